This is an optimization exercise on Yosys and OpenROAD, whose aim is small area, not a production implementation.
In this exercise RTL edits were held to simulation tests only and were not proved equivalent to the original.
The runs stand in the order in which they began. Some may have run side by side, so a run need not build on the results above it, and the first need not be the original design.
Not every run is shown, and edits may drop behaviour that the tests do not exercise.
No activity file was given, so power comes from the tool's default toggle rates.

[design.v]
module Simple_Fixed_1 (
    clock,
    reset,
    op_code,
    instr_format,
    dest_reg_addr,
    src_reg_a,
    src_reg_b,
    store_reg,
    imm_value,
    enable_reg_write,
    wb_data,
    wb_reg_addr,
    wb_enable_reg_write,
    branch_is_taken,
    delayed_rt_addr,
    delayed_enable_reg_write
);
  input clock, reset;
  input [0:10] op_code;
  input [2:0] instr_format;
  input [0:6] dest_reg_addr;
  input [0:127] src_reg_a, src_reg_b, store_reg;
  input [0:17] imm_value;
  input enable_reg_write;
  input branch_is_taken;
  output logic [0:127] wb_data;
  output logic [0:6] wb_reg_addr;
  output logic wb_enable_reg_write;
  logic [3:0][0:127] delayed_rt_data;
  output logic [1:0][0:6] delayed_rt_addr;
  output logic [1:0] delayed_enable_reg_write;
  logic [6:0] i;
  localparam logic signed [31:0] max_value_32 = 32'h7FFFFFFF;
  localparam logic signed [31:0] min_value_32 = 32'h80000000;
  localparam logic signed [15:0] max_value_16 = 16'h7FFF;
  localparam logic signed [15:0] min_value_16 = 16'h8000;
  logic [0:128] temporary_variable;
  always_comb begin
    wb_data = delayed_rt_data[0];
    wb_reg_addr = delayed_rt_addr[0];
    wb_enable_reg_write = delayed_enable_reg_write[0];
  end
  always_ff @(posedge clock) begin
    if (reset == 1) begin
      delayed_rt_data[1] <= 0;
      delayed_rt_addr[1] <= 0;
      delayed_enable_reg_write[1] <= 0;
      delayed_rt_data[0] <= 0;
      delayed_rt_addr[0] <= 0;
      delayed_enable_reg_write[0] <= 0;
      temporary_variable = 0;
    end else begin
      delayed_rt_data[1] <= delayed_rt_data[0];
      delayed_rt_addr[1] <= delayed_rt_addr[0];
      delayed_enable_reg_write[1] <= delayed_enable_reg_write[0];
      if (instr_format == 0 && op_code == 0) begin
        delayed_rt_data[0] <= 0;
        delayed_rt_addr[0] <= 0;
        delayed_enable_reg_write[0] <= 0;
      end else begin
        delayed_rt_addr[0] <= dest_reg_addr;
        delayed_enable_reg_write[0] <= enable_reg_write;
        if (branch_is_taken) begin
          delayed_rt_data[0] <= 0;
          delayed_rt_addr[0] <= 0;
          delayed_enable_reg_write[0] <= 0;
        end else if (instr_format == 0) begin
          case (op_code)
            11'b00011000010: begin
              for (int i = 0; i < 16; i = i + 4) begin
                bit [31:0] a_segment;
                bit [31:0] b_segment;
                bit [32:0] sum;
                a_segment = src_reg_a[(i*32)+:32];
                b_segment = src_reg_b[(i*32)+:32];
                sum = {1'b0, a_segment} + {1'b0, b_segment};
                delayed_rt_data[0][(i*32)+:32] <= sum[31:0];
                delayed_rt_data[0][((i+1)*32)] <= (b_segment >= a_segment) ? 1'b1 : 1'b0;
              end
            end
            11'b00001000010: begin
              for (int i = 0; i < 16; i = i + 4) begin
                bit [31:0] a_segment;
                bit [31:0] b_segment;
                bit [32:0] difference;
                a_segment = src_reg_a[(i*32)+:32];
                b_segment = src_reg_b[(i*32)+:32];
                difference = {1'b0, a_segment} - {1'b0, b_segment};
                delayed_rt_data[0][(i*32)+:32] <= difference[31:0];
                delayed_rt_data[0][((i+1)*32)] <= (b_segment > a_segment) ? 1'b1 : 1'b0;
              end
            end
            11'b00011001000: begin
              for (int i = 0; i < 16; i = i + 1) begin
                int sum;
                sum = $signed(src_reg_a[(i*16)+:16]) + $signed(src_reg_b[(i*16)+:16]);
                if (sum >= max_value_16) delayed_rt_data[0][(i*16)+:16] <= max_value_16;
                else if (sum <= min_value_16) delayed_rt_data[0][(i*16)+:16] <= min_value_16;
                else delayed_rt_data[0][(i*16)+:16] <= sum;
              end
            end
            11'b00011000000: begin
              for (int i = 0; i < 32; i = i + 1) begin
                int sum;
                sum = $signed(src_reg_a[(i*32)+:32]) + $signed(src_reg_b[(i*32)+:32]);
                if (sum >= max_value_32) delayed_rt_data[0][(i*32)+:32] <= max_value_32;
                else if (sum <= min_value_32) delayed_rt_data[0][(i*32)+:32] <= min_value_32;
                else delayed_rt_data[0][(i*32)+:32] <= sum;
              end
            end
            11'b00001001000: begin
              for (int i = 0; i < 16; i = i + 1) begin
                int difference;
                difference = $signed(src_reg_b[(i*16)+:16]) - $signed(src_reg_a[(i*16)+:16]);
                if (difference >= max_value_16) delayed_rt_data[0][(i*16)+:16] <= max_value_16;
                else if (difference <= min_value_16) delayed_rt_data[0][(i*16)+:16] <= min_value_16;
                else delayed_rt_data[0][(i*16)+:16] <= difference;
              end
            end
            11'b00001000000: begin
              for (int i = 0; i < 32; i = i + 1) begin
                int difference;
                difference = $signed(src_reg_b[(i*32)+:32]) - $signed(src_reg_a[(i*32)+:32]);
                if (difference >= max_value_32) delayed_rt_data[0][(i*32)+:32] <= max_value_32;
                else if (difference <= min_value_32) delayed_rt_data[0][(i*32)+:32] <= min_value_32;
                else delayed_rt_data[0][(i*32)+:32] <= difference;
              end
            end
            11'b00011000001: begin
              delayed_rt_data[0] <= src_reg_a & src_reg_b;
            end
            11'b00001000001: begin
              delayed_rt_data[0] <= src_reg_a | src_reg_b;
            end
            11'b01001000001: begin
              delayed_rt_data[0] <= src_reg_a ^ src_reg_b;
            end
            11'b00011001001: begin
              delayed_rt_data[0] <= ~(src_reg_a & src_reg_b);
            end
            11'b01111001000: begin
              for (int i = 0; i < 16; i = i + 2) begin
                if (src_reg_a[(i*8)+:16] == src_reg_b[(i*8)+:16]) begin
                  delayed_rt_data[0][(i*8)+:16] <= 16'hFFFF;
                end else begin
                  delayed_rt_data[0][(i*8)+:16] <= 16'h0000;
                end
              end
            end
            11'b01111000000: begin
              for (int i = 0; i < 16; i = i + 4) begin
                if (src_reg_a[(i*8)+:32] == src_reg_b[(i*8)+:32]) begin
                  delayed_rt_data[0][(i*8)+:32] <= 32'hFFFFFFFF;
                end else begin
                  delayed_rt_data[0][(i*8)+:32] <= 32'h00000000;
                end
              end
            end
            11'b01001001000: begin
              for (int i = 0; i < 16; i = i + 2) begin
                if ($signed(src_reg_a[(i*8)+:16]) > $signed(src_reg_b[(i*8)+:16])) begin
                  delayed_rt_data[0][(i*8)+:16] <= 16'hFFFF;
                end else begin
                  delayed_rt_data[0][(i*8)+:16] <= 16'h0000;
                end
              end
            end
            11'b01001000000: begin
              for (int i = 0; i < 16; i = i + 4) begin
                if ($signed(src_reg_a[(i*8)+:32]) > $signed(src_reg_b[(i*8)+:32])) begin
                  delayed_rt_data[0][(i*8)+:32] <= 32'hFFFFFFFF;
                end else begin
                  delayed_rt_data[0][(i*8)+:32] <= 32'h00000000;
                end
              end
            end
            11'b01011010000: begin
              for (int i = 0; i < 16; i = i + 1) begin
                if (src_reg_a[(i*8)+:8] > src_reg_b[(i*8)+:8]) begin
                  delayed_rt_data[0][(i*8)+:8] <= 8'hFF;
                end else begin
                  delayed_rt_data[0][(i*8)+:8] <= 8'h00;
                end
              end
            end
            11'b01011001000: begin
              for (int i = 0; i < 16; i = i + 2) begin
                if (src_reg_a[(i*8)+:16] > src_reg_b[(i*8)+:16]) begin
                  delayed_rt_data[0][(i*8)+:16] <= 16'hFFFF;
                end else begin
                  delayed_rt_data[0][(i*8)+:16] <= 16'h0000;
                end
              end
            end
            11'b01011000000: begin
              for (int i = 0; i < 16; i = i + 4) begin
                if (src_reg_a[(i*8)+:32] > src_reg_b[(i*8)+:32]) begin
                  delayed_rt_data[0][(i*8)+:32] <= 32'hFFFFFFFF;
                end else begin
                  delayed_rt_data[0][(i*8)+:32] <= 32'h00000000;
                end
              end
            end
            default begin
              delayed_rt_data[0] <= 0;
              delayed_rt_addr[0] <= 0;
              delayed_enable_reg_write[0] <= 0;
            end
          endcase
        end else if (instr_format == 4) begin   
          case (op_code)
            8'b00011101: begin
              for (int i = 0; i < 16; i = i + 1) begin
                int sum;
                sum = $signed(src_reg_a[(i*16)+:16]) + $signed(imm_value[8:17]);
                if (sum >= max_value_16) begin
                  delayed_rt_data[0][(i*16)+:16] <= max_value_16;
                end else if (sum <= min_value_16) begin
                  delayed_rt_data[0][(i*16)+:16] <= min_value_16;
                end else begin
                  delayed_rt_data[0][(i*16)+:16] <= sum;
                end
              end
            end
            8'b00011100: begin
              for (int i = 0; i < 4; i = i + 1) begin
                int sum;
                sum = $signed(src_reg_a[(i*32)+:32]) + $signed(imm_value[8:17]);
                if (sum >= max_value_32) begin
                  delayed_rt_data[0][(i*32)+:32] <= max_value_32;
                end else if (sum <= min_value_32) begin
                  delayed_rt_data[0][(i*32)+:32] <= min_value_32;
                end else begin
                  delayed_rt_data[0][(i*32)+:32] <= sum;
                end
              end
            end
            8'b00001101: begin
              for (int i = 0; i < 16; i = i + 1) begin
                int difference;
                difference = $signed(imm_value[8:17]) - $signed(src_reg_a[(i*16)+:16]);
                if (difference >= max_value_16) begin
                  delayed_rt_data[0][(i*16)+:16] <= max_value_16;
                end else if (difference <= min_value_16) begin
                  delayed_rt_data[0][(i*16)+:16] <= min_value_16;
                end else begin
                  delayed_rt_data[0][(i*16)+:16] <= difference;
                end
              end
            end
            8'b00001100: begin
              for (int i = 0; i < 32; i = i + 1) begin
                int difference;
                difference = $signed(imm_value[8:17]) - $signed(src_reg_a[(i*32)+:32]);
                if (difference >= max_value_32) begin
                  delayed_rt_data[0][(i*32)+:32] <= max_value_32;
                end else if (difference <= min_value_32) begin
                  delayed_rt_data[0][(i*32)+:32] <= min_value_32;
                end else begin
                  delayed_rt_data[0][(i*32)+:32] <= difference;
                end
              end
            end
            8'b01111101: begin
              int imm_halfword;
              imm_halfword = {imm_value[8], imm_value[8:17]};
              for (int i = 0; i < 16; i = i + 2) begin
                if (src_reg_a[(i*8)+:16] == imm_halfword) begin
                  delayed_rt_data[0][(i*8)+:16] <= 16'hFFFF;
                end else begin
                  delayed_rt_data[0][(i*8)+:16] <= 16'h0000;
                end
              end
            end
            8'b01111100: begin
              int imm_word;
              imm_word = {imm_value[8], imm_value[8:17]};
              for (int i = 0; i < 16; i = i + 4) begin
                if (src_reg_a[(i*8)+:32] == imm_word) begin
                  delayed_rt_data[0][(i*8)+:32] <= 32'hFFFFFFFF;
                end else begin
                  delayed_rt_data[0][(i*8)+:32] <= 32'h00000000;
                end
              end
            end
            8'b01001101: begin
              int imm_halfword;
              imm_halfword = {imm_value[8], imm_value[8:17]};
              for (int i = 0; i < 16; i = i + 2) begin
                if ($signed(src_reg_a[(i*8)+:16]) > $signed(imm_halfword)) begin
                  delayed_rt_data[0][(i*8)+:16] <= 16'hFFFF;
                end else begin
                  delayed_rt_data[0][(i*8)+:16] <= 16'h0000;
                end
              end
            end
            8'b01001100: begin
              int imm_word;
              imm_word = {imm_value[8], imm_value[8:17]};
              for (int i = 0; i < 16; i = i + 4) begin
                if ($signed(src_reg_a[(i*8)+:32]) > $signed(imm_word)) begin
                  delayed_rt_data[0][(i*8)+:32] <= 32'hFFFFFFFF;
                end else begin
                  delayed_rt_data[0][(i*8)+:32] <= 32'h00000000;
                end
              end
            end
            8'b01011110: begin
              int imm_byte;
              imm_byte = imm_value[10:17];
              for (int i = 0; i < 16; i = i + 1) begin
                if ($unsigned(src_reg_a[(i*8)+:8]) > $unsigned(imm_byte)) begin
                  delayed_rt_data[0][(i*8)+:8] <= 8'hFF;
                end else begin
                  delayed_rt_data[0][(i*8)+:8] <= 8'h00;
                end
              end
            end
            8'b01011101: begin
              shortint imm_halfword;
              imm_halfword = {imm_value[8], imm_value[8:17]};
              for (int i = 0; i < 16; i = i + 2) begin
                if ($unsigned(src_reg_a[(i*8)+:16]) > $unsigned(imm_halfword)) begin
                  delayed_rt_data[0][(i*8)+:16] <= 16'hFFFF;
                end else begin
                  delayed_rt_data[0][(i*8)+:16] <= 16'h0000;
                end
              end
            end
            8'b01011100: begin
              bit [31:0] imm_word;
              imm_word = imm_value[8:17];
              for (int i = 0; i < 16; i = i + 4) begin
                if ($unsigned(src_reg_a[(i*8)+:32]) > $unsigned(imm_word)) begin
                  delayed_rt_data[0][(i*8)+:32] <= 32'hFFFFFFFF;
                end else begin
                  delayed_rt_data[0][(i*8)+:32] <= 32'h00000000;
                end
              end
            end
            default begin
              delayed_rt_data[0] <= 0;
              delayed_rt_addr[0] <= 0;
              delayed_enable_reg_write[0] <= 0;
              temporary_variable = 0;
            end
          endcase
        end else if (instr_format == 5) begin
          case (op_code)
            9'b010000011: begin
              bit [15:0] imm_halfword;
              imm_halfword = imm_value[2:17];
              for (int i = 0; i < 16; i = i + 2) begin
                delayed_rt_data[0][(i*8)+:16] <= imm_halfword;
              end
            end
            9'b010000010: begin
              bit [15:0] imm_halfword_upper;
              imm_halfword_upper = imm_value[2:17];
              for (int i = 0; i < 16; i = i + 4) begin
                delayed_rt_data[0][(i*8)+:32] <= {imm_halfword_upper, 16'h0000};
              end
            end
            9'b010000001: begin
              bit [15:0] imm_word;
              imm_word = imm_value[2:17];
              for (int i = 0; i < 4; i = i + 1) begin
                delayed_rt_data[0][(i*32)+:32] <= $signed(imm_word);
              end
            end
            9'b011000001: begin
              bit [15:0] imm_halfword;
              imm_halfword = imm_value[2:17];
              for (int i = 0; i < 16; i = i + 4) begin
                delayed_rt_data[0][(i*8)+:16] <= store_reg[(i*8)+:16] | imm_halfword;
                delayed_rt_data[0][((i+2)*8)+:16] <= store_reg[((i+2)*8)+:16];
              end
            end
            default begin
              delayed_rt_data[0] <= 0;
              delayed_rt_addr[0] <= 0;
              delayed_enable_reg_write[0] <= 0;
              temporary_variable = 0;
            end
          endcase
        end else if (instr_format == 6) begin
          case (op_code)
            7'b0100001: begin
              bit [17:0] imm_address;
              imm_address = imm_value[0:17];
              for (int i = 0; i < 16; i = i + 4) begin
                delayed_rt_data[0][(i*8)+:18] <= imm_address;
                delayed_rt_data[0][((i+2)*8)+:14] <= store_reg[((i+2)*8)+:14];
              end
            end
            11'b01101000000: begin
              for (int i = 0; i < 4; i = i + 1) begin
                bit signed_sum;
                signed_sum = $signed(src_reg_a[(i*32)+:32]) + $signed(src_reg_b[(i*32)+:32]) +
                    $signed(store_reg[(i*32)+:32]);
                if (signed_sum >= max_value_32) begin
                  delayed_rt_data[0][(i*32)+:32] <= max_value_32;
                end else if (signed_sum <= min_value_32) begin
                  delayed_rt_data[0][(i*32)+:32] <= min_value_32;
                end else begin
                  delayed_rt_data[0][(i*32)+:32] <= signed_sum;
                end
              end
            end
            11'b01101000001: begin
              for (int i = 0; i < 4; i = i + 1) begin
                bit signed_diff;
                signed_diff = $signed(store_reg[(i*32)+:32]) - $signed(src_reg_b[(i*32)+:32]) -
                    $signed(src_reg_a[(i*32)+:32]);
                if (signed_diff >= max_value_32) begin
                  delayed_rt_data[0][(i*32)+:32] <= max_value_32;
                end else if (signed_diff <= min_value_32) begin
                  delayed_rt_data[0][(i*32)+:32] <= min_value_32;
                end else begin
                  delayed_rt_data[0][(i*32)+:32] <= signed_diff;
                end
              end
            end
            default begin
              delayed_rt_data[0] <= 0;
              delayed_rt_addr[0] <= 0;
              delayed_enable_reg_write[0] <= 0;
              temporary_variable = 0;
            end
          endcase
        end
      end
    end
  end
endmodule
[run.sh]
#!/bin/bash
# synth_recipe.tcl (not shown) runs the flow's synth.tcl, then flattens the netlist and writes it again
# the make line also repeats each setting of config.mk as NAME=value (left out here)
make -C /OpenROAD-flow-scripts/flow DESIGN_CONFIG=/design/flow/config.mk WORK_HOME=/design/flow/orfs CLKGATE_MAP_FILE= SYNTH_SCRIPT=/design/flow/synth_recipe.tcl finish
[config.mk]
export PLATFORM = sky130hd
export DESIGN_NAME = Simple_Fixed_1
export DESIGN_NICKNAME = Simple_Fixed_1
export VERILOG_FILES = /design/flow/design.v
export SDC_FILE = /design/flow/constraint.sdc
export NUM_CORES = 4
export LEC_CHECK = 0
export CAP_MARGIN = 20
export CORE_MARGIN = 2
export CORE_UTILIZATION = 40
export SLEW_MARGIN = 20
[constraint.sdc]
create_clock -name core_clock -period 8.0 [get_ports {clock}]
set_input_delay 1.6000 -clock core_clock [delete_from_list [all_inputs] [get_ports {clock}]]
set_output_delay 1.6000 -clock core_clock [all_outputs]
set_load 0.01 [all_outputs]
==> results of run 1 <==
[worst max-delay path by stage]
| stage | startpoint | slack (ns) | end |
|---|---|---|---|
| after floorplan | imm_value[17] | 2.76 | delayed_rt_data[90] |
| after global placement | src_reg_a[121] | -0.13 | delayed_rt_data[14] |
| after detailed placement | src_reg_a[64] | 0.05 | delayed_rt_data[59] |
| after CTS | src_reg_a[64] | 0.65 | delayed_rt_data[59] |
| after global routing | src_reg_a[16] | 0.42 | delayed_rt_data[121] |
| final | src_reg_a[16] | 0.37 | delayed_rt_data[121] |
[critical path, cell delays in order]
cell	delay (ns)
clkdlybuf4s50_1	0.80
inv_1	0.26
ha_1	0.58
or4_1	0.61
nor4_2	0.62
and4_1	0.48
nand2_1	0.26
and3_1	0.34
o311a_1	0.20
nor3_2	0.42
o211ai_1	0.42
a2111oi_0	0.89
a21oi_1	0.31
a211o_1	0.29
[layer usage]
metal	global-route usage [%]	up-vias	wire length [um]
met4	49.9	38	61100
met3	18.1	2482	70300
met2	73.7	8894	203000
met5	0.442	-	278
met1	62.1	48600	186000
li1	-	42500	-
[cells in the mapped netlist (all sizes together), types with 109 or more instances]
| cell | n | area share (%) |
|---|---|---|
| a21oi | 1069 | 7.3 |
| ha | 1006 | 17 |
| nor2 | 909 | 4.6 |
| o21ai | 884 | 6.0 |
| nand2 | 808 | 4.1 |
| inv | 622 | 3.2 |
| clkbuf | 458 | 2.3 |
| nor3 | 346 | 2.4 |
| xnor2 | 318 | 3.8 |
| nand3 | 246 | 1.7 |
| a211oi | 222 | 2.3 |
| nor4 | 221 | 2.0 |
| a31oi | 196 | 1.7 |
| a21o | 195 | 2.0 |
| o211ai | 195 | 2.0 |
| buf | 192 | 1.3 |
| nor2b | 180 | 1.5 |
| nand4 | 164 | 1.4 |
| o31ai | 164 | 1.7 |
| nand2b | 146 | 1.2 |
| dfxtp | 144 | 3.9 |
| o221ai | 132 | 1.6 |
| o21a | 131 | 1.3 |
| or3 | 129 | 1.1 |
| or2 | 124 | 1.1 |
| o21bai | 111 | 1.1 |
| a2111oi | 109 | 1.4 |
[kinds of logic after synthesis]
group	Yosys count
flip-flops	144
buffers and inverters	1291
AND/OR/NAND/NOR	3748
XOR/XNOR	373
adder cells (fa/ha/maj)	1051
AO/OA/AOI/OAI	4346
multiplexers	54
[registers in the layout (all words and copies together), names as in the netlist]
| signal | count |
|---|---|
| delayed_rt_data | 128 |
| delayed_rt_addr | 14 |
| delayed_enable_reg_write | 2 |
[layout make-up]
class	instances	area (um^2)	area share (%)
tap	2464	3080	3.66
inverter	641	2410	2.86
clock inverter	13	133	0.157
antenna	70	175	0.208
multi-input combinational	9572	65900	78.3
sequential	144	2880	3.42
timing repair buffer	1013	9200	10.9
clock buffer	19	433	0.514
[where the power goes]
part	internal (mW)	switching (mW)	leakage, nW	total, mW
sequential	0.737	0.0389	1.17	0.776
combinational	2.06	4.29	32.4	6.35
clock	0.435	0.512	0.275	0.947
total	3.23	4.84	33.8	8.07
[metrics by stage]
stage	power [mW]	util [%]	cell area (um^2)	hold WS [ns]
after floorplan	4.45	-	73500	0.490
after global placement	6.74	45.6	83400	0.464
after detailed placement	6.75	45.6	83500	0.471
after CTS	7.70	45.9	84000	0.482
after global routing	8.31	46.0	84100	0.491
final	8.07	46.1	84300	0.481
==> notes.md, run 1 <==
CTS H-Tree Depth=4; Layout fillers=around 19000; # hold bufs at CTS=0; WHS Path Cells=1; worst slew pin tran=approximately 1.4 ns; full die area=between 150000 and 200000 um^2; Ports=just under 600; GPL Wtd Cong=between 1 and 1.5; status=no timing/DRC/antenna violations; vias after detailed routing=around 100k; wirelength, routed=521000 um; CTS buffer count=17; Post-route DRC=0; area grow syn2layout=14.6%; Seq/Total Area, Yosys=under 10%; Synth Area in Compound Gates=between 30 and 40%; Min-Delay Endpoint=delayed_enable_reg_write[1]; Total Routing Usage GR=52.7%; adder-cell share of the synthesized area=18.2%; nets=12900; max frequency=about 130 MHz; XOR/XNOR share of the synthesized area=under 10%; Worst Setup End Kind=flip-flop; Startpoint Class=input pin; row cnt=between 150 and 200; pre-CTS setup slack=between 0.05 and 0.06 ns; number of distinct library cells after synthesis=between 100 and 150; number of synthesized flops with an enable pin=0; Final ANT Viol Nets=0; CTS clk-pin slew, worst paths=around 0.09 ns; final worst path period need=between 7 and 8 ns; reg2reg start=delayed_rt_data[8]; Reg2Reg Capture Point=delayed_rt_data[41]; starting density of the core=40.2%; per-cell routed wire length=~37 um; Leak=approximately 34 nW; Synth Area in Simple Gates=roughly 26%; drt via density=between 7 and 8; setup TNS=0 ns; CTS tree=built; Avg Cell Area, Syn=~6.7 um^2; commonest non-fill, non-tap cell in the layout=a21oi_1; Clock Tree Root=clkbuf_16; die width=between 400 and 500 um; Synth Register Bits=between 100 and 150; Detail Placement HPWL=about 410000 um; Pwr Density=roughly 96 nW/um^2; ys flop type=dfxtp_1; RSZ-0062 raised after global routing=no; Port Buffer Count=a little under 600; fin. max-slew vios=0; Max FO, Critical Path=17; post-route setup slack=0.372 ns; core area=183000 um^2; WP data required=8.50 ns; multiplexer share of the synthesized area=0.752%; largest family of logic cells by synthesized area=compound AO/OA/AOI/OAI gates; First DRT Iteration DRCs=approximately 18000; headroom to the max-slew limit=a little under a tenth; Arrival @ worst endpoint=a little over 8 ns; Layout Cells excl Fill=roughly 14000; final hold violation count=0; global route overflow=0; synthesized area=roughly 74000 um^2; clock latency (worst-skew pair)=slightly above 0.6 ns; commonest non-fill, non-tap cells in the layout=a21oi_1, ha_1, nor2_1, o21ai_0, nand2_1; R2R depth=5; Resize count post-CTS=0; Die Ht=about 430 um; Setup Buffers After CTS=0; Finish-stage setup viols=0; clock tree buffer depth=2; initial antenna violation count=between 70 and 80; Clock Sinks=approximately 140; ys async rst share=0%; first-pass GRT wire length=slightly above 700000 um; number of global-route vias before repair=between 90000 and 100k; Max Cap Violations=0; DRT Pass-1 Iters=14; Worst IR Drop VDD=between 0.0002 and 0.00025 V; Synth Instances=between 10000 and 15000; layout cells sized above 1=under 10%; largest net degree at the start of global routing=about 110; Hold Crit Start=delayed_enable_reg_write[0]; clock skew=about 0.024 ns; reg-to-reg slack, setup=just under 6 ns; placed cells=13800; worst min path class=reg -> reg; critical path class=in -> reg; Synthesis Warnings=about 920; ratio of final minimum period to clock period=a little over nine tenths
==> run 2, diff against run 1 <==
==> design.v (replaced) <==
module Simple_Fixed_1 (
    clock,
    reset,
    op_code,
    instr_format,
    dest_reg_addr,
    src_reg_a,
    src_reg_b,
    store_reg,
    imm_value,
    enable_reg_write,
    wb_data,
    wb_reg_addr,
    wb_enable_reg_write,
    branch_is_taken,
    delayed_rt_addr,
    delayed_enable_reg_write
);
  input clock, reset;
  input [0:10] op_code;
  input [2:0] instr_format;
  input [0:6] dest_reg_addr;
  input [0:127] src_reg_a, src_reg_b, store_reg;
  input [0:17] imm_value;
  input enable_reg_write;
  input branch_is_taken;
  output logic [0:127] wb_data;
  output logic [0:6] wb_reg_addr;
  output logic wb_enable_reg_write;
  output logic [1:0][0:6] delayed_rt_addr;
  output logic [1:0] delayed_enable_reg_write;
  wire f0 = instr_format == 3'd0;
  wire f4 = instr_format == 3'd4;
  wire f5 = instr_format == 3'd5;
  wire f6 = instr_format == 3'd6;
  wire fo = instr_format == 3'd1 || instr_format == 3'd2 || instr_format == 3'd3 ||
            instr_format == 3'd7;
  wire [10:0] o = op_code;
  wire d_cg    = f0 && o == 11'b00011000010;
  wire d_bg    = f0 && o == 11'b00001000010;
  wire d_ah    = f0 && o == 11'b00011001000;
  wire d_a     = f0 && o == 11'b00011000000;
  wire d_sfh   = f0 && o == 11'b00001001000;
  wire d_sf    = f0 && o == 11'b00001000000;
  wire d_and   = f0 && o == 11'b00011000001;
  wire d_or    = f0 && o == 11'b00001000001;
  wire d_xor   = f0 && o == 11'b01001000001;
  wire d_nand  = f0 && o == 11'b00011001001;
  wire d_ceqh  = f0 && o == 11'b01111001000;
  wire d_ceq   = f0 && o == 11'b01111000000;
  wire d_cgth  = f0 && o == 11'b01001001000;
  wire d_cgt   = f0 && o == 11'b01001000000;
  wire d_clgtb = f0 && o == 11'b01011010000;
  wire d_clgth = f0 && o == 11'b01011001000;
  wire d_clgt  = f0 && o == 11'b01011000000;
  wire d_ahi    = f4 && o == 11'b00000011101;
  wire d_ai     = f4 && o == 11'b00000011100;
  wire d_sfhi   = f4 && o == 11'b00000001101;
  wire d_sfi    = f4 && o == 11'b00000001100;
  wire d_ceqhi  = f4 && o == 11'b00001111101;
  wire d_ceqi   = f4 && o == 11'b00001111100;
  wire d_cgthi  = f4 && o == 11'b00001001101;
  wire d_cgti   = f4 && o == 11'b00001001100;
  wire d_clgtbi = f4 && o == 11'b00001011110;
  wire d_clgthi = f4 && o == 11'b00001011101;
  wire d_clgti  = f4 && o == 11'b00001011100;
  wire d_ilh  = f5 && o == 11'b00010000011;
  wire d_ilhu = f5 && o == 11'b00010000010;
  wire d_il   = f5 && o == 11'b00010000001;
  wire d_iohl = f5 && o == 11'b00011000001;
  wire d_ila  = f6 && o == 11'b00000100001;
  wire d_x    = f6 && (o == 11'b01101000000 || o == 11'b01101000001);
  wire go = !reset && !branch_is_taken;
  wire c_any = d_ceqh | d_ceq | d_cgth | d_cgt | d_clgtb | d_clgth | d_clgt |
               d_ceqhi | d_ceqi | d_cgthi | d_cgti | d_clgtbi | d_clgthi | d_clgti;
  wire a_hsat = d_ah | d_sfh | d_ahi | d_sfhi;
  wire a_word = d_a | d_sf | d_ai | d_sfi;
  wire lop = d_and | d_or | d_xor | d_nand;
  wire kop = d_ilh | d_ilhu | d_il | d_iohl | d_ila | d_x;
  wire listed = c_any | a_hsat | a_word | lop | kop | d_cg | d_bg;
  wire wr = go && listed;           
  wire keep_all = go && fo;         
  wire s_hsat = go & a_hsat;
  wire s_word = go & a_word;
  wire s_w0   = go & (a_word | d_cg | d_bg);
  wire s_cmp  = go & c_any;
  wire s_and  = go & d_and;
  wire s_or   = go & d_or;
  wire s_xor  = go & d_xor;
  wire s_nand = go & d_nand;
  wire s_cg   = go & d_cg;
  wire s_bg   = go & d_bg;
  wire s_ila  = go & d_ila;
  wire imm_form = instr_format[2];
  wire [0:10] op = op_code;
  wire inv_a  = imm_form ? (op[4] | ~op[6]) : (~op[10] & (op[1] | (~op[3] & ~op[9])));
  wire cin    = imm_form ? (op[4] | ~op[6]) : (op[1] | ~op[3]);
  wire inv_b0 = ~op[3] & op[9];                      
  wire seg8   = imm_form ? op[9] : op[6];
  wire seg16  = imm_form ? (op[9] | op[10]) : (op[6] | op[7]);
  wire k_eq   = imm_form ? op[5] : op[2];
  wire k_ugt  = imm_form ? (op[6] & ~op[5]) : (op[3] & ~op[2]);
  wire [9:0] i10 = imm_value[8:17];
  wire [10:0] u11 = {imm_value[8], i10};
  wire [15:0] i16 = imm_value[2:17];
  wire [7:0] i8 = imm_value[10:17];
  wire f4cmp = op[4];
  logic [31:0] yimm;
  always_comb begin
    if (!f4cmp) yimm = seg16 ? {2{{6{i10[9]}}, i10}} : {{22{i10[9]}}, i10};
    else if (seg8) yimm = {4{i8}};
    else if (seg16) yimm = {2{5'b0, u11}};
    else if (k_ugt) yimm = {22'b0, i10};
    else yimm = {21'b0, u11};
  end
  logic [31:0] kimm, kc;
  always_comb begin
    kimm = 32'h0;
    kc = 32'h0;
    if (d_ilh) kimm = {2{i16}};
    if (d_ilhu) kimm = {i16, 16'h0};
    if (d_il) kimm = {{16{i16[15]}}, i16};
    if (d_iohl) begin
      kimm = {i16, 16'h0};
      kc = 32'hFFFFFFFF;
    end
    if (d_ila) begin
      kimm = {imm_value[0:15], 16'h0};
      kc = 32'h0000FFFC;
    end
    if (d_x) kimm = 32'h80000000;
    if (!go) begin
      kimm = 32'h0;
      kc = 32'h0;
    end
  end
  logic [0:127] rnext;
  wire cg_ge = src_reg_b[0:31] >= src_reg_a[0:31];
  wire bg_gt;
  genvar k, j;
  generate
    for (k = 0; k < 4; k++) begin : g_word
      wire [31:0] a = src_reg_a[32*k +: 32];
      wire [31:0] b = src_reg_b[32*k +: 32];
      wire [31:0] c = store_reg[32*k +: 32];
      wire [31:0] r = wb_data[32*k +: 32];
      wire [31:0] x = a ^ {32{inv_a}};
      wire [31:0] bb = (k == 0) ? (b ^ {32{inv_b0}}) : b;
      wire [31:0] y = imm_form ? yimm : bb;
      wire [31:0] s;
      wire [3:0] co;
      wire [31:0] p, g;
      fx_add32 u_add (.x(x), .y(y), .cin(cin), .seg8(seg8), .seg16(seg16), .s(s), .co(co),
                      .p(p), .g(g));
      wire [3:0] eqb;
      for (j = 0; j < 4; j++) begin : g_eq
        assign eqb[j] = &p[8*j +: 8];
      end
      wire [1:0] eqh = {eqb[3] & eqb[2], eqb[1] & eqb[0]};
      wire eqw = &eqb;
      wire [1:0] ugth = {~co[3], ~co[1]};
      wire ugtw = ~co[3];
      wire [1:0] sgth = {ugth[1] ^ a[31] ^ y[31], ugth[0] ^ a[15] ^ y[15]};
      wire sgtw = ugtw ^ a[31] ^ y[31];
      logic [3:0] m;
      always_comb begin
        for (int q = 0; q < 4; q++) begin
          if (seg8) m[q] = ~co[q];
          else if (seg16) m[q] = k_eq ? eqh[q/2] : k_ugt ? ugth[q/2] : sgth[q/2];
          else m[q] = k_eq ? eqw : k_ugt ? ugtw : sgtw;
        end
      end
      wire [1:0] ovf;
      assign ovf[0] = (x[15] == y[15]) & (s[15] != x[15]);
      assign ovf[1] = (x[31] == y[31]) & (s[31] != x[31]);
      wire [3:0] ovs, ovv, ovm;
      for (j = 0; j < 4; j++) begin : g_ov
        assign ovs[j] = s_cmp | (s_hsat & ovf[j/2]);
        assign ovv[j] = s_cmp ? m[j] : s[16*(j/2)+15];
        assign ovm[j] = s_cmp ? m[j] : ~s[16*(j/2)+15];
      end
      wire sw = (k == 0) ? s_w0 : s_word;
      wire s_en = sw | s_hsat | s_cmp;
      wire [31:0] t;
      for (j = 0; j < 32; j++) begin : g_t
        if (j % 16 == 15) begin : msb
          assign t[j] = ovs[j/8] ? ovm[j/8] : s[j];
        end else begin : oth
          assign t[j] = ovs[j/8] ? ovv[j/8] : s[j];
        end
      end
      wire l_g = s_and | s_or;
      wire l_p = s_or | s_xor | s_nand;
      wire [31:0] lg = (g & {32{l_g}}) | (p & {32{l_p}}) | (~p & ~g & {32{s_nand}});
      wire [31:0] res = ({32{s_en}} & t) | lg | kimm | (kc & c);
      wire [31:0] kp;
      if (k == 0) begin : g_kp0
        assign kp = {{30{keep_all}}, {2{keep_all | s_ila}}};
        assign bg_gt = ~co[3];
      end else begin : g_kpn
        wire kw = keep_all | s_cg | s_bg;
        assign kp = {(k == 1) ? keep_all : kw, {29{kw}}, {2{kw | s_ila}}};
      end
      wire [31:0] nx;
      if (k == 1) begin : g_r32
        assign nx = {res[31] | (s_cg & cg_ge) | (s_bg & bg_gt), res[30:0]};
      end else begin : g_rn
        assign nx = res;
      end
      assign rnext[32*k +: 32] = (kp & r) | nx;
    end
  endgenerate
  always_ff @(posedge clock) begin
    wb_data <= rnext;
    if (reset) begin
      delayed_rt_addr[1] <= 0;
      delayed_enable_reg_write[1] <= 0;
    end else begin
      delayed_rt_addr[1] <= wb_reg_addr;
      delayed_enable_reg_write[1] <= wb_enable_reg_write;
    end
    wb_reg_addr <= (wr | keep_all) ? dest_reg_addr : 7'd0;
    wb_enable_reg_write <= (wr | keep_all) & enable_reg_write;
  end
  assign delayed_rt_addr[0] = wb_reg_addr;
  assign delayed_enable_reg_write[0] = wb_enable_reg_write;
endmodule
module fx_add32 (input [31:0] x, input [31:0] y, input cin, input seg8, input seg16,
                 output [31:0] s, output [3:0] co, output [31:0] p, output [31:0] g);
  assign p = x ^ y;
  assign g = x & y;
  wire [8:0] cg;    
  wire [7:0] G, P;
  wire [31:0] c;
  assign cg[0] = cin;
  genvar q, i;
  for (q = 0; q < 8; q++) begin : grp
    wire [3:0] pp = p[4*q +: 4];
    wire [3:0] gg = g[4*q +: 4];
    assign G[q] = gg[3] | pp[3] & (gg[2] | pp[2] & (gg[1] | pp[1] & gg[0]));
    assign P[q] = &pp;
    wire ci = (q == 2 || q == 6) ? (seg8 ? cin : cg[q]) : (q == 4) ? (seg16 ? cin : cg[q]) : cg[q];
    assign c[4*q] = ci;
    assign c[4*q+1] = gg[0] | pp[0] & ci;
    assign c[4*q+2] = gg[1] | pp[1] & c[4*q+1];
    assign c[4*q+3] = gg[2] | pp[2] & c[4*q+2];
    assign cg[q+1] = G[q] | P[q] & ci;
  end
  assign s = p ^ c;
  assign co = {cg[8], cg[6], cg[4], cg[2]};
endmodule
--- a/config.mk
+++ b/config.mk
@@ -7,5 +7,5 @@
 export LEC_CHECK = 0
 export CAP_MARGIN = 20
 export CORE_MARGIN = 2
-export CORE_UTILIZATION = 40
+export CORE_UTILIZATION = 50
 export SLEW_MARGIN = 20
==> notes.md, run 2 <==
ys async rst share=0% (unchanged); Worst IR Drop VDD=0.000135 V (was 0.000232 V); number of distinct library cells after synthesis=101 (was 115); DRT Pass-1 Iters=9 (was 14); Final ANT Viol Nets=0 (unchanged); nets=4319 (was 12900); CTS clk-pin slew, worst paths=0.08 ns (was 0.09 ns); starting density of the core=50.7% (was 40.2%); first-pass GRT wire length=162000 um (was 711000 um); number of global-route vias before repair=26400 (was 92200); CTS H-Tree Depth=4 (unchanged); crit-path cells=clkdlybuf4s50_1 > buf_4 > nor3_1 > a21oi_2 > a21o_1 > nor2_2 > buf_4 > nor2_1 > ha_1 > and4_1 > nand2_1 > a311oi_1 > o31ai_1 > a21o_1 > nand3_1 > a31oi_1 > fa_1 > fa_1 > fa_1 > xnor2_1 > nor3_1 > nor2_1 > and2_1 > o21ai_0 (was clkdlybuf4s50_1 > inv_1 > ha_1 > or4_1 > nor4_2 > and4_1 > nand2_1 > and3_1 > o311a_1 > nor3_2 > o211ai_1 > a2111oi_0 > a21oi_1 > a211o_1); clock tree buffer depth=2 (unchanged); area grow syn2layout=35.1% (was 14.6%); Largest Register=wb_data (was delayed_rt_data); largest net degree at the start of global routing=93 (was 108); Port Buffer Count=578 (unchanged); Leak=13.7 nW (was 33.8 nW); row cnt=77 (was 157); Synthesis Warnings=3 (was 921); clock latency (worst-skew pair)=0.52 ns (was 0.61 ns); Max FO, Critical Path=15 (was 17); commonest non-fill, non-tap cells in the layout=clkdlybuf4s50_1, inv_1, ha_1, nand2_1, nor2_1 (was a21oi_1, ha_1, nor2_1, o21ai_0, nand2_1); headroom to the max-slew limit=15.8% (was 9.35%); wirelength, routed=111000 um (was 521000 um); Worst Setup EP=wb_data[74] (was delayed_rt_data[121]); Max Cap Violations=0 (unchanged); Flop pwr share=19.4% (was 9.6%); max frequency=131 MHz (about the same); slowest CP cell=nor2_1 (was a2111oi_0); Finish-stage setup viols=0 (unchanged); Top Registers=wb_data x128, delayed_rt_addr x7, wb_reg_addr x7 (was delayed_rt_data x128, delayed_rt_addr x14, delayed_enable_reg_write x2); core area=44200 um^2 (was 183000 um^2); Layout Cells excl Fill=4124 (was 13900); CTS tree=built (unchanged); top cell type by total area after synthesis=ha_1 (unchanged); Synth Register Bits=144 (unchanged); WP data required=8.37 ns (was 8.50 ns); max reg flops=128 (unchanged); full die area=46600 um^2 (was 187000 um^2); Detail Placement HPWL=86000 um (was 413000 um); die width=216 um (was 433 um); top-count cell post-synth=inv_1 (was a21oi_1); WP buf/inv=3 (was 2); Worst Setup End Kind=flip-flop (unchanged); RSZ-0062 raised after global routing=no (unchanged); Avg Cell Area, Syn=7.74 um^2 (was 6.68 um^2); post-synth top area share=16.1% (was 17.1%); Total Routing Usage GR=46.1% (was 52.7%); Clk pwr share=23.7% (was 11.7%); status=no timing/DRC/antenna violations (unchanged); per-cell routed wire length=26.9 um (was 37.4 um); ratio of final minimum period to clock period=95.5% (was 95.3%); worst slew pin tran=1.26 ns (was 1.35 ns); ys flop type=dfxtp_1 (unchanged); final worst path period need=7.64 ns (was 7.63 ns); commonest non-fill, non-tap cell in the layout=clkdlybuf4s50_1 (was a21oi_1); setup TNS=0 ns (unchanged); vias after detailed routing=27000 (was 103000); top cells by count, synth=inv_1, ha_1, nand2_1, nor2_1, o21ai_0 (was a21oi_1, ha_1, nor2_1, o21ai_0, nand2_1); final hold violation count=0 (unchanged); Arrival @ worst endpoint=8.00 ns (was 8.13 ns); Ports=579 (unchanged); Clock Tree Root=clkbuf_16 (unchanged); initial antenna violation count=14 (was 78); Crit path depth=24 (was 14); Seq/Total Area, Yosys=12.9% (was 3.92%); synthesized area=22400 um^2 (was 73500 um^2); CTS buffer count=17 (unchanged); Synth Instances=2899 (was 11000); reg2reg start=wb_data[32] (was delayed_rt_data[8]); Reg2Reg Capture Point=wb_data[32] (was delayed_rt_data[41]); Startpoint Class=input pin (unchanged); worst min path class=reg -> reg (unchanged); R2R depth=6 (was 5); top post-synthesis cells by area=ha_1, dfxtp_1, fa_1 (was ha_1, a21oi_1, o21ai_0); drt via density=6.55 (was 7.36); layout cells sized above 1=7.61% (was 7.39%); CP peak stage delay=0.75 ns (was 0.89 ns); reg-to-reg slack, setup=6.38 ns (was 5.96 ns); fin. max-slew vios=0 (unchanged); Clock Sinks=144 (unchanged); GPL Wtd Cong=1.07 (was 1.14); critical path class=in -> reg (unchanged); Die Ht=216 um (was 433 um); placed cells=4080 (was 13800); CP Launch Point=op_code[6] (was src_reg_a[16]); First DRT Iteration DRCs=3839 (was 17800); Combinational Power Share=56.9% (was 78.7%); Post-route DRC=0 (unchanged); family with the most delay on the worst path=simple AND/OR/NAND/NOR gates (unchanged); cell-internal power=2.09 mW (was 3.23 mW); number of synthesized flops with an enable pin=0 (unchanged); global route overflow=0 (unchanged); clock skew=0.00116 ns (was 0.0238 ns); switch share=43.6% (was 59.9%); Most common cell on crit path=fa_1; Psw=1.62 mW (was 4.84 mW); Pwr Density=122 nW/um^2 (was 95.8 nW/um^2); # hold bufs at CTS=0 (unchanged)
==> run 2: what timing repair did <==
item                       4_1_cts  5_1_grt
setup endpoints to repair        0       30
resized for setup                0        2
buffers inserted                 0        0
==> run 2: per-layer routing <==
| metal | vias to the layer above | track usage (%) | wire, um |
|---|---|---|---|
| li1 | 11600 | - | - |
| met1 | 12800 | 57.2 | 40500 |
| met2 | 2232 | 71.6 | 48500 |
| met3 | 446 | 11.6 | 14600 |
| met4 | 6 | 28.4 | 7500 |
| met5 | - | 0 | 45 |
==> run 2: area by class of cell <==
cell class	instances	area (um^2)
antenna	11	27.5
clock buffer	18	439
clock inverter	14	140
fill	3675	13900
inverter	324	1220
multi-input combinational	2265	17700
sequential	144	2880
tap	592	741
timing repair buffer	756	7200
==> run 2: power by group through the flow <==
| stage | sequential [mW] | clock (mW) | combinational, mW |
|---|---|---|---|
| 6_report | 0.720 | 0.880 | 2.11 |
| 5_1_grt | 0.720 | 0.897 | 2.29 |
| 4_1_cts | 0.720 | 0.877 | 2.05 |
| 3_5_place_dp | 0.737 | 0 | 2.04 |
| 3_3_place_gp | 0.737 | 0 | 1.97 |
| 2_1_floorplan | 0.737 | 0 | 1.24 |
==> run 2: worst reg2reg max path, delay by kind of cell (launching register included) <==
| family | cells | cell delay, ns |
|---|---|---|
| AO/OA/AOI/OAI | 5 | 1.11 |
| flip-flops | 1 | 0.33 |
| AND/OR/NAND/NOR | 1 | 0.07 |
==> run 2: how the worst min path moves through the flow <==
stage                        startpoint                     endpoint  slack (ns)  cells past startpoint
global route        wb_enable_reg_write  delayed_enable_reg_write[1]        0.51                      1
finish                   wb_reg_addr[0]          delayed_rt_addr[13]        0.49                      1
detailed placement       wb_reg_addr[0]          delayed_rt_addr[13]        0.48                      1
floorplan           wb_enable_reg_write  delayed_enable_reg_write[1]        0.50                      1
CTS                      wb_reg_addr[0]          delayed_rt_addr[13]        0.50                      1
global placement         wb_reg_addr[0]          delayed_rt_addr[13]        0.47                      1
==> run 2: cells by family after synthesis <==
logic type	after synthesis	share of synthesized area, %
DFF	144	12.9
muxes	11	0.530
AOI/OAI and AO/OA	841	27.3
buffers and inverters	490	8.74
xor gates and xnor gates	202	7.89
adders and majority gates	384	24.6
and+or+nand+nor	827	18.1
==> run 2: stage by stage <==
step / worst slack (ns) / hold WS [ns] / util, % / instance area [um^2] / power, mW
after floorplan: 0.520 / 0.500 / - / 22400 / 1.97
after global placement: -0.0353 / 0.469 / 67.1 / 29700 / 2.70
after detailed placement: -0.184 / 0.482 / 67.1 / 29700 / 2.77
after CTS: 0.325 / 0.496 / 68.4 / 30300 / 3.65
after global routing: 0.0255 / 0.510 / 68.5 / 30300 / 3.91
final: 0.364 / 0.493 / 68.5 / 30300 / 3.71
==> run 3, diff against run 2 <==
==> flow/run.sh (new file) <==
#!/bin/bash
# Standard layout, except that the port buffers are the smallest buffer cell
# (sky130_fd_sc_hd__buf_1) instead of the cell buffer_ports picks by default.
set -euo pipefail
export BUFFER_PORTS_ARGS="-buffer_cell sky130_fd_sc_hd__buf_1"
bash standard.sh > standard.log 2>&1
==> standard.sh (new file) <==
#!/bin/bash
# synth_recipe.tcl (not shown) runs the flow's synth.tcl, then flattens the netlist and writes it again
# the make line also repeats each setting of config.mk as NAME=value (left out here)
make -C /OpenROAD-flow-scripts/flow DESIGN_CONFIG=/design/flow/config.mk WORK_HOME=/design/flow/orfs CLKGATE_MAP_FILE= SYNTH_SCRIPT=/design/flow/synth_recipe.tcl "${@:-finish}"
--- a/config.mk
+++ b/config.mk
@@ -7,5 +7,5 @@
 export LEC_CHECK = 0
 export CAP_MARGIN = 20
 export CORE_MARGIN = 2
-export CORE_UTILIZATION = 50
+export CORE_UTILIZATION = 55
 export SLEW_MARGIN = 20
removed: run.sh
==> notes.md, run 3 <==
DP Area=25300 um^2 (was 29700 um^2); final hold violation count=0 (unchanged); Total Routing Usage GR=46.9% (was 46.1%); Post-route DRC=0 (unchanged); status=no timing/DRC/antenna violations (unchanged); Finish-stage setup viols=0 (unchanged); CTS clk-pin slew, worst paths=0.08 ns (about the same); Worst Setup End Kind=flip-flop (unchanged); R2R depth=6 (unchanged); pre-CTS setup slack=0.339 ns (was -0.184 ns); worst min path class=reg -> reg (unchanged); Final ANT Viol Nets=0 (unchanged); DRT Pass-1 Iters=6 (was 9); slowest CP cell=inv_1 (was nor2_1); Pwr Density=133 nW/um^2 (was 122 nW/um^2); Detail Placement HPWL=79600 um (was 86000 um); clock tree buffer depth=2 (unchanged); synthesized area=22400 um^2 (unchanged); Port Buffer Count=578 (unchanged); RSZ-0062 raised after global routing=no (unchanged); global route overflow=0 (unchanged); initial antenna violation count=17 (was 14); CTS buffer count=17 (unchanged); ys flop type=dfxtp_1 (unchanged); post-synth top area share=16.1% (unchanged); Min-Delay Endpoint=delayed_rt_addr[10] (was delayed_rt_addr[13]); number of distinct library cells after synthesis=101 (unchanged); Layout fillers=3579 (was 3675); critical path class=in -> reg (unchanged); Ports=579 (unchanged); CP peak stage delay=0.60 ns (was 0.75 ns); commonest non-fill, non-tap cells in the layout=buf_1, inv_1, ha_1, nand2_1, nor2_1 (was clkdlybuf4s50_1, inv_1, ha_1, nand2_1, nor2_1); max frequency=137 MHz (was 131 MHz); post-layout util=65.0% (was 68.5%); First DRT Iteration DRCs=3236 (was 3839); Avg Cell Area, Syn=7.74 um^2 (unchanged); WP buf/inv=4 (was 3); post-route setup slack=0.711 ns (was 0.364 ns); Worst IR Drop VDD=0.000166 V (was 0.000135 V); Largest Register=wb_data (unchanged); WHS Path Cells=1 (unchanged); CTS H-Tree Depth=4 (unchanged); layout cells sized above 1=5.49% (was 7.61%); row cnt=73 (was 77); wirelength, routed=103000 um (was 111000 um); top cell type by total area after synthesis=ha_1 (unchanged); GPL Wtd Cong=1.05 (was 1.07); worst slew pin tran=1.19 ns (was 1.26 ns); reg-to-reg slack, setup=6.36 ns (was 6.38 ns); Startpoint Class=input pin (unchanged); Arrival @ worst endpoint=7.72 ns (was 8.00 ns); Synthesis Warnings=3 (unchanged); largest net degree at the start of global routing=75 (was 93); area of the multi-input gates=17700 um^2 (about the same); ys async rst share=0% (unchanged); per-cell routed wire length=25.8 um (was 26.9 um); number of synthesized flops with an enable pin=0 (unchanged); register area=2880 um^2 (unchanged); Max FO, Critical Path=64 (was 15); final worst path period need=7.29 ns (was 7.64 ns); full die area=42400 um^2 (was 46600 um^2); family with the most delay on the worst path=adder cells (was simple AND/OR/NAND/NOR gates); Hold Crit Start=wb_reg_addr[3] (was wb_reg_addr[0]); hold_ws=0.488 ns (was 0.493 ns); area grow syn2layout=15.9% (was 35.1%); WP data required=8.43 ns (was 8.37 ns); ratio of final minimum period to clock period=91.1% (was 95.5%); first-pass GRT wire length=149000 um (was 162000 um); Synth Instances=2899 (unchanged); top-count cell post-synth=inv_1 (unchanged); fin. max-slew vios=0 (unchanged); Clock Sinks=144 (unchanged); Setup Buffers After CTS=0 (unchanged); # hold bufs at CTS=0 (unchanged); commonest non-fill, non-tap cell in the layout=buf_1 (was clkdlybuf4s50_1); Reg2Reg Capture Point=wb_data[32] (unchanged); Clock Tree Root=clkbuf_16 (unchanged); reg2reg start=wb_data[32] (unchanged); clock skew=0.00678 ns (was 0.00116 ns); core area=40000 um^2 (was 44200 um^2); Seq/Total Area, Yosys=12.9% (unchanged); nets=4241 (was 4319); top post-synthesis cells by area=ha_1, dfxtp_1, fa_1 (unchanged); drt via density=6.59 (was 6.55); Top Registers=wb_data x128, delayed_rt_addr x7, wb_reg_addr x7 (unchanged); clock latency (worst-skew pair)=0.52 ns (about the same); final non-filler cell area=26000 um^2 (was 30300 um^2); Leak=11.8 nW (was 13.7 nW); Die Ht=206 um (was 216 um); headroom to the max-slew limit=20.1% (was 15.8%); Most common cell on crit path=fa_1 (unchanged); setup TNS=0 ns (unchanged); vias after detailed routing=26300 (was 27000); starting density of the core=56.1% (was 50.7%); top cells by count, synth=inv_1, ha_1, nand2_1, nor2_1, o21ai_0 (unchanged); CTS tree=built (unchanged); die width=206 um (was 216 um); Synth Register Bits=144 (unchanged); crit-path cells=clkbuf_4 > buf_12 > inv_1 > a21boi_0 > ha_1 > nand4_1 > or3_1 > a311oi_1 > o31ai_1 > a21o_1 > nand3_1 > a31oi_1 > fa_1 > fa_1 > fa_1 > xnor2_1 > nor3_1 > nor2_1 > buf_4 > and2_1 > o21ai_0 (was clkdlybuf4s50_1 > buf_4 > nor3_1 > a21oi_2 > a21o_1 > nor2_2 > buf_4 > nor2_1 > ha_1 > and4_1 > nand2_1 > a311oi_1 > o31ai_1 > a21o_1 > nand3_1 > a31oi_1 > fa_1 > fa_1 > fa_1 > xnor2_1 > nor3_1 > nor2_1 > and2_1 > o21ai_0); Resize count post-CTS=0 (unchanged); Max Cap Violations=0 (unchanged); number of global-route vias before repair=25000 (was 26400); max reg flops=128 (unchanged)
[run 3: stage by stage]
step           total power [mW]  std cells
6_report                   3.46       3988
5_1_grt                    3.66       3978
4_1_cts                    3.41       3968
3_5_place_dp               2.54       3936
3_3_place_gp               2.49       3936
2_1_floorplan              1.97       2899
[run 3: worst max-delay path by stage]
stage	from	end	slack [ns]	cells past startpoint
floorplan	instr_format[2]	wb_data[104]	0.52	24
global placement	instr_format[2]	wb_data[65]	0.35	21
detailed placement	instr_format[2]	wb_data[72]	0.34	21
CTS	instr_format[2]	wb_data[72]	0.84	21
global route	instr_format[2]	wb_data[72]	0.35	21
finish	instr_format[2]	wb_data[72]	0.71	21
[run 3: power breakdown]
part	internal (mW)	switching [mW]	total (mW)	leakage, nW
Combinational	0.727	1.14	1.86	10.4
Clock	0.420	0.458	0.878	0.288
Sequential	0.718	0.00139	0.720	1.16
[run 3: cell families (layout without fill, tap and decap cells)]
group	Yosys count	in the layout	synth area share (%)
XOR/XNOR	202	202	7.89
buffers and inverters	490	1034	8.74
adder cells (fa/ha/maj)	384	384	24.6
other	0	20	0
multiplexers	11	11	0.530
AO/OA/AOI/OAI	841	841	27.3
flip-flops	144	144	12.9
AND/OR/NAND/NOR	827	827	18.1
[run 3: metal layers]
metal	GRT usage [%]	up-vias	share of wire, %
li1	-	11400	-
met1	57.6	12300	36
met2	70.8	2059	43
met3	14.5	470	14
met4	30.7	6	7.3
met5	0	-	0.035
[run 3: final cells by class]
| type | count | area share (%) |
|---|---|---|
| inverters | 324 | 4.68 |
| multi-input cells | 2265 | 67.9 |
| repair buffers | 678 | 11.3 |
| clock inverters | 15 | 0.606 |
| diodes | 20 | 0.193 |
| clock buffers | 17 | 1.64 |
| well taps | 525 | 2.53 |
| flip-flops and latches | 144 | 11.1 |
==> run 4, diff against run 3 <==
--- a/design.v
+++ b/design.v
@@ -81,9 +81,9 @@
   wire wr = go && listed;           
   wire keep_all = go && fo;         
   wire s_hsat = go & a_hsat;
-  wire s_word = go & a_word;
-  wire s_w0   = go & (a_word | d_cg | d_bg);
   wire s_cmp  = go & c_any;
+  wire s_en0  = go & (a_hsat | a_word | c_any | d_cg | d_bg);
+  wire s_en   = go & (a_hsat | a_word | c_any);
   wire s_and  = go & d_and;
   wire s_or   = go & d_or;
   wire s_xor  = go & d_xor;
@@ -91,6 +91,9 @@
   wire s_cg   = go & d_cg;
   wire s_bg   = go & d_bg;
   wire s_ila  = go & d_ila;
+  wire l_g = s_and | s_or;                     
+  wire l_t = s_or | s_xor | s_nand;            
+  wire l_n = s_nand;                           
   wire imm_form = instr_format[2];
   wire [0:10] op = op_code;
   wire inv_a  = imm_form ? (op[4] | ~op[6]) : (~op[10] & (op[1] | (~op[3] & ~op[9])));
@@ -134,80 +137,34 @@
       kc = 32'h0;
     end
   end
+  wire kw = keep_all | s_cg | s_bg;            
+  wire [31:0] kp0 = {{30{keep_all}}, {2{keep_all | s_ila}}};
+  wire [31:0] kpn = {{30{kw}}, {2{kw | s_ila}}};
+  wire [31:0] kp1 = {keep_all, {29{kw}}, {2{kw | s_ila}}};
   logic [0:127] rnext;
-  wire cg_ge = src_reg_b[0:31] >= src_reg_a[0:31];
-  wire bg_gt;
-  genvar k, j;
+  wire cg_ge, bg_gt, r32;
+  fx_ge32 u_ge (.a(src_reg_a[0:31]), .b(src_reg_b[0:31]), .ge(cg_ge));
+  genvar k;
   generate
     for (k = 0; k < 4; k++) begin : g_word
-      wire [31:0] a = src_reg_a[32*k +: 32];
-      wire [31:0] b = src_reg_b[32*k +: 32];
-      wire [31:0] c = store_reg[32*k +: 32];
-      wire [31:0] r = wb_data[32*k +: 32];
-      wire [31:0] x = a ^ {32{inv_a}};
-      wire [31:0] bb = (k == 0) ? (b ^ {32{inv_b0}}) : b;
-      wire [31:0] y = imm_form ? yimm : bb;
-      wire [31:0] s;
       wire [3:0] co;
-      wire [31:0] p, g;
-      fx_add32 u_add (.x(x), .y(y), .cin(cin), .seg8(seg8), .seg16(seg16), .s(s), .co(co),
-                      .p(p), .g(g));
-      wire [3:0] eqb;
-      for (j = 0; j < 4; j++) begin : g_eq
-        assign eqb[j] = &p[8*j +: 8];
+      wire [31:0] d;
+      fx_word #(.W0(k == 0)) u_w (
+          .a(src_reg_a[32*k +: 32]), .b(src_reg_b[32*k +: 32]), .c(store_reg[32*k +: 32]),
+          .r(wb_data[32*k +: 32]), .inv_a(inv_a), .inv_b(inv_b0), .ub(~imm_form),
+          .yi(imm_form ? yimm : 32'h0), .cin(cin), .seg8(seg8), .seg16(seg16), .k_eq(k_eq), .k_ugt(k_ugt),
+          .s_hsat(s_hsat), .s_cmp(s_cmp), .s_en((k == 0) ? s_en0 : s_en), .l_g(l_g),
+          .l_t(l_t), .l_n(l_n), .kimm(kimm), .kc(kc),
+          .kp((k == 0) ? kp0 : (k == 1) ? kp1 : kpn), .co(co), .d(d));
+      if (k == 1) begin : g_r32
+        assign rnext[32] = d[31] | (s_cg & cg_ge) | (s_bg & bg_gt);
+        assign rnext[33:63] = d[30:0];
+      end else begin : g_rn
+        assign rnext[32*k +: 32] = d;
       end
-      wire [1:0] eqh = {eqb[3] & eqb[2], eqb[1] & eqb[0]};
-      wire eqw = &eqb;
-      wire [1:0] ugth = {~co[3], ~co[1]};
-      wire ugtw = ~co[3];
-      wire [1:0] sgth = {ugth[1] ^ a[31] ^ y[31], ugth[0] ^ a[15] ^ y[15]};
-      wire sgtw = ugtw ^ a[31] ^ y[31];
-      logic [3:0] m;
-      always_comb begin
-        for (int q = 0; q < 4; q++) begin
-          if (seg8) m[q] = ~co[q];
-          else if (seg16) m[q] = k_eq ? eqh[q/2] : k_ugt ? ugth[q/2] : sgth[q/2];
-          else m[q] = k_eq ? eqw : k_ugt ? ugtw : sgtw;
-        end
+      if (k == 0) begin : g_bg
+        assign bg_gt = ~co[3];
       end
-      wire [1:0] ovf;
-      assign ovf[0] = (x[15] == y[15]) & (s[15] != x[15]);
-      assign ovf[1] = (x[31] == y[31]) & (s[31] != x[31]);
-      wire [3:0] ovs, ovv, ovm;
-      for (j = 0; j < 4; j++) begin : g_ov
-        assign ovs[j] = s_cmp | (s_hsat & ovf[j/2]);
-        assign ovv[j] = s_cmp ? m[j] : s[16*(j/2)+15];
-        assign ovm[j] = s_cmp ? m[j] : ~s[16*(j/2)+15];
-      end
-      wire sw = (k == 0) ? s_w0 : s_word;
-      wire s_en = sw | s_hsat | s_cmp;
-      wire [31:0] t;
-      for (j = 0; j < 32; j++) begin : g_t
-        if (j % 16 == 15) begin : msb
-          assign t[j] = ovs[j/8] ? ovm[j/8] : s[j];
-        end else begin : oth
-          assign t[j] = ovs[j/8] ? ovv[j/8] : s[j];
-        end
-      end
-      wire l_g = s_and | s_or;
-      wire l_p = s_or | s_xor | s_nand;
-      wire [31:0] lg = (g & {32{l_g}}) | (p & {32{l_p}}) | (~p & ~g & {32{s_nand}});
-      wire [31:0] res = ({32{s_en}} & t) | lg | kimm | (kc & c);
-      wire [31:0] kp;
-      if (k == 0) begin : g_kp0
-        assign kp = {{30{keep_all}}, {2{keep_all | s_ila}}};
-        assign bg_gt = ~co[3];
-      end else begin : g_kpn
-        wire kw = keep_all | s_cg | s_bg;
-        assign kp = {(k == 1) ? keep_all : kw, {29{kw}}, {2{kw | s_ila}}};
-      end
-      wire [31:0] nx;
-      if (k == 1) begin : g_r32
-        assign nx = {res[31] | (s_cg & cg_ge) | (s_bg & bg_gt), res[30:0]};
-      end else begin : g_rn
-        assign nx = res;
-      end
-      assign rnext[32*k +: 32] = (kp & r) | nx;
     end
   endgenerate
   always_ff @(posedge clock) begin
@@ -225,27 +182,128 @@
   assign delayed_rt_addr[0] = wb_reg_addr;
   assign delayed_enable_reg_write[0] = wb_enable_reg_write;
 endmodule
-module fx_add32 (input [31:0] x, input [31:0] y, input cin, input seg8, input seg16,
-                 output [31:0] s, output [3:0] co, output [31:0] p, output [31:0] g);
-  assign p = x ^ y;
-  assign g = x & y;
-  wire [8:0] cg;    
-  wire [7:0] G, P;
-  wire [31:0] c;
-  assign cg[0] = cin;
-  genvar q, i;
-  for (q = 0; q < 8; q++) begin : grp
-    wire [3:0] pp = p[4*q +: 4];
-    wire [3:0] gg = g[4*q +: 4];
-    assign G[q] = gg[3] | pp[3] & (gg[2] | pp[2] & (gg[1] | pp[1] & gg[0]));
-    assign P[q] = &pp;
-    wire ci = (q == 2 || q == 6) ? (seg8 ? cin : cg[q]) : (q == 4) ? (seg16 ? cin : cg[q]) : cg[q];
-    assign c[4*q] = ci;
-    assign c[4*q+1] = gg[0] | pp[0] & ci;
-    assign c[4*q+2] = gg[1] | pp[1] & c[4*q+1];
-    assign c[4*q+3] = gg[2] | pp[2] & c[4*q+2];
-    assign cg[q+1] = G[q] | P[q] & ci;
-  end
-  assign s = p ^ c;
-  assign co = {cg[8], cg[6], cg[4], cg[2]};
-endmodule
+module fx_word #(
+    parameter bit W0 = 0
+) (
+    input [31:0] a, b, c, r,
+    input inv_a, inv_b, ub,
+    input [31:0] yi,
+    input cin, seg8, seg16, k_eq, k_ugt,
+    input s_hsat, s_cmp, s_en, l_g, l_t, l_n,
+    input [31:0] kimm, kc, kp,
+    output [3:0] co,
+    output [31:0] d
+);
+  genvar i, q;
+  wire [31:0] x, y, bb;
+  for (i = 0; i < 32; i++) begin : g_xy
+    c_xor2 u_x (.a(a[i]), .b(inv_a), .y(x[i]));
+    if (W0) begin : w0
+      c_xor2 u_b (.a(b[i]), .b(inv_b), .y(bb[i]));
+    end else begin : wn
+      assign bb[i] = b[i];
+    end
+    c_a21o u_y (.a1(bb[i]), .a2(ub), .b1(yi[i]), .x(y[i]));
+  end
+  wire [31:0] s, p, g;
+  wire [8:0] cb;       
+  wire [7:0] bp;       
+  assign cb[0] = cin;
+  wire nseg8 = ~seg8, nseg16 = ~seg16;
+  wire cs8 = seg8 & cin, cs16 = seg16 & cin;
+  for (q = 0; q < 8; q++) begin : g_blk
+    wire ci;
+    if (q == 2 || q == 6) begin : s8
+      c_a21o u_ci (.a1(cb[q]), .a2(nseg8), .b1(cs8), .x(ci));
+    end else if (q == 4) begin : s16
+      c_a21o u_ci (.a1(cb[q]), .a2(nseg16), .b1(cs16), .x(ci));
+    end else begin : ns
+      assign ci = cb[q];
+    end
+    fx_blk4 u_b (.x(x[4*q +: 4]), .y(y[4*q +: 4]), .ci(ci), .s(s[4*q +: 4]), .p(p[4*q +: 4]),
+                 .g(g[4*q +: 4]), .bp(bp[q]), .co(cb[q+1]));
+  end
+  assign co = {cb[8], cb[6], cb[4], cb[2]};
+  wire [3:0] eqb = {bp[7] & bp[6], bp[5] & bp[4], bp[3] & bp[2], bp[1] & bp[0]};
+  wire [1:0] eqh = {eqb[3] & eqb[2], eqb[1] & eqb[0]};
+  wire eqw = &eqb;
+  wire [1:0] ugth = {~co[3], ~co[1]};
+  wire ugtw = ~co[3];
+  wire [1:0] sgth = {ugth[1] ^ a[31] ^ y[31], ugth[0] ^ a[15] ^ y[15]};
+  wire sgtw = ugtw ^ a[31] ^ y[31];
+  logic [3:0] m;
+  always_comb begin
+    for (int j = 0; j < 4; j++) begin
+      if (seg8) m[j] = ~co[j];
+      else if (seg16) m[j] = k_eq ? eqh[j/2] : k_ugt ? ugth[j/2] : sgth[j/2];
+      else m[j] = k_eq ? eqw : k_ugt ? ugtw : sgtw;
+    end
+  end
+  wire [1:0] ovf;
+  assign ovf[0] = (x[15] == y[15]) & (s[15] != x[15]);
+  assign ovf[1] = (x[31] == y[31]) & (s[31] != x[31]);
+  wire [3:0] fq, fp, fpm;
+  for (q = 0; q < 4; q++) begin : g_ov
+    wire sat = s_hsat & ovf[q/2];
+    assign fq[q] = s_en & ~s_cmp & ~sat;
+    assign fp[q] = (s_cmp & m[q]) | (sat & s[16*(q/2)+15]);
+    assign fpm[q] = (s_cmp & m[q]) | (sat & ~s[16*(q/2)+15]);
+  end
+  for (i = 0; i < 32; i++) begin : g_o
+    fx_out u_o (.s(s[i]), .p(p[i]), .g(g[i]), .c(c[i]), .r(r[i]), .fq(fq[i/8]),
+                .fp((i % 16 == 15) ? fpm[i/8] : fp[i/8]), .l_g(l_g), .l_t(l_t), .l_n(l_n),
+                .kimm(kimm[i]), .kc(kc[i]), .kp(kp[i]), .d(d[i]));
+  end
+endmodule
+module fx_blk4 (input [3:0] x, y, input ci, output [3:0] s, p, g, output bp, co);
+  wire c1, c2, c3, g1, g2, g3;
+  genvar j;
+  for (j = 0; j < 4; j++) begin : g_h
+    c_ha u_h (.a(x[j]), .b(y[j]), .s(p[j]), .co(g[j]));
+  end
+  c_a21o u_c1 (.a1(p[0]), .a2(ci), .b1(g[0]), .x(c1));
+  c_a21o u_c2 (.a1(p[1]), .a2(c1), .b1(g[1]), .x(c2));
+  c_a21o u_c3 (.a1(p[2]), .a2(c2), .b1(g[2]), .x(c3));
+  c_a21o u_g1 (.a1(p[1]), .a2(g[0]), .b1(g[1]), .x(g1));
+  c_a21o u_g2 (.a1(p[2]), .a2(g1), .b1(g[2]), .x(g2));
+  c_a21o u_g3 (.a1(p[3]), .a2(g2), .b1(g[3]), .x(g3));
+  c_and4 u_p (.a(p[0]), .b(p[1]), .c(p[2]), .d(p[3]), .x(bp));
+  c_a21o u_co (.a1(bp), .a2(ci), .b1(g3), .x(co));
+  c_xor2 u_s0 (.a(p[0]), .b(ci), .y(s[0]));
+  c_xor2 u_s1 (.a(p[1]), .b(c1), .y(s[1]));
+  c_xor2 u_s2 (.a(p[2]), .b(c2), .y(s[2]));
+  c_xor2 u_s3 (.a(p[3]), .b(c3), .y(s[3]));
+endmodule
+module fx_out (input s, p, g, c, r, fq, fp, l_g, l_t, l_n, kimm, kc, kp, output d);
+  wire n1, n2, n3, z;
+  c_a222oi u_1 (.a1(fq), .a2(s), .b1(kc), .b2(c), .c1(kp), .c2(r), .y(n1));
+  c_nor2 u_z (.a(p), .b(g), .y(z));
+  c_a222oi u_2 (.a1(g), .a2(l_g), .b1(p), .b2(l_t), .c1(z), .c2(l_n), .y(n2));
+  c_nor2 u_3 (.a(fp), .b(kimm), .y(n3));
+  c_nand3 u_d (.a(n1), .b(n2), .c(n3), .y(d));
+endmodule
+module fx_ge32 (input [31:0] a, b, output ge);
+  assign ge = b >= a;
+endmodule
+module c_xor2 (input a, b, output y);
+  assign y = a ^ b;
+endmodule
+module c_a21o (input a1, a2, b1, output x);
+  assign x = (a1 & a2) | b1;
+endmodule
+module c_ha (input a, b, output s, co);
+  assign s = a ^ b;
+  assign co = a & b;
+endmodule
+module c_and4 (input a, b, c, d, output x);
+  assign x = a & b & c & d;
+endmodule
+module c_nor2 (input a, b, output y);
+  assign y = ~(a | b);
+endmodule
+module c_nand3 (input a, b, c, output y);
+  assign y = ~(a & b & c);
+endmodule
+module c_a222oi (input a1, a2, b1, b2, c1, c2, output y);
+  assign y = ~((a1 & a2) | (b1 & b2) | (c1 & c2));
+endmodule
--- a/config.mk
+++ b/config.mk
@@ -9,3 +9,4 @@
 export CORE_MARGIN = 2
 export CORE_UTILIZATION = 55
 export SLEW_MARGIN = 20
+export SYNTH_HIERARCHICAL = 1
==> notes.md, run 4 <==
full die area=33800 um^2 (was 42400 um^2); number of distinct library cells after synthesis=71 (was 101); Total Routing Usage GR=47.2% (was 46.9%); nets=3374 (was 4241); Clock Sinks=144 (unchanged); max frequency=128 MHz (was 137 MHz); Die Ht=184 um (was 206 um); number of synthesized flops with an enable pin=0 (unchanged); RSZ-0062 raised after global routing=yes (was no); max reg flops=128 (unchanged); fin. max-slew vios=0 (unchanged); ys flop type=dfxtp_1 (unchanged); post-layout util=68.0% (was 65.0%); final non-filler cell area=21600 um^2 (was 26000 um^2); per-cell routed wire length=26.0 um (was 25.8 um); clock latency (worst-skew pair)=0.44 ns (was 0.52 ns); Max FO, Critical Path=16 (was 64); Ports=579 (unchanged); Leak=10.8 nW (was 11.8 nW); Largest Register=wb_data (unchanged); CTS clk-pin slew, worst paths=0.07 ns (was 0.08 ns); Combinational Power Share=51.3% (was 53.8%); Synth Instances=2160 (was 2899); CTS tree=built (unchanged); Avg Cell Area, Syn=8.24 um^2 (was 7.74 um^2); WP data required=8.37 ns (was 8.43 ns); headroom to the max-slew limit=19.7% (was 20.1%); layout cells sized above 1=5.14% (was 5.49%); First DRT Iteration DRCs=4354 (was 3236); core area=31700 um^2 (was 40000 um^2); commonest non-fill, non-tap cells in the layout=buf_1, a21o_1, nor2_1, xor2_1, a222oi_1 (was buf_1, inv_1, ha_1, nand2_1, nor2_1); vias after detailed routing=22600 (was 26300); Psw=1.38 mW (was 1.59 mW); Seq/Total Area, Yosys=16.2% (was 12.9%); post-synth top area share=16.2% (was 16.1%); top-count cell post-synth=a21o_1 (was inv_1); Clk pwr share=26.4% (was 25.4%); Clock Tree Root=clkbuf_16 (unchanged); pre-CTS setup slack=-0.193 ns (was 0.339 ns); hold_ws=0.484 ns (was 0.488 ns); drt via density=7.05 (was 6.59); final worst path period need=7.82 ns (was 7.29 ns); final hold violation count=0 (unchanged); Pwr Density=150 nW/um^2 (was 133 nW/um^2); switch share=42.6% (was 46.1%); synthesized area=17800 um^2 (was 22400 um^2); cell-internal power=1.86 mW (was 1.87 mW); largest net degree at the start of global routing=77 (was 75); initial antenna violation count=6 (was 17); Flop pwr share=22.3% (was 20.8%); Top Registers=wb_data x128, delayed_rt_addr x7, wb_reg_addr x7 (unchanged); clock tree buffer depth=2 (unchanged); first-pass GRT wire length=122000 um (was 149000 um); global route overflow=0 (unchanged); top cells by count, synth=a21o_1, nor2_1, xor2_1, a222oi_1, ha_1 (was inv_1, ha_1, nand2_1, nor2_1, o21ai_0); post-route setup slack=0.176 ns (was 0.711 ns); Arrival @ worst endpoint=8.19 ns (was 7.72 ns); Worst IR Drop VDD=0.000158 V (was 0.000166 V); die width=184 um (was 206 um); CTS buffer count=17 (unchanged); worst min path class=reg -> reg (unchanged); Synth Register Bits=144 (unchanged); commonest non-fill, non-tap cell in the layout=buf_1 (unchanged); area grow syn2layout=21.3% (was 15.9%); Final ANT Viol Nets=0 (unchanged); wirelength, routed=83500 um (was 103000 um); row cnt=65 (was 73); DP Area=20900 um^2 (was 25300 um^2); Synthesis Warnings=11 (was 3); top cell type by total area after synthesis=dfxtp_1 (was ha_1); Post-route DRC=0 (unchanged); top post-synthesis cells by area=dfxtp_1, a21o_1, a222oi_1 (was ha_1, dfxtp_1, fa_1); Startpoint Class=input pin (unchanged); Layout fillers=2836 (was 3579); GPL Wtd Cong=1.03 (was 1.05); ys async rst share=0% (unchanged); Detail Placement HPWL=62300 um (was 79600 um); ratio of final minimum period to clock period=97.8% (was 91.1%); Max Cap Violations=0 (unchanged); CTS H-Tree Depth=4 (unchanged); clock skew=0.00192 ns (was 0.00678 ns); Worst Setup End Kind=flip-flop (unchanged); critical path class=in -> reg (unchanged); worst slew pin tran=1.20 ns (was 1.19 ns); Port Buffer Count=578 (unchanged); starting density of the core=56.1% (about the same); Finish-stage setup viols=0 (unchanged); number of global-route vias before repair=20900 (was 25000); status=no timing/DRC/antenna violations (unchanged); DRT Pass-1 Iters=15 (was 6)
==> run 4: cell count changes in the layout (fill, tap and decap cells not counted), moves of 128 or more <==
cell / change
a21o_1: +307
inv_1: -275
a222oi_1: +249
xor2_1: +192
nand2_1: -186
o21ai_0: -148
ha_1: -128
==> run 4: routing by layer <==
metal | up-vias | part of all wire, % | track usage, %
met5 | - | 0.026 | 0
met4 | 4 | 8.5 | 35.3
met3 | 426 | 13 | 11.6
met2 | 1908 | 43 | 73.0
met1 | 10400 | 35 | 56.7
li1 | 9879 | - | -
==> run 4: path summary, 6_finish.rpt <==
| kind | start | endpoint | slack, ns | cells past startpoint |
|---|---|---|---|---|
| worst max-delay path | op_code[1] | wb_data[64] | 0.18 | 26 |
| worst min register to register | wb_reg_addr[2] | delayed_rt_addr[11] | 0.48 | 1 |
| worst max register to register | wb_data[32] | wb_data[32] | 6.95 | 3 |
| worst min-delay path | wb_reg_addr[2] | delayed_rt_addr[11] | 0.48 | 1 |
==> run 4: modules after synthesis (local to each module, per instance), excerpt <==
module / flip-flops and latches / cells
c_nor2: 0 / 1
c_nand3: 0 / 1
c_xor2: 0 / 1
Simple_Fixed_1: 144 / 405
c_and4: 0 / 1
fx_ge32: 0 / 111
c_a21o: 0 / 1
c_a222oi: 0 / 1
c_ha: 0 / 1
==> run 4: metrics by stage <==
stage	setup TNS, ns	power [mW]	instances
6_report	0	3.23	3209
2_1_floorplan	-165.65	1.90	2160
3_5_place_dp	-3.94	2.32	3168
3_3_place_gp	0	2.29	3167
5_1_grt	-0.0631	3.38	3206
4_1_cts	0	3.17	3200
==> run 4: critical path, stage by stage <==
cell      delay, ns
buf_1          0.26
o21bai_1       0.19
a21oi_2        0.09
a31oi_4        0.35
buf_4          0.35
xor2_1         0.20
ha_1           0.30
and4_1         0.24
a21o_1         0.25
a21o_1         0.22
a21o_1         0.23
a21o_1         0.22
a21o_1         0.23
a21o_1         0.27
a21o_1         0.22
a21o_1         0.21
a21o_1         0.24
a21o_1         0.21
a21o_1         0.19
a21o_1         0.18
a21o_1         0.19
xor2_2         0.25
o21ai_1        0.12
a21oi_2        0.88
a222oi_1       0.30
nand3_1        0.19
==> run 4: area by class of cell <==
class                           count  area, um^2  share of cell area, %
Multi-Input combinational cell   1937       14800                   68.4
Sequential cell                   144        2880                   13.4
Timing Repair Buffer              637        2650                   12.3
Tap cell                          402         503                   2.33
Clock buffer                       20         457                   2.12
Inverter                           50         190                  0.881
Clock inverter                     12         134                  0.620
Antenna cell                        7        17.5                 0.0812
==> run 4: cell families after synthesis <==
group,synth area share (%)
flops,16.2
mux,0.183
compound gates,36.4
buf+inv,2.04
fa+ha+maj,11.2
xor+xnor,14.8
simple gates,19.2
==> run 4: power by group through the flow <==
| stage | Sequential (mW) | Combinational [mW] | Clock, mW |
|---|---|---|---|
| detailed placement | 0.737 | 1.59 | 0 |
| CTS | 0.721 | 1.60 | 0.848 |
| floorplan | 0.738 | 1.16 | 0 |
| global route | 0.721 | 1.78 | 0.879 |
| finish | 0.721 | 1.66 | 0.853 |
| global placement | 0.737 | 1.56 | 0 |
==> run 4: repair_timing <==
action                     in CTS  in global routing
resized for setup               0                  2
setup endpoints to repair       0                 36
hold buffers                    0                  0
buffers inserted                0                  2
==> run 5, diff against run 4 <==
--- a/design.v
+++ b/design.v
@@ -143,19 +143,20 @@
   wire [31:0] kp1 = {keep_all, {29{kw}}, {2{kw | s_ila}}};
   logic [0:127] rnext;
   wire cg_ge, bg_gt, r32;
-  fx_ge32 u_ge (.a(src_reg_a[0:31]), .b(src_reg_b[0:31]), .ge(cg_ge));
+  wire [31:0] p0;
+  fx_ge32 u_ge (.p(p0), .a(src_reg_a[0:31]), .b(src_reg_b[0:31]), .ge(cg_ge));
   genvar k;
   generate
     for (k = 0; k < 4; k++) begin : g_word
       wire [3:0] co;
-      wire [31:0] d;
+      wire [31:0] d, pw;
       fx_word #(.W0(k == 0)) u_w (
           .a(src_reg_a[32*k +: 32]), .b(src_reg_b[32*k +: 32]), .c(store_reg[32*k +: 32]),
           .r(wb_data[32*k +: 32]), .inv_a(inv_a), .inv_b(inv_b0), .ub(~imm_form),
           .yi(imm_form ? yimm : 32'h0), .cin(cin), .seg8(seg8), .seg16(seg16), .k_eq(k_eq), .k_ugt(k_ugt),
           .s_hsat(s_hsat), .s_cmp(s_cmp), .s_en((k == 0) ? s_en0 : s_en), .l_g(l_g),
-          .l_t(l_t), .l_n(l_n), .kimm(kimm), .kc(kc),
-          .kp((k == 0) ? kp0 : (k == 1) ? kp1 : kpn), .co(co), .d(d));
+          .l_t(l_t), .l_n(l_n), .nkimm(~kimm), .kc(kc),
+          .kp((k == 0) ? kp0 : (k == 1) ? kp1 : kpn), .co(co), .d(d), .p(pw));
       if (k == 1) begin : g_r32
         assign rnext[32] = d[31] | (s_cg & cg_ge) | (s_bg & bg_gt);
         assign rnext[33:63] = d[30:0];
@@ -164,6 +165,7 @@
       end
       if (k == 0) begin : g_bg
         assign bg_gt = ~co[3];
+        assign p0 = pw;
       end
     end
   endgenerate
@@ -190,9 +192,10 @@
     input [31:0] yi,
     input cin, seg8, seg16, k_eq, k_ugt,
     input s_hsat, s_cmp, s_en, l_g, l_t, l_n,
-    input [31:0] kimm, kc, kp,
+    input [31:0] nkimm, kc, kp,
     output [3:0] co,
-    output [31:0] d
+    output [31:0] d,
+    output [31:0] p
 );
   genvar i, q;
   wire [31:0] x, y, bb;
@@ -205,7 +208,7 @@
     end
     c_a21o u_y (.a1(bb[i]), .a2(ub), .b1(yi[i]), .x(y[i]));
   end
-  wire [31:0] s, p, g;
+  wire [31:0] s, g;
   wire [8:0] cb;       
   wire [7:0] bp;       
   assign cb[0] = cin;
@@ -251,8 +254,8 @@
   end
   for (i = 0; i < 32; i++) begin : g_o
     fx_out u_o (.s(s[i]), .p(p[i]), .g(g[i]), .c(c[i]), .r(r[i]), .fq(fq[i/8]),
-                .fp((i % 16 == 15) ? fpm[i/8] : fp[i/8]), .l_g(l_g), .l_t(l_t), .l_n(l_n),
-                .kimm(kimm[i]), .kc(kc[i]), .kp(kp[i]), .d(d[i]));
+                .nfp((i % 16 == 15) ? ~fpm[i/8] : ~fp[i/8]), .l_g(l_g), .l_t(l_t), .l_n(l_n),
+                .nkimm(nkimm[i]), .kc(kc[i]), .kp(kp[i]), .d(d[i]));
   end
 endmodule
 module fx_blk4 (input [3:0] x, y, input ci, output [3:0] s, p, g, output bp, co);
@@ -274,16 +277,37 @@
   c_xor2 u_s2 (.a(p[2]), .b(c2), .y(s[2]));
   c_xor2 u_s3 (.a(p[3]), .b(c3), .y(s[3]));
 endmodule
-module fx_out (input s, p, g, c, r, fq, fp, l_g, l_t, l_n, kimm, kc, kp, output d);
-  wire n1, n2, n3, z;
+module fx_out (input s, p, g, c, r, fq, nfp, l_g, l_t, l_n, nkimm, kc, kp, output d);
+  wire n1, n2, z;
   c_a222oi u_1 (.a1(fq), .a2(s), .b1(kc), .b2(c), .c1(kp), .c2(r), .y(n1));
   c_nor2 u_z (.a(p), .b(g), .y(z));
   c_a222oi u_2 (.a1(g), .a2(l_g), .b1(p), .b2(l_t), .c1(z), .c2(l_n), .y(n2));
-  c_nor2 u_3 (.a(fp), .b(kimm), .y(n3));
-  c_nand3 u_d (.a(n1), .b(n2), .c(n3), .y(d));
+  c_nand4 u_d (.a(n1), .b(n2), .c(nfp), .d(nkimm), .y(d));
 endmodule
-module fx_ge32 (input [31:0] a, b, output ge);
-  assign ge = b >= a;
+module fx_ge32 (input [31:0] p, a, b, output ge);
+  wire [3:0] gg, ee;
+  genvar q, j;
+  for (q = 0; q < 4; q++) begin : g_grp
+    wire [8:1] c;    
+    wire e0, e1;
+    c_nand2 u_c1 (.a(p[8*q]), .b(b[8*q]), .y(c[1]));
+    for (j = 1; j < 8; j++) begin : g_m
+      if (j % 2 == 1) begin : od
+        c_mux2i u_m (.s(p[8*q+j]), .a1(a[8*q+j]), .a0(c[j]), .y(c[j+1]));
+      end else begin : ev
+        c_mux2i u_m (.s(p[8*q+j]), .a1(b[8*q+j]), .a0(c[j]), .y(c[j+1]));
+      end
+    end
+    assign gg[q] = c[8];
+    c_nor4 u_e0 (.a(p[8*q]), .b(p[8*q+1]), .c(p[8*q+2]), .d(p[8*q+3]), .y(e0));
+    c_nor4 u_e1 (.a(p[8*q+4]), .b(p[8*q+5]), .c(p[8*q+6]), .d(p[8*q+7]), .y(e1));
+    c_and2 u_e (.a(e0), .b(e1), .x(ee[q]));
+  end
+  wire t0, t1, t2;
+  c_or2 u_t0 (.a(gg[0]), .b(ee[0]), .x(t0));
+  c_a21o u_t1 (.a1(ee[1]), .a2(t0), .b1(gg[1]), .x(t1));
+  c_a21o u_t2 (.a1(ee[2]), .a2(t1), .b1(gg[2]), .x(t2));
+  c_a21o u_t3 (.a1(ee[3]), .a2(t2), .b1(gg[3]), .x(ge));
 endmodule
 module c_xor2 (input a, b, output y);
   assign y = a ^ b;
@@ -307,3 +331,24 @@
 module c_a222oi (input a1, a2, b1, b2, c1, c2, output y);
   assign y = ~((a1 & a2) | (b1 & b2) | (c1 & c2));
 endmodule
+module c_and2 (input a, b, output x);
+  assign x = a & b;
+endmodule
+module c_or2 (input a, b, output x);
+  assign x = a | b;
+endmodule
+module c_mux2 (input s, a1, a0, output x);
+  assign x = s ? a1 : a0;
+endmodule
+module c_nor4 (input a, b, c, d, output y);
+  assign y = ~(a | b | c | d);
+endmodule
+module c_nand4 (input a, b, c, d, output y);
+  assign y = ~(a & b & c & d);
+endmodule
+module c_nand2 (input a, b, output y);
+  assign y = ~(a & b);
+endmodule
+module c_mux2i (input s, a1, a0, output y);
+  assign y = ~(s ? a1 : a0);
+endmodule
==> notes.md, run 5 <==
status=no timing/DRC/antenna violations (unchanged); Port Buffer Count=578 (unchanged); full die area=32400 um^2 (was 33800 um^2); Die Ht=180 um (was 184 um); ys flop type=dfxtp_1 (unchanged); CTS H-Tree Depth=4 (unchanged); number of global-route vias before repair=20500 (was 20900); core area=30600 um^2 (was 31700 um^2); final hold violation count=0 (unchanged); first-pass GRT wire length=121000 um (was 122000 um); initial antenna violation count=10 (was 6); Layout Cells excl Fill=3031 (was 3209); Synth Register Bits=144 (unchanged); wirelength, routed=82600 um (was 83500 um); max reg flops=128 (unchanged); Pwr Density=156 nW/um^2 (was 150 nW/um^2); met3 Resource Use GR=12.6% (was 11.6%); Layout fillers=2700 (was 2836); largest net degree at the start of global routing=73 (was 77); area grow syn2layout=22.2% (was 21.3%); Finish-stage setup viols=0 (unchanged); CTS clk-pin slew, worst paths=0.06 ns (was 0.07 ns); DP Area=20300 um^2 (was 20900 um^2); clock latency (worst-skew pair)=0.45 ns (was 0.44 ns); final non-filler cell area=20800 um^2 (was 21600 um^2); headroom to the max-slew limit=26.8% (was 19.7%); Max FO, Critical Path=21 (was 16); ratio of final minimum period to clock period=94.9% (was 97.8%); top cells by count, synth=a21o_1, xor2_1, a222oi_1, nor2_1, dfxtp_1 (was a21o_1, nor2_1, xor2_1, a222oi_1, ha_1); WP buf/inv=4 (was 2); Detail Placement HPWL=60700 um (was 62300 um); hold_ws=0.479 ns (was 0.484 ns); number of synthesized flops with an enable pin=0 (unchanged); critical path class=in -> reg (unchanged); Avg Cell Area, Syn=8.64 um^2 (was 8.24 um^2); Power, Total=3.25 mW (was 3.23 mW); Resize count post-CTS=0 (unchanged); max frequency=132 MHz (was 128 MHz); reg-to-reg slack, setup=6.94 ns (was 6.95 ns); number of distinct library cells after synthesis=65 (was 71); DRT Pass-1 Iters=13 (was 15); Synthesis Warnings=11 (unchanged); Top Registers=wb_data x128, delayed_rt_addr x7, wb_reg_addr x7 (unchanged); Worst IR Drop VDD=0.000160 V (was 0.000158 V); CTS tree=built (unchanged); Startpoint Class=input pin (unchanged); clock tree buffer depth=2 (unchanged); # hold bufs at CTS=0 (unchanged); Total Routing Usage GR=47.6% (was 47.2%); top post-synthesis cells by area=dfxtp_1, a21o_1, xor2_1 (was dfxtp_1, a21o_1, a222oi_1); Arrival @ worst endpoint=7.88 ns (was 8.19 ns); per-cell routed wire length=27.2 um (was 26.0 um); Leak=10.3 nW (was 10.8 nW); worst slew pin tran=1.09 ns (was 1.20 ns); Post-route DRC=0 (unchanged); Ports=579 (unchanged); placed cells=2987 (was 3168); pre-CTS setup slack=-0.00986 ns (was -0.193 ns); commonest non-fill, non-tap cell in the layout=buf_1 (unchanged); post-route setup slack=0.410 ns (was 0.176 ns); synthesized area=17100 um^2 (was 17800 um^2); row cnt=64 (was 65); top-count cell post-synth=a21o_1 (unchanged); post-synth top area share=16.9% (was 16.2%); Worst Setup End Kind=flip-flop (unchanged); Synth Instances=1975 (was 2160); vias after detailed routing=22100 (was 22600); starting density of the core=55.8% (was 56.1%); Most common cell on crit path=a21o_1 (unchanged); layout cells sized above 1=6.29% (was 5.14%); clock skew=0.00205 ns (was 0.00192 ns); RSZ-0062 raised after global routing=no (was yes); fin. max-slew vios=0 (unchanged); Seq/Total Area, Yosys=16.9% (was 16.2%); nets=3165 (was 3374); area of the multi-input gates=14100 um^2 (was 14800 um^2); register area=2880 um^2 (unchanged); final worst path period need=7.59 ns (was 7.82 ns); GR peak layer=met2 (unchanged); CTS buffer count=17 (unchanged); drt via density=7.29 (was 7.05); Max Cap Violations=0 (unchanged); top cell type by total area after synthesis=dfxtp_1 (unchanged); GRT met2 Usage=73.2% (was 73.0%); First DRT Iteration DRCs=4112 (was 4354); worst min path class=reg -> reg (unchanged); ys async rst share=0% (unchanged); CP peak stage delay=0.43 ns (was 0.88 ns); GR Util met1=58.7% (was 56.7%); Clock Tree Root=clkbuf_16 (unchanged); die width=180 um (was 184 um); Setup Buffers After CTS=0 (unchanged); commonest non-fill, non-tap cells in the layout=buf_1, a21o_1, xor2_1, a222oi_1, nor2_1 (was buf_1, a21o_1, nor2_1, xor2_1, a222oi_1); Final ANT Viol Nets=0 (unchanged); Largest Register=wb_data (unchanged); global route overflow=0 (unchanged); GPL Wtd Cong=1.01 (was 1.03); slowest CP cell=o21a_4 (was a21oi_2); WP data required=8.29 ns (was 8.37 ns); Clock Sinks=144 (unchanged); family with the most delay on the worst path=compound AO/OA/AOI/OAI gates (unchanged)
==> run 5: changes by cell type in the layout (fill, tap and decap cells not counted), moves of 12 or more <==
| cell | change |
|---|---|
| mux2i_1 | +30 |
| ha_1 | -33 |
| o21ai_1 | -12 |
| nand2_1 | +14 |
| nand3_1 | -136 |
| nor2_1 | -130 |
| a221oi_1 | -14 |
| inv_1 | -24 |
| nand4_1 | +130 |
| a21oi_1 | -16 |
| a31oi_1 | +12 |
| buf_4 | +14 |
==> run 5: power by group <==
group / internal (mW) / switching, mW / leakage [nW]
logic: 0.692 / 1.04 / 8.86
clock network: 0.432 / 0.366 / 0.258
registers: 0.719 / 0.00162 / 1.16
==> run 5: per-layer routing <==
layer  part of all wire, %  vias to the layer above
met3                    14                      404
li1                      -                     9476
met4                   7.0                        2
met2                    43                     2034
met1                    36                    10200
met5                 0.013                        -
==> run 5: path summary, 6_finish.rpt <==
| check | from | end | cells after the start |
|---|---|---|---|
| max reg2reg | wb_data[32] | wb_data[32] | 3 |
| min | wb_reg_addr[5] | delayed_rt_addr[8] | 1 |
| min reg2reg | wb_reg_addr[5] | delayed_rt_addr[8] | 1 |
| max | op_code[1] | wb_data[41] | 29 |
==> run 5: area by class of cell <==
class	instances	area share, %
Multi-Input combinational cell	1771	67.6
Sequential cell	144	13.8
Timing Repair Buffer	650	13.1
Clock buffer	24	2.22
Antenna cell	13	0.156
Clock inverter	7	0.300
Inverter	26	0.480
Tap cell	396	2.38
==> run 5: cells by family (layout without fill, tap and decap cells) <==
kind of cell    after synthesis  count (layout)  synth area share, %
compound gates              763             763                 37.0
xor+xnor                    301             301                 15.5
fa+ha+maj                   128             128                 9.39
buf+inv                      60             707                 1.66
flops                       144             144                 16.9
mux                          34              34                 2.02
other cells                   0              13                    0
simple gates                545             545                 17.6
==> run 5: worst register-to-register path: cells and delay by family (launching register included) <==
kind               cells  cell delay [ns]
DFF                    1             0.33
and+or+nand+nor        1             0.15
AOI/OAI and AO/OA      2             0.48
==> run 5: per-module statistics from Yosys (local to each module, per instance), a selection <==
module          copies in the design  flip-flops and latches  cells
c_a21o                           367                       0      1
c_and2                             4                       0      1
c_nand4                          128                       0      1
c_mux2i                           28                       0      1
c_a222oi                         256                       0      1
Simple_Fixed_1                     1                     144    403
c_nor4                             8                       0      1
c_or2                              1                       0      1
c_nand2                            4                       0      1
c_ha                             128                       0      1
c_xor2                           288                       0      1
c_and4                            32                       0      1
c_nor2                           128                       0      1
==> run 5: stage by stage <==
step / setup TNS (ns) / util [%]
4_1_cts: 0 / 68.0
6_report: 0 / 68.1
5_1_grt: 0 / 68.1
3_3_place_gp: 0 / 66.3
3_5_place_dp: -0.0106 / 66.3
2_1_floorplan: -1.18 / -
==> run 6, diff against run 5 <==
==> flow/run.sh (replaced) <==
#!/bin/bash
# Standard layout with two changes to how it is made:
#  - the port buffers are the smallest buffer cell (sky130_fd_sc_hd__buf_1) instead of the
#    cell buffer_ports picks by default;
#  - clock tree synthesis uses clkbuf_8 buffers and inserts no dummy loads.
# make's output goes to standard.log; each tool's full log is under orfs/logs/.
set -euo pipefail
export BUFFER_PORTS_ARGS="-buffer_cell sky130_fd_sc_hd__buf_1"
export CTS_ARGS="-sink_clustering_enable -repair_clock_nets -buf_list sky130_fd_sc_hd__clkbuf_8 -dont_use_dummy_load"
bash standard.sh > standard.log 2>&1
==> notes.md, run 6 <==
status=no timing/DRC/antenna violations (unchanged); post-route setup slack=0.439 ns (was 0.410 ns); Detail Placement HPWL=60700 um (unchanged); switch share=45.8% (was 43.3%); first-pass GRT wire length=120000 um (was 121000 um); CTS clk-pin slew, worst paths=0.08 ns (was 0.06 ns); First DRT Iteration DRCs=4235 (was 4112); top cell type by total area after synthesis=dfxtp_1 (unchanged); fin. max-slew vios=0 (unchanged); CTS tree=built (unchanged); Largest Register=wb_data (unchanged); Top Registers=wb_data x128, delayed_rt_addr x7, wb_reg_addr x7 (unchanged); starting density of the core=55.8% (unchanged); ys async rst share=0% (unchanged); number of global-route vias before repair=20500 (about the same); multiplexer share of the synthesized area=2.02% (unchanged); # hold bufs at CTS=0 (unchanged); Clock Sinks=144 (unchanged); core area=30600 um^2 (unchanged); CP peak stage delay=0.43 ns (about the same); placed cells=2987 (unchanged); critical path class=in -> reg (unchanged); top cells by count, synth=a21o_1, xor2_1, a222oi_1, nor2_1, dfxtp_1 (unchanged); Clock Tree Root=clkbuf_8 (was clkbuf_16); DP Area=20300 um^2 (unchanged); Avg Cell Area, Syn=8.64 um^2 (unchanged); CTS buffer count=17 (unchanged); Worst Setup End Kind=flip-flop (unchanged); reg2reg start=wb_data[32] (unchanged); commonest non-fill, non-tap cells in the layout=buf_1, a21o_1, xor2_1, a222oi_1, nor2_1 (unchanged); Synth Register Bits=144 (unchanged); Total Routing Usage GR=47.5% (was 47.6%); Most common cell on crit path=a21o_1 (unchanged); Synthesis Warnings=11 (unchanged); Combinational Power Share=58.8% (was 53.3%); Post-route DRC=0 (unchanged); Flop pwr share=24.4% (was 22.2%); family with the most delay on the worst path=compound AO/OA/AOI/OAI gates (unchanged); Layout Cells excl Fill=3018 (was 3031); Ports=579 (unchanged); Final ANT Viol Nets=0 (unchanged); Synth Area in Simple Gates=17.6% (unchanged); area grow syn2layout=20.5% (was 22.2%); Setup Buffers After CTS=0 (unchanged); GPL Wtd Cong=1.01 (unchanged); post-layout util=67.2% (was 68.1%); WHS Path Cells=1 (unchanged); Pwr Density=143 nW/um^2 (was 156 nW/um^2); ratio of final minimum period to clock period=94.5% (was 94.9%); Max Cap Violations=0 (unchanged); CTS H-Tree Depth=4 (unchanged); worst slew pin tran=1.13 ns (was 1.09 ns); WP data required=8.33 ns (was 8.29 ns); Worst IR Drop VDD=0.0000979 V (was 0.000160 V); die width=180 um (unchanged); setup TNS=0 ns (unchanged); Synth Area in Compound Gates=37.0% (unchanged); Power, Total=2.95 mW (was 3.25 mW); full die area=32400 um^2 (unchanged); hold_ws=0.482 ns (was 0.479 ns); Leak=10.1 nW (was 10.3 nW); slowest CP cell=o21a_4 (unchanged); worst min path class=reg -> reg (unchanged); Seq/Total Area, Yosys=16.9% (unchanged); Clk pwr share=16.8% (was 24.5%); synthesized area=17100 um^2 (unchanged); Resize count post-CTS=0 (unchanged); drt via density=7.32 (was 7.29); Min-Delay Endpoint=delayed_rt_addr[12] (was delayed_rt_addr[8]); Psw=1.35 mW (was 1.41 mW); final worst path period need=7.56 ns (was 7.59 ns); max frequency=132 MHz (about the same); clock tree buffer depth=2 (unchanged); reg-to-reg slack, setup=6.94 ns (about the same); adder-cell share of the synthesized area=9.39% (unchanged); ys flop type=dfxtp_1 (unchanged); DRT Pass-1 Iters=14 (was 13); R2R depth=3 (unchanged); post-synth top area share=16.9% (unchanged); top post-synthesis cells by area=dfxtp_1, a21o_1, xor2_1 (unchanged); vias after detailed routing=22100 (about the same); Max FO, Critical Path=21 (unchanged); Finish-stage setup viols=0 (unchanged); Startpoint Class=input pin (unchanged); RSZ-0062 raised after global routing=no (unchanged); XOR/XNOR share of the synthesized area=15.5% (unchanged); pre-CTS setup slack=-0.00986 ns (unchanged); max reg flops=128 (unchanged); Reg2Reg Capture Point=wb_data[32] (unchanged); headroom to the max-slew limit=23.9% (was 26.8%); Layout fillers=2744 (was 2700); clock latency (worst-skew pair)=0.49 ns (was 0.45 ns); layout cells sized above 1=6.02% (was 6.29%); commonest non-fill, non-tap cell in the layout=buf_1 (unchanged); Synth Instances=1975 (unchanged); largest net degree at the start of global routing=73 (unchanged); nets=3165 (unchanged); Hold Crit Start=wb_reg_addr[1] (was wb_reg_addr[5]); wirelength, routed=82400 um (was 82600 um); Arrival @ worst endpoint=7.89 ns (was 7.88 ns); Port Buffer Count=578 (unchanged); number of synthesized flops with an enable pin=0 (unchanged); WP buf/inv=4 (unchanged); global route overflow=0 (unchanged); final hold violation count=0 (unchanged); per-cell routed wire length=27.3 um (was 27.2 um); initial antenna violation count=8 (was 10); cell-internal power=1.60 mW (was 1.84 mW); largest family of logic cells by synthesized area=compound AO/OA/AOI/OAI gates (unchanged); clock skew=0.00178 ns (was 0.00205 ns); Die Ht=180 um (unchanged); top-count cell post-synth=a21o_1 (unchanged); row cnt=64 (unchanged); final non-filler cell area=20500 um^2 (was 20800 um^2); number of distinct library cells after synthesis=65 (unchanged)
run 6: cell counts after synthesis:
No cell type changed its count.
run 6: how the worst max path moves through the flow:
stage	startpoint	endpoint	slack [ns]	cells after the start
after detailed placement	op_code[1]	wb_data[77]	-0.01	27
after floorplan	op_code[3]	wb_data[32]	-0.09	30
after global routing	op_code[1]	wb_data[41]	0.15	29
final	op_code[1]	wb_data[41]	0.44	29
after CTS	op_code[1]	wb_data[77]	0.46	27
after global placement	op_code[1]	wb_data[78]	0.15	27
run 6: kinds of logic after synthesis:
logic type / after synthesis
AO/OA/AOI/OAI: 763
XOR/XNOR: 301
adder cells (fa/ha/maj): 128
buffers and inverters: 60
flip-flops: 144
multiplexers: 34
AND/OR/NAND/NOR: 545
run 6: per-layer routing:
layer	routed length (um)	track usage [%]	vias up	part of all wire (%)
met3	11200	12.0	390	14
met1	29900	58.7	10300	36
li1	-	-	9454	-
met4	5730	30.9	2	7.0
met5	14	0	-	0.017
met2	35600	73.3	1948	43
run 6: power groups by stage:
stage / logic, mW / registers, mW / clock network [mW]
after global placement: 1.63 / 0.737 / 0
final: 1.73 / 0.720 / 0.495
after floorplan: 1.22 / 0.738 / 0
after detailed placement: 1.66 / 0.737 / 0
after global routing: 1.85 / 0.721 / 0.515
after CTS: 1.67 / 0.720 / 0.495
run 6: area by class of cell:
type                    instances  area (um^2)  area share, %
diodes                         14         35.0          0.170
well taps                     396          495           2.41
repair buffers                650         2720           13.2
flip-flops and latches        144         2880           14.0
clock buffers                  17          234           1.14
inverters                      26          100          0.487
multi-input cells            1771        14100           68.5
run 6: per-module statistics from Yosys, one instance, submodules excluded, a selection:
module / cell area [um^2] / flops+latches / copies in the design
c_nor4: 12.5 / 0 / 8
c_ha: 12.5 / 0 / 128
c_and2: 6.26 / 0 / 4
Simple_Fixed_1: 4440 / 144 / 1
c_a21o: 7.51 / 0 / 367
c_nor2: 3.75 / 0 / 128
c_a222oi: 10.0 / 0 / 256
c_nand2: 3.75 / 0 / 4
c_or2: 6.26 / 0 / 1
c_xor2: 8.76 / 0 / 288
c_nand4: 6.26 / 0 / 128
c_mux2i: 10.0 / 0 / 28
c_and4: 8.76 / 0 / 32
==> run 7, diff against run 6 <==
--- a/design.v
+++ b/design.v
@@ -103,6 +103,13 @@
   wire seg16  = imm_form ? (op[9] | op[10]) : (op[6] | op[7]);
   wire k_eq   = imm_form ? op[5] : op[2];
   wire k_ugt  = imm_form ? (op[6] & ~op[5]) : (op[3] & ~op[2]);
+  wire c_b  = s_cmp & seg8;
+  wire c_h  = s_cmp & ~seg8 & seg16;
+  wire c_w  = s_cmp & ~seg16;
+  wire c_he = c_h & k_eq, c_hu = c_h & ~k_eq & k_ugt, c_hs = c_h & ~k_eq & ~k_ugt;
+  wire c_we = c_w & k_eq, c_wu = c_w & ~k_eq & k_ugt, c_ws = c_w & ~k_eq & ~k_ugt;
+  wire fq0 = s_en & ~s_cmp;
+  wire fq00 = s_en0 & ~s_cmp;
   wire [9:0] i10 = imm_value[8:17];
   wire [10:0] u11 = {imm_value[8], i10};
   wire [15:0] i16 = imm_value[2:17];
@@ -153,8 +160,9 @@
       fx_word #(.W0(k == 0)) u_w (
           .a(src_reg_a[32*k +: 32]), .b(src_reg_b[32*k +: 32]), .c(store_reg[32*k +: 32]),
           .r(wb_data[32*k +: 32]), .inv_a(inv_a), .inv_b(inv_b0), .ub(~imm_form),
-          .yi(imm_form ? yimm : 32'h0), .cin(cin), .seg8(seg8), .seg16(seg16), .k_eq(k_eq), .k_ugt(k_ugt),
-          .s_hsat(s_hsat), .s_cmp(s_cmp), .s_en((k == 0) ? s_en0 : s_en), .l_g(l_g),
+          .yi(imm_form ? yimm : 32'h0), .cin(cin), .seg8(seg8), .seg16(seg16), .nc_b(~c_b),
+          .c_he(c_he), .c_hu(c_hu), .c_hs(c_hs), .c_we(c_we), .c_wu(c_wu), .c_ws(c_ws),
+          .s_hsat(s_hsat), .fq0((k == 0) ? fq00 : fq0), .l_g(l_g),
           .l_t(l_t), .l_n(l_n), .nkimm(~kimm), .kc(kc),
           .kp((k == 0) ? kp0 : (k == 1) ? kp1 : kpn), .co(co), .d(d), .p(pw));
       if (k == 1) begin : g_r32
@@ -190,8 +198,9 @@
     input [31:0] a, b, c, r,
     input inv_a, inv_b, ub,
     input [31:0] yi,
-    input cin, seg8, seg16, k_eq, k_ugt,
-    input s_hsat, s_cmp, s_en, l_g, l_t, l_n,
+    input cin, seg8, seg16,
+    input nc_b, c_he, c_hu, c_hs, c_we, c_wu, c_ws,
+    input s_hsat, fq0, l_g, l_t, l_n,
     input [31:0] nkimm, kc, kp,
     output [3:0] co,
     output [31:0] d,
@@ -227,34 +236,42 @@
                  .g(g[4*q +: 4]), .bp(bp[q]), .co(cb[q+1]));
   end
   assign co = {cb[8], cb[6], cb[4], cb[2]};
-  wire [3:0] eqb = {bp[7] & bp[6], bp[5] & bp[4], bp[3] & bp[2], bp[1] & bp[0]};
-  wire [1:0] eqh = {eqb[3] & eqb[2], eqb[1] & eqb[0]};
-  wire eqw = &eqb;
-  wire [1:0] ugth = {~co[3], ~co[1]};
-  wire ugtw = ~co[3];
-  wire [1:0] sgth = {ugth[1] ^ a[31] ^ y[31], ugth[0] ^ a[15] ^ y[15]};
-  wire sgtw = ugtw ^ a[31] ^ y[31];
-  logic [3:0] m;
-  always_comb begin
-    for (int j = 0; j < 4; j++) begin
-      if (seg8) m[j] = ~co[j];
-      else if (seg16) m[j] = k_eq ? eqh[j/2] : k_ugt ? ugth[j/2] : sgth[j/2];
-      else m[j] = k_eq ? eqw : k_ugt ? ugtw : sgtw;
-    end
+  wire [1:0] eqh, sgt, nsat, t, ns;
+  wire eqw;
+  wire [3:0] nco;
+  wire [1:0] nh;
+  wire nw;
+  for (q = 0; q < 4; q++) begin : g_nco
+    c_inv u_n (.a(co[q]), .y(nco[q]));
+  end
+  for (q = 0; q < 2; q++) begin : g_h
+    c_and4 u_eq (.a(bp[4*q]), .b(bp[4*q+1]), .c(bp[4*q+2]), .d(bp[4*q+3]), .x(eqh[q]));
+    c_xor2 u_sg (.a(co[2*q+1]), .b(p[16*q+15]), .y(sgt[q]));
+    c_a222oi u_h (.a1(c_he), .a2(eqh[q]), .b1(c_hs), .b2(sgt[q]), .c1(c_hu), .c2(nco[2*q+1]),
+                  .y(nh[q]));
+    c_xor2 u_t (.a(s[16*q+15]), .b(x[16*q+15]), .y(t[q]));
+    c_nand3b u_sat (.a_n(p[16*q+15]), .b(t[q]), .c(s_hsat), .y(nsat[q]));
+    c_and2 u_fq (.a(nsat[q]), .b(fq0), .x(fq[2*q]));
+    assign fq[2*q+1] = fq[2*q];
+    c_inv u_ns (.a(s[16*q+15]), .y(ns[q]));
   end
-  wire [1:0] ovf;
-  assign ovf[0] = (x[15] == y[15]) & (s[15] != x[15]);
-  assign ovf[1] = (x[31] == y[31]) & (s[31] != x[31]);
-  wire [3:0] fq, fp, fpm;
-  for (q = 0; q < 4; q++) begin : g_ov
-    wire sat = s_hsat & ovf[q/2];
-    assign fq[q] = s_en & ~s_cmp & ~sat;
-    assign fp[q] = (s_cmp & m[q]) | (sat & s[16*(q/2)+15]);
-    assign fpm[q] = (s_cmp & m[q]) | (sat & ~s[16*(q/2)+15]);
+  c_and2 u_eqw (.a(eqh[0]), .b(eqh[1]), .x(eqw));
+  c_a222oi u_w (.a1(c_we), .a2(eqw), .b1(c_ws), .b2(sgt[1]), .c1(c_wu), .c2(nco[3]), .y(nw));
+  wire [3:0] fq, nfp, nfpm;
+  for (q = 0; q < 4; q++) begin : g_f
+    wire u, um;
+    c_o22a u_u (.a1(nc_b), .a2(co[q]), .b1(nsat[q/2]), .b2(ns[q/2]), .x(u));
+    c_and3 u_f (.a(u), .b(nh[q/2]), .c(nw), .x(nfp[q]));
+    if (q % 2 == 1) begin : m
+      c_o22a u_um (.a1(nc_b), .a2(co[q]), .b1(nsat[q/2]), .b2(s[16*(q/2)+15]), .x(um));
+      c_and3 u_fm (.a(um), .b(nh[q/2]), .c(nw), .x(nfpm[q]));
+    end else begin : nm
+      assign nfpm[q] = nfp[q];
+    end
   end
   for (i = 0; i < 32; i++) begin : g_o
     fx_out u_o (.s(s[i]), .p(p[i]), .g(g[i]), .c(c[i]), .r(r[i]), .fq(fq[i/8]),
-                .nfp((i % 16 == 15) ? ~fpm[i/8] : ~fp[i/8]), .l_g(l_g), .l_t(l_t), .l_n(l_n),
+                .nfp((i % 16 == 15) ? nfpm[i/8] : nfp[i/8]), .l_g(l_g), .l_t(l_t), .l_n(l_n),
                 .nkimm(nkimm[i]), .kc(kc[i]), .kp(kp[i]), .d(d[i]));
   end
 endmodule
@@ -299,9 +316,9 @@
       end
     end
     assign gg[q] = c[8];
-    c_nor4 u_e0 (.a(p[8*q]), .b(p[8*q+1]), .c(p[8*q+2]), .d(p[8*q+3]), .y(e0));
-    c_nor4 u_e1 (.a(p[8*q+4]), .b(p[8*q+5]), .c(p[8*q+6]), .d(p[8*q+7]), .y(e1));
-    c_and2 u_e (.a(e0), .b(e1), .x(ee[q]));
+    c_or4 u_e0 (.a(p[8*q]), .b(p[8*q+1]), .c(p[8*q+2]), .d(p[8*q+3]), .x(e0));
+    c_or4 u_e1 (.a(p[8*q+4]), .b(p[8*q+5]), .c(p[8*q+6]), .d(p[8*q+7]), .x(e1));
+    c_nor2 u_e (.a(e0), .b(e1), .y(ee[q]));
   end
   wire t0, t1, t2;
   c_or2 u_t0 (.a(gg[0]), .b(ee[0]), .x(t0));
@@ -352,3 +369,27 @@
 module c_mux2i (input s, a1, a0, output y);
   assign y = ~(s ? a1 : a0);
 endmodule
+module c_inv (input a, output y);
+  assign y = ~a;
+endmodule
+module c_and3 (input a, b, c, output x);
+  assign x = a & b & c;
+endmodule
+module c_and3b (input a_n, b, c, output x);
+  assign x = ~a_n & b & c;
+endmodule
+module c_nor2b (input a, b_n, output y);
+  assign y = ~(a | ~b_n);
+endmodule
+module c_a22oi (input a1, a2, b1, b2, output y);
+  assign y = ~((a1 & a2) | (b1 & b2));
+endmodule
+module c_nand3b (input a_n, b, c, output y);
+  assign y = ~(~a_n & b & c);
+endmodule
+module c_o22a (input a1, a2, b1, b2, output x);
+  assign x = (a1 | a2) & (b1 | b2);
+endmodule
+module c_or4 (input a, b, c, d, output x);
+  assign x = a | b | c | d;
+endmodule
==> flow/run.sh (replaced) <==
#!/bin/bash
# Standard layout, except that the port buffers are the smallest buffer cell
# (sky130_fd_sc_hd__buf_1) instead of the cell buffer_ports picks by default.
set -euo pipefail
export BUFFER_PORTS_ARGS="-buffer_cell sky130_fd_sc_hd__buf_1"
bash standard.sh > standard.log 2>&1
==> notes.md, run 7 <==
Total Routing Usage GR=47.2% (was 47.5%); synthesized area=16900 um^2 (was 17100 um^2); die width=179 um (was 180 um); largest family of logic cells by synthesized area=compound AO/OA/AOI/OAI gates (unchanged); Max FO, Critical Path=28 (was 21); ys flop type=dfxtp_1 (unchanged); Worst IR Drop VDD=0.000159 V (was 0.0000979 V); Layout fillers=2754 (was 2744); Ports=579 (unchanged); Seq/Total Area, Yosys=17.1% (was 16.9%); Port Buffer Count=578 (unchanged); Flop pwr share=21.9% (was 24.4%); CP Launch Point=op_code[4] (was op_code[1]); first-pass GRT wire length=115000 um (was 120000 um); XOR/XNOR share of the synthesized area=15.8% (was 15.5%); top post-synthesis cells by area=dfxtp_1, a21o_1, a222oi_1 (was dfxtp_1, a21o_1, xor2_1); Pwr Density=160 nW/um^2 (was 143 nW/um^2); vias after detailed routing=21600 (was 22100); CTS H-Tree Depth=4 (unchanged); Power, Total=3.29 mW (was 2.95 mW); worst slew pin tran=1.27 ns (was 1.13 ns); R2R depth=3 (unchanged); CTS tree=built (unchanged); status=no timing/DRC/antenna violations (unchanged); max reg flops=128 (unchanged); clock skew=0.00243 ns (was 0.00178 ns); GRT met2 Usage=75.8% (was 73.3%); global route overflow=0 (unchanged); GR Util met1=55.5% (was 58.7%); Combinational Power Share=51.5% (was 58.8%); final hold violation count=0 (unchanged); cell-internal power=1.92 mW (was 1.60 mW); max frequency=132 MHz (about the same); critical path class=in -> reg (unchanged); Synth Instances=1911 (was 1975); multiplexer share of the synthesized area=1.85% (was 2.02%); Synth Area in Compound Gates=37.1% (was 37.0%); met3 Resource Use GR=12.4% (was 12.0%); GPL Wtd Cong=1.02 (was 1.01); per-cell routed wire length=27.3 um (about the same); core area=30400 um^2 (was 30600 um^2); Top Registers=wb_data x128, delayed_rt_addr x7, wb_reg_addr x7 (unchanged); reg2reg start=wb_data[32] (unchanged); Max Cap Violations=0 (unchanged); full die area=32100 um^2 (was 32400 um^2); Largest Register=wb_data (unchanged); Psw=1.37 mW (was 1.35 mW); post-synth top area share=17.1% (was 16.9%); drt via density=7.28 (was 7.32); CTS buffer count=17 (unchanged); Detail Placement HPWL=58800 um (was 60700 um); Arrival @ worst endpoint=7.89 ns (about the same); Worst Setup EP=wb_data[78] (was wb_data[41]); Finish-stage setup viols=0 (unchanged); DRT Pass-1 Iters=15 (was 14); Setup Buffers After CTS=0 (unchanged); clock latency (worst-skew pair)=0.44 ns (was 0.49 ns); hold_ws=0.482 ns (about the same); top cells by count, synth=a21o_1, xor2_1, a222oi_1, nor2_1, dfxtp_1 (unchanged); top cell type by total area after synthesis=dfxtp_1 (unchanged); nets=3100 (was 3165); wirelength, routed=80800 um (was 82400 um); setup TNS=0 ns (unchanged); Resize count post-CTS=0 (unchanged); row cnt=64 (unchanged); ratio of final minimum period to clock period=95.0% (was 94.5%); Startpoint Class=input pin (unchanged); First DRT Iteration DRCs=4256 (was 4235); Synthesis Warnings=9 (was 11); largest net degree at the start of global routing=90 (was 73); Clk pwr share=26.6% (was 16.8%); Clock Sinks=144 (unchanged); number of distinct library cells after synthesis=67 (was 65); Clock Tree Root=clkbuf_16 (was clkbuf_8); GR peak layer=met2 (unchanged); commonest non-fill, non-tap cell in the layout=buf_1 (unchanged); clock tree buffer depth=2 (unchanged); # hold bufs at CTS=0 (unchanged); fin. max-slew vios=0 (unchanged); commonest non-fill, non-tap cells in the layout=buf_1, a21o_1, xor2_1, a222oi_1, nor2_1 (unchanged); number of global-route vias before repair=19800 (was 20500); headroom to the max-slew limit=14.9% (was 23.9%); Worst Setup End Kind=flip-flop (unchanged); CTS clk-pin slew, worst paths=0.07 ns (was 0.08 ns); Die Ht=179 um (was 180 um); Final ANT Viol Nets=0 (unchanged); RSZ-0062 raised after global routing=no (unchanged); Synth Register Bits=144 (unchanged); worst min path class=reg -> reg (unchanged); Synth Area in Simple Gates=16.7% (was 17.6%); adder-cell share of the synthesized area=9.54% (was 9.39%); final worst path period need=7.60 ns (was 7.56 ns); area grow syn2layout=22.2% (was 20.5%); post-layout util=67.8% (was 67.2%); WP data required=8.29 ns (was 8.33 ns); Post-route DRC=0 (unchanged); initial antenna violation count=5 (was 8); Reg2Reg Capture Point=wb_data[32] (unchanged); Avg Cell Area, Syn=8.84 um^2 (was 8.64 um^2); Leak=10.3 nW (was 10.1 nW); number of synthesized flops with an enable pin=0 (unchanged); layout cells sized above 1=5.83% (was 6.02%); top-count cell post-synth=a21o_1 (unchanged); post-route setup slack=0.397 ns (was 0.439 ns); switch share=41.7% (was 45.8%); ys async rst share=0% (unchanged); reg-to-reg slack, setup=6.92 ns (was 6.94 ns); pre-CTS setup slack=0.124 ns (was -0.00986 ns); starting density of the core=55.5% (was 55.8%); WHS Path Cells=1 (unchanged)
## run 7: routing by layer
metal	part of all wire (%)	wire length, um
met5	0.035	28
met4	7.3	5900
met3	14	11100
met2	45	36100
met1	34	27700
## run 7: how the worst min path moves through the flow
| stage | startpoint | to |
|---|---|---|
| 3_3_place_gp | wb_reg_addr[0] | delayed_rt_addr[13] |
| 2_1_floorplan | wb_enable_reg_write | delayed_enable_reg_write[1] |
| 4_1_cts | wb_reg_addr[3] | delayed_rt_addr[10] |
| 5_1_grt | wb_reg_addr[3] | delayed_rt_addr[10] |
| 6_report | wb_reg_addr[3] | delayed_rt_addr[10] |
| 3_5_place_dp | wb_reg_addr[3] | delayed_rt_addr[10] |
## run 7: Yosys stat by module, one instance, submodules excluded, a selection
| module | times used | cell area, um^2 |
|---|---|---|
| c_xor2 | 304 | 8.76 |
| c_a21o | 367 | 7.51 |
| c_mux2i | 28 | 10.0 |
| c_a222oi | 268 | 10.0 |
| c_and3 | 24 | 6.26 |
| c_o22a | 24 | 8.76 |
## run 7: power by group through the flow
| stage | clock network (mW) | logic [mW] | registers (mW) |
|---|---|---|---|
| finish | 0.875 | 1.70 | 0.721 |
| global route | 0.903 | 1.82 | 0.721 |
| CTS | 0.872 | 1.64 | 0.721 |
| detailed placement | 0 | 1.62 | 0.737 |
| global placement | 0 | 1.60 | 0.737 |
| floorplan | 0 | 1.19 | 0.738 |
## run 7: final cells by class
class	count	area, um^2	area share (%)
sequential	144	2880	14.0
clock inverter	10	135	0.655
tap	396	495	2.40
antenna	7	17.5	0.0849
inverter	39	149	0.722
clock buffer	21	470	2.28
multi-input combinational	1701	13800	66.9
timing repair buffer	642	2680	13.0
## run 7: critical path: stages
cell and delay [ns]:
buf_1 0.35, inv_1 0.16, a31oi_4 0.23, buf_12 0.27
xor2_1 0.18, ha_1 0.31, a21o_1 0.21, a21o_1 0.15
a21o_1 0.15, a21o_1 0.21, a21o_1 0.20, a21o_1 0.24
a21o_1 0.21, a21o_1 0.27, a21o_1 0.26, a21o_1 0.21
a21o_1 0.22, a21o_1 0.26, a21o_1 0.21, a21o_1 0.19
a21o_1 0.18, a21o_1 0.19, xor2_2 0.28, xor2_1 0.18
nand3b_1 0.16, and2_4 0.28, a222oi_1 0.36, nand4_1 0.14
## run 7: cells by family (layout without fill, tap and decap cells)
| logic type | count (synthesis) | in the layout |
|---|---|---|
| compound gates | 733 | 733 |
| xor+xnor | 304 | 304 |
| fa+ha+maj | 129 | 129 |
| buf+inv | 66 | 712 |
| flops | 144 | 144 |
| mux | 31 | 31 |
| other cells | 0 | 7 |
| simple gates | 504 | 504 |
## run 7: stage by stage
step | cells | area, um^2
6_report | 2960 | 20600
4_1_cts | 2953 | 20600
3_5_place_dp | 2922 | 20000
3_3_place_gp | 2922 | 20000
5_1_grt | 2955 | 20600
2_1_floorplan | 1911 | 17000
==> run 8, diff against run 7 <==
==> flow/run.sh (replaced) <==
#!/bin/bash
# Standard layout with three changes to how it is made:
#  - the port buffers are the smallest buffer cell (sky130_fd_sc_hd__buf_1) instead of the
#    cell buffer_ports picks by default;
#  - clock tree synthesis uses clkbuf_8 buffers and inserts no dummy loads;
#  - floorplan removes synthesis buffers instead of sizing for timing before placement
#    (REMOVE_ABC_BUFFERS); timing is repaired after placement and clock tree synthesis.
# make's output goes to standard.log; each tool's full log is under orfs/logs/.
set -euo pipefail
export BUFFER_PORTS_ARGS="-buffer_cell sky130_fd_sc_hd__buf_1"
export CTS_ARGS="-sink_clustering_enable -repair_clock_nets -buf_list sky130_fd_sc_hd__clkbuf_8 -dont_use_dummy_load"
export REMOVE_ABC_BUFFERS=1
bash standard.sh > standard.log 2>&1
==> notes.md, run 8 <==
First DRT Iteration DRCs=4325 (was 4256); GR peak layer=met2 (unchanged); starting density of the core=55.5% (unchanged); max frequency=128 MHz (was 132 MHz); clock tree buffer depth=2 (unchanged); post-synth top area share=17.1% (unchanged); final non-filler cell area=20400 um^2 (was 20600 um^2); clock skew=0.00815 ns (was 0.00243 ns); commonest non-fill, non-tap cell in the layout=buf_1 (unchanged); Seq/Total Area, Yosys=17.1% (unchanged); post-layout util=66.9% (was 67.8%); pre-CTS setup slack=-0.0977 ns (was 0.124 ns); post-route setup slack=0.173 ns (was 0.397 ns); DP Area=20100 um^2 (was 20000 um^2); placed cells=2943 (was 2922); fin. max-slew vios=0 (unchanged); # hold bufs at CTS=0 (unchanged); Largest Register=wb_data (unchanged); Clock Tree Root=clkbuf_8 (was clkbuf_16); status=no timing/DRC/antenna violations (unchanged); top-count cell post-synth=a21o_1 (unchanged); per-cell routed wire length=27.6 um (was 27.3 um); CTS H-Tree Depth=4 (unchanged); row cnt=64 (unchanged); area grow syn2layout=20.6% (was 22.2%); CP Launch Point=op_code[1] (was op_code[4]); DRT Pass-1 Iters=13 (was 15); GR Util met1=56.3% (was 55.5%); layout cells sized above 1=5.89% (was 5.83%); Layout Cells excl Fill=2961 (was 2960); Reg2Reg Capture Point=wb_data[32] (unchanged); Detail Placement HPWL=60000 um (was 58800 um); Post-route DRC=0 (unchanged); Power, Total=2.96 mW (was 3.29 mW); GRT met2 Usage=75.8% (about the same); Worst Setup End Kind=flip-flop (unchanged); full die area=32100 um^2 (unchanged); reg-to-reg slack, setup=7.00 ns (was 6.92 ns); final worst path period need=7.83 ns (was 7.60 ns); Startpoint Class=input pin (unchanged); clock latency (worst-skew pair)=0.49 ns (was 0.44 ns); drt via density=7.32 (was 7.28); Final ANT Viol Nets=0 (unchanged); max reg flops=128 (unchanged); initial antenna violation count=3 (was 5); met3 Resource Use GR=15.2% (was 12.4%); Max Cap Violations=0 (unchanged); global route overflow=0 (unchanged); Synthesis Warnings=9 (unchanged); Flop pwr share=24.4% (was 21.9%); wirelength, routed=81800 um (was 80800 um); top cell type by total area after synthesis=dfxtp_1 (unchanged); Max FO, Critical Path=27 (was 28); switch share=45.1% (was 41.7%); RSZ-0062 raised after global routing=no (unchanged); Port Buffer Count=578 (unchanged); ratio of final minimum period to clock period=97.8% (was 95.0%); Synth Register Bits=144 (unchanged); number of global-route vias before repair=19800 (about the same); GPL Wtd Cong=1.06 (was 1.02); Finish-stage setup viols=0 (unchanged); critical path class=in -> reg (unchanged); commonest non-fill, non-tap cells in the layout=buf_1, a21o_1, xor2_1, a222oi_1, nor2_1 (unchanged); WP data required=8.35 ns (was 8.29 ns); CTS tree=built (unchanged); Clock Sinks=144 (unchanged); synthesized area=16900 um^2 (unchanged); Leak=10.2 nW (was 10.3 nW); largest net degree at the start of global routing=90 (unchanged); worst min path class=reg -> reg (unchanged); final hold violation count=0 (unchanged); R2R depth=3 (unchanged); ys async rst share=0% (unchanged); number of distinct library cells after synthesis=67 (unchanged); top cells by count, synth=a21o_1, xor2_1, a222oi_1, nor2_1, dfxtp_1 (unchanged); Total Routing Usage GR=48.2% (was 47.2%); CTS buffer count=17 (unchanged); Top Registers=wb_data x128, delayed_rt_addr x7, wb_reg_addr x7 (unchanged); core area=30400 um^2 (unchanged); Psw=1.33 mW (was 1.37 mW); vias after detailed routing=21700 (was 21600); headroom to the max-slew limit=24.7% (was 14.9%); cell-internal power=1.62 mW (was 1.92 mW); Worst Setup EP=wb_data[101] (was wb_data[78]); top post-synthesis cells by area=dfxtp_1, a21o_1, a222oi_1 (unchanged); CTS clk-pin slew, worst paths=0.09 ns (was 0.07 ns); Clk pwr share=16.4% (was 26.6%); Ports=579 (unchanged); Die Ht=179 um (unchanged); reg2reg start=wb_data[32] (unchanged); Resize count post-CTS=0 (unchanged); Arrival @ worst endpoint=8.18 ns (was 7.89 ns); Combinational Power Share=59.2% (was 51.5%); Avg Cell Area, Syn=8.84 um^2 (unchanged); Synth Instances=1911 (unchanged); Pwr Density=145 nW/um^2 (was 160 nW/um^2); die width=179 um (unchanged); ys flop type=dfxtp_1 (unchanged); Worst IR Drop VDD=0.000109 V (was 0.000159 V); nets=3121 (was 3100); worst slew pin tran=1.13 ns (was 1.27 ns); Setup Buffers After CTS=0 (unchanged); first-pass GRT wire length=117000 um (was 115000 um); number of synthesized flops with an enable pin=0 (unchanged)
==> run 8: cell counts after synthesis <==
No cell type changed its count.
==> run 8: layer usage <==
| layer | vias up | wire length, um |
|---|---|---|
| met5 | - | 38 |
| met4 | 4 | 6200 |
| met3 | 416 | 11500 |
| met2 | 1923 | 36400 |
| met1 | 10100 | 27800 |
| li1 | 9260 | - |
==> run 8: power by group through the flow <==
stage	clock [mW]	sequential, mW	combinational (mW)
after floorplan	0	0.738	1.17
after global placement	0	0.737	1.64
after detailed placement	0	0.737	1.67
after CTS	0.483	0.721	1.68
after global routing	0.502	0.721	1.87
final	0.485	0.721	1.75
==> run 8: per-module statistics from Yosys, one instance, submodules excluded, a selection <==
module	copies in the design	flip-flops and latches
Simple_Fixed_1	1	144
c_a21o	367	0
c_a222oi	268	0
c_and2	12	0
c_and4	40	0
c_ha	128	0
c_inv	16	0
c_mux2i	28	0
c_nand2	4	0
c_nand4	128	0
c_nor2	132	0
c_o22a	24	0
c_or2	1	0
c_xor2	304	0
==> run 8: per-stage QoR <==
step	hold slack, ns	TNS [ns]
3_3_place_gp	0.477	0
4_1_cts	0.504	0
5_1_grt	0.518	0
6_report	0.508	0
3_5_place_dp	0.486	-1.22
2_1_floorplan	0.542	-1018.62
==> run 8: worst max-delay path, cell delays in order <==
cell	delay (ns)
buf_1	0.23
o21bai_1	0.16
a21oi_1	0.12
a31oi_4	0.20
buf_12	0.24
buf_4	0.22
buf_4	0.45
xor2_1	0.14
ha_1	0.33
a21o_1	0.20
a21o_1	0.15
a21o_1	0.15
a21o_1	0.19
a21o_1	0.19
a21o_1	0.27
a21o_1	0.22
a21o_1	0.23
a21o_1	0.26
a21o_1	0.22
a21o_1	0.19
a21o_1	0.18
a21o_1	0.17
xor2_1	0.25
xor2_1	0.21
nand3b_1	0.18
and2_1	0.55
a222oi_1	0.48
nand4_1	0.15
==> run 8: cells by family after synthesis <==
group                      share of synthesized area, %
adders and majority gates                          9.54
AOI/OAI and AO/OA                                  37.1
and+or+nand+nor                                    16.7
DFF                                                17.1
buffers and inverters                              1.98
xor gates and xnor gates                           15.8
muxes                                              1.85
==> run 8: worst min-delay path by stage <==
stage,startpoint,to,slack [ns],cells past startpoint
global route,wb_reg_addr[5],delayed_rt_addr[8],0.52,1
detailed placement,wb_reg_addr[4],delayed_rt_addr[9],0.49,1
finish,wb_reg_addr[4],delayed_rt_addr[9],0.51,1
global placement,wb_reg_addr[1],delayed_rt_addr[12],0.48,1
floorplan,wb_enable_reg_write,delayed_enable_reg_write[1],0.54,1
CTS,wb_reg_addr[4],delayed_rt_addr[9],0.50,1
==> run 8: cell type report <==
class                   instances  area (um^2)
flip-flops and latches        144         2880
repair buffers                663         2830
diodes                          1         2.50
well taps                     396          495
inverters                      39          149
multi-input cells            1701        13800
clock buffers                  17          234
fillers                      2700        10100
==> run 9, diff against run 8 <==
--- a/design.v
+++ b/design.v
@@ -115,35 +115,58 @@
   wire [15:0] i16 = imm_value[2:17];
   wire [7:0] i8 = imm_value[10:17];
   wire f4cmp = op[4];
-  logic [31:0] yimm;
-  always_comb begin
-    if (!f4cmp) yimm = seg16 ? {2{{6{i10[9]}}, i10}} : {{22{i10[9]}}, i10};
-    else if (seg8) yimm = {4{i8}};
-    else if (seg16) yimm = {2{5'b0, u11}};
-    else if (k_ugt) yimm = {22'b0, i10};
-    else yimm = {21'b0, u11};
-  end
-  logic [31:0] kimm, kc;
-  always_comb begin
-    kimm = 32'h0;
-    kc = 32'h0;
-    if (d_ilh) kimm = {2{i16}};
-    if (d_ilhu) kimm = {i16, 16'h0};
-    if (d_il) kimm = {{16{i16[15]}}, i16};
-    if (d_iohl) begin
-      kimm = {i16, 16'h0};
-      kc = 32'hFFFFFFFF;
-    end
-    if (d_ila) begin
-      kimm = {imm_value[0:15], 16'h0};
-      kc = 32'h0000FFFC;
-    end
-    if (d_x) kimm = 32'h80000000;
-    if (!go) begin
-      kimm = 32'h0;
-      kc = 32'h0;
-    end
-  end
+  wire sg = i10[9];
+  wire im_a  = imm_form & ~f4cmp;                     
+  wire im_ah = im_a & seg16, im_aw = im_a & ~seg16;
+  wire im_cb = imm_form & f4cmp & seg8;                
+  wire im_ch = imm_form & f4cmp & seg16 & ~seg8;       
+  wire im_co = imm_form & f4cmp & ~seg16 & ~k_ugt;     
+  wire im_nb = imm_form & ~im_cb;
+  wire as_ = im_a & sg;                                
+  wire aws = im_aw & sg;
+  wire s10 = im_a | im_ch | im_co;                     
+  wire s26 = im_a | im_ch;
+  wire hb = im_ah | im_cb | im_ch;
+  wire ahc = im_ah | im_ch;
+  wire [31:0] yi;
+  genvar n;
+  for (n = 0; n < 8; n++) begin : g_y0
+    c_and2 u (.a(imm_form), .b(i10[n]), .x(yi[n]));
+  end
+  for (n = 8; n < 10; n++) begin : g_y8
+    c_a22o u (.a1(im_cb), .a2(i10[n-8]), .b1(im_nb), .b2(i10[n]), .x(yi[n]));
+  end
+  c_a22o u_y10 (.a1(im_cb), .a2(i10[2]), .b1(s10), .b2(sg), .x(yi[10]));
+  for (n = 11; n < 16; n++) begin : g_y11
+    c_a21o u (.a1(im_cb), .a2(i10[n-8]), .b1(as_), .x(yi[n]));
+  end
+  for (n = 16; n < 24; n++) begin : g_y16
+    c_a21o u (.a1(hb), .a2(i10[n-16]), .b1(aws), .x(yi[n]));
+  end
+  for (n = 24; n < 26; n++) begin : g_y24
+    c_a221o u (.a1(im_cb), .a2(i10[n-24]), .b1(ahc), .b2(i10[n-16]), .c1(aws), .x(yi[n]));
+  end
+  c_a22o u_y26 (.a1(im_cb), .a2(i10[2]), .b1(s26), .b2(sg), .x(yi[26]));
+  for (n = 27; n < 32; n++) begin : g_y27
+    c_a21o u (.a1(im_cb), .a2(i10[n-24]), .b1(as_), .x(yi[n]));
+  end
+  wire k_lo = go & (d_ilh | d_il);
+  wire k_hi = go & (d_ilh | d_ilhu | d_iohl);
+  wire k_la = go & d_ila;
+  wire k_x  = go & d_x;
+  wire [31:0] nkimm;
+  for (n = 0; n < 16; n++) begin : g_k0
+    c_nand2 u (.a(k_lo), .b(i16[n]), .y(nkimm[n]));
+  end
+  wire k_il = go & d_il;
+  for (n = 16; n < 31; n++) begin : g_k16
+    c_a222oi u (.a1(k_hi), .a2(i16[n-16]), .b1(k_la), .b2(imm_value[31-n]), .c1(k_il),
+                .c2(i16[15]), .y(nkimm[n]));
+  end
+  wire k_hs = k_hi | k_il;
+  c_a222oi u_k31 (.a1(k_hs), .a2(i16[15]), .b1(k_la), .b2(imm_value[0]), .c1(d_x), .c2(go),
+                  .y(nkimm[31]));
+  wire [31:0] kc = {{16{go & d_iohl}}, {14{go & (d_iohl | d_ila)}}, {2{go & d_iohl}}};
   wire kw = keep_all | s_cg | s_bg;            
   wire [31:0] kp0 = {{30{keep_all}}, {2{keep_all | s_ila}}};
   wire [31:0] kpn = {{30{kw}}, {2{kw | s_ila}}};
@@ -160,10 +183,10 @@
       fx_word #(.W0(k == 0)) u_w (
           .a(src_reg_a[32*k +: 32]), .b(src_reg_b[32*k +: 32]), .c(store_reg[32*k +: 32]),
           .r(wb_data[32*k +: 32]), .inv_a(inv_a), .inv_b(inv_b0), .ub(~imm_form),
-          .yi(imm_form ? yimm : 32'h0), .cin(cin), .seg8(seg8), .seg16(seg16), .nc_b(~c_b),
+          .yi(yi), .cin(cin), .seg8(seg8), .seg16(seg16), .nc_b(~c_b),
           .c_he(c_he), .c_hu(c_hu), .c_hs(c_hs), .c_we(c_we), .c_wu(c_wu), .c_ws(c_ws),
           .s_hsat(s_hsat), .fq0((k == 0) ? fq00 : fq0), .l_g(l_g),
-          .l_t(l_t), .l_n(l_n), .nkimm(~kimm), .kc(kc),
+          .l_t(l_t), .l_n(l_n), .nkimm(nkimm), .kc(kc),
           .kp((k == 0) ? kp0 : (k == 1) ? kp1 : kpn), .co(co), .d(d), .p(pw));
       if (k == 1) begin : g_r32
         assign rnext[32] = d[31] | (s_cg & cg_ge) | (s_bg & bg_gt);
@@ -393,3 +416,12 @@
 module c_or4 (input a, b, c, d, output x);
   assign x = a | b | c | d;
 endmodule
+module c_a22o (input a1, a2, b1, b2, output x);
+  assign x = (a1 & a2) | (b1 & b2);
+endmodule
+module c_a221o (input a1, a2, b1, b2, c1, output x);
+  assign x = (a1 & a2) | (b1 & b2) | c1;
+endmodule
+module c_a221oi (input a1, a2, b1, b2, c1, output y);
+  assign y = ~((a1 & a2) | (b1 & b2) | c1);
+endmodule
==> flow/run.sh (replaced) <==
#!/bin/bash
# Standard layout with two changes to how it is made:
#  - the port buffers are the smallest buffer cell (sky130_fd_sc_hd__buf_1) instead of the
#    cell buffer_ports picks by default;
#  - clock tree synthesis uses clkbuf_8 buffers and inserts no dummy loads.
# make's output goes to standard.log; each tool's full log is under orfs/logs/.
set -euo pipefail
export BUFFER_PORTS_ARGS="-buffer_cell sky130_fd_sc_hd__buf_1"
export CTS_ARGS="-sink_clustering_enable -repair_clock_nets -buf_list sky130_fd_sc_hd__clkbuf_8 -dont_use_dummy_load"
bash standard.sh > standard.log 2>&1
==> notes.md, run 9 <==
area grow syn2layout=20.6% (about the same); Seq/Total Area, Yosys=17.1% (about the same); critical path class=in -> reg (unchanged); Setup Buffers After CTS=0 (unchanged); Finish-stage setup viols=0 (unchanged); slowest CP cell=a222oi_1 (was and2_1); nets=3098 (was 3121); Avg Cell Area, Syn=8.92 um^2 (was 8.84 um^2); clock latency (worst-skew pair)=0.49 ns (about the same); commonest non-fill, non-tap cell in the layout=buf_1 (unchanged); post-synth top area share=17.2% (was 17.1%); core area=30400 um^2 (unchanged); Combinational Power Share=59.3% (was 59.2%); max frequency=129 MHz (was 128 MHz); Max Cap Violations=0 (unchanged); worst min path class=reg -> reg (unchanged); switch share=45.9% (was 45.1%); status=no timing/DRC/antenna violations (unchanged); DRT Pass-1 Iters=17 (was 13); Worst Setup End Kind=flip-flop (unchanged); top cell type by total area after synthesis=a21o_1 (was dfxtp_1); Clk pwr share=16.5% (was 16.4%); per-cell routed wire length=28.0 um (was 27.6 um); Startpoint Class=input pin (unchanged); Worst IR Drop VDD=0.0000921 V (was 0.000109 V); GPL Wtd Cong=1.03 (was 1.06); vias after detailed routing=21700 (about the same); Max FO, Critical Path=19 (was 27); Post-route DRC=0 (unchanged); First DRT Iteration DRCs=4442 (was 4325); Resize count post-CTS=0 (unchanged); cell-internal power=1.61 mW (was 1.62 mW); global route overflow=0 (unchanged); initial antenna violation count=4 (was 3); Top Registers=wb_data x128, delayed_rt_addr x7, wb_reg_addr x7 (unchanged); Synthesis Warnings=9 (unchanged); Pwr Density=146 nW/um^2 (was 145 nW/um^2); Final ANT Viol Nets=0 (unchanged); full die area=32100 um^2 (about the same); uppermost layer routed=met4 (was met5); commonest non-fill, non-tap cells in the layout=buf_1, a21o_1, xor2_1, a222oi_1, nor2_1 (unchanged); Layout fillers=2716 (was 2700); placed cells=2918 (was 2943); Leak=10.3 nW (was 10.2 nW); worst slew pin tran=1.27 ns (was 1.13 ns); Synth Instances=1893 (was 1911); WP data required=8.37 ns (was 8.35 ns); wirelength, routed=82400 um (was 81800 um); ratio of final minimum period to clock period=96.5% (was 97.8%); RSZ-0062 raised after global routing=no (unchanged); CTS H-Tree Depth=4 (unchanged); Die Ht=179 um (about the same); met2 wire len=35500 um (was 36400 um); Psw=1.37 mW (was 1.33 mW); row cnt=64 (unchanged); clock tree buffer depth=2 (unchanged); starting density of the core=55.5% (about the same); ys async rst share=0% (unchanged); Arrival @ worst endpoint=8.09 ns (was 8.18 ns); Layout Cells excl Fill=2940 (was 2961); CTS buffer count=17 (unchanged); max reg flops=128 (unchanged); met3 wire length=11100 um (was 11500 um); number of global-route vias before repair=19700 (was 19800); CP peak stage delay=0.37 ns (was 0.55 ns); final worst path period need=7.72 ns (was 7.83 ns); Detail Placement HPWL=61800 um (was 60000 um); headroom to the max-slew limit=15.1% (was 24.7%); Most common cell on crit path=a21o_1 (unchanged); top-count cell post-synth=a21o_1 (unchanged); CTS tree=built (unchanged); fin. max-slew vios=0 (unchanged); Largest Register=wb_data (unchanged); setup TNS=0 ns (unchanged); register area=2880 um^2 (unchanged); number of distinct library cells after synthesis=60 (was 67); # hold bufs at CTS=0 (unchanged); Ports=579 (unchanged); layout cells sized above 1=5.67% (was 5.89%); top cells by count, synth=a21o_1, xor2_1, a222oi_1, nor2_1, dfxtp_1 (unchanged); first-pass GRT wire length=118000 um (was 117000 um); clock skew=0.0213 ns (was 0.00815 ns); number of synthesized flops with an enable pin=0 (unchanged); synthesized area=16900 um^2 (about the same); die width=179 um (about the same); Flop pwr share=24.2% (was 24.4%); top post-synthesis cells by area=a21o_1, dfxtp_1, a222oi_1 (was dfxtp_1, a21o_1, a222oi_1); Metal-1 WL=28100 um (was 27800 um); final hold violation count=0 (unchanged); largest net degree at the start of global routing=83 (was 90); Clock Sinks=144 (unchanged); drt via density=7.37 (was 7.32); CTS clk-pin slew, worst paths=0.11 ns (was 0.09 ns); Port Buffer Count=578 (unchanged); post-layout util=66.9% (unchanged); Clock Tree Root=clkbuf_8 (unchanged); Total Routing Usage GR=48.5% (was 48.2%); Synth Register Bits=144 (unchanged); area of the multi-input gates=13900 um^2 (was 13800 um^2); ys flop type=dfxtp_1 (unchanged)
## run 9: metrics by stage
| stage | worst slack (ns) | hold WS, ns | power, mW | cell area [um^2] |
|---|---|---|---|---|
| finish | 0.278 | 0.465 | 2.98 | 20400 |
| global route | 0.112 | 0.474 | 3.11 | 20400 |
| CTS | 0.494 | 0.470 | 2.91 | 20300 |
| detailed placement | -0.0127 | 0.471 | 2.43 | 20100 |
| global placement | 0.219 | 0.462 | 2.40 | 20100 |
| floorplan | -2.00 | 0.500 | 1.95 | 17000 |
## run 9: cell families after synthesis
| kind of cell | count (synthesis) | synth area share (%) |
|---|---|---|
| AOI/OAI and AO/OA | 730 | 37.0 |
| and+or+nand+nor | 505 | 17.3 |
| muxes | 31 | 1.84 |
| xor gates and xnor gates | 304 | 15.8 |
| buffers and inverters | 51 | 1.63 |
| DFF | 144 | 17.1 |
| adders and majority gates | 128 | 9.48 |
## run 9: metal layers
layer,GRT usage (%),up-vias
li1,-,9238
met1,56.9,9969
met2,74.1,2000
met3,13.0,464
met4,39.1,0
met5,0,-
## run 9: power by group through the flow
stage	combinational, mW	clock, mW	sequential [mW]
3_3_place_gp	1.66	0	0.737
5_1_grt	1.88	0.512	0.720
4_1_cts	1.70	0.485	0.720
6_report	1.77	0.492	0.720
2_1_floorplan	1.21	0	0.738
3_5_place_dp	1.69	0	0.737
## run 9: final cells by class
cell class                 count  area share [%]
timing repair buffer         651            13.5
antenna                        3          0.0369
clock buffer                  17            1.15
tap                          396            2.43
sequential                   144            14.2
multi-input combinational   1698            68.2
inverter                      31           0.584
## run 9: path summary, 6_finish.rpt
| check | startpoint | to | slack [ns] | depth (start not counted) |
|---|---|---|---|---|
| hold reg to reg | wb_enable_reg_write | delayed_enable_reg_write[1] | 0.46 | 1 |
| setup reg to reg | wb_data[32] | wb_data[32] | 6.88 | 3 |
| setup / recovery | op_code[9] | wb_data[32] | 0.28 | 32 |
| hold / removal | wb_enable_reg_write | delayed_enable_reg_write[1] | 0.46 | 1 |
## run 9: critical path, delay by kind of cell
family / cells / cell delay [ns]
compound gates: 18 / 3.87
simple gates: 7 / 1.18
xor+xnor: 3 / 0.63
buf+inv: 3 / 0.52
fa+ha+maj: 1 / 0.26
## run 9: modules after synthesis, one instance, submodules excluded, excerpt
module   cell area [um^2]  flops+latches
c_and4               8.76              0
c_ha                 12.5              0
c_o22a               8.76              0
c_mux2i              10.0              0
c_or4                7.51              0
c_and2               6.26              0
c_nand2              3.75              0
c_nor2               3.75              0
==> run 10, diff against run 9 <==
--- a/design.v
+++ b/design.v
@@ -243,6 +243,7 @@
   wire [31:0] s, g;
   wire [8:0] cb;       
   wire [7:0] bp;       
+  wire [7:0] c3b;      
   assign cb[0] = cin;
   wire nseg8 = ~seg8, nseg16 = ~seg16;
   wire cs8 = seg8 & cin, cs16 = seg16 & cin;
@@ -255,8 +256,9 @@
     end else begin : ns
       assign ci = cb[q];
     end
-    fx_blk4 u_b (.x(x[4*q +: 4]), .y(y[4*q +: 4]), .ci(ci), .s(s[4*q +: 4]), .p(p[4*q +: 4]),
-                 .g(g[4*q +: 4]), .bp(bp[q]), .co(cb[q+1]));
+    fx_blk4 #(.RIP(q == 0 || q == 7)) u_b (.x(x[4*q +: 4]), .y(y[4*q +: 4]), .ci(ci), .s(s[4*q +: 4]),
+                                 .p(p[4*q +: 4]), .g(g[4*q +: 4]), .bp(bp[q]), .co(cb[q+1]),
+                                 .c3(c3b[q]));
   end
   assign co = {cb[8], cb[6], cb[4], cb[2]};
   wire [1:0] eqh, sgt, nsat, t, ns;
@@ -272,11 +274,11 @@
     c_xor2 u_sg (.a(co[2*q+1]), .b(p[16*q+15]), .y(sgt[q]));
     c_a222oi u_h (.a1(c_he), .a2(eqh[q]), .b1(c_hs), .b2(sgt[q]), .c1(c_hu), .c2(nco[2*q+1]),
                   .y(nh[q]));
-    c_xor2 u_t (.a(s[16*q+15]), .b(x[16*q+15]), .y(t[q]));
+    c_xor2 u_t (.a(c3b[4*q+3]), .b(x[16*q+15]), .y(t[q]));
     c_nand3b u_sat (.a_n(p[16*q+15]), .b(t[q]), .c(s_hsat), .y(nsat[q]));
     c_and2 u_fq (.a(nsat[q]), .b(fq0), .x(fq[2*q]));
     assign fq[2*q+1] = fq[2*q];
-    c_inv u_ns (.a(s[16*q+15]), .y(ns[q]));
+    c_inv u_ns (.a(c3b[4*q+3]), .y(ns[q]));
   end
   c_and2 u_eqw (.a(eqh[0]), .b(eqh[1]), .x(eqw));
   c_a222oi u_w (.a1(c_we), .a2(eqw), .b1(c_ws), .b2(sgt[1]), .c1(c_wu), .c2(nco[3]), .y(nw));
@@ -286,7 +288,7 @@
     c_o22a u_u (.a1(nc_b), .a2(co[q]), .b1(nsat[q/2]), .b2(ns[q/2]), .x(u));
     c_and3 u_f (.a(u), .b(nh[q/2]), .c(nw), .x(nfp[q]));
     if (q % 2 == 1) begin : m
-      c_o22a u_um (.a1(nc_b), .a2(co[q]), .b1(nsat[q/2]), .b2(s[16*(q/2)+15]), .x(um));
+      c_o22a u_um (.a1(nc_b), .a2(co[q]), .b1(nsat[q/2]), .b2(c3b[4*(q/2)+3]), .x(um));
       c_and3 u_fm (.a(um), .b(nh[q/2]), .c(nw), .x(nfpm[q]));
     end else begin : nm
       assign nfpm[q] = nfp[q];
@@ -298,8 +300,10 @@
                 .nkimm(nkimm[i]), .kc(kc[i]), .kp(kp[i]), .d(d[i]));
   end
 endmodule
-module fx_blk4 (input [3:0] x, y, input ci, output [3:0] s, p, g, output bp, co);
-  wire c1, c2, c3, g1, g2, g3;
+module fx_blk4 #(
+    parameter bit RIP = 0
+) (input [3:0] x, y, input ci, output [3:0] s, p, g, output bp, co, c3);
+  wire c1, c2, g1, g2, g3;
   genvar j;
   for (j = 0; j < 4; j++) begin : g_h
     c_ha u_h (.a(x[j]), .b(y[j]), .s(p[j]), .co(g[j]));
@@ -307,11 +311,15 @@
   c_a21o u_c1 (.a1(p[0]), .a2(ci), .b1(g[0]), .x(c1));
   c_a21o u_c2 (.a1(p[1]), .a2(c1), .b1(g[1]), .x(c2));
   c_a21o u_c3 (.a1(p[2]), .a2(c2), .b1(g[2]), .x(c3));
-  c_a21o u_g1 (.a1(p[1]), .a2(g[0]), .b1(g[1]), .x(g1));
-  c_a21o u_g2 (.a1(p[2]), .a2(g1), .b1(g[2]), .x(g2));
-  c_a21o u_g3 (.a1(p[3]), .a2(g2), .b1(g[3]), .x(g3));
   c_and4 u_p (.a(p[0]), .b(p[1]), .c(p[2]), .d(p[3]), .x(bp));
-  c_a21o u_co (.a1(bp), .a2(ci), .b1(g3), .x(co));
+  if (RIP) begin : rip
+    c_a21o u_co (.a1(p[3]), .a2(c3), .b1(g[3]), .x(co));
+  end else begin : la
+    c_a21o u_g1 (.a1(p[1]), .a2(g[0]), .b1(g[1]), .x(g1));
+    c_a21o u_g2 (.a1(p[2]), .a2(g1), .b1(g[2]), .x(g2));
+    c_a21o u_g3 (.a1(p[3]), .a2(g2), .b1(g[3]), .x(g3));
+    c_a21o u_co (.a1(bp), .a2(ci), .b1(g3), .x(co));
+  end
   c_xor2 u_s0 (.a(p[0]), .b(ci), .y(s[0]));
   c_xor2 u_s1 (.a(p[1]), .b(c1), .y(s[1]));
   c_xor2 u_s2 (.a(p[2]), .b(c2), .y(s[2]));
==> notes.md, run 10 <==
nets=3082 (was 3098); area of the multi-input gates=13700 um^2 (was 13900 um^2); reg-to-reg slack, setup=6.97 ns (was 6.88 ns); Synth Instances=1869 (was 1893); per-cell routed wire length=28.7 um (was 28.0 um); number of global-route vias before repair=20300 (was 19700); WP data required=8.36 ns (was 8.37 ns); final worst path period need=7.67 ns (was 7.72 ns); drt via density=7.47 (was 7.37); area grow syn2layout=21.0% (was 20.6%); Clock Tree Root=clkbuf_8 (unchanged); placed cells=2896 (was 2918); headroom to the max-slew limit=11.5% (was 15.1%); Worst IR Drop VDD=0.0000959 V (was 0.0000921 V); worst min path class=reg -> reg (unchanged); Setup Buffers After CTS=0 (unchanged); Leak=10.1 nW (was 10.3 nW); clock tree buffer depth=2 (unchanged); CTS clk-pin slew, worst paths=0.09 ns (was 0.11 ns); Port Buffer Count=578 (unchanged); clock latency (worst-skew pair)=0.50 ns (was 0.49 ns); Avg Cell Area, Syn=8.94 um^2 (was 8.92 um^2); final hold violation count=0 (unchanged); number of synthesized flops with an enable pin=0 (unchanged); Seq/Total Area, Yosys=17.2% (was 17.1%); top cells by count, synth=a21o_1, xor2_1, a222oi_1, nor2_1, dfxtp_1 (unchanged); top post-synthesis cells by area=dfxtp_1, a222oi_1, a21o_1 (was a21o_1, dfxtp_1, a222oi_1); top-count cell post-synth=a21o_1 (unchanged); wirelength, routed=83700 um (was 82400 um); Max Cap Violations=0 (unchanged); Top Registers=wb_data x128, delayed_rt_addr x7, wb_reg_addr x7 (unchanged); Total Routing Usage GR=49.9% (was 48.5%); synthesized area=16700 um^2 (was 16900 um^2); Pwr Density=144 nW/um^2 (was 146 nW/um^2); # hold bufs at CTS=0 (unchanged); initial antenna violation count=4 (unchanged); setup TNS=0 ns (unchanged); fin. max-slew vios=0 (unchanged); status=no timing/DRC/antenna violations (unchanged); DRT Pass-1 Iters=17 (unchanged); CTS H-Tree Depth=4 (unchanged); Max FO, Critical Path=19 (unchanged); CTS tree=built (unchanged); Finish-stage setup viols=0 (unchanged); clock skew=0.0127 ns (was 0.0213 ns); register area=2880 um^2 (unchanged); Startpoint Class=input pin (unchanged); max frequency=130 MHz (was 129 MHz); Die Ht=178 um (was 179 um); R2R depth=3 (unchanged); core area=29800 um^2 (was 30400 um^2); critical path class=in -> reg (unchanged); ratio of final minimum period to clock period=95.8% (was 96.5%); Final ANT Viol Nets=0 (unchanged); commonest non-fill, non-tap cells in the layout=buf_1, a21o_1, xor2_1, a222oi_1, nor2_1 (unchanged); full die area=31800 um^2 (was 32100 um^2); Largest Register=wb_data (unchanged); Clock Sinks=144 (unchanged); starting density of the core=56.1% (was 55.5%); first-pass GRT wire length=119000 um (was 118000 um); Post-route DRC=0 (unchanged); Worst Setup End Kind=flip-flop (unchanged); number of distinct library cells after synthesis=60 (unchanged); WHS Path Cells=1 (unchanged); vias after detailed routing=21800 (was 21700); GPL Wtd Cong=1.09 (was 1.03); Arrival @ worst endpoint=8.03 ns (was 8.09 ns); Resize count post-CTS=0 (unchanged); First DRT Iteration DRCs=4961 (was 4442); row cnt=63 (was 64); layout cells sized above 1=6.02% (was 5.67%); Ports=579 (unchanged); worst slew pin tran=1.32 ns (was 1.27 ns); ys flop type=dfxtp_1 (unchanged); ys async rst share=0% (unchanged); Layout fillers=2648 (was 2716); CTS buffer count=17 (unchanged); max reg flops=128 (unchanged); post-synth top area share=17.2% (about the same); largest net degree at the start of global routing=73 (was 83); top cell type by total area after synthesis=dfxtp_1 (was a21o_1); global route overflow=0 (unchanged); Synth Register Bits=144 (unchanged); RSZ-0062 raised after global routing=no (unchanged); commonest non-fill, non-tap cell in the layout=buf_1 (unchanged); Detail Placement HPWL=62200 um (was 61800 um); Layout Cells excl Fill=2918 (was 2940); Synthesis Warnings=9 (unchanged); die width=178 um (was 179 um)
==> run 10: critical path, stage by stage <==
cell	delay, ns
buf_1	0.31
nor2_1	0.14
a31oi_4	0.39
buf_4	0.22
buf_12	0.18
xor2_1	0.21
ha_1	0.31
a21o_1	0.23
a21o_1	0.22
a21o_1	0.21
a21o_1	0.23
a21o_1	0.22
a21o_1	0.20
a21o_1	0.27
a21o_1	0.22
a21o_1	0.19
a21o_1	0.24
a21o_1	0.19
a21o_1	0.18
a21o_1	0.19
a21o_1	0.22
a21o_1	0.22
xor2_1	0.16
a222oi_1	0.48
buf_4	0.24
and3_2	0.36
nand4_1	0.14
==> run 10: final timing paths <==
path                                           end            start
worst max register to register         wb_data[32]      wb_data[32]
worst min-delay path            delayed_rt_addr[8]   wb_reg_addr[5]
worst max-delay path                  wb_data[126]  instr_format[2]
worst min register to register  delayed_rt_addr[8]   wb_reg_addr[5]
==> run 10: layout make-up <==
| type | count | area share [%] |
|---|---|---|
| tap | 390 | 2.41 |
| sequential | 144 | 14.3 |
| timing repair buffer | 659 | 13.9 |
| clock buffer | 17 | 1.16 |
| inverter | 31 | 0.588 |
| antenna | 3 | 0.0371 |
| multi-input combinational | 1674 | 67.6 |
==> run 10: logic make-up after synthesis <==
logic type / count (synthesis) / synth area share [%]
AOI/OAI and AO/OA: 706 / 36.3
xor gates and xnor gates: 304 / 15.9
adders and majority gates: 128 / 9.58
buffers and inverters: 51 / 1.65
DFF: 144 / 17.2
muxes: 31 / 1.86
and+or+nand+nor: 505 / 17.4
==> run 10: routing by layer <==
layer / up-vias / GRT usage (%) / part of all wire [%]
met2: 2116 / 77.0 / 43
met1: 9973 / 58.1 / 33
met5: - / 0 / 0.014
met4: 2 / 41.1 / 9.7
met3: 537 / 12.8 / 15
li1: 9158 / - / -
==> run 10: where the power goes <==
part	switching (mW)	leakage (nW)	internal [mW]
Clock	0.296	0.122	0.187
Combinational	1.02	8.79	0.684
Sequential	0.00148	1.16	0.719
==> run 10: stage by stage <==
stage	hold slack (ns)	instance area [um^2]	utilization, %	total power [mW]	setup WS (ns)
floorplan	0.500	16800	-	1.89	-1.99
global placement	0.463	19900	66.9	2.34	0.286
detailed placement	0.475	20000	67.0	2.36	0.0515
CTS	0.481	20200	67.8	2.84	0.552
global route	0.489	20200	67.8	3.03	0.150
finish	0.486	20200	67.9	2.91	0.333
==> run 10: per-module statistics from Yosys (local to each module, per instance), a selection <==
module / cell area (um^2) / flops+latches / cells inside / copies in the design
c_nand4: 6.26 / 0 / 1 / 128
c_ha: 12.5 / 0 / 1 / 128
c_inv: 3.75 / 0 / 1 / 16
c_o22a: 8.76 / 0 / 1 / 24
c_nor2: 3.75 / 0 / 1 / 132
c_or4: 7.51 / 0 / 1 / 8
c_and3: 6.26 / 0 / 1 / 24
c_a21o: 7.51 / 0 / 1 / 361
c_and2: 6.26 / 0 / 1 / 20
c_nand3b: 7.51 / 0 / 1 / 8
c_or2: 6.26 / 0 / 1 / 1
Simple_Fixed_1: 4090 / 144 / 321 / 1
c_a221o: 10.0 / 0 / 1 / 2
c_mux2i: 10.0 / 0 / 1 / 28
==> run 11, diff against run 10 <==
--- a/config.mk
+++ b/config.mk
@@ -5,8 +5,8 @@
 export SDC_FILE = /design/flow/constraint.sdc
 export NUM_CORES = 4
 export LEC_CHECK = 0
-export CAP_MARGIN = 20
+export CAP_MARGIN = 10
 export CORE_MARGIN = 2
 export CORE_UTILIZATION = 55
-export SLEW_MARGIN = 20
+export SLEW_MARGIN = 10
 export SYNTH_HIERARCHICAL = 1
==> notes.md, run 11 <==
final worst path period need=7.69 ns (was 7.67 ns); Final ANT Viol Nets=0 (unchanged); post-synth top area share=17.2% (unchanged); Synth Instances=1869 (unchanged); Synthesis Warnings=9 (unchanged); max reg flops=128 (unchanged); top-count cell post-synth=a21o_1 (unchanged); clock tree buffer depth=2 (unchanged); Die Ht=178 um (unchanged); Max FO, Critical Path=17 (was 19); Finish-stage setup viols=0 (unchanged); pre-CTS setup slack=0.0147 ns (was 0.0515 ns); GPL Wtd Cong=1.09 (unchanged); Seq/Total Area, Yosys=17.2% (unchanged); drt via density=7.44 (was 7.47); CTS tree=built (unchanged); Synth Register Bits=144 (unchanged); initial antenna violation count=3 (was 4); CTS clk-pin slew, worst paths=0.07 ns (was 0.09 ns); vias after detailed routing=21700 (was 21800); layout cells sized above 1=5.91% (was 6.02%); status=no timing/DRC/antenna violations (unchanged); Leak=10.1 nW (about the same); Total Routing Usage GR=49.8% (was 49.9%); Post-route DRC=0 (unchanged); post-layout util=67.8% (was 67.9%); # hold bufs at CTS=0 (unchanged); Largest Register=wb_data (unchanged); critical path class=in -> reg (unchanged); Port Buffer Count=578 (unchanged); row cnt=63 (unchanged); clock latency (worst-skew pair)=0.48 ns (was 0.50 ns); number of distinct library cells after synthesis=60 (unchanged); fin. max-slew vios=0 (unchanged); full die area=31800 um^2 (unchanged); First DRT Iteration DRCs=4946 (was 4961); starting density of the core=56.1% (unchanged); clock skew=0.0105 ns (was 0.0127 ns); Ports=579 (unchanged); Worst IR Drop VDD=0.0000931 V (was 0.0000959 V); Clock Sinks=144 (unchanged); DRT Pass-1 Iters=17 (unchanged); die width=178 um (unchanged); Pwr Density=144 nW/um^2 (about the same); commonest non-fill, non-tap cell in the layout=buf_1 (unchanged); ys async rst share=0% (unchanged); Power, Total=2.91 mW (about the same); max frequency=130 MHz (about the same); Arrival @ worst endpoint=8.01 ns (was 8.03 ns); wirelength, routed=83900 um (was 83700 um); number of synthesized flops with an enable pin=0 (unchanged); CTS buffer count=17 (unchanged); worst min path class=reg -> reg (unchanged); commonest non-fill, non-tap cells in the layout=buf_1, a21o_1, xor2_1, a222oi_1, nor2_1 (unchanged); CTS H-Tree Depth=4 (unchanged); post-route setup slack=0.313 ns (was 0.333 ns); ys flop type=dfxtp_1 (unchanged); worst slew pin tran=1.35 ns (was 1.32 ns); WP data required=8.32 ns (was 8.36 ns); Clock Tree Root=clkbuf_8 (unchanged); area grow syn2layout=20.8% (was 21.0%); CP peak stage delay=0.51 ns (was 0.48 ns); Setup Buffers After CTS=0 (unchanged); Top Registers=wb_data x128, delayed_rt_addr x7, wb_reg_addr x7 (unchanged); top cells by count, synth=a21o_1, xor2_1, a222oi_1, nor2_1, dfxtp_1 (unchanged); ratio of final minimum period to clock period=96.1% (was 95.8%); Max Cap Violations=0 (unchanged); top cell type by total area after synthesis=dfxtp_1 (unchanged); final hold violation count=0 (unchanged); Resize count post-CTS=0 (unchanged); Worst Setup End Kind=flip-flop (unchanged); nets=3079 (was 3082); global route overflow=0 (unchanged); per-cell routed wire length=28.8 um (was 28.7 um); first-pass GRT wire length=119000 um (about the same); core area=29800 um^2 (unchanged); synthesized area=16700 um^2 (unchanged); Detail Placement HPWL=62000 um (was 62200 um); largest net degree at the start of global routing=99 (was 73); headroom to the max-slew limit=9.95% (was 11.5%); RSZ-0062 raised after global routing=no (unchanged); Startpoint Class=input pin (unchanged); top post-synthesis cells by area=dfxtp_1, a222oi_1, a21o_1 (unchanged); Avg Cell Area, Syn=8.94 um^2 (unchanged); Most common cell on crit path=a21o_1 (unchanged); slowest CP cell=a222oi_1 (unchanged); number of global-route vias before repair=20200 (was 20300)
## run 11: cell types whose count changed in the layout (fill, tap and decap cells not counted), sizes merged
cell,delta
buf,-2
clkbuf,-1
diode,+2
## run 11: cell families (layout without fill, tap and decap cells)
| logic type | count (synthesis) | after routing | share of synthesized area (%) |
|---|---|---|---|
| flops | 144 | 144 | 17.2 |
| xor+xnor | 304 | 304 | 15.9 |
| mux | 31 | 31 | 1.86 |
| simple gates | 505 | 505 | 17.4 |
| other cells | 0 | 5 | 0 |
| compound gates | 706 | 706 | 36.3 |
| fa+ha+maj | 128 | 128 | 9.58 |
| buf+inv | 51 | 704 | 1.65 |
## run 11: path summary, 6_finish.rpt
check / start / endpoint / slack [ns] / cells past startpoint
setup / recovery: op_code[9] / wb_data[31] / 0.31 / 29
setup reg to reg: wb_data[32] / wb_data[32] / 6.96 / 3
hold / removal: wb_reg_addr[5] / delayed_rt_addr[8] / 0.48 / 1
hold reg to reg: wb_reg_addr[5] / delayed_rt_addr[8] / 0.48 / 1
## run 11: stage by stage
stage	area, um^2	hold slack, ns	setup TNS (ns)	std cells
final	20200	0.478	0	2917
after global routing	20200	0.484	0	2914
after CTS	20200	0.476	0	2911
after detailed placement	19900	0.476	0	2894
after global placement	19900	0.463	0	2894
after floorplan	16800	0.500	-251.16	1869
## run 11: per-module statistics from Yosys, one instance, submodules excluded, a selection
module	cells inside	cell area, um^2
c_and4	1	8.76
Simple_Fixed_1	321	4090
c_inv	1	3.75
c_xor2	1	8.76
c_a21o	1	7.51
c_nand2	1	3.75
c_nor2	1	3.75
c_or2	1	6.26
c_mux2i	1	10.0
c_ha	1	12.5
c_a221o	1	10.0
c_and3	1	6.26
c_a222oi	1	10.0
c_nand3b	1	7.51
c_a22o	1	8.76
## run 11: cell type report
cell class / count / area (um^2)
repair buffers: 656 / 2780
diodes: 5 / 12.5
flip-flops and latches: 144 / 2880
multi-input cells: 1674 / 13700
clock buffers: 17 / 234
well taps: 390 / 488
fillers: 2674 / 9610
inverters: 31 / 119
## run 11: metal layers
| layer | share of wire, % | vias to the layer above | GRT usage (%) |
|---|---|---|---|
| li1 | - | 9160 | - |
| met1 | 33 | 9927 | 57.9 |
| met2 | 43 | 2077 | 78.1 |
| met3 | 15 | 537 | 14.3 |
| met4 | 8.9 | 0 | 36.3 |
| met5 | 0 | - | 0 |
## run 11: report_power, final
| group | switching, mW | internal (mW) | total (mW) |
|---|---|---|---|
| logic | 1.02 | 0.684 | 1.71 |
| registers | 0.00150 | 0.719 | 0.720 |
| clock network | 0.289 | 0.188 | 0.477 |
## run 11: critical path: cells and delay by family
kind | cells | cell delay, ns
compound gates | 16 | 3.97
buf+inv | 4 | 0.98
xor+xnor | 2 | 0.35
fa+ha+maj | 1 | 0.27
simple gates | 6 | 0.82
==> run 12, diff against run 11 <==
--- a/design.v
+++ b/design.v
@@ -29,80 +29,61 @@
   output logic wb_enable_reg_write;
   output logic [1:0][0:6] delayed_rt_addr;
   output logic [1:0] delayed_enable_reg_write;
+  wire [0:10] op = op_code;
+  wire imm_form = instr_format[2];
   wire f0 = instr_format == 3'd0;
   wire f4 = instr_format == 3'd4;
   wire f5 = instr_format == 3'd5;
   wire f6 = instr_format == 3'd6;
   wire fo = instr_format == 3'd1 || instr_format == 3'd2 || instr_format == 3'd3 ||
             instr_format == 3'd7;
-  wire [10:0] o = op_code;
-  wire d_cg    = f0 && o == 11'b00011000010;
-  wire d_bg    = f0 && o == 11'b00001000010;
-  wire d_ah    = f0 && o == 11'b00011001000;
-  wire d_a     = f0 && o == 11'b00011000000;
-  wire d_sfh   = f0 && o == 11'b00001001000;
-  wire d_sf    = f0 && o == 11'b00001000000;
-  wire d_and   = f0 && o == 11'b00011000001;
-  wire d_or    = f0 && o == 11'b00001000001;
-  wire d_xor   = f0 && o == 11'b01001000001;
-  wire d_nand  = f0 && o == 11'b00011001001;
-  wire d_ceqh  = f0 && o == 11'b01111001000;
-  wire d_ceq   = f0 && o == 11'b01111000000;
-  wire d_cgth  = f0 && o == 11'b01001001000;
-  wire d_cgt   = f0 && o == 11'b01001000000;
-  wire d_clgtb = f0 && o == 11'b01011010000;
-  wire d_clgth = f0 && o == 11'b01011001000;
-  wire d_clgt  = f0 && o == 11'b01011000000;
-  wire d_ahi    = f4 && o == 11'b00000011101;
-  wire d_ai     = f4 && o == 11'b00000011100;
-  wire d_sfhi   = f4 && o == 11'b00000001101;
-  wire d_sfi    = f4 && o == 11'b00000001100;
-  wire d_ceqhi  = f4 && o == 11'b00001111101;
-  wire d_ceqi   = f4 && o == 11'b00001111100;
-  wire d_cgthi  = f4 && o == 11'b00001001101;
-  wire d_cgti   = f4 && o == 11'b00001001100;
-  wire d_clgtbi = f4 && o == 11'b00001011110;
-  wire d_clgthi = f4 && o == 11'b00001011101;
-  wire d_clgti  = f4 && o == 11'b00001011100;
-  wire d_ilh  = f5 && o == 11'b00010000011;
-  wire d_ilhu = f5 && o == 11'b00010000010;
-  wire d_il   = f5 && o == 11'b00010000001;
-  wire d_iohl = f5 && o == 11'b00011000001;
-  wire d_ila  = f6 && o == 11'b00000100001;
-  wire d_x    = f6 && (o == 11'b01101000000 || o == 11'b01101000001);
   wire go = !reset && !branch_is_taken;
-  wire c_any = d_ceqh | d_ceq | d_cgth | d_cgt | d_clgtb | d_clgth | d_clgt |
-               d_ceqhi | d_ceqi | d_cgthi | d_cgti | d_clgtbi | d_clgthi | d_clgti;
-  wire a_hsat = d_ah | d_sfh | d_ahi | d_sfhi;
-  wire a_word = d_a | d_sf | d_ai | d_sfi;
+  wire q1 = imm_form ? op[4] : op[1];
+  wire q2 = imm_form ? op[5] : op[2];
+  wire q3 = imm_form ? op[6] : op[3];
+  wire q6 = imm_form ? op[9] : op[6];
+  wire q7 = imm_form ? op[10] : op[7];
+  wire z0 = f0 & ~op[0] & op[4] & ~op[5] & ~op[8];
+  wire z4 = f4 & ~op[0] & ~op[1] & ~op[2] & ~op[3] & op[7] & op[8];
+  wire za = (z0 & ~op[9] & ~op[10]) | z4;           
+  wire ar = za & ~q1 & ~q2 & ~q6;                   
+  wire cvalid = (~q6 & (~q2 | q3)) | (q6 & ~q2 & q3 & ~q7);
+  wire cm = za & q1 & cvalid;                       
+  wire l0 = z0 & ~op[9] & op[10] & ~op[2] & ~op[6];
+  wire d_and = l0 & ~op[1] & op[3] & ~op[7];
+  wire d_or = l0 & ~op[1] & ~op[3] & ~op[7];
+  wire d_xor = l0 & op[1] & ~op[3] & ~op[7];
+  wire d_nand = l0 & ~op[1] & op[3] & op[7];
+  wire cgbg = z0 & op[9] & ~op[10] & ~op[1] & ~op[2] & ~op[6] & ~op[7];
+  wire d_cg = cgbg & op[3], d_bg = cgbg & ~op[3];
+  wire z5 = f5 & ~op[0] & ~op[1] & ~op[2] & op[3] & ~op[5] & ~op[6] & ~op[7] & ~op[8];
+  wire d_ilh = z5 & ~op[4] & op[9] & op[10];
+  wire d_ilhu = z5 & ~op[4] & op[9] & ~op[10];
+  wire d_il = z5 & ~op[4] & ~op[9] & op[10];
+  wire d_iohl = z5 & op[4] & ~op[9] & op[10];
+  wire d_ila = f6 && op == 11'b00000100001;
+  wire d_x = f6 && (op[0:9] == 10'b0110100000);
   wire lop = d_and | d_or | d_xor | d_nand;
   wire kop = d_ilh | d_ilhu | d_il | d_iohl | d_ila | d_x;
-  wire listed = c_any | a_hsat | a_word | lop | kop | d_cg | d_bg;
-  wire wr = go && listed;           
-  wire keep_all = go && fo;         
-  wire s_hsat = go & a_hsat;
-  wire s_cmp  = go & c_any;
-  wire s_en0  = go & (a_hsat | a_word | c_any | d_cg | d_bg);
-  wire s_en   = go & (a_hsat | a_word | c_any);
-  wire s_and  = go & d_and;
-  wire s_or   = go & d_or;
-  wire s_xor  = go & d_xor;
-  wire s_nand = go & d_nand;
-  wire s_cg   = go & d_cg;
-  wire s_bg   = go & d_bg;
-  wire s_ila  = go & d_ila;
-  wire l_g = s_and | s_or;                     
-  wire l_t = s_or | s_xor | s_nand;            
-  wire l_n = s_nand;                           
-  wire imm_form = instr_format[2];
-  wire [0:10] op = op_code;
+  wire listed = ar | cm | lop | kop | cgbg;
+  wire wr = go && listed;
+  wire keep_all = go && fo;
+  wire s_hsat = go & ar & q7;
+  wire s_cmp = go & cm;
+  wire s_en = go & (ar | cm);
+  wire s_en0 = go & (ar | cm | cgbg);
+  wire s_and = go & d_and, s_or = go & d_or, s_xor = go & d_xor, s_nand = go & d_nand;
+  wire s_cg = go & d_cg, s_bg = go & d_bg, s_ila = go & d_ila;
+  wire l_g = s_and | s_or;
+  wire l_t = s_or | s_xor | s_nand;
+  wire l_n = s_nand;
   wire inv_a  = imm_form ? (op[4] | ~op[6]) : (~op[10] & (op[1] | (~op[3] & ~op[9])));
   wire cin    = imm_form ? (op[4] | ~op[6]) : (op[1] | ~op[3]);
-  wire inv_b0 = ~op[3] & op[9];                      
-  wire seg8   = imm_form ? op[9] : op[6];
-  wire seg16  = imm_form ? (op[9] | op[10]) : (op[6] | op[7]);
-  wire k_eq   = imm_form ? op[5] : op[2];
-  wire k_ugt  = imm_form ? (op[6] & ~op[5]) : (op[3] & ~op[2]);
+  wire inv_b0 = ~op[3] & op[9];
+  wire seg8   = q6;
+  wire seg16  = q6 | q7;
+  wire k_eq   = q2;
+  wire k_ugt  = q3 & ~q2;
   wire c_b  = s_cmp & seg8;
   wire c_h  = s_cmp & ~seg8 & seg16;
   wire c_w  = s_cmp & ~seg16;
--- a/config.mk
+++ b/config.mk
@@ -5,8 +5,8 @@
 export SDC_FILE = /design/flow/constraint.sdc
 export NUM_CORES = 4
 export LEC_CHECK = 0
-export CAP_MARGIN = 10
+export CAP_MARGIN = 20
 export CORE_MARGIN = 2
 export CORE_UTILIZATION = 55
-export SLEW_MARGIN = 10
+export SLEW_MARGIN = 20
 export SYNTH_HIERARCHICAL = 1
==> notes.md, run 12 <==
headroom to the max-slew limit=10.8% (was 9.95%); Resize count post-CTS=0 (unchanged); reg-to-reg slack, setup=6.82 ns (was 6.96 ns); fin. max-slew vios=0 (unchanged); initial antenna violation count=3 (unchanged); WHS Path Cells=1 (unchanged); final hold violation count=0 (unchanged); drt via density=7.32 (was 7.44); full die area=31400 um^2 (was 31800 um^2); largest net degree at the start of global routing=90 (was 99); number of synthesized flops with an enable pin=0 (unchanged); layout cells sized above 1=4.95% (was 5.91%); reg2reg start=wb_data[32] (unchanged); clock latency (worst-skew pair)=0.49 ns (was 0.48 ns); CTS clk-pin slew, worst paths=0.08 ns (was 0.07 ns); GR Util met1=55.3% (was 57.9%); First DRT Iteration DRCs=4087 (was 4946); Layout fillers=2613 (was 2674); final non-filler cell area=19900 um^2 (was 20200 um^2); number of global-route vias before repair=20100 (was 20200); Startpoint Class=input pin (unchanged); Port Buffer Count=578 (unchanged); RSZ-0062 raised after global routing=no (unchanged); first-pass GRT wire length=115000 um (was 119000 um); post-synth top area share=17.5% (was 17.2%); Hold Crit Start=wb_reg_addr[1] (was wb_reg_addr[5]); top cell type by total area after synthesis=dfxtp_1 (unchanged); Clock Tree Root=clkbuf_8 (unchanged); Pwr Density=144 nW/um^2 (about the same); Arrival @ worst endpoint=8.14 ns (was 8.01 ns); Final ANT Viol Nets=0 (unchanged); Synth Instances=1857 (was 1869); CTS H-Tree Depth=4 (unchanged); CP peak stage delay=0.54 ns (was 0.51 ns); CTS tree=built (unchanged); commonest non-fill, non-tap cell in the layout=buf_1 (unchanged); Max Cap Violations=0 (unchanged); row cnt=63 (unchanged); Largest Register=wb_data (unchanged); met3 Resource Use GR=13.3% (was 14.3%); CTS buffer count=17 (unchanged); Max FO, Critical Path=16 (was 17); Post-route DRC=0 (unchanged); Avg Cell Area, Syn=8.87 um^2 (was 8.94 um^2); DP Area=19700 um^2 (was 19900 um^2); Total Routing Usage GR=47.8% (was 49.8%); GR peak layer=met2 (unchanged); Synthesis Warnings=9 (unchanged); Reg2Reg Capture Point=wb_data[32] (unchanged); max frequency=128 MHz (was 130 MHz); GRT met2 Usage=75.4% (was 78.1%); worst min path class=reg -> reg (unchanged); nets=3060 (was 3079); clock skew=0.0182 ns (was 0.0105 ns); Die Ht=177 um (was 178 um); Synth Register Bits=144 (unchanged); GPL Wtd Cong=1.06 (was 1.09); Seq/Total Area, Yosys=17.5% (was 17.2%); area grow syn2layout=21.0% (was 20.8%); max reg flops=128 (unchanged); Setup Buffers After CTS=0 (unchanged); Most common cell on crit path=a21o_1 (unchanged); commonest non-fill, non-tap cells in the layout=buf_1, a21o_1, xor2_1, a222oi_1, nor2_1 (unchanged); status=no timing/DRC/antenna violations (unchanged); clock tree buffer depth=2 (unchanged); DRT Pass-1 Iters=17 (unchanged); setup TNS=0 ns (unchanged); Leak=10.1 nW (about the same); global route overflow=0 (unchanged); wirelength, routed=79000 um (was 83900 um); Ports=579 (unchanged); per-cell routed wire length=27.3 um (was 28.8 um); Min-Delay Endpoint=delayed_rt_addr[12] (was delayed_rt_addr[8]); core area=29600 um^2 (was 29800 um^2); top post-synthesis cells by area=dfxtp_1, a222oi_1, a21o_1 (unchanged); number of distinct library cells after synthesis=51 (was 60); synthesized area=16500 um^2 (was 16700 um^2); starting density of the core=55.8% (was 56.1%); # hold bufs at CTS=0 (unchanged); Top Registers=wb_data x128, delayed_rt_addr x7, wb_reg_addr x7 (unchanged); Worst IR Drop VDD=0.0000803 V (was 0.0000931 V); R2R depth=3 (unchanged); ratio of final minimum period to clock period=97.8% (was 96.1%); slowest CP cell=and2_1 (was a222oi_1); Worst Setup End Kind=flip-flop (unchanged); ys async rst share=0% (unchanged); hold_ws=0.484 ns (was 0.478 ns); critical path class=in -> reg (unchanged); die width=177 um (was 178 um); Finish-stage setup viols=0 (unchanged); worst slew pin tran=1.34 ns (was 1.35 ns); Clock Sinks=144 (unchanged); final worst path period need=7.82 ns (was 7.69 ns); WP data required=8.32 ns (about the same); vias after detailed routing=21200 (was 21700); top-count cell post-synth=a21o_1 (unchanged); Detail Placement HPWL=58400 um (was 62000 um); ys flop type=dfxtp_1 (unchanged); top cells by count, synth=a21o_1, xor2_1, a222oi_1, nor2_1, dfxtp_1 (unchanged); post-layout util=67.5% (was 67.8%)
## run 12: cell count changes after synthesis, moves of 3 or more
cell,change
nor2b_1,+4
nor4_2,-4
clkbuf_1,+3
nand2_2,-3
or2_1,-5
nor3_1,-5
o21ai_0,+4
a21o_1,-3
a21oi_1,+3
nand2_1,+10
buf_6,-4
## run 12: critical path, delay by kind of cell
family,cells,cell delay [ns]
AOI/OAI and AO/OA,18,4.24
xor gates and xnor gates,1,0.15
and+or+nand+nor,4,1.15
adders and majority gates,1,0.28
buffers and inverters,2,0.70
## run 12: Yosys stat by module (local to each module, per instance), excerpt
module	cells	cell area [um^2]
c_o22a	1	8.76
c_a22o	1	8.76
c_nand4	1	6.26
c_or4	1	7.51
c_and3	1	6.26
c_mux2i	1	10.0
c_inv	1	3.75
c_a21o	1	7.51
Simple_Fixed_1	309	3850
c_a222oi	1	10.0
c_or2	1	6.26
c_nor2	1	3.75
## run 12: cells by family (layout without fill, tap and decap cells)
family                   after synthesis  count (layout)  share of synthesized area, %
flip-flops                           144             144                          17.5
multiplexers                          32              32                          2.03
other                                  0               5                             0
AO/OA/AOI/OAI                        708             708                          36.7
adder cells (fa/ha/maj)              128             128                          9.72
AND/OR/NAND/NOR                      491             491                          16.5
buffers and inverters                 50             696                          1.40
XOR/XNOR                             304             304                          16.2
## run 12: stage by stage
stage	power (mW)	worst slack, ns	cells
6_report	2.88	0.180	2898
5_1_grt	3.02	0.0147	2895
4_1_cts	2.82	0.381	2892
3_5_place_dp	2.34	-0.105	2875
3_3_place_gp	2.31	0.130	2874
2_1_floorplan	1.90	-3.16	1857
## run 12: worst max path at each step
stage	start	end	slack [ns]
floorplan	op_code[9]	wb_data[24]	-3.16
global placement	instr_format[2]	wb_data[101]	0.13
detailed placement	instr_format[2]	wb_data[59]	-0.11
CTS	instr_format[2]	wb_data[59]	0.38
global route	instr_format[2]	wb_data[59]	0.01
finish	instr_format[2]	wb_data[109]	0.18
## run 12: layout make-up
type / instances / area [um^2] / area share, %
clock buffer: 17 / 234 / 1.17
antenna: 5 / 12.5 / 0.0627
tap: 390 / 488 / 2.45
inverter: 31 / 119 / 0.596
sequential: 144 / 2880 / 14.5
timing repair buffer: 648 / 2720 / 13.6
multi-input combinational: 1663 / 13500 / 67.7
## run 12: power breakdown
group          internal (mW)  switching, mW
combinational          0.682          0.990
sequential             0.719        0.00178
clock                  0.188          0.296
total                   1.59           1.29
## run 12: metal layers
metal / part of all wire, % / vias up
met5: 0 / -
met4: 8.0 / 0
met3: 13 / 427
met2: 44 / 1855
met1: 34 / 9862
li1: - / 9064
==> run 13, diff against run 12 <==
--- a/config.mk
+++ b/config.mk
@@ -5,8 +5,8 @@
 export SDC_FILE = /design/flow/constraint.sdc
 export NUM_CORES = 4
 export LEC_CHECK = 0
-export CAP_MARGIN = 20
+export CAP_MARGIN = 5
 export CORE_MARGIN = 2
 export CORE_UTILIZATION = 55
-export SLEW_MARGIN = 20
+export SLEW_MARGIN = 5
 export SYNTH_HIERARCHICAL = 1
==> notes.md, run 13 <==
per-cell routed wire length=27.3 um (about the same); worst slew pin tran=1.37 ns (was 1.34 ns); Ports=579 (unchanged); GRT met2 Usage=75.7% (was 75.4%); area of the multi-input gates=13500 um^2 (about the same); Post-route DRC=0 (unchanged); Synth Area in Compound Gates=36.7% (unchanged); largest family of logic cells by synthesized area=compound AO/OA/AOI/OAI gates (unchanged); pre-CTS setup slack=-0.0992 ns (was -0.105 ns); die width=177 um (unchanged); ratio of final minimum period to clock period=97.4% (was 97.8%); starting density of the core=55.8% (unchanged); Max FO, Critical Path=15 (was 16); placed cells=2874 (was 2875); status=no timing/DRC/antenna violations (unchanged); area grow syn2layout=20.9% (was 21.0%); Synth Area in Simple Gates=16.5% (unchanged); Largest Register=wb_data (unchanged); Layout fillers=2595 (was 2613); XOR/XNOR share of the synthesized area=16.2% (unchanged); core area=29600 um^2 (unchanged); full die area=31400 um^2 (unchanged); number of distinct library cells after synthesis=51 (unchanged); register area=2880 um^2 (unchanged); CP Launch Point=instr_format[2] (unchanged); number of global-route vias before repair=20200 (was 20100); top cell type by total area after synthesis=dfxtp_1 (unchanged); post-route setup slack=0.206 ns (was 0.180 ns); Hold Crit Start=wb_reg_addr[1] (unchanged); Finish-stage setup viols=0 (unchanged); Total Routing Usage GR=47.9% (was 47.8%); post-synth top area share=17.5% (unchanged); initial antenna violation count=2 (was 3); Synth Register Bits=144 (unchanged); # hold bufs at CTS=0 (unchanged); Setup Buffers After CTS=0 (unchanged); Clock Tree Root=clkbuf_8 (unchanged); Clock Sinks=144 (unchanged); final hold violation count=0 (unchanged); clock latency (worst-skew pair)=0.48 ns (was 0.49 ns); DRT Pass-1 Iters=15 (was 17); ys flop type=dfxtp_1 (unchanged); commonest non-fill, non-tap cells in the layout=buf_1, a21o_1, xor2_1, a222oi_1, nor2_1 (unchanged); headroom to the max-slew limit=8.75% (was 10.8%); post-layout util=67.4% (was 67.5%); reg2reg start=wb_data[32] (unchanged); Avg Cell Area, Syn=8.87 um^2 (unchanged); Layout Cells excl Fill=2895 (was 2898); reg-to-reg slack, setup=6.78 ns (was 6.82 ns); WP data required=8.34 ns (was 8.32 ns); top cells by count, synth=a21o_1, xor2_1, a222oi_1, nor2_1, dfxtp_1 (unchanged); adder-cell share of the synthesized area=9.72% (unchanged); Seq/Total Area, Yosys=17.5% (unchanged); Pwr Density=145 nW/um^2 (was 144 nW/um^2); clock tree buffer depth=2 (unchanged); vias after detailed routing=21400 (was 21200); Worst IR Drop VDD=0.0000799 V (was 0.0000803 V); Die Ht=177 um (unchanged); CTS tree=built (unchanged); largest net degree at the start of global routing=90 (unchanged); global route overflow=0 (unchanged); commonest non-fill, non-tap cell in the layout=buf_1 (unchanged); row cnt=63 (unchanged); GPL Wtd Cong=1.06 (unchanged); worst min path class=reg -> reg (unchanged); CTS clk-pin slew, worst paths=0.08 ns (about the same); Port Buffer Count=578 (unchanged); wirelength, routed=79200 um (was 79000 um); met3 Resource Use GR=12.4% (was 13.3%); RSZ-0062 raised after global routing=no (unchanged); number of synthesized flops with an enable pin=0 (unchanged); Arrival @ worst endpoint=8.14 ns (about the same); clock skew=0.0178 ns (was 0.0182 ns); fin. max-slew vios=0 (unchanged); final worst path period need=7.79 ns (was 7.82 ns); top post-synthesis cells by area=dfxtp_1, a222oi_1, a21o_1 (unchanged); GR peak layer=met2 (unchanged); Resize count post-CTS=0 (unchanged); Synthesis Warnings=9 (unchanged); CTS buffer count=17 (unchanged); ys async rst share=0% (unchanged); GR Util met1=56.3% (was 55.3%); multiplexer share of the synthesized area=2.03% (unchanged); synthesized area=16500 um^2 (unchanged); max frequency=128 MHz (about the same); max reg flops=128 (unchanged); Detail Placement HPWL=58500 um (was 58400 um); Worst Setup End Kind=flip-flop (unchanged); Leak=10.1 nW (about the same); Startpoint Class=input pin (unchanged); first-pass GRT wire length=115000 um (about the same); drt via density=7.38 (was 7.32); critical path class=in -> reg (unchanged); Final ANT Viol Nets=0 (unchanged); Synth Instances=1857 (unchanged); top-count cell post-synth=a21o_1 (unchanged); nets=3058 (was 3060); Max Cap Violations=0 (unchanged); First DRT Iteration DRCs=4231 (was 4087); CTS H-Tree Depth=4 (unchanged); Top Registers=wb_data x128, delayed_rt_addr x7, wb_reg_addr x7 (unchanged); layout cells sized above 1=4.80% (was 4.95%)
run 13: cell types whose count changed in the layout (fill, tap and decap cells not counted), sizes merged:
cell	before	now
buf	648	646
diode	5	4
run 13: stage by stage:
step | cell area (um^2) | TNS [ns] | hold slack, ns | total power [mW]
after floorplan | 16600 | -401.18 | 0.500 | 1.90
after global placement | 19700 | 0 | 0.463 | 2.31
after detailed placement | 19700 | -1.89 | 0.480 | 2.34
after CTS | 19900 | 0 | 0.489 | 2.82
after global routing | 19900 | 0 | 0.496 | 3.02
final | 19900 | 0 | 0.483 | 2.88
run 13: final cells by class:
cell class	count	area share, %
Tap cell	390	2.45
Clock buffer	17	1.17
Timing Repair Buffer	646	13.6
Multi-Input combinational cell	1663	67.7
Antenna cell	4	0.0502
Sequential cell	144	14.5
Inverter	31	0.597
run 13: worst paths after layout:
check	endpoint	depth (start not counted)
setup / recovery	wb_data[51]	27
hold / removal	delayed_rt_addr[12]	1
setup reg to reg	wb_data[32]	3
hold reg to reg	delayed_rt_addr[12]	1
run 13: cells by family (layout without fill, tap and decap cells):
kind of cell    Yosys count  count (layout)
buf+inv                  50             694
flops                   144             144
mux                      32              32
compound gates          708             708
simple gates            491             491
other cells               0               4
xor+xnor                304             304
fa+ha+maj               128             128
run 13: critical path, cell delays in order:
cell and delay, ns:
buf_1 0.38, buf_4 0.31, mux2_2 0.39, nor2_1 0.16, nand2_1 0.08, a31oi_1 0.19
a22o_1 0.40, a21o_1 0.14, ha_1 0.29, a21o_1 0.20, a21o_1 0.15, a21o_1 0.20
a21o_1 0.25, a21o_1 0.30, a21o_1 0.23, a21o_1 0.19, a21o_1 0.26, a21o_1 0.20
a21o_1 0.17, a21o_1 0.18, a21o_1 0.23, a21o_1 0.22, xor2_1 0.16, a222oi_1 0.51
buf_4 0.26, and3_2 0.32, nand4_1 0.13
run 13: power breakdown:
| part | switching (mW) | internal, mW |
|---|---|---|
| registers | 0.00176 | 0.719 |
| clock network | 0.301 | 0.188 |
| logic | 0.991 | 0.682 |
run 13: metal layers:
metal / part of all wire, % / vias up
met5: 0 / -
met3: 13 / 442
met4: 7.8 / 0
li1: - / 9055
met2: 45 / 1900
met1: 34 / 9960
run 13: per-module statistics from Yosys, one instance, submodules excluded, a selection:
module	copies in the design	cells inside
c_and4	40	1
c_inv	16	1
c_nand3b	8	1
c_nand4	128	1
c_or2	1	1
c_and3	24	1
c_a21o	361	1
c_nand2	20	1
c_o22a	24	1
c_a22o	4	1
c_a222oi	284	1
c_a221o	2	1
Simple_Fixed_1	1	309
c_xor2	304	1
c_and2	20	1
c_ha	128	1
==> run 14, diff against run 13 <==
--- a/config.mk
+++ b/config.mk
@@ -5,8 +5,8 @@
 export SDC_FILE = /design/flow/constraint.sdc
 export NUM_CORES = 4
 export LEC_CHECK = 0
-export CAP_MARGIN = 5
+export CAP_MARGIN = 10
 export CORE_MARGIN = 2
 export CORE_UTILIZATION = 55
-export SLEW_MARGIN = 5
+export SLEW_MARGIN = 10
 export SYNTH_HIERARCHICAL = 1
==> notes.md, run 14 <==
status=no timing/DRC/antenna violations (unchanged); largest net degree at the start of global routing=90 (unchanged); Layout fillers=2594 (was 2595); Clock Tree Root=clkbuf_8 (unchanged); cell-internal power=1.59 mW (unchanged); drt via density=7.36 (was 7.38); Die Ht=177 um (unchanged); Ports=579 (unchanged); Synth Instances=1857 (unchanged); Combinational Power Share=58.1% (was 58.0%); # hold bufs at CTS=0 (unchanged); Synth Register Bits=144 (unchanged); top cells by count, synth=a21o_1, xor2_1, a222oi_1, nor2_1, dfxtp_1 (unchanged); Pwr Density=144 nW/um^2 (was 145 nW/um^2); number of global-route vias before repair=20200 (unchanged); hold_ws=0.485 ns (was 0.483 ns); WP data required=8.31 ns (was 8.34 ns); top post-synthesis cells by area=dfxtp_1, a222oi_1, a21o_1 (unchanged); Clock Sinks=144 (unchanged); global route overflow=0 (unchanged); ys async rst share=0% (unchanged); Setup Buffers After CTS=0 (unchanged); placed cells=2874 (unchanged); number of synthesized flops with an enable pin=0 (unchanged); post-synth top area share=17.5% (unchanged); max frequency=129 MHz (was 128 MHz); CTS clk-pin slew, worst paths=0.08 ns (about the same); Worst Setup End Kind=flip-flop (unchanged); Seq/Total Area, Yosys=17.5% (unchanged); Most common cell on crit path=a21o_1 (unchanged); nets=3059 (was 3058); First DRT Iteration DRCs=4168 (was 4231); GPL Wtd Cong=1.06 (unchanged); critical path class=in -> reg (unchanged); core area=29600 um^2 (unchanged); final hold violation count=0 (unchanged); Worst IR Drop VDD=0.0000786 V (was 0.0000799 V); starting density of the core=55.8% (unchanged); clock skew=0.0193 ns (was 0.0178 ns); Psw=1.29 mW (about the same); die width=177 um (unchanged); vias after detailed routing=21300 (was 21400); Avg Cell Area, Syn=8.87 um^2 (unchanged); headroom to the max-slew limit=9.95% (was 8.75%); number of distinct library cells after synthesis=51 (unchanged); commonest non-fill, non-tap cell in the layout=buf_1 (unchanged); Arrival @ worst endpoint=8.05 ns (was 8.14 ns); Startpoint Class=input pin (unchanged); Resize count post-CTS=0 (unchanged); commonest non-fill, non-tap cells in the layout=buf_1, a21o_1, xor2_1, a222oi_1, nor2_1 (unchanged); area grow syn2layout=20.9% (about the same); Synthesis Warnings=9 (unchanged); area of the multi-input gates=13500 um^2 (unchanged); CP peak stage delay=0.51 ns (about the same); family with the most delay on the worst path=compound AO/OA/AOI/OAI gates (unchanged); DRT Pass-1 Iters=17 (was 15); Clk pwr share=16.9% (was 17.0%); Max FO, Critical Path=16 (was 15); ys flop type=dfxtp_1 (unchanged); Largest Register=wb_data (unchanged); Flop pwr share=25.0% (about the same); final worst path period need=7.74 ns (was 7.79 ns); ratio of final minimum period to clock period=96.8% (was 97.4%); Max Cap Violations=0 (unchanged); final non-filler cell area=19900 um^2 (about the same); post-layout util=67.4% (about the same); Final ANT Viol Nets=0 (unchanged); per-cell routed wire length=27.3 um (about the same); max reg flops=128 (unchanged); full die area=31400 um^2 (unchanged); row cnt=63 (unchanged); wirelength, routed=79000 um (was 79200 um); CTS tree=built (unchanged); top cell type by total area after synthesis=dfxtp_1 (unchanged); Power, Total=2.88 mW (about the same); initial antenna violation count=2 (unchanged); Port Buffer Count=578 (unchanged); Top Registers=wb_data x128, delayed_rt_addr x7, wb_reg_addr x7 (unchanged); DP Area=19700 um^2 (unchanged); Post-route DRC=0 (unchanged); first-pass GRT wire length=115000 um (unchanged); worst slew pin tran=1.35 ns (was 1.37 ns); worst min path class=reg -> reg (unchanged); Detail Placement HPWL=58500 um (unchanged); CTS buffer count=17 (unchanged); layout cells sized above 1=4.84% (was 4.80%); Leak=10.1 nW (about the same); CTS H-Tree Depth=4 (unchanged); clock latency (worst-skew pair)=0.48 ns (about the same); clock tree buffer depth=2 (unchanged); Finish-stage setup viols=0 (unchanged); fin. max-slew vios=0 (unchanged); Layout Cells excl Fill=2896 (was 2895); slowest CP cell=and2_1 (was a222oi_1); synthesized area=16500 um^2 (unchanged); WP buf/inv=2 (was 3); switch share=44.8% (was 44.9%); top-count cell post-synth=a21o_1 (unchanged); RSZ-0062 raised after global routing=no (unchanged); Total Routing Usage GR=47.9% (unchanged); register area=2880 um^2 (unchanged)
-- run 14: cell counts after synthesis --
No cell type changed its count.
-- run 14: kinds of logic (layout without fill, tap and decap cells) --
kind of cell,Yosys count,in the layout,share of synthesized area [%]
other,0,4,0
AND/OR/NAND/NOR,491,491,16.5
AO/OA/AOI/OAI,708,708,36.7
buffers and inverters,50,695,1.40
flip-flops,144,144,17.5
multiplexers,32,32,2.03
XOR/XNOR,304,304,16.2
adder cells (fa/ha/maj),128,128,9.72
-- run 14: layer usage --
metal	vias up	track usage, %	wire, um
met5	-	0	0
met4	0	34.4	6130
met1	9932	56.3	27100
met2	1888	75.7	35300
li1	9071	-	-
met3	424	12.4	10500
-- run 14: path summary, 6_finish.rpt --
path | end | depth (start not counted) | slack, ns | from
worst max-delay path | wb_data[101] | 26 | 0.26 | instr_format[2]
worst min-delay path | delayed_rt_addr[12] | 1 | 0.48 | wb_reg_addr[1]
worst max register to register | wb_data[32] | 3 | 6.77 | wb_data[32]
worst min register to register | delayed_rt_addr[12] | 1 | 0.48 | wb_reg_addr[1]
-- run 14: modules after synthesis, one instance, submodules excluded, excerpt --
module | flops+latches | cells inside
c_a221o | 0 | 1
c_mux2i | 0 | 1
c_nand3b | 0 | 1
c_or4 | 0 | 1
c_a21o | 0 | 1
c_or2 | 0 | 1
c_nor2 | 0 | 1
-- run 14: worst register-to-register path: cells and delay by family (launching register included) --
kind	cells	cell delay (ns)
DFF	1	0.36
AOI/OAI and AO/OA	2	0.57
and+or+nand+nor	1	0.18
-- run 14: through the flow --
| step | TNS [ns] | worst slack [ns] |
|---|---|---|
| 4_1_cts | 0 | 0.415 |
| 5_1_grt | 0 | 0.0316 |
| 6_report | 0 | 0.260 |
| 3_5_place_dp | -1.89 | -0.0992 |
| 2_1_floorplan | -401.18 | -3.16 |
| 3_3_place_gp | 0 | 0.130 |
-- run 14: cell type report --
type,count,area share [%]
Multi-Input combinational cell,1663,67.7
Sequential cell,144,14.5
Timing Repair Buffer,647,13.6
Tap cell,390,2.45
Clock buffer,17,1.17
Inverter,31,0.596
Antenna cell,4,0.0502
-- run 14: power by group through the flow --
stage / Clock (mW) / Sequential, mW / Combinational [mW]
floorplan: 0 / 0.738 / 1.16
global placement: 0 / 0.737 / 1.57
detailed placement: 0 / 0.737 / 1.60
CTS: 0.484 / 0.720 / 1.61
global route: 0.509 / 0.720 / 1.79
finish: 0.486 / 0.720 / 1.67
==> run 15, diff against run 14 <==
--- a/design.v
+++ b/design.v
@@ -31,66 +31,120 @@
   output logic [1:0] delayed_enable_reg_write;
   wire [0:10] op = op_code;
   wire imm_form = instr_format[2];
-  wire f0 = instr_format == 3'd0;
-  wire f4 = instr_format == 3'd4;
-  wire f5 = instr_format == 3'd5;
-  wire f6 = instr_format == 3'd6;
-  wire fo = instr_format == 3'd1 || instr_format == 3'd2 || instr_format == 3'd3 ||
-            instr_format == 3'd7;
-  wire go = !reset && !branch_is_taken;
-  wire q1 = imm_form ? op[4] : op[1];
-  wire q2 = imm_form ? op[5] : op[2];
-  wire q3 = imm_form ? op[6] : op[3];
-  wire q6 = imm_form ? op[9] : op[6];
-  wire q7 = imm_form ? op[10] : op[7];
-  wire z0 = f0 & ~op[0] & op[4] & ~op[5] & ~op[8];
-  wire z4 = f4 & ~op[0] & ~op[1] & ~op[2] & ~op[3] & op[7] & op[8];
-  wire za = (z0 & ~op[9] & ~op[10]) | z4;           
-  wire ar = za & ~q1 & ~q2 & ~q6;                   
-  wire cvalid = (~q6 & (~q2 | q3)) | (q6 & ~q2 & q3 & ~q7);
-  wire cm = za & q1 & cvalid;                       
-  wire l0 = z0 & ~op[9] & op[10] & ~op[2] & ~op[6];
-  wire d_and = l0 & ~op[1] & op[3] & ~op[7];
-  wire d_or = l0 & ~op[1] & ~op[3] & ~op[7];
-  wire d_xor = l0 & op[1] & ~op[3] & ~op[7];
-  wire d_nand = l0 & ~op[1] & op[3] & op[7];
-  wire cgbg = z0 & op[9] & ~op[10] & ~op[1] & ~op[2] & ~op[6] & ~op[7];
-  wire d_cg = cgbg & op[3], d_bg = cgbg & ~op[3];
-  wire z5 = f5 & ~op[0] & ~op[1] & ~op[2] & op[3] & ~op[5] & ~op[6] & ~op[7] & ~op[8];
-  wire d_ilh = z5 & ~op[4] & op[9] & op[10];
-  wire d_ilhu = z5 & ~op[4] & op[9] & ~op[10];
-  wire d_il = z5 & ~op[4] & ~op[9] & op[10];
-  wire d_iohl = z5 & op[4] & ~op[9] & op[10];
-  wire d_ila = f6 && op == 11'b00000100001;
-  wire d_x = f6 && (op[0:9] == 10'b0110100000);
-  wire lop = d_and | d_or | d_xor | d_nand;
-  wire kop = d_ilh | d_ilhu | d_il | d_iohl | d_ila | d_x;
-  wire listed = ar | cm | lop | kop | cgbg;
-  wire wr = go && listed;
-  wire keep_all = go && fo;
-  wire s_hsat = go & ar & q7;
-  wire s_cmp = go & cm;
-  wire s_en = go & (ar | cm);
-  wire s_en0 = go & (ar | cm | cgbg);
-  wire s_and = go & d_and, s_or = go & d_or, s_xor = go & d_xor, s_nand = go & d_nand;
-  wire s_cg = go & d_cg, s_bg = go & d_bg, s_ila = go & d_ila;
-  wire l_g = s_and | s_or;
-  wire l_t = s_or | s_xor | s_nand;
-  wire l_n = s_nand;
-  wire inv_a  = imm_form ? (op[4] | ~op[6]) : (~op[10] & (op[1] | (~op[3] & ~op[9])));
-  wire cin    = imm_form ? (op[4] | ~op[6]) : (op[1] | ~op[3]);
-  wire inv_b0 = ~op[3] & op[9];
-  wire seg8   = q6;
-  wire seg16  = q6 | q7;
-  wire k_eq   = q2;
-  wire k_ugt  = q3 & ~q2;
-  wire c_b  = s_cmp & seg8;
-  wire c_h  = s_cmp & ~seg8 & seg16;
-  wire c_w  = s_cmp & ~seg16;
-  wire c_he = c_h & k_eq, c_hu = c_h & ~k_eq & k_ugt, c_hs = c_h & ~k_eq & ~k_ugt;
-  wire c_we = c_w & k_eq, c_wu = c_w & ~k_eq & k_ugt, c_ws = c_w & ~k_eq & ~k_ugt;
-  wire fq0 = s_en & ~s_cmp;
-  wire fq00 = s_en0 & ~s_cmp;
+  wire fm1 = instr_format[1], fm0 = instr_format[0];
+  wire go, o10, n10, f0, f4, f5, f6, a111, nfm2, fo, keep_all;
+  c_nor2 u_go (.a(reset), .b(branch_is_taken), .y(go));
+  c_or2 u_o10 (.a(fm1), .b(fm0), .x(o10));
+  c_nor2 u_n10 (.a(fm1), .b(fm0), .y(n10));
+  c_nor2 u_f0 (.a(imm_form), .b(o10), .y(f0));
+  c_and2 u_f4 (.a(imm_form), .b(n10), .x(f4));
+  c_and3b u_f5 (.a_n(fm1), .b(imm_form), .c(fm0), .x(f5));
+  c_and3b u_f6 (.a_n(fm0), .b(imm_form), .c(fm1), .x(f6));
+  c_and3 u_a111 (.a(imm_form), .b(fm1), .c(fm0), .x(a111));
+  c_inv u_nfm2 (.a(imm_form), .y(nfm2));
+  c_a21o u_fo (.a1(nfm2), .a2(o10), .b1(a111), .x(fo));
+  c_and2 u_ka (.a(go), .b(fo), .x(keep_all));
+  wire nq1, nq2, nq3, nq6, nq7, q2, q3, q6, q7;
+  c_mux2i u_q1 (.s(imm_form), .a1(op[4]), .a0(op[1]), .y(nq1));
+  c_mux2i u_q2 (.s(imm_form), .a1(op[5]), .a0(op[2]), .y(nq2));
+  c_mux2i u_q3 (.s(imm_form), .a1(op[6]), .a0(op[3]), .y(nq3));
+  c_mux2i u_q6 (.s(imm_form), .a1(op[9]), .a0(op[6]), .y(nq6));
+  c_mux2i u_q7 (.s(imm_form), .a1(op[10]), .a0(op[7]), .y(nq7));
+  c_inv u_iq2 (.a(nq2), .y(q2));
+  c_inv u_iq3 (.a(nq3), .y(q3));
+  c_inv u_iq6 (.a(nq6), .y(q6));
+  c_inv u_iq7 (.a(nq7), .y(q7));
+  wire seg8 = q6;
+  wire seg16, n67, k_eq, k_ugt;
+  c_nand2 u_s16 (.a(nq6), .b(nq7), .y(seg16));
+  c_nor2 u_n67 (.a(q6), .b(q7), .y(n67));
+  assign k_eq = q2;
+  c_nor2 u_ku (.a(nq3), .b(q2), .y(k_ugt));
+  wire o058, nz0b, o0123, a78, z4, o910, z0a, za, ar, t1, t2, cvalid, cm;
+  c_or3 u_o058 (.a(op[0]), .b(op[5]), .c(op[8]), .x(o058));
+  c_nand3b u_z0 (.a_n(o058), .b(f0), .c(op[4]), .y(nz0b));
+  c_or4 u_o0123 (.a(op[0]), .b(op[1]), .c(op[2]), .d(op[3]), .x(o0123));
+  c_and2 u_a78 (.a(op[7]), .b(op[8]), .x(a78));
+  c_and3b u_z4 (.a_n(o0123), .b(f4), .c(a78), .x(z4));
+  c_or2 u_o910 (.a(op[9]), .b(op[10]), .x(o910));
+  c_nor2 u_z0a (.a(nz0b), .b(o910), .y(z0a));
+  c_or2 u_za (.a(z0a), .b(z4), .x(za));
+  c_and4 u_ar (.a(za), .b(nq1), .c(nq2), .d(nq6), .x(ar));        
+  c_nand2 u_t1 (.a(q2), .b(nq3), .y(t1));
+  c_and3 u_t2 (.a(nq2), .b(q3), .c(nq7), .x(t2));
+  c_a22o u_cv (.a1(q6), .a2(t2), .b1(nq6), .b2(t1), .x(cvalid));
+  c_and3b u_cm (.a_n(nq1), .b(za), .c(cvalid), .x(cm));           
+  wire o269, w0, ngl0, o17, l_g, gl0n1, a37, l_n, n37, gl0, l_t;
+  c_or3 u_o269 (.a(op[2]), .b(op[6]), .c(op[9]), .x(o269));
+  c_nor2 u_w0 (.a(nz0b), .b(o269), .y(w0));
+  c_nand3 u_gl0 (.a(go), .b(w0), .c(op[10]), .y(ngl0));
+  c_or2 u_o17 (.a(op[1]), .b(op[7]), .x(o17));
+  c_nor2 u_lg (.a(ngl0), .b(o17), .y(l_g));                       
+  c_nor2 u_g1 (.a(ngl0), .b(op[1]), .y(gl0n1));
+  c_and2 u_a37 (.a(op[3]), .b(op[7]), .x(a37));
+  c_and2 u_ln (.a(gl0n1), .b(a37), .x(l_n));                      
+  c_nor2 u_n37 (.a(op[3]), .b(op[7]), .y(n37));
+  c_inv u_gl (.a(ngl0), .y(gl0));
+  c_a21o u_lt (.a1(gl0), .a2(n37), .b1(l_n), .x(l_t));            
+  wire o1267, t3, nop9, cgbg, ngc, nop3, s_cg, s_bg, gcgbg;
+  c_or4 u_o1267 (.a(op[1]), .b(op[2]), .c(op[6]), .d(op[7]), .x(o1267));
+  c_or3 u_t3 (.a(nz0b), .b(op[10]), .c(o1267), .x(t3));
+  c_inv u_nop9 (.a(op[9]), .y(nop9));
+  c_nor2 u_cgbg (.a(t3), .b(nop9), .y(cgbg));
+  c_nand2 u_ngc (.a(go), .b(cgbg), .y(ngc));
+  c_inv u_nop3 (.a(op[3]), .y(nop3));
+  c_nor2 u_cg (.a(ngc), .b(nop3), .y(s_cg));
+  c_nor2 u_bg (.a(ngc), .b(op[3]), .y(s_bg));
+  c_inv u_gcgbg (.a(ngc), .y(gcgbg));
+  wire o0125, o678, nz5a, gf5, gz5, nop4, k_lo, k_il, g_iohl, t4, k_hi;
+  c_or4 u_o0125 (.a(op[0]), .b(op[1]), .c(op[2]), .d(op[5]), .x(o0125));
+  c_or3 u_o678 (.a(op[6]), .b(op[7]), .c(op[8]), .x(o678));
+  c_nor2 u_nz5 (.a(o0125), .b(o678), .y(nz5a));
+  c_and3 u_gf5 (.a(go), .b(f5), .c(op[3]), .x(gf5));
+  c_and2 u_gz5 (.a(gf5), .b(nz5a), .x(gz5));
+  c_inv u_nop4 (.a(op[4]), .y(nop4));
+  c_and3 u_klo (.a(gz5), .b(nop4), .c(op[10]), .x(k_lo));        
+  c_and2 u_kil (.a(k_lo), .b(nop9), .x(k_il));                   
+  c_and4 u_iohl (.a(gz5), .b(op[4]), .c(nop9), .d(op[10]), .x(g_iohl));
+  c_and3 u_t4 (.a(gz5), .b(nop4), .c(op[9]), .x(t4));            
+  c_or2 u_khi (.a(t4), .b(g_iohl), .x(k_hi));                    
+  wire c6, w6, gf6, o124, nt5, s_ila, a124, nop5, k_x;
+  c_or3 u_c6 (.a(op[0]), .b(op[3]), .c(op[9]), .x(c6));
+  c_nor2 u_w6 (.a(c6), .b(o678), .y(w6));
+  c_and2 u_gf6 (.a(go), .b(f6), .x(gf6));
+  c_or3 u_o124 (.a(op[1]), .b(op[2]), .c(op[4]), .x(o124));
+  c_nand4 u_nt5 (.a(gf6), .b(w6), .c(op[5]), .d(op[10]), .y(nt5));
+  c_nor2 u_ila (.a(nt5), .b(o124), .y(s_ila));
+  c_and3 u_a124 (.a(op[1]), .b(op[2]), .c(op[4]), .x(a124));
+  c_inv u_nop5 (.a(op[5]), .y(nop5));
+  c_and4 u_kx (.a(gf6), .b(w6), .c(a124), .d(nop5), .x(k_x));
+  wire s_hsat, fq0, s_cmp, fq00, nc_b, c_he, c_we, c_hs, c_ws, c_hu, c_wu;
+  c_and3 u_hs (.a(go), .b(ar), .c(q7), .x(s_hsat));
+  c_and2 u_fq0 (.a(go), .b(ar), .x(fq0));
+  c_and2 u_scm (.a(go), .b(cm), .x(s_cmp));
+  c_o21a u_fq00 (.a1(ar), .a2(cgbg), .b1(go), .x(fq00));
+  c_nand2 u_ncb (.a(s_cmp), .b(q6), .y(nc_b));
+  c_and3 u_che (.a(s_cmp), .b(q2), .c(q7), .x(c_he));
+  c_and3 u_cwe (.a(s_cmp), .b(q2), .c(nq7), .x(c_we));
+  c_and3 u_chs (.a(s_cmp), .b(nq3), .c(q7), .x(c_hs));
+  c_and3 u_cws (.a(s_cmp), .b(nq3), .c(nq7), .x(c_ws));
+  c_and4 u_chu (.a(s_cmp), .b(nq2), .c(q3), .d(q7), .x(c_hu));
+  c_and4 u_cwu (.a(s_cmp), .b(nq2), .c(q3), .d(n67), .x(c_wu));
+  wire e1, e2, e3, en_a;
+  c_or4 u_e1 (.a(fq0), .b(s_cmp), .c(l_g), .d(l_t), .x(e1));
+  c_or4 u_e2 (.a(k_hi), .b(k_lo), .c(s_ila), .d(k_x), .x(e2));
+  c_or2 u_e3 (.a(gcgbg), .b(keep_all), .x(e3));
+  c_or3 u_ea (.a(e1), .b(e2), .c(e3), .x(en_a));
+  wire ia4, nop1, cin0, n39, nt, inv0, inv_a, cin, inv_b0;
+  c_nand2 u_ia4 (.a(nop4), .b(op[6]), .y(ia4));                   
+  c_inv u_nop1 (.a(op[1]), .y(nop1));
+  c_nand2 u_cin0 (.a(nop1), .b(op[3]), .y(cin0));                 
+  c_nor2 u_n39 (.a(op[3]), .b(op[9]), .y(n39));
+  c_nor2 u_nt (.a(op[1]), .b(n39), .y(nt));
+  c_nor2 u_inv0 (.a(op[10]), .b(nt), .y(inv0));                   
+  c_a22o u_inva (.a1(imm_form), .a2(ia4), .b1(nfm2), .b2(inv0), .x(inv_a));
+  c_a22o u_cin (.a1(imm_form), .a2(ia4), .b1(nfm2), .b2(cin0), .x(cin));
+  c_nor2 u_ib0 (.a(op[3]), .b(nop9), .y(inv_b0));                 
   wire [9:0] i10 = imm_value[8:17];
   wire [10:0] u11 = {imm_value[8], i10};
   wire [15:0] i16 = imm_value[2:17];
@@ -131,27 +185,28 @@
   for (n = 27; n < 32; n++) begin : g_y27
     c_a21o u (.a1(im_cb), .a2(i10[n-24]), .b1(as_), .x(yi[n]));
   end
-  wire k_lo = go & (d_ilh | d_il);
-  wire k_hi = go & (d_ilh | d_ilhu | d_iohl);
-  wire k_la = go & d_ila;
-  wire k_x  = go & d_x;
+  wire k_la = s_ila;
   wire [31:0] nkimm;
   for (n = 0; n < 16; n++) begin : g_k0
     c_nand2 u (.a(k_lo), .b(i16[n]), .y(nkimm[n]));
   end
-  wire k_il = go & d_il;
   for (n = 16; n < 31; n++) begin : g_k16
     c_a222oi u (.a1(k_hi), .a2(i16[n-16]), .b1(k_la), .b2(imm_value[31-n]), .c1(k_il),
                 .c2(i16[15]), .y(nkimm[n]));
   end
   wire k_hs = k_hi | k_il;
-  c_a222oi u_k31 (.a1(k_hs), .a2(i16[15]), .b1(k_la), .b2(imm_value[0]), .c1(d_x), .c2(go),
+  c_a222oi u_k31 (.a1(k_hs), .a2(i16[15]), .b1(k_la), .b2(imm_value[0]), .c1(k_x), .c2(go),
                   .y(nkimm[31]));
-  wire [31:0] kc = {{16{go & d_iohl}}, {14{go & (d_iohl | d_ila)}}, {2{go & d_iohl}}};
-  wire kw = keep_all | s_cg | s_bg;            
-  wire [31:0] kp0 = {{30{keep_all}}, {2{keep_all | s_ila}}};
-  wire [31:0] kpn = {{30{kw}}, {2{kw | s_ila}}};
-  wire [31:0] kp1 = {keep_all, {29{kw}}, {2{kw | s_ila}}};
+  wire kc_m;
+  c_or2 u_kcm (.a(g_iohl), .b(s_ila), .x(kc_m));
+  wire [31:0] kc = {{16{g_iohl}}, {14{kc_m}}, {2{g_iohl}}};
+  wire kw, kwi, kai;
+  c_or2 u_kw (.a(keep_all), .b(gcgbg), .x(kw));                   
+  c_or2 u_kwi (.a(kw), .b(s_ila), .x(kwi));
+  c_or2 u_kai (.a(keep_all), .b(s_ila), .x(kai));
+  wire [31:0] kp0 = {{30{keep_all}}, {2{kai}}};
+  wire [31:0] kpn = {{30{kw}}, {2{kwi}}};
+  wire [31:0] kp1 = {keep_all, {29{kw}}, {2{kwi}}};
   logic [0:127] rnext;
   wire cg_ge, bg_gt, r32;
   wire [31:0] p0;
@@ -164,7 +219,7 @@
       fx_word #(.W0(k == 0)) u_w (
           .a(src_reg_a[32*k +: 32]), .b(src_reg_b[32*k +: 32]), .c(store_reg[32*k +: 32]),
           .r(wb_data[32*k +: 32]), .inv_a(inv_a), .inv_b(inv_b0), .ub(~imm_form),
-          .yi(yi), .cin(cin), .seg8(seg8), .seg16(seg16), .nc_b(~c_b),
+          .yi(yi), .cin(cin), .seg8(seg8), .seg16(seg16), .nc_b(nc_b),
           .c_he(c_he), .c_hu(c_hu), .c_hs(c_hs), .c_we(c_we), .c_wu(c_wu), .c_ws(c_ws),
           .s_hsat(s_hsat), .fq0((k == 0) ? fq00 : fq0), .l_g(l_g),
           .l_t(l_t), .l_n(l_n), .nkimm(nkimm), .kc(kc),
@@ -181,17 +236,24 @@
       end
     end
   endgenerate
+  wire nreset;
+  wire [0:6] a1d, a2d;
+  wire e1d, e2d;
+  c_inv u_nrst (.a(reset), .y(nreset));
+  generate
+    for (k = 0; k < 7; k++) begin : g_ad
+      c_and2 u_a1 (.a(en_a), .b(dest_reg_addr[k]), .x(a1d[k]));
+      c_and2 u_a2 (.a(nreset), .b(wb_reg_addr[k]), .x(a2d[k]));
+    end
+  endgenerate
+  c_and2 u_e1d (.a(en_a), .b(enable_reg_write), .x(e1d));
+  c_and2 u_e2d (.a(nreset), .b(wb_enable_reg_write), .x(e2d));
   always_ff @(posedge clock) begin
     wb_data <= rnext;
-    if (reset) begin
-      delayed_rt_addr[1] <= 0;
-      delayed_enable_reg_write[1] <= 0;
-    end else begin
-      delayed_rt_addr[1] <= wb_reg_addr;
-      delayed_enable_reg_write[1] <= wb_enable_reg_write;
-    end
-    wb_reg_addr <= (wr | keep_all) ? dest_reg_addr : 7'd0;
-    wb_enable_reg_write <= (wr | keep_all) & enable_reg_write;
+    delayed_rt_addr[1] <= a2d;
+    delayed_enable_reg_write[1] <= e2d;
+    wb_reg_addr <= a1d;
+    wb_enable_reg_write <= e1d;
   end
   assign delayed_rt_addr[0] = wb_reg_addr;
   assign delayed_enable_reg_write[0] = wb_enable_reg_write;
@@ -414,3 +476,9 @@
 module c_a221oi (input a1, a2, b1, b2, c1, output y);
   assign y = ~((a1 & a2) | (b1 & b2) | c1);
 endmodule
+module c_or3 (input a, b, c, output x);
+  assign x = a | b | c;
+endmodule
+module c_o21a (input a1, a2, b1, output x);
+  assign x = (a1 | a2) & b1;
+endmodule
==> notes.md, run 15 <==
status=no timing/DRC/antenna violations (unchanged); Detail Placement HPWL=57200 um (was 58500 um); full die area=31200 um^2 (was 31400 um^2); ys async rst share=0% (unchanged); CTS H-Tree Depth=4 (unchanged); Arrival @ worst endpoint=7.96 ns (was 8.05 ns); XOR/XNOR share of the synthesized area=16.2% (about the same); setup TNS=0 ns (unchanged); area of the multi-input gates=13300 um^2 (was 13500 um^2); critical path class=in -> reg (unchanged); starting density of the core=55.6% (was 55.8%); fin. max-slew vios=0 (unchanged); switch share=44.9% (was 44.8%); Pwr Density=146 nW/um^2 (was 144 nW/um^2); max reg flops=128 (unchanged); Total Routing Usage GR=46.8% (was 47.9%); Max Cap Violations=0 (unchanged); Reg2Reg Capture Point=wb_data[32] (unchanged); Port Buffer Count=578 (unchanged); wirelength, routed=77600 um (was 79000 um); per-cell routed wire length=26.9 um (was 27.3 um); CP Launch Point=instr_format[2] (unchanged); Worst Setup End Kind=flip-flop (unchanged); # hold bufs at CTS=0 (unchanged); Synth Instances=1837 (was 1857); initial antenna violation count=4 (was 2); ratio of final minimum period to clock period=95.7% (was 96.8%); number of global-route vias before repair=19400 (was 20200); CTS clk-pin slew, worst paths=0.10 ns (was 0.08 ns); global route overflow=0 (unchanged); adder-cell share of the synthesized area=9.77% (was 9.72%); commonest non-fill, non-tap cell in the layout=buf_1 (unchanged); DRT Pass-1 Iters=15 (was 17); First DRT Iteration DRCs=4683 (was 4168); drt via density=7.26 (was 7.36); top cells by count, synth=a21o_1, xor2_1, a222oi_1, nor2_1, dfxtp_1 (unchanged); CTS tree=built (unchanged); final non-filler cell area=19800 um^2 (was 19900 um^2); top-count cell post-synth=a21o_1 (unchanged); WP data required=8.30 ns (was 8.31 ns); final worst path period need=7.66 ns (was 7.74 ns); Synth Area in Compound Gates=36.0% (was 36.7%); Die Ht=177 um (about the same); CTS buffer count=17 (unchanged); vias after detailed routing=21000 (was 21300); first-pass GRT wire length=112000 um (was 115000 um); post-layout util=67.2% (was 67.4%); nets=3049 (was 3059); DP Area=19600 um^2 (was 19700 um^2); Synth Register Bits=144 (unchanged); Layout Cells excl Fill=2886 (was 2896); Startpoint Class=input pin (unchanged); max frequency=131 MHz (was 129 MHz); Flop pwr share=25.0% (about the same); Seq/Total Area, Yosys=17.6% (was 17.5%); clock latency (worst-skew pair)=0.48 ns (about the same); reg2reg start=wb_data[32] (unchanged); Combinational Power Share=58.1% (about the same); Largest Register=wb_data (unchanged); Leak=10.2 nW (was 10.1 nW); core area=29500 um^2 (was 29600 um^2); Clock Sinks=144 (unchanged); area grow syn2layout=20.9% (about the same); placed cells=2864 (was 2874); top cell type by total area after synthesis=dfxtp_1 (unchanged); Clk pwr share=17.0% (was 16.9%); Ports=579 (unchanged); register area=2880 um^2 (unchanged); Synth Area in Simple Gates=17.0% (was 16.5%); R2R depth=4 (was 3); Final ANT Viol Nets=0 (unchanged); hold_ws=0.489 ns (was 0.485 ns); Top Registers=wb_data x128, delayed_rt_addr x7, wb_reg_addr x7 (unchanged); Worst IR Drop VDD=0.0000840 V (was 0.0000786 V); largest net degree at the start of global routing=75 (was 90); Avg Cell Area, Syn=8.92 um^2 (was 8.87 um^2); top post-synthesis cells by area=dfxtp_1, a222oi_1, a21o_1 (unchanged); largest family of logic cells by synthesized area=compound AO/OA/AOI/OAI gates (unchanged); cell-internal power=1.59 mW (about the same); number of synthesized flops with an enable pin=0 (unchanged); synthesized area=16400 um^2 (was 16500 um^2); worst min path class=reg -> reg (unchanged); clock tree buffer depth=2 (unchanged); final hold violation count=0 (unchanged); row cnt=63 (unchanged); Psw=1.30 mW (was 1.29 mW); reg-to-reg slack, setup=6.91 ns (was 6.77 ns); post-synth top area share=17.6% (was 17.5%); headroom to the max-slew limit=3.49% (was 9.95%); worst slew pin tran=1.45 ns (was 1.35 ns); Max FO, Critical Path=8 (was 16); multiplexer share of the synthesized area=2.11% (was 2.03%); GPL Wtd Cong=1.06 (about the same); RSZ-0062 raised after global routing=no (unchanged); Finish-stage setup viols=0 (unchanged); Clock Tree Root=clkbuf_8 (unchanged); Post-route DRC=0 (unchanged); clock skew=0.0176 ns (was 0.0193 ns); number of distinct library cells after synthesis=33 (was 51); layout cells sized above 1=4.05% (was 4.84%); commonest non-fill, non-tap cells in the layout=buf_1, a21o_1, xor2_1, a222oi_1, nor2_1 (unchanged); ys flop type=dfxtp_1 (unchanged); die width=177 um (about the same); Worst Setup EP=wb_data[44] (was wb_data[101]); Synthesis Warnings=9 (unchanged); Layout fillers=2612 (was 2594)
==> run 15: cell types whose count changed in the layout (fill, tap and decap cells not counted), moves of 8 or more <==
cell | before | now
a21oi_1 | 16 | 3
inv_1 | 29 | 38
nor2b_1 | 14 | 0
and2_1 | 30 | 53
nand2_1 | 49 | 26
and3_2 | 10 | 1
or2_1 | 1 | 9
and3_1 | 8 | 35
==> run 15: stage by stage <==
stage	total power, mW	setup slack [ns]
floorplan	1.89	0.0977
global placement	2.31	0.0825
detailed placement	2.34	-0.133
CTS	2.82	0.363
global route	3.02	0.182
finish	2.89	0.343
==> run 15: critical path, cell delays in order <==
cell      delay (ns)
clkbuf_2        0.21
buf_4           0.16
mux2i_1         0.40
nand2_1         0.17
mux2_4          0.33
a21oi_2         0.13
a22o_1          0.31
buf_4           0.17
a21o_1          0.08
ha_1            0.29
a21o_1          0.22
a21o_1          0.17
a21o_1          0.20
a21o_1          0.26
a21o_1          0.27
a21o_1          0.22
a21o_1          0.20
a21o_1          0.25
a21o_1          0.20
a21o_1          0.18
a21o_1          0.18
a21o_1          0.23
a21o_1          0.23
xor2_1          0.17
a222oi_1        0.34
buf_4           0.24
and3_1          0.39
nand4_1         0.15
==> run 15: logic make-up (layout without fill, tap and decap cells) <==
| group | count (synthesis) | after routing |
|---|---|---|
| XOR/XNOR | 304 | 304 |
| adder cells (fa/ha/maj) | 128 | 128 |
| buffers and inverters | 47 | 702 |
| AO/OA/AOI/OAI | 687 | 687 |
| AND/OR/NAND/NOR | 493 | 493 |
| flip-flops | 144 | 144 |
| multiplexers | 34 | 34 |
| other | 0 | 4 |
==> run 15: area by class of cell <==
type,count,area share [%]
flip-flops and latches,144,14.5
diodes,4,0.0505
clock buffers,17,1.18
well taps,390,2.46
multi-input cells,1646,67.3
repair buffers,646,13.7
inverters,39,0.758
==> run 15: repair_timing <==
item	CTS	global route
gates resized for setup	0	2
endpoints found under the setup margin	0	15
setup buffers	0	1
==> run 15: worst min path at each step <==
stage,from,endpoint,slack (ns),depth (start not counted)
2_1_floorplan,wb_enable_reg_write,delayed_enable_reg_write[1],0.51,1
3_3_place_gp,wb_reg_addr[4],delayed_rt_addr[9],0.46,1
3_5_place_dp,wb_reg_addr[0],delayed_rt_addr[13],0.46,1
4_1_cts,wb_reg_addr[1],delayed_rt_addr[12],0.49,1
5_1_grt,wb_reg_addr[1],delayed_rt_addr[12],0.52,1
6_report,wb_reg_addr[1],delayed_rt_addr[12],0.49,1
==> run 15: per-module statistics from Yosys, one instance, submodules excluded, a selection <==
module / area [um^2] / cells inside / times used / flip-flops and latches
c_ha: 12.5 / 1 / 128 / 0
c_a221o: 10.0 / 1 / 2 / 0
c_a22o: 8.76 / 1 / 7 / 0
c_a21o: 7.51 / 1 / 363 / 0
c_or4: 7.51 / 1 / 13 / 0
c_nand3b: 7.51 / 1 / 9 / 0
c_o21a: 7.51 / 1 / 1 / 0
c_or3: 6.26 / 1 / 7 / 0
c_nor2: 3.75 / 1 / 152 / 0
c_inv: 3.75 / 1 / 29 / 0
==> run 15: power by group through the flow <==
| stage | sequential, mW | clock [mW] | combinational, mW |
|---|---|---|---|
| final | 0.720 | 0.490 | 1.68 |
| after global routing | 0.720 | 0.514 | 1.79 |
| after CTS | 0.720 | 0.488 | 1.61 |
| after detailed placement | 0.737 | 0 | 1.60 |
| after global placement | 0.737 | 0 | 1.57 |
| after floorplan | 0.738 | 0 | 1.15 |
==> run 15: metal layers <==
layer	GRT usage, %	vias to the layer above	part of all wire, %
met5	0	-	0
met4	29.5	0	7.3
met3	11.2	393	13
met2	75.3	1785	45
met1	56.1	9771	35
li1	-	9015	-
==> run 16, diff against run 15 <==
--- a/design.v
+++ b/design.v
@@ -299,7 +299,7 @@
     end else begin : ns
       assign ci = cb[q];
     end
-    fx_blk4 #(.RIP(q == 0 || q == 7)) u_b (.x(x[4*q +: 4]), .y(y[4*q +: 4]), .ci(ci), .s(s[4*q +: 4]),
+    fx_blk4 #(.RIP(q == 0 || q == 1 || q == 7)) u_b (.x(x[4*q +: 4]), .y(y[4*q +: 4]), .ci(ci), .s(s[4*q +: 4]),
                                  .p(p[4*q +: 4]), .g(g[4*q +: 4]), .bp(bp[q]), .co(cb[q+1]),
                                  .c3(c3b[q]));
   end
==> notes.md, run 16 <==
status=no timing/DRC/antenna violations (unchanged); headroom to the max-slew limit=9.87% (was 3.49%); Pwr Density=145 nW/um^2 (was 146 nW/um^2); ys flop type=dfxtp_1 (unchanged); Arrival @ worst endpoint=8.08 ns (was 7.96 ns); clock latency (worst-skew pair)=0.47 ns (was 0.48 ns); number of distinct library cells after synthesis=33 (unchanged); commonest non-fill, non-tap cell in the layout=buf_1 (unchanged); # hold bufs at CTS=0 (unchanged); top cells by count, synth=a21o_1, xor2_1, a222oi_1, nor2_1, dfxtp_1 (unchanged); CTS tree=built (unchanged); GPL Wtd Cong=1.02 (was 1.06); Finish-stage setup viols=0 (unchanged); Port Buffer Count=578 (unchanged); RSZ-0062 raised after global routing=no (unchanged); die width=176 um (was 177 um); DP Area=19600 um^2 (about the same); Power, Total=2.89 mW (about the same); synthesized area=16300 um^2 (was 16400 um^2); vias after detailed routing=21000 (about the same); CTS buffer count=17 (unchanged); row cnt=63 (unchanged); Synthesis Warnings=9 (unchanged); first-pass GRT wire length=112000 um (about the same); WP buf/inv=2 (was 4); Seq/Total Area, Yosys=17.7% (was 17.6%); drt via density=7.23 (was 7.26); CP peak stage delay=0.50 ns (was 0.40 ns); per-cell routed wire length=26.8 um (was 26.9 um); Layout fillers=2632 (was 2612); Layout Cells excl Fill=2898 (was 2886); wirelength, routed=77600 um (about the same); final worst path period need=7.78 ns (was 7.66 ns); Max FO, Critical Path=16 (was 8); Top Registers=wb_data x128, delayed_rt_addr x7, wb_reg_addr x7 (unchanged); top cell type by total area after synthesis=dfxtp_1 (unchanged); final hold violation count=0 (unchanged); top-count cell post-synth=a21o_1 (unchanged); area grow syn2layout=22.4% (was 20.9%); number of global-route vias before repair=19500 (was 19400); Clock Tree Root=clkbuf_8 (unchanged); worst slew pin tran=1.35 ns (was 1.45 ns); Startpoint Class=input pin (unchanged); Clock Sinks=144 (unchanged); Synth Register Bits=144 (unchanged); final non-filler cell area=19900 um^2 (was 19800 um^2); max reg flops=128 (unchanged); placed cells=2872 (was 2864); core area=29400 um^2 (was 29500 um^2); Post-route DRC=0 (unchanged); Worst Setup End Kind=flip-flop (unchanged); Max Cap Violations=0 (unchanged); DRT Pass-1 Iters=15 (unchanged); clock skew=0.0170 ns (was 0.0176 ns); layout cells sized above 1=5.83% (was 4.05%); family with the most delay on the worst path=compound AO/OA/AOI/OAI gates (unchanged); Leak=10.2 nW (about the same); full die area=31000 um^2 (was 31200 um^2); clock tree buffer depth=2 (unchanged); Die Ht=176 um (was 177 um); CTS clk-pin slew, worst paths=0.10 ns (about the same); Synth Instances=1825 (was 1837); pre-CTS setup slack=-0.132 ns (was -0.133 ns); Most common cell on crit path=a21o_1 (unchanged); commonest non-fill, non-tap cells in the layout=buf_1, a21o_1, xor2_1, a222oi_1, nor2_1 (unchanged); setup TNS=0 ns (unchanged); critical path class=in -> reg (unchanged); WP data required=8.31 ns (was 8.30 ns); top post-synthesis cells by area=dfxtp_1, a222oi_1, xor2_1 (was dfxtp_1, a222oi_1, a21o_1); max frequency=129 MHz (was 131 MHz); Ports=579 (unchanged); Largest Register=wb_data (unchanged); global route overflow=0 (unchanged); ratio of final minimum period to clock period=97.2% (was 95.7%); Detail Placement HPWL=57400 um (was 57200 um); hold_ws=0.493 ns (was 0.489 ns); post-route setup slack=0.223 ns (was 0.343 ns); fin. max-slew vios=0 (unchanged); Worst IR Drop VDD=0.0000975 V (was 0.0000840 V); nets=3061 (was 3049); Final ANT Viol Nets=0 (unchanged); post-synth top area share=17.7% (was 17.6%); starting density of the core=55.4% (was 55.6%); post-layout util=67.8% (was 67.2%); worst min path class=reg -> reg (unchanged); First DRT Iteration DRCs=4465 (was 4683); largest net degree at the start of global routing=79 (was 75); slowest CP cell=and2_1 (was mux2i_1); Total Routing Usage GR=47.1% (was 46.8%); number of synthesized flops with an enable pin=0 (unchanged); initial antenna violation count=7 (was 4); CTS H-Tree Depth=4 (unchanged); ys async rst share=0% (unchanged); Avg Cell Area, Syn=8.93 um^2 (was 8.92 um^2)
[run 16: cell types whose count changed after synthesis]
| cell | before | now |
|---|---|---|
| a21o_1 | 363 | 351 |
[run 16: routing by layer]
layer	global-route usage [%]	part of all wire, %
met1	55.5	34
met4	32.3	7.7
met2	76.1	45
met3	10.9	13
met5	0	0.021
[run 16: cell type report]
class | count | area, um^2 | share of cell area [%]
Antenna cell | 4 | 10.0 | 0.0502
Clock buffer | 17 | 234 | 1.17
Inverter | 39 | 150 | 0.753
Multi-Input combinational cell | 1634 | 13300 | 66.7
Sequential cell | 144 | 2880 | 14.5
Tap cell | 390 | 488 | 2.45
Timing Repair Buffer | 670 | 2880 | 14.4
[run 16: Yosys stat by module, one instance, submodules excluded, a selection]
module          cells inside  flops+latches  cell area, um^2  copies in the design
c_nand4                    1              0             6.26                   129
c_and2                     1              0             6.26                    46
c_and3b                    1              0             8.76                     4
c_nor2                     1              0             3.75                   152
Simple_Fixed_1           168            144             3050                     1
c_xor2                     1              0             8.76                   304
c_mux2i                    1              0             10.0                    33
c_a21o                     1              0             7.51                   351
c_nand2                    1              0             3.75                    26
c_o21a                     1              0             7.51                     1
c_nand3b                   1              0             7.51                     9
c_a221o                    1              0             10.0                     2
[run 16: kinds of logic (layout without fill, tap and decap cells)]
group / after synthesis / count (layout) / share of synthesized area (%)
AOI/OAI and AO/OA: 675 / 675 / 35.7
xor gates and xnor gates: 304 / 304 / 16.3
adders and majority gates: 128 / 128 / 9.82
buffers and inverters: 47 / 726 / 1.27
DFF: 144 / 144 / 17.7
muxes: 34 / 34 / 2.12
other: 0 / 4 / 0
and+or+nand+nor: 493 / 493 / 17.1
[run 16: worst register-to-register path: stages, from the launching register on]
cell      delay (ns)
dfxtp_1         0.32
a222oi_1        0.28
nand4_1         0.14
a21oi_1         0.15
o21ai_0         0.10
[run 16: power breakdown]
part	leakage [nW]	switching (mW)	internal, mW
Sequential	1.16	0.00138	0.719
Combinational	8.97	0.986	0.704
Clock	0.122	0.295	0.188
[run 16: repair_timing]
action	in CTS	in global routing
resized for setup	0	7
setup buffers	0	5
endpoints found under the setup margin	0	14
[run 16: final timing paths]
check                        from                  end  slack, ns  cells past startpoint
hold / removal     wb_reg_addr[1]  delayed_rt_addr[12]       0.49                      1
setup reg to reg      wb_data[32]          wb_data[32]       6.89                      4
setup / recovery  instr_format[2]         wb_data[110]       0.22                     29
hold reg to reg    wb_reg_addr[1]  delayed_rt_addr[12]       0.49                      1

-- afterwards: timing with drivers on the ports --
In the flow no input, the clock included, has a driving cell. The finished layouts below were timed again as built, in two steps. Step 1 (the two cells are an assumption about what drives the block):
set clk [get_ports {clock}]
set_driving_cell -lib_cell sky130_fd_sc_hd__clkbuf_16 $clk
set_driving_cell -lib_cell sky130_fd_sc_hd__buf_2 [delete_from_list [all_inputs] $clk]
Step 2 moves the port delays by t, midway between the first and last clock arrival at a register: inputs arrive t later, outputs are due t later. That takes back most of the time a late clock gives input paths. Slacks: ideal ports / drivers / drivers and shift; pairs: ideal ports / drivers.
| run | shift t [ns] | slack for setup (ns) | worst setup path after step 2 | latest minus earliest clock arrival (ns) | pins driven straight from the clock port |
|---|---|---|---|---|---|
| run 1 | 0.667 | 0.372 / 0.411 / -0.256 | input to register | 0.026 / 0.026 | 1 |
| run 2 | 0.579 | 0.364 / 0.376 / -0.204 | input to register | 0.018 / 0.017 | 1 |
| run 3 | 0.575 | 0.711 / 0.704 / 0.129 | input to register | 0.013 / 0.013 | 1 |
| run 4 | 0.501 | 0.176 / 0.212 / -0.289 | input to register | 0.014 / 0.014 | 1 |
| run 5 | 0.509 | 0.410 / 0.433 / -0.076 | input to register | 0.024 / 0.024 | 1 |
| run 6 | 0.548 | 0.439 / 0.462 / -0.086 | input to register | 0.033 / 0.033 | 1 |
| run 7 | 0.499 | 0.397 / 0.361 / -0.138 | input to register | 0.015 / 0.016 | 1 |
| run 8 | 0.538 | 0.173 / 0.195 / -0.342 | input to register | 0.033 / 0.033 | 1 |
| run 9 | 0.524 | 0.278 / 0.307 / -0.216 | input to register | 0.037 / 0.037 | 1 |
| run 10 | 0.546 | 0.333 / 0.361 / -0.185 | input to register | 0.023 / 0.024 | 1 |
| run 11 | 0.520 | 0.313 / 0.341 / -0.179 | input to register | 0.027 / 0.027 | 1 |
| run 12 | 0.537 | 0.180 / 0.208 / -0.329 | input to register | 0.038 / 0.038 | 1 |
| run 13 | 0.532 | 0.206 / 0.232 / -0.300 | input to register | 0.034 / 0.033 | 1 |
| run 14 | 0.530 | 0.260 / 0.285 / -0.245 | input to register | 0.036 / 0.035 | 1 |
| run 15 | 0.536 | 0.343 / 0.364 / -0.172 | input to register | 0.033 / 0.033 | 1 |
| run 16 | 0.521 | 0.223 / 0.250 / -0.271 | input to register | 0.033 / 0.034 | 1 |
Met with ideal ports but missed after step 2: setup timing in 15 of these runs. For run 1, which loses most, drivers alone change the setup slack by +0.039 ns; drivers and shift together by -0.628 ns.
